This is an optimization exercise on Yosys and OpenROAD, whose aim is small area, not a production implementation.
Where RTL was checked, it was by simulation tests only, not by an equivalence proof against the original.
Runs are listed by start time; runs that overlapped did not see each other's results, and the first one shown may already differ from the original design.
Not every run is shown, and edits may drop behaviour that the tests do not exercise.
Function not checked in runs 5 and 6: the RTL went through the layout flow alone.
Power figures rest on the tool's default switching activity, not on a simulated workload.

==> design.v <==
module Queue(
  input         clock,
  input         reset,
  output        io_enq_ready,
  input         io_enq_valid,
  input  [63:0] io_enq_bits_addr,
  input  [63:0] io_enq_bits_PTBR,
  input  [1:0]  io_enq_bits_source,
  input         io_deq_ready,
  output        io_deq_valid,
  output [63:0] io_deq_bits_addr,
  output [63:0] io_deq_bits_PTBR,
  output [1:0]  io_deq_bits_source
);
  reg [63:0] ram_addr [0:0];  
  wire  ram_addr_io_deq_bits_MPORT_en;  
  wire  ram_addr_io_deq_bits_MPORT_addr;  
  wire [63:0] ram_addr_io_deq_bits_MPORT_data;  
  wire [63:0] ram_addr_MPORT_data;  
  wire  ram_addr_MPORT_addr;  
  wire  ram_addr_MPORT_mask;  
  wire  ram_addr_MPORT_en;  
  reg [63:0] ram_PTBR [0:0];  
  wire  ram_PTBR_io_deq_bits_MPORT_en;  
  wire  ram_PTBR_io_deq_bits_MPORT_addr;  
  wire [63:0] ram_PTBR_io_deq_bits_MPORT_data;  
  wire [63:0] ram_PTBR_MPORT_data;  
  wire  ram_PTBR_MPORT_addr;  
  wire  ram_PTBR_MPORT_mask;  
  wire  ram_PTBR_MPORT_en;  
  reg [1:0] ram_source [0:0];  
  wire  ram_source_io_deq_bits_MPORT_en;  
  wire  ram_source_io_deq_bits_MPORT_addr;  
  wire [1:0] ram_source_io_deq_bits_MPORT_data;  
  wire [1:0] ram_source_MPORT_data;  
  wire  ram_source_MPORT_addr;  
  wire  ram_source_MPORT_mask;  
  wire  ram_source_MPORT_en;  
  reg  maybe_full;  
  wire  empty = ~maybe_full;  
  wire  do_enq = io_enq_ready & io_enq_valid;  
  wire  do_deq = io_deq_ready & io_deq_valid;  
  assign ram_addr_io_deq_bits_MPORT_en = 1'h1;
  assign ram_addr_io_deq_bits_MPORT_addr = 1'h0;
  assign ram_addr_io_deq_bits_MPORT_data = ram_addr[ram_addr_io_deq_bits_MPORT_addr];  
  assign ram_addr_MPORT_data = io_enq_bits_addr;
  assign ram_addr_MPORT_addr = 1'h0;
  assign ram_addr_MPORT_mask = 1'h1;
  assign ram_addr_MPORT_en = io_enq_ready & io_enq_valid;
  assign ram_PTBR_io_deq_bits_MPORT_en = 1'h1;
  assign ram_PTBR_io_deq_bits_MPORT_addr = 1'h0;
  assign ram_PTBR_io_deq_bits_MPORT_data = ram_PTBR[ram_PTBR_io_deq_bits_MPORT_addr];  
  assign ram_PTBR_MPORT_data = io_enq_bits_PTBR;
  assign ram_PTBR_MPORT_addr = 1'h0;
  assign ram_PTBR_MPORT_mask = 1'h1;
  assign ram_PTBR_MPORT_en = io_enq_ready & io_enq_valid;
  assign ram_source_io_deq_bits_MPORT_en = 1'h1;
  assign ram_source_io_deq_bits_MPORT_addr = 1'h0;
  assign ram_source_io_deq_bits_MPORT_data = ram_source[ram_source_io_deq_bits_MPORT_addr];  
  assign ram_source_MPORT_data = io_enq_bits_source;
  assign ram_source_MPORT_addr = 1'h0;
  assign ram_source_MPORT_mask = 1'h1;
  assign ram_source_MPORT_en = io_enq_ready & io_enq_valid;
  assign io_enq_ready = ~maybe_full;  
  assign io_deq_valid = ~empty;  
  assign io_deq_bits_addr = ram_addr_io_deq_bits_MPORT_data;  
  assign io_deq_bits_PTBR = ram_PTBR_io_deq_bits_MPORT_data;  
  assign io_deq_bits_source = ram_source_io_deq_bits_MPORT_data;  
  always @(posedge clock) begin
    if (ram_addr_MPORT_en & ram_addr_MPORT_mask) begin
      ram_addr[ram_addr_MPORT_addr] <= ram_addr_MPORT_data;  
    end
    if (ram_PTBR_MPORT_en & ram_PTBR_MPORT_mask) begin
      ram_PTBR[ram_PTBR_MPORT_addr] <= ram_PTBR_MPORT_data;  
    end
    if (ram_source_MPORT_en & ram_source_MPORT_mask) begin
      ram_source[ram_source_MPORT_addr] <= ram_source_MPORT_data;  
    end
    if (reset) begin  
      maybe_full <= 1'h0;  
    end else if (do_enq != do_deq) begin  
      maybe_full <= do_enq;  
    end
  end
endmodule
module Queue_1(
  input         clock,
  input         reset,
  output        io_enq_ready,
  input         io_enq_valid,
  input  [63:0] io_enq_bits_addr,
  input  [1:0]  io_enq_bits_source,
  input         io_deq_ready,
  output        io_deq_valid,
  output [63:0] io_deq_bits_addr,
  output [1:0]  io_deq_bits_source
);
  reg [63:0] ram_addr [0:0];  
  wire  ram_addr_io_deq_bits_MPORT_en;  
  wire  ram_addr_io_deq_bits_MPORT_addr;  
  wire [63:0] ram_addr_io_deq_bits_MPORT_data;  
  wire [63:0] ram_addr_MPORT_data;  
  wire  ram_addr_MPORT_addr;  
  wire  ram_addr_MPORT_mask;  
  wire  ram_addr_MPORT_en;  
  reg [1:0] ram_source [0:0];  
  wire  ram_source_io_deq_bits_MPORT_en;  
  wire  ram_source_io_deq_bits_MPORT_addr;  
  wire [1:0] ram_source_io_deq_bits_MPORT_data;  
  wire [1:0] ram_source_MPORT_data;  
  wire  ram_source_MPORT_addr;  
  wire  ram_source_MPORT_mask;  
  wire  ram_source_MPORT_en;  
  reg  maybe_full;  
  wire  empty = ~maybe_full;  
  wire  do_enq = io_enq_ready & io_enq_valid;  
  wire  do_deq = io_deq_ready & io_deq_valid;  
  assign ram_addr_io_deq_bits_MPORT_en = 1'h1;
  assign ram_addr_io_deq_bits_MPORT_addr = 1'h0;
  assign ram_addr_io_deq_bits_MPORT_data = ram_addr[ram_addr_io_deq_bits_MPORT_addr];  
  assign ram_addr_MPORT_data = io_enq_bits_addr;
  assign ram_addr_MPORT_addr = 1'h0;
  assign ram_addr_MPORT_mask = 1'h1;
  assign ram_addr_MPORT_en = io_enq_ready & io_enq_valid;
  assign ram_source_io_deq_bits_MPORT_en = 1'h1;
  assign ram_source_io_deq_bits_MPORT_addr = 1'h0;
  assign ram_source_io_deq_bits_MPORT_data = ram_source[ram_source_io_deq_bits_MPORT_addr];  
  assign ram_source_MPORT_data = io_enq_bits_source;
  assign ram_source_MPORT_addr = 1'h0;
  assign ram_source_MPORT_mask = 1'h1;
  assign ram_source_MPORT_en = io_enq_ready & io_enq_valid;
  assign io_enq_ready = ~maybe_full;  
  assign io_deq_valid = ~empty;  
  assign io_deq_bits_addr = ram_addr_io_deq_bits_MPORT_data;  
  assign io_deq_bits_source = ram_source_io_deq_bits_MPORT_data;  
  always @(posedge clock) begin
    if (ram_addr_MPORT_en & ram_addr_MPORT_mask) begin
      ram_addr[ram_addr_MPORT_addr] <= ram_addr_MPORT_data;  
    end
    if (ram_source_MPORT_en & ram_source_MPORT_mask) begin
      ram_source[ram_source_MPORT_addr] <= ram_source_MPORT_data;  
    end
    if (reset) begin  
      maybe_full <= 1'h0;  
    end else if (do_enq != do_deq) begin  
      maybe_full <= do_enq;  
    end
  end
endmodule
module TLB(
  input         clock,
  input         reset,
  output        io_tlb_req_ready,
  input         io_tlb_req_valid,
  input  [63:0] io_tlb_req_bits_addr,
  input  [63:0] io_tlb_req_bits_PTBR,
  input  [1:0]  io_tlb_req_bits_source,
  input         io_tlb_rsp_ready,
  output        io_tlb_rsp_valid,
  output [63:0] io_tlb_rsp_bits_addr,
  output [1:0]  io_tlb_rsp_bits_source,
  output        io_l2tlb_rsp_ready,
  input         io_l2tlb_rsp_valid,
  input  [63:0] io_l2tlb_rsp_bits_addr,
  input  [1:0]  io_l2tlb_rsp_bits_source,
  input         io_l2tlb_req_ready,
  output        io_l2tlb_req_valid,
  output [63:0] io_l2tlb_req_bits_addr,
  output [63:0] io_l2tlb_req_bits_PTBR,
  output [1:0]  io_l2tlb_req_bits_source
);
  wire  l2tlb_req_fifo_clock;  
  wire  l2tlb_req_fifo_reset;  
  wire  l2tlb_req_fifo_io_enq_ready;  
  wire  l2tlb_req_fifo_io_enq_valid;  
  wire [63:0] l2tlb_req_fifo_io_enq_bits_addr;  
  wire [63:0] l2tlb_req_fifo_io_enq_bits_PTBR;  
  wire [1:0] l2tlb_req_fifo_io_enq_bits_source;  
  wire  l2tlb_req_fifo_io_deq_ready;  
  wire  l2tlb_req_fifo_io_deq_valid;  
  wire [63:0] l2tlb_req_fifo_io_deq_bits_addr;  
  wire [63:0] l2tlb_req_fifo_io_deq_bits_PTBR;  
  wire [1:0] l2tlb_req_fifo_io_deq_bits_source;  
  wire  tlb_rsp_fifo_clock;  
  wire  tlb_rsp_fifo_reset;  
  wire  tlb_rsp_fifo_io_enq_ready;  
  wire  tlb_rsp_fifo_io_enq_valid;  
  wire [63:0] tlb_rsp_fifo_io_enq_bits_addr;  
  wire [1:0] tlb_rsp_fifo_io_enq_bits_source;  
  wire  tlb_rsp_fifo_io_deq_ready;  
  wire  tlb_rsp_fifo_io_deq_valid;  
  wire [63:0] tlb_rsp_fifo_io_deq_bits_addr;  
  wire [1:0] tlb_rsp_fifo_io_deq_bits_source;  
  Queue l2tlb_req_fifo (  
    .clock(l2tlb_req_fifo_clock),
    .reset(l2tlb_req_fifo_reset),
    .io_enq_ready(l2tlb_req_fifo_io_enq_ready),
    .io_enq_valid(l2tlb_req_fifo_io_enq_valid),
    .io_enq_bits_addr(l2tlb_req_fifo_io_enq_bits_addr),
    .io_enq_bits_PTBR(l2tlb_req_fifo_io_enq_bits_PTBR),
    .io_enq_bits_source(l2tlb_req_fifo_io_enq_bits_source),
    .io_deq_ready(l2tlb_req_fifo_io_deq_ready),
    .io_deq_valid(l2tlb_req_fifo_io_deq_valid),
    .io_deq_bits_addr(l2tlb_req_fifo_io_deq_bits_addr),
    .io_deq_bits_PTBR(l2tlb_req_fifo_io_deq_bits_PTBR),
    .io_deq_bits_source(l2tlb_req_fifo_io_deq_bits_source)
  );
  Queue_1 tlb_rsp_fifo (  
    .clock(tlb_rsp_fifo_clock),
    .reset(tlb_rsp_fifo_reset),
    .io_enq_ready(tlb_rsp_fifo_io_enq_ready),
    .io_enq_valid(tlb_rsp_fifo_io_enq_valid),
    .io_enq_bits_addr(tlb_rsp_fifo_io_enq_bits_addr),
    .io_enq_bits_source(tlb_rsp_fifo_io_enq_bits_source),
    .io_deq_ready(tlb_rsp_fifo_io_deq_ready),
    .io_deq_valid(tlb_rsp_fifo_io_deq_valid),
    .io_deq_bits_addr(tlb_rsp_fifo_io_deq_bits_addr),
    .io_deq_bits_source(tlb_rsp_fifo_io_deq_bits_source)
  );
  assign io_tlb_req_ready = l2tlb_req_fifo_io_enq_ready;  
  assign io_tlb_rsp_valid = tlb_rsp_fifo_io_deq_valid;  
  assign io_tlb_rsp_bits_addr = tlb_rsp_fifo_io_deq_bits_addr;  
  assign io_tlb_rsp_bits_source = tlb_rsp_fifo_io_deq_bits_source;  
  assign io_l2tlb_rsp_ready = tlb_rsp_fifo_io_enq_ready;  
  assign io_l2tlb_req_valid = l2tlb_req_fifo_io_deq_valid;  
  assign io_l2tlb_req_bits_addr = l2tlb_req_fifo_io_deq_bits_addr;  
  assign io_l2tlb_req_bits_PTBR = l2tlb_req_fifo_io_deq_bits_PTBR;  
  assign io_l2tlb_req_bits_source = l2tlb_req_fifo_io_deq_bits_source;  
  assign l2tlb_req_fifo_clock = clock;
  assign l2tlb_req_fifo_reset = reset;
  assign l2tlb_req_fifo_io_enq_valid = io_tlb_req_valid;  
  assign l2tlb_req_fifo_io_enq_bits_addr = io_tlb_req_bits_addr;  
  assign l2tlb_req_fifo_io_enq_bits_PTBR = io_tlb_req_bits_PTBR;  
  assign l2tlb_req_fifo_io_enq_bits_source = io_tlb_req_bits_source;  
  assign l2tlb_req_fifo_io_deq_ready = io_l2tlb_req_ready;  
  assign tlb_rsp_fifo_clock = clock;
  assign tlb_rsp_fifo_reset = reset;
  assign tlb_rsp_fifo_io_enq_valid = io_l2tlb_rsp_valid;  
  assign tlb_rsp_fifo_io_enq_bits_addr = io_l2tlb_rsp_bits_addr;  
  assign tlb_rsp_fifo_io_enq_bits_source = io_l2tlb_rsp_bits_source;  
  assign tlb_rsp_fifo_io_deq_ready = io_tlb_rsp_ready;  
endmodule
module L2TLB(
  input         clock,
  input         reset,
  output        io_l2tlb_req_ready,
  input         io_l2tlb_req_valid,
  input  [63:0] io_l2tlb_req_bits_addr,
  input  [63:0] io_l2tlb_req_bits_PTBR,
  input  [1:0]  io_l2tlb_req_bits_source,
  input         io_l2tlb_rsp_ready,
  output        io_l2tlb_rsp_valid,
  output [63:0] io_l2tlb_rsp_bits_addr,
  output [1:0]  io_l2tlb_rsp_bits_source,
  output        io_ptw_rsp_ready,
  input         io_ptw_rsp_valid,
  input  [63:0] io_ptw_rsp_bits_addr,
  input  [1:0]  io_ptw_rsp_bits_source,
  input         io_ptw_req_ready,
  output        io_ptw_req_valid,
  output [63:0] io_ptw_req_bits_addr,
  output [63:0] io_ptw_req_bits_PTBR,
  output [1:0]  io_ptw_req_bits_source
);
  wire  ptw_req_fifo_clock;  
  wire  ptw_req_fifo_reset;  
  wire  ptw_req_fifo_io_enq_ready;  
  wire  ptw_req_fifo_io_enq_valid;  
  wire [63:0] ptw_req_fifo_io_enq_bits_addr;  
  wire [63:0] ptw_req_fifo_io_enq_bits_PTBR;  
  wire [1:0] ptw_req_fifo_io_enq_bits_source;  
  wire  ptw_req_fifo_io_deq_ready;  
  wire  ptw_req_fifo_io_deq_valid;  
  wire [63:0] ptw_req_fifo_io_deq_bits_addr;  
  wire [63:0] ptw_req_fifo_io_deq_bits_PTBR;  
  wire [1:0] ptw_req_fifo_io_deq_bits_source;  
  wire  l2tlb_rsp_fifo_clock;  
  wire  l2tlb_rsp_fifo_reset;  
  wire  l2tlb_rsp_fifo_io_enq_ready;  
  wire  l2tlb_rsp_fifo_io_enq_valid;  
  wire [63:0] l2tlb_rsp_fifo_io_enq_bits_addr;  
  wire [1:0] l2tlb_rsp_fifo_io_enq_bits_source;  
  wire  l2tlb_rsp_fifo_io_deq_ready;  
  wire  l2tlb_rsp_fifo_io_deq_valid;  
  wire [63:0] l2tlb_rsp_fifo_io_deq_bits_addr;  
  wire [1:0] l2tlb_rsp_fifo_io_deq_bits_source;  
  Queue ptw_req_fifo (  
    .clock(ptw_req_fifo_clock),
    .reset(ptw_req_fifo_reset),
    .io_enq_ready(ptw_req_fifo_io_enq_ready),
    .io_enq_valid(ptw_req_fifo_io_enq_valid),
    .io_enq_bits_addr(ptw_req_fifo_io_enq_bits_addr),
    .io_enq_bits_PTBR(ptw_req_fifo_io_enq_bits_PTBR),
    .io_enq_bits_source(ptw_req_fifo_io_enq_bits_source),
    .io_deq_ready(ptw_req_fifo_io_deq_ready),
    .io_deq_valid(ptw_req_fifo_io_deq_valid),
    .io_deq_bits_addr(ptw_req_fifo_io_deq_bits_addr),
    .io_deq_bits_PTBR(ptw_req_fifo_io_deq_bits_PTBR),
    .io_deq_bits_source(ptw_req_fifo_io_deq_bits_source)
  );
  Queue_1 l2tlb_rsp_fifo (  
    .clock(l2tlb_rsp_fifo_clock),
    .reset(l2tlb_rsp_fifo_reset),
    .io_enq_ready(l2tlb_rsp_fifo_io_enq_ready),
    .io_enq_valid(l2tlb_rsp_fifo_io_enq_valid),
    .io_enq_bits_addr(l2tlb_rsp_fifo_io_enq_bits_addr),
    .io_enq_bits_source(l2tlb_rsp_fifo_io_enq_bits_source),
    .io_deq_ready(l2tlb_rsp_fifo_io_deq_ready),
    .io_deq_valid(l2tlb_rsp_fifo_io_deq_valid),
    .io_deq_bits_addr(l2tlb_rsp_fifo_io_deq_bits_addr),
    .io_deq_bits_source(l2tlb_rsp_fifo_io_deq_bits_source)
  );
  assign io_l2tlb_req_ready = ptw_req_fifo_io_enq_ready;  
  assign io_l2tlb_rsp_valid = l2tlb_rsp_fifo_io_deq_valid;  
  assign io_l2tlb_rsp_bits_addr = l2tlb_rsp_fifo_io_deq_bits_addr;  
  assign io_l2tlb_rsp_bits_source = l2tlb_rsp_fifo_io_deq_bits_source;  
  assign io_ptw_rsp_ready = l2tlb_rsp_fifo_io_enq_ready;  
  assign io_ptw_req_valid = ptw_req_fifo_io_deq_valid;  
  assign io_ptw_req_bits_addr = ptw_req_fifo_io_deq_bits_addr;  
  assign io_ptw_req_bits_PTBR = ptw_req_fifo_io_deq_bits_PTBR;  
  assign io_ptw_req_bits_source = ptw_req_fifo_io_deq_bits_source;  
  assign ptw_req_fifo_clock = clock;
  assign ptw_req_fifo_reset = reset;
  assign ptw_req_fifo_io_enq_valid = io_l2tlb_req_valid;  
  assign ptw_req_fifo_io_enq_bits_addr = io_l2tlb_req_bits_addr;  
  assign ptw_req_fifo_io_enq_bits_PTBR = io_l2tlb_req_bits_PTBR;  
  assign ptw_req_fifo_io_enq_bits_source = io_l2tlb_req_bits_source;  
  assign ptw_req_fifo_io_deq_ready = io_ptw_req_ready;  
  assign l2tlb_rsp_fifo_clock = clock;
  assign l2tlb_rsp_fifo_reset = reset;
  assign l2tlb_rsp_fifo_io_enq_valid = io_ptw_rsp_valid;  
  assign l2tlb_rsp_fifo_io_enq_bits_addr = io_ptw_rsp_bits_addr;  
  assign l2tlb_rsp_fifo_io_enq_bits_source = io_ptw_rsp_bits_source;  
  assign l2tlb_rsp_fifo_io_deq_ready = io_l2tlb_rsp_ready;  
endmodule
module RRArbiter(
  input         clock,
  input         reset,
  input         io_in_0_valid,
  input  [43:0] io_in_0_bits_ppn,
  input  [26:0] io_in_0_bits_vpn,
  input  [1:0]  io_in_0_bits_cur_level,
  input  [1:0]  io_in_0_bits_source,
  input         io_in_1_valid,
  input  [43:0] io_in_1_bits_ppn,
  input  [26:0] io_in_1_bits_vpn,
  input  [1:0]  io_in_1_bits_cur_level,
  input  [1:0]  io_in_1_bits_source,
  input         io_in_2_valid,
  input  [43:0] io_in_2_bits_ppn,
  input  [26:0] io_in_2_bits_vpn,
  input  [1:0]  io_in_2_bits_cur_level,
  input  [1:0]  io_in_2_bits_source,
  input         io_in_3_valid,
  input  [43:0] io_in_3_bits_ppn,
  input  [26:0] io_in_3_bits_vpn,
  input  [1:0]  io_in_3_bits_cur_level,
  input  [1:0]  io_in_3_bits_source,
  input         io_out_ready,
  output        io_out_valid,
  output [43:0] io_out_bits_ppn,
  output [26:0] io_out_bits_vpn,
  output [1:0]  io_out_bits_cur_level,
  output [1:0]  io_out_bits_source,
  output [1:0]  io_chosen
);
  wire  _GEN_1 = 2'h1 == io_chosen ? io_in_1_valid : io_in_0_valid;  
  wire  _GEN_2 = 2'h2 == io_chosen ? io_in_2_valid : _GEN_1;  
  wire [43:0] _GEN_5 = 2'h1 == io_chosen ? io_in_1_bits_ppn : io_in_0_bits_ppn;  
  wire [43:0] _GEN_6 = 2'h2 == io_chosen ? io_in_2_bits_ppn : _GEN_5;  
  wire [26:0] _GEN_9 = 2'h1 == io_chosen ? io_in_1_bits_vpn : io_in_0_bits_vpn;  
  wire [26:0] _GEN_10 = 2'h2 == io_chosen ? io_in_2_bits_vpn : _GEN_9;  
  wire [1:0] _GEN_13 = 2'h1 == io_chosen ? io_in_1_bits_cur_level : io_in_0_bits_cur_level;  
  wire [1:0] _GEN_14 = 2'h2 == io_chosen ? io_in_2_bits_cur_level : _GEN_13;  
  wire [1:0] _GEN_17 = 2'h1 == io_chosen ? io_in_1_bits_source : io_in_0_bits_source;  
  wire [1:0] _GEN_18 = 2'h2 == io_chosen ? io_in_2_bits_source : _GEN_17;  
  wire  _ctrl_validMask_grantMask_lastGrant_T = io_out_ready & io_out_valid;  
  reg [1:0] lastGrant;  
  wire  grantMask_1 = 2'h1 > lastGrant;  
  wire  grantMask_2 = 2'h2 > lastGrant;  
  wire  grantMask_3 = 2'h3 > lastGrant;  
  wire  validMask_1 = io_in_1_valid & grantMask_1;  
  wire  validMask_2 = io_in_2_valid & grantMask_2;  
  wire  validMask_3 = io_in_3_valid & grantMask_3;  
  wire [1:0] _GEN_21 = io_in_2_valid ? 2'h2 : 2'h3;  
  wire [1:0] _GEN_22 = io_in_1_valid ? 2'h1 : _GEN_21;  
  wire [1:0] _GEN_23 = io_in_0_valid ? 2'h0 : _GEN_22;  
  wire [1:0] _GEN_24 = validMask_3 ? 2'h3 : _GEN_23;  
  wire [1:0] _GEN_25 = validMask_2 ? 2'h2 : _GEN_24;  
  assign io_out_valid = 2'h3 == io_chosen ? io_in_3_valid : _GEN_2;  
  assign io_out_bits_ppn = 2'h3 == io_chosen ? io_in_3_bits_ppn : _GEN_6;  
  assign io_out_bits_vpn = 2'h3 == io_chosen ? io_in_3_bits_vpn : _GEN_10;  
  assign io_out_bits_cur_level = 2'h3 == io_chosen ? io_in_3_bits_cur_level : _GEN_14;  
  assign io_out_bits_source = 2'h3 == io_chosen ? io_in_3_bits_source : _GEN_18;  
  assign io_chosen = validMask_1 ? 2'h1 : _GEN_25;  
  always @(posedge clock) begin
    if (reset) begin  
      lastGrant <= 2'h0;
    end else if (_ctrl_validMask_grantMask_lastGrant_T) begin  
      lastGrant <= io_chosen;  
    end
  end
endmodule
module FistLevelPTW(
  input         clock,
  input         reset,
  output        io_ptw_req_ready,
  input         io_ptw_req_valid,
  input  [63:0] io_ptw_req_bits_addr,
  input  [63:0] io_ptw_req_bits_PTBR,
  input  [1:0]  io_ptw_req_bits_source,
  input         io_mem_req_ready,
  output        io_mem_req_valid,
  output [63:0] io_mem_req_bits_addr,
  output [1:0]  io_mem_req_bits_source,
  output        io_mem_rsp_ready,
  input         io_mem_rsp_valid,
  input  [63:0] io_mem_rsp_bits_addr,
  input  [1:0]  io_mem_rsp_bits_source,
  input         io_ll_req_ready,
  output        io_ll_req_valid,
  output [63:0] io_ll_req_bits_addr,
  output [1:0]  io_ll_req_bits_source
);
  wire  memreq_arb_clock;  
  wire  memreq_arb_io_in_0_valid;  
  wire [43:0] memreq_arb_io_in_0_bits_ppn;  
  wire [26:0] memreq_arb_io_in_0_bits_vpn;  
  wire [1:0] memreq_arb_io_in_0_bits_cur_level;  
  wire [1:0] memreq_arb_io_in_0_bits_source;  
  wire  memreq_arb_io_in_1_valid;  
  wire [43:0] memreq_arb_io_in_1_bits_ppn;  
  wire [26:0] memreq_arb_io_in_1_bits_vpn;  
  wire [1:0] memreq_arb_io_in_1_bits_cur_level;  
  wire [1:0] memreq_arb_io_in_1_bits_source;  
  wire  memreq_arb_io_in_2_valid;  
  wire [43:0] memreq_arb_io_in_2_bits_ppn;  
  wire [26:0] memreq_arb_io_in_2_bits_vpn;  
  wire [1:0] memreq_arb_io_in_2_bits_cur_level;  
  wire [1:0] memreq_arb_io_in_2_bits_source;  
  wire  memreq_arb_io_in_3_valid;  
  wire [43:0] memreq_arb_io_in_3_bits_ppn;  
  wire [26:0] memreq_arb_io_in_3_bits_vpn;  
  wire [1:0] memreq_arb_io_in_3_bits_cur_level;  
  wire [1:0] memreq_arb_io_in_3_bits_source;  
  wire  memreq_arb_io_out_ready;  
  wire  memreq_arb_io_out_valid;  
  wire [43:0] memreq_arb_io_out_bits_ppn;  
  wire [26:0] memreq_arb_io_out_bits_vpn;  
  wire [1:0] memreq_arb_io_out_bits_cur_level;  
  wire [1:0] memreq_arb_io_out_bits_source;  
  wire [1:0] memreq_arb_io_chosen;  
  wire  llreq_arb_clock;  
  wire  llreq_arb_io_in_0_valid;  
  wire [43:0] llreq_arb_io_in_0_bits_ppn;  
  wire [26:0] llreq_arb_io_in_0_bits_vpn;  
  wire [1:0] llreq_arb_io_in_0_bits_cur_level;  
  wire [1:0] llreq_arb_io_in_0_bits_source;  
  wire  llreq_arb_io_in_1_valid;  
  wire [43:0] llreq_arb_io_in_1_bits_ppn;  
  wire [26:0] llreq_arb_io_in_1_bits_vpn;  
  wire [1:0] llreq_arb_io_in_1_bits_cur_level;  
  wire [1:0] llreq_arb_io_in_1_bits_source;  
  wire  llreq_arb_io_in_2_valid;  
  wire [43:0] llreq_arb_io_in_2_bits_ppn;  
  wire [26:0] llreq_arb_io_in_2_bits_vpn;  
  wire [1:0] llreq_arb_io_in_2_bits_cur_level;  
  wire [1:0] llreq_arb_io_in_2_bits_source;  
  wire  llreq_arb_io_in_3_valid;  
  wire [43:0] llreq_arb_io_in_3_bits_ppn;  
  wire [26:0] llreq_arb_io_in_3_bits_vpn;  
  wire [1:0] llreq_arb_io_in_3_bits_cur_level;  
  wire [1:0] llreq_arb_io_in_3_bits_source;  
  wire  llreq_arb_io_out_ready;  
  wire  llreq_arb_io_out_valid;  
  wire [43:0] llreq_arb_io_out_bits_ppn;  
  wire [26:0] llreq_arb_io_out_bits_vpn;  
  wire [1:0] llreq_arb_io_out_bits_cur_level;  
  wire [1:0] llreq_arb_io_out_bits_source;  
  wire [1:0] llreq_arb_io_chosen;  
  reg [43:0] entries_0_ppn;  
  reg [26:0] entries_0_vpn;  
  reg [1:0] entries_0_cur_level;  
  reg [1:0] entries_0_source;  
  reg [43:0] entries_1_ppn;  
  reg [26:0] entries_1_vpn;  
  reg [1:0] entries_1_cur_level;  
  reg [1:0] entries_1_source;  
  reg [43:0] entries_2_ppn;  
  reg [26:0] entries_2_vpn;  
  reg [1:0] entries_2_cur_level;  
  reg [1:0] entries_2_source;  
  reg [43:0] entries_3_ppn;  
  reg [26:0] entries_3_vpn;  
  reg [1:0] entries_3_cur_level;  
  reg [1:0] entries_3_source;  
  reg [1:0] state_0;  
  reg [1:0] state_1;  
  reg [1:0] state_2;  
  reg [1:0] state_3;  
  wire  is_idle_0 = state_0 == 2'h0;  
  wire  is_idle_1 = state_1 == 2'h0;  
  wire  is_idle_2 = state_2 == 2'h0;  
  wire  is_idle_3 = state_3 == 2'h0;  
  wire [1:0] _enq_ptr_T = is_idle_2 ? 2'h2 : 2'h3;  
  wire [1:0] _enq_ptr_T_1 = is_idle_1 ? 2'h1 : _enq_ptr_T;  
  wire [1:0] enq_ptr = is_idle_0 ? 2'h0 : _enq_ptr_T_1;  
  wire  is_memwait_0 = state_0 == 2'h2;  
  wire  is_memwait_1 = state_1 == 2'h2;  
  wire  is_memwait_2 = state_2 == 2'h2;  
  wire  is_memwait_3 = state_3 == 2'h2;  
  wire  is_llreq_0 = state_0 == 2'h3;  
  wire  is_llreq_1 = state_1 == 2'h3;  
  wire  is_llreq_2 = state_2 == 2'h3;  
  wire  _T = io_ptw_req_ready & io_ptw_req_valid;  
  wire [1:0] _GEN_0 = 2'h0 == enq_ptr ? 2'h1 : state_0;  
  wire [1:0] _GEN_1 = 2'h1 == enq_ptr ? 2'h1 : state_1;  
  wire [1:0] _GEN_2 = 2'h2 == enq_ptr ? 2'h1 : state_2;  
  wire [1:0] _GEN_3 = 2'h3 == enq_ptr ? 2'h1 : state_3;  
  wire [1:0] _entries_cur_level_T_1 = 2'h3 - 2'h1;  
  wire [1:0] _GEN_4 = 2'h0 == enq_ptr ? _entries_cur_level_T_1 : entries_0_cur_level;  
  wire [1:0] _GEN_5 = 2'h1 == enq_ptr ? _entries_cur_level_T_1 : entries_1_cur_level;  
  wire [1:0] _GEN_6 = 2'h2 == enq_ptr ? _entries_cur_level_T_1 : entries_2_cur_level;  
  wire [1:0] _GEN_7 = 2'h3 == enq_ptr ? _entries_cur_level_T_1 : entries_3_cur_level;  
  wire [26:0] _GEN_8 = 2'h0 == enq_ptr ? io_ptw_req_bits_addr[38:12] : entries_0_vpn;  
  wire [26:0] _GEN_9 = 2'h1 == enq_ptr ? io_ptw_req_bits_addr[38:12] : entries_1_vpn;  
  wire [26:0] _GEN_10 = 2'h2 == enq_ptr ? io_ptw_req_bits_addr[38:12] : entries_2_vpn;  
  wire [26:0] _GEN_11 = 2'h3 == enq_ptr ? io_ptw_req_bits_addr[38:12] : entries_3_vpn;  
  wire [43:0] _GEN_12 = 2'h0 == enq_ptr ? io_ptw_req_bits_PTBR[43:0] : entries_0_ppn;  
  wire [43:0] _GEN_13 = 2'h1 == enq_ptr ? io_ptw_req_bits_PTBR[43:0] : entries_1_ppn;  
  wire [43:0] _GEN_14 = 2'h2 == enq_ptr ? io_ptw_req_bits_PTBR[43:0] : entries_2_ppn;  
  wire [43:0] _GEN_15 = 2'h3 == enq_ptr ? io_ptw_req_bits_PTBR[43:0] : entries_3_ppn;  
  wire [1:0] _GEN_16 = 2'h0 == enq_ptr ? io_ptw_req_bits_source : entries_0_source;  
  wire [1:0] _GEN_17 = 2'h1 == enq_ptr ? io_ptw_req_bits_source : entries_1_source;  
  wire [1:0] _GEN_18 = 2'h2 == enq_ptr ? io_ptw_req_bits_source : entries_2_source;  
  wire [1:0] _GEN_19 = 2'h3 == enq_ptr ? io_ptw_req_bits_source : entries_3_source;  
  wire [1:0] _GEN_20 = _T ? _GEN_0 : state_0;  
  wire [1:0] _GEN_21 = _T ? _GEN_1 : state_1;  
  wire [1:0] _GEN_22 = _T ? _GEN_2 : state_2;  
  wire [1:0] _GEN_23 = _T ? _GEN_3 : state_3;  
  wire [1:0] _GEN_24 = _T ? _GEN_4 : entries_0_cur_level;  
  wire [1:0] _GEN_25 = _T ? _GEN_5 : entries_1_cur_level;  
  wire [1:0] _GEN_26 = _T ? _GEN_6 : entries_2_cur_level;  
  wire [1:0] _GEN_27 = _T ? _GEN_7 : entries_3_cur_level;  
  wire [26:0] _GEN_28 = _T ? _GEN_8 : entries_0_vpn;  
  wire [26:0] _GEN_29 = _T ? _GEN_9 : entries_1_vpn;  
  wire [26:0] _GEN_30 = _T ? _GEN_10 : entries_2_vpn;  
  wire [26:0] _GEN_31 = _T ? _GEN_11 : entries_3_vpn;  
  wire [43:0] _GEN_32 = _T ? _GEN_12 : entries_0_ppn;  
  wire [43:0] _GEN_33 = _T ? _GEN_13 : entries_1_ppn;  
  wire [43:0] _GEN_34 = _T ? _GEN_14 : entries_2_ppn;  
  wire [43:0] _GEN_35 = _T ? _GEN_15 : entries_3_ppn;  
  wire [1:0] _GEN_36 = _T ? _GEN_16 : entries_0_source;  
  wire [1:0] _GEN_37 = _T ? _GEN_17 : entries_1_source;  
  wire [1:0] _GEN_38 = _T ? _GEN_18 : entries_2_source;  
  wire [1:0] _GEN_39 = _T ? _GEN_19 : entries_3_source;  
  wire [5:0] _io_mem_req_bits_addr_vpnidx_T = memreq_arb_io_out_bits_cur_level * 4'h9;  
  wire [26:0] _io_mem_req_bits_addr_vpnidx_T_1 = memreq_arb_io_out_bits_vpn >> _io_mem_req_bits_addr_vpnidx_T;  
  wire [8:0] io_mem_req_bits_addr_vpnidx = _io_mem_req_bits_addr_vpnidx_T_1[8:0];  
  wire [55:0] _GEN_112 = {memreq_arb_io_out_bits_ppn, 12'h0};  
  wire [58:0] _io_mem_req_bits_addr_T = {{3'd0}, _GEN_112};  
  wire [11:0] _io_mem_req_bits_addr_T_1 = {io_mem_req_bits_addr_vpnidx, 3'h0};  
  wire [58:0] _GEN_113 = {{47'd0}, _io_mem_req_bits_addr_T_1};  
  wire [58:0] _io_mem_req_bits_addr_T_3 = _io_mem_req_bits_addr_T + _GEN_113;  
  wire [58:0] _io_mem_req_bits_addr_T_4 = _io_mem_req_bits_addr_T_3 & 59'hffffffffffffff;  
  wire  _T_1 = io_mem_req_ready & io_mem_req_valid;  
  wire [1:0] _GEN_40 = 2'h0 == memreq_arb_io_chosen ? 2'h2 : _GEN_20;  
  wire [1:0] _GEN_41 = 2'h1 == memreq_arb_io_chosen ? 2'h2 : _GEN_21;  
  wire [1:0] _GEN_42 = 2'h2 == memreq_arb_io_chosen ? 2'h2 : _GEN_22;  
  wire [1:0] _GEN_43 = 2'h3 == memreq_arb_io_chosen ? 2'h2 : _GEN_23;  
  wire [1:0] _GEN_44 = _T_1 ? _GEN_40 : _GEN_20;  
  wire [1:0] _GEN_45 = _T_1 ? _GEN_41 : _GEN_21;  
  wire [1:0] _GEN_46 = _T_1 ? _GEN_42 : _GEN_22;  
  wire [1:0] _GEN_47 = _T_1 ? _GEN_43 : _GEN_23;  
  wire  _T_2 = io_mem_rsp_ready & io_mem_rsp_valid;  
  wire [1:0] _state_0_T_1 = entries_0_cur_level > 2'h1 ? 2'h1 : 2'h3;  
  wire [1:0] _entries_0_cur_level_T_1 = entries_0_cur_level - 2'h1;  
  wire [1:0] _GEN_48 = is_memwait_0 & entries_0_source == io_mem_rsp_bits_source ? _state_0_T_1 : _GEN_44;  
  wire [1:0] _GEN_49 = is_memwait_0 & entries_0_source == io_mem_rsp_bits_source ? _entries_0_cur_level_T_1 : _GEN_24;  
  wire [43:0] _GEN_50 = is_memwait_0 & entries_0_source == io_mem_rsp_bits_source ? io_mem_rsp_bits_addr[53:10] :
    _GEN_32;  
  wire [1:0] _state_1_T_1 = entries_1_cur_level > 2'h1 ? 2'h1 : 2'h3;  
  wire [1:0] _entries_1_cur_level_T_1 = entries_1_cur_level - 2'h1;  
  wire [1:0] _GEN_51 = is_memwait_1 & entries_1_source == io_mem_rsp_bits_source ? _state_1_T_1 : _GEN_45;  
  wire [1:0] _GEN_52 = is_memwait_1 & entries_1_source == io_mem_rsp_bits_source ? _entries_1_cur_level_T_1 : _GEN_25;  
  wire [43:0] _GEN_53 = is_memwait_1 & entries_1_source == io_mem_rsp_bits_source ? io_mem_rsp_bits_addr[53:10] :
    _GEN_33;  
  wire [1:0] _state_2_T_1 = entries_2_cur_level > 2'h1 ? 2'h1 : 2'h3;  
  wire [1:0] _entries_2_cur_level_T_1 = entries_2_cur_level - 2'h1;  
  wire [1:0] _GEN_54 = is_memwait_2 & entries_2_source == io_mem_rsp_bits_source ? _state_2_T_1 : _GEN_46;  
  wire [1:0] _GEN_55 = is_memwait_2 & entries_2_source == io_mem_rsp_bits_source ? _entries_2_cur_level_T_1 : _GEN_26;  
  wire [43:0] _GEN_56 = is_memwait_2 & entries_2_source == io_mem_rsp_bits_source ? io_mem_rsp_bits_addr[53:10] :
    _GEN_34;  
  wire [1:0] _state_3_T_1 = entries_3_cur_level > 2'h1 ? 2'h1 : 2'h3;  
  wire [1:0] _entries_3_cur_level_T_1 = entries_3_cur_level - 2'h1;  
  wire [1:0] _GEN_57 = is_memwait_3 & entries_3_source == io_mem_rsp_bits_source ? _state_3_T_1 : _GEN_47;  
  wire [1:0] _GEN_58 = is_memwait_3 & entries_3_source == io_mem_rsp_bits_source ? _entries_3_cur_level_T_1 : _GEN_27;  
  wire [43:0] _GEN_59 = is_memwait_3 & entries_3_source == io_mem_rsp_bits_source ? io_mem_rsp_bits_addr[53:10] :
    _GEN_35;  
  wire [1:0] _GEN_60 = _T_2 ? _GEN_48 : _GEN_44;  
  wire [1:0] _GEN_61 = _T_2 ? _GEN_49 : _GEN_24;  
  wire [43:0] _GEN_62 = _T_2 ? _GEN_50 : _GEN_32;  
  wire [1:0] _GEN_63 = _T_2 ? _GEN_51 : _GEN_45;  
  wire [1:0] _GEN_64 = _T_2 ? _GEN_52 : _GEN_25;  
  wire [43:0] _GEN_65 = _T_2 ? _GEN_53 : _GEN_33;  
  wire [1:0] _GEN_66 = _T_2 ? _GEN_54 : _GEN_46;  
  wire [1:0] _GEN_67 = _T_2 ? _GEN_55 : _GEN_26;  
  wire [43:0] _GEN_68 = _T_2 ? _GEN_56 : _GEN_34;  
  wire [1:0] _GEN_69 = _T_2 ? _GEN_57 : _GEN_47;  
  wire [1:0] _GEN_70 = _T_2 ? _GEN_58 : _GEN_27;  
  wire [43:0] _GEN_71 = _T_2 ? _GEN_59 : _GEN_35;  
  wire [1:0] _deq_ptr_T = is_llreq_2 ? 2'h2 : 2'h3;  
  wire [1:0] _deq_ptr_T_1 = is_llreq_1 ? 2'h1 : _deq_ptr_T;  
  wire [1:0] deq_ptr = llreq_arb_io_chosen;  
  wire  _T_11 = io_ll_req_ready & io_ll_req_valid;  
  wire [5:0] _io_ll_req_bits_addr_vpnidx_T = llreq_arb_io_out_bits_cur_level * 4'h9;  
  wire [26:0] _io_ll_req_bits_addr_vpnidx_T_1 = llreq_arb_io_out_bits_vpn >> _io_ll_req_bits_addr_vpnidx_T;  
  wire [8:0] io_ll_req_bits_addr_vpnidx = _io_ll_req_bits_addr_vpnidx_T_1[8:0];  
  wire [55:0] _GEN_114 = {llreq_arb_io_out_bits_ppn, 12'h0};  
  wire [58:0] _io_ll_req_bits_addr_T = {{3'd0}, _GEN_114};  
  wire [11:0] _io_ll_req_bits_addr_T_1 = {io_ll_req_bits_addr_vpnidx, 3'h0};  
  wire [58:0] _GEN_115 = {{47'd0}, _io_ll_req_bits_addr_T_1};  
  wire [58:0] _io_ll_req_bits_addr_T_3 = _io_ll_req_bits_addr_T + _GEN_115;  
  wire [58:0] _io_ll_req_bits_addr_T_4 = _io_ll_req_bits_addr_T_3 & 59'hffffffffffffff;  
  RRArbiter memreq_arb (  
    .clock(memreq_arb_clock),
    .reset(reset),
    .io_in_0_valid(memreq_arb_io_in_0_valid),
    .io_in_0_bits_ppn(memreq_arb_io_in_0_bits_ppn),
    .io_in_0_bits_vpn(memreq_arb_io_in_0_bits_vpn),
    .io_in_0_bits_cur_level(memreq_arb_io_in_0_bits_cur_level),
    .io_in_0_bits_source(memreq_arb_io_in_0_bits_source),
    .io_in_1_valid(memreq_arb_io_in_1_valid),
    .io_in_1_bits_ppn(memreq_arb_io_in_1_bits_ppn),
    .io_in_1_bits_vpn(memreq_arb_io_in_1_bits_vpn),
    .io_in_1_bits_cur_level(memreq_arb_io_in_1_bits_cur_level),
    .io_in_1_bits_source(memreq_arb_io_in_1_bits_source),
    .io_in_2_valid(memreq_arb_io_in_2_valid),
    .io_in_2_bits_ppn(memreq_arb_io_in_2_bits_ppn),
    .io_in_2_bits_vpn(memreq_arb_io_in_2_bits_vpn),
    .io_in_2_bits_cur_level(memreq_arb_io_in_2_bits_cur_level),
    .io_in_2_bits_source(memreq_arb_io_in_2_bits_source),
    .io_in_3_valid(memreq_arb_io_in_3_valid),
    .io_in_3_bits_ppn(memreq_arb_io_in_3_bits_ppn),
    .io_in_3_bits_vpn(memreq_arb_io_in_3_bits_vpn),
    .io_in_3_bits_cur_level(memreq_arb_io_in_3_bits_cur_level),
    .io_in_3_bits_source(memreq_arb_io_in_3_bits_source),
    .io_out_ready(memreq_arb_io_out_ready),
    .io_out_valid(memreq_arb_io_out_valid),
    .io_out_bits_ppn(memreq_arb_io_out_bits_ppn),
    .io_out_bits_vpn(memreq_arb_io_out_bits_vpn),
    .io_out_bits_cur_level(memreq_arb_io_out_bits_cur_level),
    .io_out_bits_source(memreq_arb_io_out_bits_source),
    .io_chosen(memreq_arb_io_chosen)
  );
  RRArbiter llreq_arb (  
    .clock(llreq_arb_clock),
    .reset(reset),
    .io_in_0_valid(llreq_arb_io_in_0_valid),
    .io_in_0_bits_ppn(llreq_arb_io_in_0_bits_ppn),
    .io_in_0_bits_vpn(llreq_arb_io_in_0_bits_vpn),
    .io_in_0_bits_cur_level(llreq_arb_io_in_0_bits_cur_level),
    .io_in_0_bits_source(llreq_arb_io_in_0_bits_source),
    .io_in_1_valid(llreq_arb_io_in_1_valid),
    .io_in_1_bits_ppn(llreq_arb_io_in_1_bits_ppn),
    .io_in_1_bits_vpn(llreq_arb_io_in_1_bits_vpn),
    .io_in_1_bits_cur_level(llreq_arb_io_in_1_bits_cur_level),
    .io_in_1_bits_source(llreq_arb_io_in_1_bits_source),
    .io_in_2_valid(llreq_arb_io_in_2_valid),
    .io_in_2_bits_ppn(llreq_arb_io_in_2_bits_ppn),
    .io_in_2_bits_vpn(llreq_arb_io_in_2_bits_vpn),
    .io_in_2_bits_cur_level(llreq_arb_io_in_2_bits_cur_level),
    .io_in_2_bits_source(llreq_arb_io_in_2_bits_source),
    .io_in_3_valid(llreq_arb_io_in_3_valid),
    .io_in_3_bits_ppn(llreq_arb_io_in_3_bits_ppn),
    .io_in_3_bits_vpn(llreq_arb_io_in_3_bits_vpn),
    .io_in_3_bits_cur_level(llreq_arb_io_in_3_bits_cur_level),
    .io_in_3_bits_source(llreq_arb_io_in_3_bits_source),
    .io_out_ready(llreq_arb_io_out_ready),
    .io_out_valid(llreq_arb_io_out_valid),
    .io_out_bits_ppn(llreq_arb_io_out_bits_ppn),
    .io_out_bits_vpn(llreq_arb_io_out_bits_vpn),
    .io_out_bits_cur_level(llreq_arb_io_out_bits_cur_level),
    .io_out_bits_source(llreq_arb_io_out_bits_source),
    .io_chosen(llreq_arb_io_chosen)
  );
  assign io_ptw_req_ready = is_idle_0 | is_idle_1 | is_idle_2 | is_idle_3;  
  assign io_mem_req_valid = memreq_arb_io_out_valid;  
  assign io_mem_req_bits_addr = {{5'd0}, _io_mem_req_bits_addr_T_4};  
  assign io_mem_req_bits_source = memreq_arb_io_out_bits_source;  
  assign io_mem_rsp_ready = is_memwait_0 | is_memwait_1 | is_memwait_2 | is_memwait_3;  
  assign io_ll_req_valid = llreq_arb_io_out_valid;  
  assign io_ll_req_bits_addr = {{5'd0}, _io_ll_req_bits_addr_T_4};  
  assign io_ll_req_bits_source = llreq_arb_io_out_bits_source;  
  assign memreq_arb_clock = clock;
  assign memreq_arb_io_in_0_valid = state_0 == 2'h1;  
  assign memreq_arb_io_in_0_bits_ppn = entries_0_ppn;  
  assign memreq_arb_io_in_0_bits_vpn = entries_0_vpn;  
  assign memreq_arb_io_in_0_bits_cur_level = entries_0_cur_level;  
  assign memreq_arb_io_in_0_bits_source = entries_0_source;  
  assign memreq_arb_io_in_1_valid = state_1 == 2'h1;  
  assign memreq_arb_io_in_1_bits_ppn = entries_1_ppn;  
  assign memreq_arb_io_in_1_bits_vpn = entries_1_vpn;  
  assign memreq_arb_io_in_1_bits_cur_level = entries_1_cur_level;  
  assign memreq_arb_io_in_1_bits_source = entries_1_source;  
  assign memreq_arb_io_in_2_valid = state_2 == 2'h1;  
  assign memreq_arb_io_in_2_bits_ppn = entries_2_ppn;  
  assign memreq_arb_io_in_2_bits_vpn = entries_2_vpn;  
  assign memreq_arb_io_in_2_bits_cur_level = entries_2_cur_level;  
  assign memreq_arb_io_in_2_bits_source = entries_2_source;  
  assign memreq_arb_io_in_3_valid = state_3 == 2'h1;  
  assign memreq_arb_io_in_3_bits_ppn = entries_3_ppn;  
  assign memreq_arb_io_in_3_bits_vpn = entries_3_vpn;  
  assign memreq_arb_io_in_3_bits_cur_level = entries_3_cur_level;  
  assign memreq_arb_io_in_3_bits_source = entries_3_source;  
  assign memreq_arb_io_out_ready = io_mem_req_ready;  
  assign llreq_arb_clock = clock;
  assign llreq_arb_io_in_0_valid = state_0 == 2'h3;  
  assign llreq_arb_io_in_0_bits_ppn = entries_0_ppn;  
  assign llreq_arb_io_in_0_bits_vpn = entries_0_vpn;  
  assign llreq_arb_io_in_0_bits_cur_level = entries_0_cur_level;  
  assign llreq_arb_io_in_0_bits_source = entries_0_source;  
  assign llreq_arb_io_in_1_valid = state_1 == 2'h3;  
  assign llreq_arb_io_in_1_bits_ppn = entries_1_ppn;  
  assign llreq_arb_io_in_1_bits_vpn = entries_1_vpn;  
  assign llreq_arb_io_in_1_bits_cur_level = entries_1_cur_level;  
  assign llreq_arb_io_in_1_bits_source = entries_1_source;  
  assign llreq_arb_io_in_2_valid = state_2 == 2'h3;  
  assign llreq_arb_io_in_2_bits_ppn = entries_2_ppn;  
  assign llreq_arb_io_in_2_bits_vpn = entries_2_vpn;  
  assign llreq_arb_io_in_2_bits_cur_level = entries_2_cur_level;  
  assign llreq_arb_io_in_2_bits_source = entries_2_source;  
  assign llreq_arb_io_in_3_valid = state_3 == 2'h3;  
  assign llreq_arb_io_in_3_bits_ppn = entries_3_ppn;  
  assign llreq_arb_io_in_3_bits_vpn = entries_3_vpn;  
  assign llreq_arb_io_in_3_bits_cur_level = entries_3_cur_level;  
  assign llreq_arb_io_in_3_bits_source = entries_3_source;  
  assign llreq_arb_io_out_ready = io_ll_req_ready;  
  always @(posedge clock) begin
    if (reset) begin  
      entries_0_ppn <= 44'h0;  
    end else if (_T_11) begin  
      if (2'h0 == deq_ptr) begin  
        entries_0_ppn <= 44'h0;  
      end else begin
        entries_0_ppn <= _GEN_62;
      end
    end else begin
      entries_0_ppn <= _GEN_62;
    end
    if (reset) begin  
      entries_0_vpn <= 27'h0;  
    end else if (_T_11) begin  
      if (2'h0 == deq_ptr) begin  
        entries_0_vpn <= 27'h0;  
      end else begin
        entries_0_vpn <= _GEN_28;
      end
    end else begin
      entries_0_vpn <= _GEN_28;
    end
    if (reset) begin  
      entries_0_cur_level <= 2'h0;  
    end else if (_T_11) begin  
      if (2'h0 == deq_ptr) begin  
        entries_0_cur_level <= 2'h0;  
      end else begin
        entries_0_cur_level <= _GEN_61;
      end
    end else begin
      entries_0_cur_level <= _GEN_61;
    end
    if (reset) begin  
      entries_0_source <= 2'h0;  
    end else if (_T_11) begin  
      if (2'h0 == deq_ptr) begin  
        entries_0_source <= 2'h0;  
      end else begin
        entries_0_source <= _GEN_36;
      end
    end else begin
      entries_0_source <= _GEN_36;
    end
    if (reset) begin  
      entries_1_ppn <= 44'h0;  
    end else if (_T_11) begin  
      if (2'h1 == deq_ptr) begin  
        entries_1_ppn <= 44'h0;  
      end else begin
        entries_1_ppn <= _GEN_65;
      end
    end else begin
      entries_1_ppn <= _GEN_65;
    end
    if (reset) begin  
      entries_1_vpn <= 27'h0;  
    end else if (_T_11) begin  
      if (2'h1 == deq_ptr) begin  
        entries_1_vpn <= 27'h0;  
      end else begin
        entries_1_vpn <= _GEN_29;
      end
    end else begin
      entries_1_vpn <= _GEN_29;
    end
    if (reset) begin  
      entries_1_cur_level <= 2'h0;  
    end else if (_T_11) begin  
      if (2'h1 == deq_ptr) begin  
        entries_1_cur_level <= 2'h0;  
      end else begin
        entries_1_cur_level <= _GEN_64;
      end
    end else begin
      entries_1_cur_level <= _GEN_64;
    end
    if (reset) begin  
      entries_1_source <= 2'h0;  
    end else if (_T_11) begin  
      if (2'h1 == deq_ptr) begin  
        entries_1_source <= 2'h0;  
      end else begin
        entries_1_source <= _GEN_37;
      end
    end else begin
      entries_1_source <= _GEN_37;
    end
    if (reset) begin  
      entries_2_ppn <= 44'h0;  
    end else if (_T_11) begin  
      if (2'h2 == deq_ptr) begin  
        entries_2_ppn <= 44'h0;  
      end else begin
        entries_2_ppn <= _GEN_68;
      end
    end else begin
      entries_2_ppn <= _GEN_68;
    end
    if (reset) begin  
      entries_2_vpn <= 27'h0;  
    end else if (_T_11) begin  
      if (2'h2 == deq_ptr) begin  
        entries_2_vpn <= 27'h0;  
      end else begin
        entries_2_vpn <= _GEN_30;
      end
    end else begin
      entries_2_vpn <= _GEN_30;
    end
    if (reset) begin  
      entries_2_cur_level <= 2'h0;  
    end else if (_T_11) begin  
      if (2'h2 == deq_ptr) begin  
        entries_2_cur_level <= 2'h0;  
      end else begin
        entries_2_cur_level <= _GEN_67;
      end
    end else begin
      entries_2_cur_level <= _GEN_67;
    end
    if (reset) begin  
      entries_2_source <= 2'h0;  
    end else if (_T_11) begin  
      if (2'h2 == deq_ptr) begin  
        entries_2_source <= 2'h0;  
      end else begin
        entries_2_source <= _GEN_38;
      end
    end else begin
      entries_2_source <= _GEN_38;
    end
    if (reset) begin  
      entries_3_ppn <= 44'h0;  
    end else if (_T_11) begin  
      if (2'h3 == deq_ptr) begin  
        entries_3_ppn <= 44'h0;  
      end else begin
        entries_3_ppn <= _GEN_71;
      end
    end else begin
      entries_3_ppn <= _GEN_71;
    end
    if (reset) begin  
      entries_3_vpn <= 27'h0;  
    end else if (_T_11) begin  
      if (2'h3 == deq_ptr) begin  
        entries_3_vpn <= 27'h0;  
      end else begin
        entries_3_vpn <= _GEN_31;
      end
    end else begin
      entries_3_vpn <= _GEN_31;
    end
    if (reset) begin  
      entries_3_cur_level <= 2'h0;  
    end else if (_T_11) begin  
      if (2'h3 == deq_ptr) begin  
        entries_3_cur_level <= 2'h0;  
      end else begin
        entries_3_cur_level <= _GEN_70;
      end
    end else begin
      entries_3_cur_level <= _GEN_70;
    end
    if (reset) begin  
      entries_3_source <= 2'h0;  
    end else if (_T_11) begin  
      if (2'h3 == deq_ptr) begin  
        entries_3_source <= 2'h0;  
      end else begin
        entries_3_source <= _GEN_39;
      end
    end else begin
      entries_3_source <= _GEN_39;
    end
    if (reset) begin  
      state_0 <= 2'h0;  
    end else if (_T_11) begin  
      if (2'h0 == deq_ptr) begin  
        state_0 <= 2'h0;  
      end else begin
        state_0 <= _GEN_60;
      end
    end else begin
      state_0 <= _GEN_60;
    end
    if (reset) begin  
      state_1 <= 2'h0;  
    end else if (_T_11) begin  
      if (2'h1 == deq_ptr) begin  
        state_1 <= 2'h0;  
      end else begin
        state_1 <= _GEN_63;
      end
    end else begin
      state_1 <= _GEN_63;
    end
    if (reset) begin  
      state_2 <= 2'h0;  
    end else if (_T_11) begin  
      if (2'h2 == deq_ptr) begin  
        state_2 <= 2'h0;  
      end else begin
        state_2 <= _GEN_66;
      end
    end else begin
      state_2 <= _GEN_66;
    end
    if (reset) begin  
      state_3 <= 2'h0;  
    end else if (_T_11) begin  
      if (2'h3 == deq_ptr) begin  
        state_3 <= 2'h0;  
      end else begin
        state_3 <= _GEN_69;
      end
    end else begin
      state_3 <= _GEN_69;
    end
  end
endmodule
module RRArbiter_2(
  input         clock,
  input         reset,
  input         io_in_0_valid,
  input  [63:0] io_in_0_bits_addr,
  input  [1:0]  io_in_0_bits_source,
  input         io_in_1_valid,
  input  [63:0] io_in_1_bits_addr,
  input  [1:0]  io_in_1_bits_source,
  input         io_in_2_valid,
  input  [63:0] io_in_2_bits_addr,
  input  [1:0]  io_in_2_bits_source,
  input         io_in_3_valid,
  input  [63:0] io_in_3_bits_addr,
  input  [1:0]  io_in_3_bits_source,
  input         io_out_ready,
  output        io_out_valid,
  output [63:0] io_out_bits_addr,
  output [1:0]  io_out_bits_source,
  output [1:0]  io_chosen
);
  wire  _GEN_1 = 2'h1 == io_chosen ? io_in_1_valid : io_in_0_valid;  
  wire  _GEN_2 = 2'h2 == io_chosen ? io_in_2_valid : _GEN_1;  
  wire [63:0] _GEN_5 = 2'h1 == io_chosen ? io_in_1_bits_addr : io_in_0_bits_addr;  
  wire [63:0] _GEN_6 = 2'h2 == io_chosen ? io_in_2_bits_addr : _GEN_5;  
  wire [1:0] _GEN_9 = 2'h1 == io_chosen ? io_in_1_bits_source : io_in_0_bits_source;  
  wire [1:0] _GEN_10 = 2'h2 == io_chosen ? io_in_2_bits_source : _GEN_9;  
  wire  _ctrl_validMask_grantMask_lastGrant_T = io_out_ready & io_out_valid;  
  reg [1:0] lastGrant;  
  wire  grantMask_1 = 2'h1 > lastGrant;  
  wire  grantMask_2 = 2'h2 > lastGrant;  
  wire  grantMask_3 = 2'h3 > lastGrant;  
  wire  validMask_1 = io_in_1_valid & grantMask_1;  
  wire  validMask_2 = io_in_2_valid & grantMask_2;  
  wire  validMask_3 = io_in_3_valid & grantMask_3;  
  wire [1:0] _GEN_13 = io_in_2_valid ? 2'h2 : 2'h3;  
  wire [1:0] _GEN_14 = io_in_1_valid ? 2'h1 : _GEN_13;  
  wire [1:0] _GEN_15 = io_in_0_valid ? 2'h0 : _GEN_14;  
  wire [1:0] _GEN_16 = validMask_3 ? 2'h3 : _GEN_15;  
  wire [1:0] _GEN_17 = validMask_2 ? 2'h2 : _GEN_16;  
  assign io_out_valid = 2'h3 == io_chosen ? io_in_3_valid : _GEN_2;  
  assign io_out_bits_addr = 2'h3 == io_chosen ? io_in_3_bits_addr : _GEN_6;  
  assign io_out_bits_source = 2'h3 == io_chosen ? io_in_3_bits_source : _GEN_10;  
  assign io_chosen = validMask_1 ? 2'h1 : _GEN_17;  
  always @(posedge clock) begin
    if (reset) begin  
      lastGrant <= 2'h0;
    end else if (_ctrl_validMask_grantMask_lastGrant_T) begin  
      lastGrant <= io_chosen;  
    end
  end
endmodule
module LastLevelPTW(
  input         clock,
  input         reset,
  output        io_ll_req_ready,
  input         io_ll_req_valid,
  input  [63:0] io_ll_req_bits_addr,
  input  [1:0]  io_ll_req_bits_source,
  input         io_mem_req_ready,
  output        io_mem_req_valid,
  output [63:0] io_mem_req_bits_addr,
  output [1:0]  io_mem_req_bits_source,
  output        io_mem_rsp_ready,
  input         io_mem_rsp_valid,
  input  [63:0] io_mem_rsp_bits_addr,
  input  [1:0]  io_mem_rsp_bits_source,
  input         io_ptw_rsp_ready,
  output        io_ptw_rsp_valid,
  output [63:0] io_ptw_rsp_bits_addr,
  output [1:0]  io_ptw_rsp_bits_source
);
  wire  memreq_arb_clock;  
  wire  memreq_arb_io_in_0_valid;  
  wire [63:0] memreq_arb_io_in_0_bits_addr;  
  wire [1:0] memreq_arb_io_in_0_bits_source;  
  wire  memreq_arb_io_in_1_valid;  
  wire [63:0] memreq_arb_io_in_1_bits_addr;  
  wire [1:0] memreq_arb_io_in_1_bits_source;  
  wire  memreq_arb_io_in_2_valid;  
  wire [63:0] memreq_arb_io_in_2_bits_addr;  
  wire [1:0] memreq_arb_io_in_2_bits_source;  
  wire  memreq_arb_io_in_3_valid;  
  wire [63:0] memreq_arb_io_in_3_bits_addr;  
  wire [1:0] memreq_arb_io_in_3_bits_source;  
  wire  memreq_arb_io_out_ready;  
  wire  memreq_arb_io_out_valid;  
  wire [63:0] memreq_arb_io_out_bits_addr;  
  wire [1:0] memreq_arb_io_out_bits_source;  
  wire [1:0] memreq_arb_io_chosen;  
  wire  ptwrsp_arb_clock;  
  wire  ptwrsp_arb_io_in_0_valid;  
  wire [63:0] ptwrsp_arb_io_in_0_bits_addr;  
  wire [1:0] ptwrsp_arb_io_in_0_bits_source;  
  wire  ptwrsp_arb_io_in_1_valid;  
  wire [63:0] ptwrsp_arb_io_in_1_bits_addr;  
  wire [1:0] ptwrsp_arb_io_in_1_bits_source;  
  wire  ptwrsp_arb_io_in_2_valid;  
  wire [63:0] ptwrsp_arb_io_in_2_bits_addr;  
  wire [1:0] ptwrsp_arb_io_in_2_bits_source;  
  wire  ptwrsp_arb_io_in_3_valid;  
  wire [63:0] ptwrsp_arb_io_in_3_bits_addr;  
  wire [1:0] ptwrsp_arb_io_in_3_bits_source;  
  wire  ptwrsp_arb_io_out_ready;  
  wire  ptwrsp_arb_io_out_valid;  
  wire [63:0] ptwrsp_arb_io_out_bits_addr;  
  wire [1:0] ptwrsp_arb_io_out_bits_source;  
  wire [1:0] ptwrsp_arb_io_chosen;  
  reg [63:0] entries_0_addr;  
  reg [1:0] entries_0_source;  
  reg [63:0] entries_1_addr;  
  reg [1:0] entries_1_source;  
  reg [63:0] entries_2_addr;  
  reg [1:0] entries_2_source;  
  reg [63:0] entries_3_addr;  
  reg [1:0] entries_3_source;  
  reg [1:0] state_0;  
  reg [1:0] state_1;  
  reg [1:0] state_2;  
  reg [1:0] state_3;  
  wire  is_idle_0 = state_0 == 2'h0;  
  wire  is_idle_1 = state_1 == 2'h0;  
  wire  is_idle_2 = state_2 == 2'h0;  
  wire  is_idle_3 = state_3 == 2'h0;  
  wire [1:0] _enq_ptr_T = is_idle_2 ? 2'h2 : 2'h3;  
  wire [1:0] _enq_ptr_T_1 = is_idle_1 ? 2'h1 : _enq_ptr_T;  
  wire [1:0] enq_ptr = is_idle_0 ? 2'h0 : _enq_ptr_T_1;  
  wire  is_memwait_0 = state_0 == 2'h2;  
  wire  is_memwait_1 = state_1 == 2'h2;  
  wire  is_memwait_2 = state_2 == 2'h2;  
  wire  is_memwait_3 = state_3 == 2'h2;  
  wire  is_ptwrsp_0 = state_0 == 2'h3;  
  wire  is_ptwrsp_1 = state_1 == 2'h3;  
  wire  is_ptwrsp_2 = state_2 == 2'h3;  
  wire  _T = io_ll_req_ready & io_ll_req_valid;  
  wire [1:0] _GEN_0 = 2'h0 == enq_ptr ? 2'h1 : state_0;  
  wire [1:0] _GEN_1 = 2'h1 == enq_ptr ? 2'h1 : state_1;  
  wire [1:0] _GEN_2 = 2'h2 == enq_ptr ? 2'h1 : state_2;  
  wire [1:0] _GEN_3 = 2'h3 == enq_ptr ? 2'h1 : state_3;  
  wire [63:0] _GEN_4 = 2'h0 == enq_ptr ? io_ll_req_bits_addr : entries_0_addr;  
  wire [63:0] _GEN_5 = 2'h1 == enq_ptr ? io_ll_req_bits_addr : entries_1_addr;  
  wire [63:0] _GEN_6 = 2'h2 == enq_ptr ? io_ll_req_bits_addr : entries_2_addr;  
  wire [63:0] _GEN_7 = 2'h3 == enq_ptr ? io_ll_req_bits_addr : entries_3_addr;  
  wire [1:0] _GEN_8 = 2'h0 == enq_ptr ? io_ll_req_bits_source : entries_0_source;  
  wire [1:0] _GEN_9 = 2'h1 == enq_ptr ? io_ll_req_bits_source : entries_1_source;  
  wire [1:0] _GEN_10 = 2'h2 == enq_ptr ? io_ll_req_bits_source : entries_2_source;  
  wire [1:0] _GEN_11 = 2'h3 == enq_ptr ? io_ll_req_bits_source : entries_3_source;  
  wire [1:0] _GEN_12 = _T ? _GEN_0 : state_0;  
  wire [1:0] _GEN_13 = _T ? _GEN_1 : state_1;  
  wire [1:0] _GEN_14 = _T ? _GEN_2 : state_2;  
  wire [1:0] _GEN_15 = _T ? _GEN_3 : state_3;  
  wire [63:0] _GEN_16 = _T ? _GEN_4 : entries_0_addr;  
  wire [63:0] _GEN_17 = _T ? _GEN_5 : entries_1_addr;  
  wire [63:0] _GEN_18 = _T ? _GEN_6 : entries_2_addr;  
  wire [63:0] _GEN_19 = _T ? _GEN_7 : entries_3_addr;  
  wire [1:0] _GEN_20 = _T ? _GEN_8 : entries_0_source;  
  wire [1:0] _GEN_21 = _T ? _GEN_9 : entries_1_source;  
  wire [1:0] _GEN_22 = _T ? _GEN_10 : entries_2_source;  
  wire [1:0] _GEN_23 = _T ? _GEN_11 : entries_3_source;  
  wire  _T_1 = io_mem_req_ready & io_mem_req_valid;  
  wire [1:0] _GEN_24 = 2'h0 == memreq_arb_io_chosen ? 2'h2 : _GEN_12;  
  wire [1:0] _GEN_25 = 2'h1 == memreq_arb_io_chosen ? 2'h2 : _GEN_13;  
  wire [1:0] _GEN_26 = 2'h2 == memreq_arb_io_chosen ? 2'h2 : _GEN_14;  
  wire [1:0] _GEN_27 = 2'h3 == memreq_arb_io_chosen ? 2'h2 : _GEN_15;  
  wire [1:0] _GEN_28 = _T_1 ? _GEN_24 : _GEN_12;  
  wire [1:0] _GEN_29 = _T_1 ? _GEN_25 : _GEN_13;  
  wire [1:0] _GEN_30 = _T_1 ? _GEN_26 : _GEN_14;  
  wire [1:0] _GEN_31 = _T_1 ? _GEN_27 : _GEN_15;  
  wire  _T_2 = io_mem_rsp_ready & io_mem_rsp_valid;  
  wire [1:0] _GEN_32 = is_memwait_0 & entries_0_source == io_mem_rsp_bits_source ? 2'h3 : _GEN_28;  
  wire [63:0] _GEN_33 = is_memwait_0 & entries_0_source == io_mem_rsp_bits_source ? io_mem_rsp_bits_addr : _GEN_16;  
  wire [1:0] _GEN_34 = is_memwait_1 & entries_1_source == io_mem_rsp_bits_source ? 2'h3 : _GEN_29;  
  wire [63:0] _GEN_35 = is_memwait_1 & entries_1_source == io_mem_rsp_bits_source ? io_mem_rsp_bits_addr : _GEN_17;  
  wire [1:0] _GEN_36 = is_memwait_2 & entries_2_source == io_mem_rsp_bits_source ? 2'h3 : _GEN_30;  
  wire [63:0] _GEN_37 = is_memwait_2 & entries_2_source == io_mem_rsp_bits_source ? io_mem_rsp_bits_addr : _GEN_18;  
  wire [1:0] _GEN_38 = is_memwait_3 & entries_3_source == io_mem_rsp_bits_source ? 2'h3 : _GEN_31;  
  wire [63:0] _GEN_39 = is_memwait_3 & entries_3_source == io_mem_rsp_bits_source ? io_mem_rsp_bits_addr : _GEN_19;  
  wire [1:0] _GEN_40 = _T_2 ? _GEN_32 : _GEN_28;  
  wire [63:0] _GEN_41 = _T_2 ? _GEN_33 : _GEN_16;  
  wire [1:0] _GEN_42 = _T_2 ? _GEN_34 : _GEN_29;  
  wire [63:0] _GEN_43 = _T_2 ? _GEN_35 : _GEN_17;  
  wire [1:0] _GEN_44 = _T_2 ? _GEN_36 : _GEN_30;  
  wire [63:0] _GEN_45 = _T_2 ? _GEN_37 : _GEN_18;  
  wire [1:0] _GEN_46 = _T_2 ? _GEN_38 : _GEN_31;  
  wire [63:0] _GEN_47 = _T_2 ? _GEN_39 : _GEN_19;  
  wire [1:0] _deq_ptr_T = is_ptwrsp_2 ? 2'h2 : 2'h3;  
  wire [1:0] _deq_ptr_T_1 = is_ptwrsp_1 ? 2'h1 : _deq_ptr_T;  
  wire [1:0] deq_ptr = ptwrsp_arb_io_chosen;  
  wire  _T_11 = io_ptw_rsp_ready & io_ptw_rsp_valid;  
  RRArbiter_2 memreq_arb (  
    .clock(memreq_arb_clock),
    .reset(reset),
    .io_in_0_valid(memreq_arb_io_in_0_valid),
    .io_in_0_bits_addr(memreq_arb_io_in_0_bits_addr),
    .io_in_0_bits_source(memreq_arb_io_in_0_bits_source),
    .io_in_1_valid(memreq_arb_io_in_1_valid),
    .io_in_1_bits_addr(memreq_arb_io_in_1_bits_addr),
    .io_in_1_bits_source(memreq_arb_io_in_1_bits_source),
    .io_in_2_valid(memreq_arb_io_in_2_valid),
    .io_in_2_bits_addr(memreq_arb_io_in_2_bits_addr),
    .io_in_2_bits_source(memreq_arb_io_in_2_bits_source),
    .io_in_3_valid(memreq_arb_io_in_3_valid),
    .io_in_3_bits_addr(memreq_arb_io_in_3_bits_addr),
    .io_in_3_bits_source(memreq_arb_io_in_3_bits_source),
    .io_out_ready(memreq_arb_io_out_ready),
    .io_out_valid(memreq_arb_io_out_valid),
    .io_out_bits_addr(memreq_arb_io_out_bits_addr),
    .io_out_bits_source(memreq_arb_io_out_bits_source),
    .io_chosen(memreq_arb_io_chosen)
  );
  RRArbiter_2 ptwrsp_arb (  
    .clock(ptwrsp_arb_clock),
    .reset(reset),
    .io_in_0_valid(ptwrsp_arb_io_in_0_valid),
    .io_in_0_bits_addr(ptwrsp_arb_io_in_0_bits_addr),
    .io_in_0_bits_source(ptwrsp_arb_io_in_0_bits_source),
    .io_in_1_valid(ptwrsp_arb_io_in_1_valid),
    .io_in_1_bits_addr(ptwrsp_arb_io_in_1_bits_addr),
    .io_in_1_bits_source(ptwrsp_arb_io_in_1_bits_source),
    .io_in_2_valid(ptwrsp_arb_io_in_2_valid),
    .io_in_2_bits_addr(ptwrsp_arb_io_in_2_bits_addr),
    .io_in_2_bits_source(ptwrsp_arb_io_in_2_bits_source),
    .io_in_3_valid(ptwrsp_arb_io_in_3_valid),
    .io_in_3_bits_addr(ptwrsp_arb_io_in_3_bits_addr),
    .io_in_3_bits_source(ptwrsp_arb_io_in_3_bits_source),
    .io_out_ready(ptwrsp_arb_io_out_ready),
    .io_out_valid(ptwrsp_arb_io_out_valid),
    .io_out_bits_addr(ptwrsp_arb_io_out_bits_addr),
    .io_out_bits_source(ptwrsp_arb_io_out_bits_source),
    .io_chosen(ptwrsp_arb_io_chosen)
  );
  assign io_ll_req_ready = is_idle_0 | is_idle_1 | is_idle_2 | is_idle_3;  
  assign io_mem_req_valid = memreq_arb_io_out_valid;  
  assign io_mem_req_bits_addr = memreq_arb_io_out_bits_addr;  
  assign io_mem_req_bits_source = memreq_arb_io_out_bits_source;  
  assign io_mem_rsp_ready = is_memwait_0 | is_memwait_1 | is_memwait_2 | is_memwait_3;  
  assign io_ptw_rsp_valid = ptwrsp_arb_io_out_valid;  
  assign io_ptw_rsp_bits_addr = ptwrsp_arb_io_out_bits_addr;  
  assign io_ptw_rsp_bits_source = ptwrsp_arb_io_out_bits_source;  
  assign memreq_arb_clock = clock;
  assign memreq_arb_io_in_0_valid = state_0 == 2'h1;  
  assign memreq_arb_io_in_0_bits_addr = entries_0_addr;  
  assign memreq_arb_io_in_0_bits_source = entries_0_source;  
  assign memreq_arb_io_in_1_valid = state_1 == 2'h1;  
  assign memreq_arb_io_in_1_bits_addr = entries_1_addr;  
  assign memreq_arb_io_in_1_bits_source = entries_1_source;  
  assign memreq_arb_io_in_2_valid = state_2 == 2'h1;  
  assign memreq_arb_io_in_2_bits_addr = entries_2_addr;  
  assign memreq_arb_io_in_2_bits_source = entries_2_source;  
  assign memreq_arb_io_in_3_valid = state_3 == 2'h1;  
  assign memreq_arb_io_in_3_bits_addr = entries_3_addr;  
  assign memreq_arb_io_in_3_bits_source = entries_3_source;  
  assign memreq_arb_io_out_ready = io_mem_req_ready;  
  assign ptwrsp_arb_clock = clock;
  assign ptwrsp_arb_io_in_0_valid = state_0 == 2'h3;  
  assign ptwrsp_arb_io_in_0_bits_addr = entries_0_addr;  
  assign ptwrsp_arb_io_in_0_bits_source = entries_0_source;  
  assign ptwrsp_arb_io_in_1_valid = state_1 == 2'h3;  
  assign ptwrsp_arb_io_in_1_bits_addr = entries_1_addr;  
  assign ptwrsp_arb_io_in_1_bits_source = entries_1_source;  
  assign ptwrsp_arb_io_in_2_valid = state_2 == 2'h3;  
  assign ptwrsp_arb_io_in_2_bits_addr = entries_2_addr;  
  assign ptwrsp_arb_io_in_2_bits_source = entries_2_source;  
  assign ptwrsp_arb_io_in_3_valid = state_3 == 2'h3;  
  assign ptwrsp_arb_io_in_3_bits_addr = entries_3_addr;  
  assign ptwrsp_arb_io_in_3_bits_source = entries_3_source;  
  assign ptwrsp_arb_io_out_ready = io_ptw_rsp_ready;  
  always @(posedge clock) begin
    if (reset) begin  
      entries_0_addr <= 64'h0;  
    end else if (_T_11) begin  
      if (2'h0 == deq_ptr) begin  
        entries_0_addr <= 64'h0;  
      end else begin
        entries_0_addr <= _GEN_41;
      end
    end else begin
      entries_0_addr <= _GEN_41;
    end
    if (reset) begin  
      entries_0_source <= 2'h0;  
    end else if (_T_11) begin  
      if (2'h0 == deq_ptr) begin  
        entries_0_source <= 2'h0;  
      end else begin
        entries_0_source <= _GEN_20;
      end
    end else begin
      entries_0_source <= _GEN_20;
    end
    if (reset) begin  
      entries_1_addr <= 64'h0;  
    end else if (_T_11) begin  
      if (2'h1 == deq_ptr) begin  
        entries_1_addr <= 64'h0;  
      end else begin
        entries_1_addr <= _GEN_43;
      end
    end else begin
      entries_1_addr <= _GEN_43;
    end
    if (reset) begin  
      entries_1_source <= 2'h0;  
    end else if (_T_11) begin  
      if (2'h1 == deq_ptr) begin  
        entries_1_source <= 2'h0;  
      end else begin
        entries_1_source <= _GEN_21;
      end
    end else begin
      entries_1_source <= _GEN_21;
    end
    if (reset) begin  
      entries_2_addr <= 64'h0;  
    end else if (_T_11) begin  
      if (2'h2 == deq_ptr) begin  
        entries_2_addr <= 64'h0;  
      end else begin
        entries_2_addr <= _GEN_45;
      end
    end else begin
      entries_2_addr <= _GEN_45;
    end
    if (reset) begin  
      entries_2_source <= 2'h0;  
    end else if (_T_11) begin  
      if (2'h2 == deq_ptr) begin  
        entries_2_source <= 2'h0;  
      end else begin
        entries_2_source <= _GEN_22;
      end
    end else begin
      entries_2_source <= _GEN_22;
    end
    if (reset) begin  
      entries_3_addr <= 64'h0;  
    end else if (_T_11) begin  
      if (2'h3 == deq_ptr) begin  
        entries_3_addr <= 64'h0;  
      end else begin
        entries_3_addr <= _GEN_47;
      end
    end else begin
      entries_3_addr <= _GEN_47;
    end
    if (reset) begin  
      entries_3_source <= 2'h0;  
    end else if (_T_11) begin  
      if (2'h3 == deq_ptr) begin  
        entries_3_source <= 2'h0;  
      end else begin
        entries_3_source <= _GEN_23;
      end
    end else begin
      entries_3_source <= _GEN_23;
    end
    if (reset) begin  
      state_0 <= 2'h0;  
    end else if (_T_11) begin  
      if (2'h0 == deq_ptr) begin  
        state_0 <= 2'h0;  
      end else begin
        state_0 <= _GEN_40;
      end
    end else begin
      state_0 <= _GEN_40;
    end
    if (reset) begin  
      state_1 <= 2'h0;  
    end else if (_T_11) begin  
      if (2'h1 == deq_ptr) begin  
        state_1 <= 2'h0;  
      end else begin
        state_1 <= _GEN_42;
      end
    end else begin
      state_1 <= _GEN_42;
    end
    if (reset) begin  
      state_2 <= 2'h0;  
    end else if (_T_11) begin  
      if (2'h2 == deq_ptr) begin  
        state_2 <= 2'h0;  
      end else begin
        state_2 <= _GEN_44;
      end
    end else begin
      state_2 <= _GEN_44;
    end
    if (reset) begin  
      state_3 <= 2'h0;  
    end else if (_T_11) begin  
      if (2'h3 == deq_ptr) begin  
        state_3 <= 2'h0;  
      end else begin
        state_3 <= _GEN_46;
      end
    end else begin
      state_3 <= _GEN_46;
    end
  end
endmodule
module PageCache(
  input         clock,
  input         reset,
  output        io_in_req_ready,
  input         io_in_req_valid,
  input  [63:0] io_in_req_bits_addr,
  input  [1:0]  io_in_req_bits_source,
  input         io_in_rsp_ready,
  output        io_in_rsp_valid,
  output [63:0] io_in_rsp_bits_addr,
  output [1:0]  io_in_rsp_bits_source,
  input         io_out_req_ready,
  output        io_out_req_valid,
  output [63:0] io_out_req_bits_addr,
  output [1:0]  io_out_req_bits_source,
  output        io_out_rsp_ready,
  input         io_out_rsp_valid,
  input  [63:0] io_out_rsp_bits_data,
  input  [1:0]  io_out_rsp_bits_source
);
  wire  mem_req_fifo_clock;  
  wire  mem_req_fifo_reset;  
  wire  mem_req_fifo_io_enq_ready;  
  wire  mem_req_fifo_io_enq_valid;  
  wire [63:0] mem_req_fifo_io_enq_bits_addr;  
  wire [1:0] mem_req_fifo_io_enq_bits_source;  
  wire  mem_req_fifo_io_deq_ready;  
  wire  mem_req_fifo_io_deq_valid;  
  wire [63:0] mem_req_fifo_io_deq_bits_addr;  
  wire [1:0] mem_req_fifo_io_deq_bits_source;  
  wire  mem_rsp_fifo_clock;  
  wire  mem_rsp_fifo_reset;  
  wire  mem_rsp_fifo_io_enq_ready;  
  wire  mem_rsp_fifo_io_enq_valid;  
  wire [63:0] mem_rsp_fifo_io_enq_bits_addr;  
  wire [1:0] mem_rsp_fifo_io_enq_bits_source;  
  wire  mem_rsp_fifo_io_deq_ready;  
  wire  mem_rsp_fifo_io_deq_valid;  
  wire [63:0] mem_rsp_fifo_io_deq_bits_addr;  
  wire [1:0] mem_rsp_fifo_io_deq_bits_source;  
  Queue_1 mem_req_fifo (  
    .clock(mem_req_fifo_clock),
    .reset(mem_req_fifo_reset),
    .io_enq_ready(mem_req_fifo_io_enq_ready),
    .io_enq_valid(mem_req_fifo_io_enq_valid),
    .io_enq_bits_addr(mem_req_fifo_io_enq_bits_addr),
    .io_enq_bits_source(mem_req_fifo_io_enq_bits_source),
    .io_deq_ready(mem_req_fifo_io_deq_ready),
    .io_deq_valid(mem_req_fifo_io_deq_valid),
    .io_deq_bits_addr(mem_req_fifo_io_deq_bits_addr),
    .io_deq_bits_source(mem_req_fifo_io_deq_bits_source)
  );
  Queue_1 mem_rsp_fifo (  
    .clock(mem_rsp_fifo_clock),
    .reset(mem_rsp_fifo_reset),
    .io_enq_ready(mem_rsp_fifo_io_enq_ready),
    .io_enq_valid(mem_rsp_fifo_io_enq_valid),
    .io_enq_bits_addr(mem_rsp_fifo_io_enq_bits_addr),
    .io_enq_bits_source(mem_rsp_fifo_io_enq_bits_source),
    .io_deq_ready(mem_rsp_fifo_io_deq_ready),
    .io_deq_valid(mem_rsp_fifo_io_deq_valid),
    .io_deq_bits_addr(mem_rsp_fifo_io_deq_bits_addr),
    .io_deq_bits_source(mem_rsp_fifo_io_deq_bits_source)
  );
  assign io_in_req_ready = mem_req_fifo_io_enq_ready;  
  assign io_in_rsp_valid = mem_rsp_fifo_io_deq_valid;  
  assign io_in_rsp_bits_addr = mem_rsp_fifo_io_deq_bits_addr;  
  assign io_in_rsp_bits_source = mem_rsp_fifo_io_deq_bits_source;  
  assign io_out_req_valid = mem_req_fifo_io_deq_valid;  
  assign io_out_req_bits_addr = mem_req_fifo_io_deq_bits_addr;  
  assign io_out_req_bits_source = mem_req_fifo_io_deq_bits_source;  
  assign io_out_rsp_ready = mem_rsp_fifo_io_enq_ready;  
  assign mem_req_fifo_clock = clock;
  assign mem_req_fifo_reset = reset;
  assign mem_req_fifo_io_enq_valid = io_in_req_valid;  
  assign mem_req_fifo_io_enq_bits_addr = io_in_req_bits_addr;  
  assign mem_req_fifo_io_enq_bits_source = io_in_req_bits_source;  
  assign mem_req_fifo_io_deq_ready = io_out_req_ready;  
  assign mem_rsp_fifo_clock = clock;
  assign mem_rsp_fifo_reset = reset;
  assign mem_rsp_fifo_io_enq_valid = io_out_rsp_valid;  
  assign mem_rsp_fifo_io_enq_bits_addr = io_out_rsp_bits_data;  
  assign mem_rsp_fifo_io_enq_bits_source = io_out_rsp_bits_source;  
  assign mem_rsp_fifo_io_deq_ready = io_in_rsp_ready;  
endmodule
module Arbiter(
  output        io_in_0_ready,
  input         io_in_0_valid,
  input  [63:0] io_in_0_bits_addr,
  input  [2:0]  io_in_0_bits_source,
  output        io_in_1_ready,
  input         io_in_1_valid,
  input  [63:0] io_in_1_bits_addr,
  input  [2:0]  io_in_1_bits_source,
  input         io_out_ready,
  output        io_out_valid,
  output [63:0] io_out_bits_addr,
  output [2:0]  io_out_bits_source
);
  wire  grant_1 = ~io_in_0_valid;  
  assign io_in_0_ready = io_out_ready;  
  assign io_in_1_ready = grant_1 & io_out_ready;  
  assign io_out_valid = ~grant_1 | io_in_1_valid;  
  assign io_out_bits_addr = io_in_0_valid ? io_in_0_bits_addr : io_in_1_bits_addr;  
  assign io_out_bits_source = io_in_0_valid ? io_in_0_bits_source : io_in_1_bits_source;  
endmodule
module MMUMemArbiter(
  output        io_memReqVecIn_0_ready,
  input         io_memReqVecIn_0_valid,
  input  [63:0] io_memReqVecIn_0_bits_addr,
  input  [1:0]  io_memReqVecIn_0_bits_source,
  output        io_memReqVecIn_1_ready,
  input         io_memReqVecIn_1_valid,
  input  [63:0] io_memReqVecIn_1_bits_addr,
  input  [1:0]  io_memReqVecIn_1_bits_source,
  input         io_memReqOut_ready,
  output        io_memReqOut_valid,
  output [63:0] io_memReqOut_bits_addr,
  output [2:0]  io_memReqOut_bits_source,
  output        io_memRspIn_ready,
  input         io_memRspIn_valid,
  input  [63:0] io_memRspIn_bits_data,
  input  [2:0]  io_memRspIn_bits_source,
  input         io_memRspVecOut_0_ready,
  output        io_memRspVecOut_0_valid,
  output [63:0] io_memRspVecOut_0_bits_data,
  output [1:0]  io_memRspVecOut_0_bits_source,
  input         io_memRspVecOut_1_ready,
  output        io_memRspVecOut_1_valid,
  output [63:0] io_memRspVecOut_1_bits_data,
  output [1:0]  io_memRspVecOut_1_bits_source
);
  wire  memReqArb_io_in_0_ready;  
  wire  memReqArb_io_in_0_valid;  
  wire [63:0] memReqArb_io_in_0_bits_addr;  
  wire [2:0] memReqArb_io_in_0_bits_source;  
  wire  memReqArb_io_in_1_ready;  
  wire  memReqArb_io_in_1_valid;  
  wire [63:0] memReqArb_io_in_1_bits_addr;  
  wire [2:0] memReqArb_io_in_1_bits_source;  
  wire  memReqArb_io_out_ready;  
  wire  memReqArb_io_out_valid;  
  wire [63:0] memReqArb_io_out_bits_addr;  
  wire [2:0] memReqArb_io_out_bits_source;  
  wire [1:0] _io_memRspIn_ready_T_1 = 2'h1 << io_memRspIn_bits_source[2];  
  wire [1:0] _io_memRspIn_ready_T_2 = {io_memRspVecOut_0_ready,io_memRspVecOut_1_ready};  
  wire [1:0] _io_memRspIn_ready_T_5 = {_io_memRspIn_ready_T_2[0],_io_memRspIn_ready_T_2[1]};  
  wire [1:0] _io_memRspIn_ready_T_6 = _io_memRspIn_ready_T_1 & _io_memRspIn_ready_T_5;  
  Arbiter memReqArb (  
    .io_in_0_ready(memReqArb_io_in_0_ready),
    .io_in_0_valid(memReqArb_io_in_0_valid),
    .io_in_0_bits_addr(memReqArb_io_in_0_bits_addr),
    .io_in_0_bits_source(memReqArb_io_in_0_bits_source),
    .io_in_1_ready(memReqArb_io_in_1_ready),
    .io_in_1_valid(memReqArb_io_in_1_valid),
    .io_in_1_bits_addr(memReqArb_io_in_1_bits_addr),
    .io_in_1_bits_source(memReqArb_io_in_1_bits_source),
    .io_out_ready(memReqArb_io_out_ready),
    .io_out_valid(memReqArb_io_out_valid),
    .io_out_bits_addr(memReqArb_io_out_bits_addr),
    .io_out_bits_source(memReqArb_io_out_bits_source)
  );
  assign io_memReqVecIn_0_ready = memReqArb_io_in_0_ready;  
  assign io_memReqVecIn_1_ready = memReqArb_io_in_1_ready;  
  assign io_memReqOut_valid = memReqArb_io_out_valid;  
  assign io_memReqOut_bits_addr = memReqArb_io_out_bits_addr;  
  assign io_memReqOut_bits_source = memReqArb_io_out_bits_source;  
  assign io_memRspIn_ready = |_io_memRspIn_ready_T_6;  
  assign io_memRspVecOut_0_valid = ~io_memRspIn_bits_source[2] & io_memRspIn_valid;  
  assign io_memRspVecOut_0_bits_data = io_memRspIn_bits_data;  
  assign io_memRspVecOut_0_bits_source = io_memRspIn_bits_source[1:0];  
  assign io_memRspVecOut_1_valid = io_memRspIn_bits_source[2] & io_memRspIn_valid;  
  assign io_memRspVecOut_1_bits_data = io_memRspIn_bits_data;  
  assign io_memRspVecOut_1_bits_source = io_memRspIn_bits_source[1:0];  
  assign memReqArb_io_in_0_valid = io_memReqVecIn_0_valid;  
  assign memReqArb_io_in_0_bits_addr = io_memReqVecIn_0_bits_addr;  
  assign memReqArb_io_in_0_bits_source = {1'h0,io_memReqVecIn_0_bits_source};  
  assign memReqArb_io_in_1_valid = io_memReqVecIn_1_valid;  
  assign memReqArb_io_in_1_bits_addr = io_memReqVecIn_1_bits_addr;  
  assign memReqArb_io_in_1_bits_source = {1'h1,io_memReqVecIn_1_bits_source};  
  assign memReqArb_io_out_ready = io_memReqOut_ready;  
endmodule
module MMU(
  input         clock,
  input         reset,
  output        io_mmu_req_ready,
  input         io_mmu_req_valid,
  input  [63:0] io_mmu_req_bits_addr,
  input  [63:0] io_mmu_req_bits_PTBR,
  input  [1:0]  io_mmu_req_bits_source,
  input         io_mmu_rsp_ready,
  output        io_mmu_rsp_valid,
  output [63:0] io_mmu_rsp_bits_addr,
  output [1:0]  io_mmu_rsp_bits_source,
  input         io_mem_req_ready,
  output        io_mem_req_valid,
  output [63:0] io_mem_req_bits_addr,
  output [2:0]  io_mem_req_bits_source,
  output        io_mem_rsp_ready,
  input         io_mem_rsp_valid,
  input  [63:0] io_mem_rsp_bits_data,
  input  [2:0]  io_mem_rsp_bits_source
);
  wire  tlb_clock;  
  wire  tlb_reset;  
  wire  tlb_io_tlb_req_ready;  
  wire  tlb_io_tlb_req_valid;  
  wire [63:0] tlb_io_tlb_req_bits_addr;  
  wire [63:0] tlb_io_tlb_req_bits_PTBR;  
  wire [1:0] tlb_io_tlb_req_bits_source;  
  wire  tlb_io_tlb_rsp_ready;  
  wire  tlb_io_tlb_rsp_valid;  
  wire [63:0] tlb_io_tlb_rsp_bits_addr;  
  wire [1:0] tlb_io_tlb_rsp_bits_source;  
  wire  tlb_io_l2tlb_rsp_ready;  
  wire  tlb_io_l2tlb_rsp_valid;  
  wire [63:0] tlb_io_l2tlb_rsp_bits_addr;  
  wire [1:0] tlb_io_l2tlb_rsp_bits_source;  
  wire  tlb_io_l2tlb_req_ready;  
  wire  tlb_io_l2tlb_req_valid;  
  wire [63:0] tlb_io_l2tlb_req_bits_addr;  
  wire [63:0] tlb_io_l2tlb_req_bits_PTBR;  
  wire [1:0] tlb_io_l2tlb_req_bits_source;  
  wire  l2tlb_clock;  
  wire  l2tlb_reset;  
  wire  l2tlb_io_l2tlb_req_ready;  
  wire  l2tlb_io_l2tlb_req_valid;  
  wire [63:0] l2tlb_io_l2tlb_req_bits_addr;  
  wire [63:0] l2tlb_io_l2tlb_req_bits_PTBR;  
  wire [1:0] l2tlb_io_l2tlb_req_bits_source;  
  wire  l2tlb_io_l2tlb_rsp_ready;  
  wire  l2tlb_io_l2tlb_rsp_valid;  
  wire [63:0] l2tlb_io_l2tlb_rsp_bits_addr;  
  wire [1:0] l2tlb_io_l2tlb_rsp_bits_source;  
  wire  l2tlb_io_ptw_rsp_ready;  
  wire  l2tlb_io_ptw_rsp_valid;  
  wire [63:0] l2tlb_io_ptw_rsp_bits_addr;  
  wire [1:0] l2tlb_io_ptw_rsp_bits_source;  
  wire  l2tlb_io_ptw_req_ready;  
  wire  l2tlb_io_ptw_req_valid;  
  wire [63:0] l2tlb_io_ptw_req_bits_addr;  
  wire [63:0] l2tlb_io_ptw_req_bits_PTBR;  
  wire [1:0] l2tlb_io_ptw_req_bits_source;  
  wire  ptw_clock;  
  wire  ptw_reset;  
  wire  ptw_io_ptw_req_ready;  
  wire  ptw_io_ptw_req_valid;  
  wire [63:0] ptw_io_ptw_req_bits_addr;  
  wire [63:0] ptw_io_ptw_req_bits_PTBR;  
  wire [1:0] ptw_io_ptw_req_bits_source;  
  wire  ptw_io_mem_req_ready;  
  wire  ptw_io_mem_req_valid;  
  wire [63:0] ptw_io_mem_req_bits_addr;  
  wire [1:0] ptw_io_mem_req_bits_source;  
  wire  ptw_io_mem_rsp_ready;  
  wire  ptw_io_mem_rsp_valid;  
  wire [63:0] ptw_io_mem_rsp_bits_addr;  
  wire [1:0] ptw_io_mem_rsp_bits_source;  
  wire  ptw_io_ll_req_ready;  
  wire  ptw_io_ll_req_valid;  
  wire [63:0] ptw_io_ll_req_bits_addr;  
  wire [1:0] ptw_io_ll_req_bits_source;  
  wire  llptw_clock;  
  wire  llptw_reset;  
  wire  llptw_io_ll_req_ready;  
  wire  llptw_io_ll_req_valid;  
  wire [63:0] llptw_io_ll_req_bits_addr;  
  wire [1:0] llptw_io_ll_req_bits_source;  
  wire  llptw_io_mem_req_ready;  
  wire  llptw_io_mem_req_valid;  
  wire [63:0] llptw_io_mem_req_bits_addr;  
  wire [1:0] llptw_io_mem_req_bits_source;  
  wire  llptw_io_mem_rsp_ready;  
  wire  llptw_io_mem_rsp_valid;  
  wire [63:0] llptw_io_mem_rsp_bits_addr;  
  wire [1:0] llptw_io_mem_rsp_bits_source;  
  wire  llptw_io_ptw_rsp_ready;  
  wire  llptw_io_ptw_rsp_valid;  
  wire [63:0] llptw_io_ptw_rsp_bits_addr;  
  wire [1:0] llptw_io_ptw_rsp_bits_source;  
  wire  page_cache_clock;  
  wire  page_cache_reset;  
  wire  page_cache_io_in_req_ready;  
  wire  page_cache_io_in_req_valid;  
  wire [63:0] page_cache_io_in_req_bits_addr;  
  wire [1:0] page_cache_io_in_req_bits_source;  
  wire  page_cache_io_in_rsp_ready;  
  wire  page_cache_io_in_rsp_valid;  
  wire [63:0] page_cache_io_in_rsp_bits_addr;  
  wire [1:0] page_cache_io_in_rsp_bits_source;  
  wire  page_cache_io_out_req_ready;  
  wire  page_cache_io_out_req_valid;  
  wire [63:0] page_cache_io_out_req_bits_addr;  
  wire [1:0] page_cache_io_out_req_bits_source;  
  wire  page_cache_io_out_rsp_ready;  
  wire  page_cache_io_out_rsp_valid;  
  wire [63:0] page_cache_io_out_rsp_bits_data;  
  wire [1:0] page_cache_io_out_rsp_bits_source;  
  wire  ll_page_cache_clock;  
  wire  ll_page_cache_reset;  
  wire  ll_page_cache_io_in_req_ready;  
  wire  ll_page_cache_io_in_req_valid;  
  wire [63:0] ll_page_cache_io_in_req_bits_addr;  
  wire [1:0] ll_page_cache_io_in_req_bits_source;  
  wire  ll_page_cache_io_in_rsp_ready;  
  wire  ll_page_cache_io_in_rsp_valid;  
  wire [63:0] ll_page_cache_io_in_rsp_bits_addr;  
  wire [1:0] ll_page_cache_io_in_rsp_bits_source;  
  wire  ll_page_cache_io_out_req_ready;  
  wire  ll_page_cache_io_out_req_valid;  
  wire [63:0] ll_page_cache_io_out_req_bits_addr;  
  wire [1:0] ll_page_cache_io_out_req_bits_source;  
  wire  ll_page_cache_io_out_rsp_ready;  
  wire  ll_page_cache_io_out_rsp_valid;  
  wire [63:0] ll_page_cache_io_out_rsp_bits_data;  
  wire [1:0] ll_page_cache_io_out_rsp_bits_source;  
  wire  mem_arb_io_memReqVecIn_0_ready;  
  wire  mem_arb_io_memReqVecIn_0_valid;  
  wire [63:0] mem_arb_io_memReqVecIn_0_bits_addr;  
  wire [1:0] mem_arb_io_memReqVecIn_0_bits_source;  
  wire  mem_arb_io_memReqVecIn_1_ready;  
  wire  mem_arb_io_memReqVecIn_1_valid;  
  wire [63:0] mem_arb_io_memReqVecIn_1_bits_addr;  
  wire [1:0] mem_arb_io_memReqVecIn_1_bits_source;  
  wire  mem_arb_io_memReqOut_ready;  
  wire  mem_arb_io_memReqOut_valid;  
  wire [63:0] mem_arb_io_memReqOut_bits_addr;  
  wire [2:0] mem_arb_io_memReqOut_bits_source;  
  wire  mem_arb_io_memRspIn_ready;  
  wire  mem_arb_io_memRspIn_valid;  
  wire [63:0] mem_arb_io_memRspIn_bits_data;  
  wire [2:0] mem_arb_io_memRspIn_bits_source;  
  wire  mem_arb_io_memRspVecOut_0_ready;  
  wire  mem_arb_io_memRspVecOut_0_valid;  
  wire [63:0] mem_arb_io_memRspVecOut_0_bits_data;  
  wire [1:0] mem_arb_io_memRspVecOut_0_bits_source;  
  wire  mem_arb_io_memRspVecOut_1_ready;  
  wire  mem_arb_io_memRspVecOut_1_valid;  
  wire [63:0] mem_arb_io_memRspVecOut_1_bits_data;  
  wire [1:0] mem_arb_io_memRspVecOut_1_bits_source;  
  TLB tlb (  
    .clock(tlb_clock),
    .reset(tlb_reset),
    .io_tlb_req_ready(tlb_io_tlb_req_ready),
    .io_tlb_req_valid(tlb_io_tlb_req_valid),
    .io_tlb_req_bits_addr(tlb_io_tlb_req_bits_addr),
    .io_tlb_req_bits_PTBR(tlb_io_tlb_req_bits_PTBR),
    .io_tlb_req_bits_source(tlb_io_tlb_req_bits_source),
    .io_tlb_rsp_ready(tlb_io_tlb_rsp_ready),
    .io_tlb_rsp_valid(tlb_io_tlb_rsp_valid),
    .io_tlb_rsp_bits_addr(tlb_io_tlb_rsp_bits_addr),
    .io_tlb_rsp_bits_source(tlb_io_tlb_rsp_bits_source),
    .io_l2tlb_rsp_ready(tlb_io_l2tlb_rsp_ready),
    .io_l2tlb_rsp_valid(tlb_io_l2tlb_rsp_valid),
    .io_l2tlb_rsp_bits_addr(tlb_io_l2tlb_rsp_bits_addr),
    .io_l2tlb_rsp_bits_source(tlb_io_l2tlb_rsp_bits_source),
    .io_l2tlb_req_ready(tlb_io_l2tlb_req_ready),
    .io_l2tlb_req_valid(tlb_io_l2tlb_req_valid),
    .io_l2tlb_req_bits_addr(tlb_io_l2tlb_req_bits_addr),
    .io_l2tlb_req_bits_PTBR(tlb_io_l2tlb_req_bits_PTBR),
    .io_l2tlb_req_bits_source(tlb_io_l2tlb_req_bits_source)
  );
  L2TLB l2tlb (  
    .clock(l2tlb_clock),
    .reset(l2tlb_reset),
    .io_l2tlb_req_ready(l2tlb_io_l2tlb_req_ready),
    .io_l2tlb_req_valid(l2tlb_io_l2tlb_req_valid),
    .io_l2tlb_req_bits_addr(l2tlb_io_l2tlb_req_bits_addr),
    .io_l2tlb_req_bits_PTBR(l2tlb_io_l2tlb_req_bits_PTBR),
    .io_l2tlb_req_bits_source(l2tlb_io_l2tlb_req_bits_source),
    .io_l2tlb_rsp_ready(l2tlb_io_l2tlb_rsp_ready),
    .io_l2tlb_rsp_valid(l2tlb_io_l2tlb_rsp_valid),
    .io_l2tlb_rsp_bits_addr(l2tlb_io_l2tlb_rsp_bits_addr),
    .io_l2tlb_rsp_bits_source(l2tlb_io_l2tlb_rsp_bits_source),
    .io_ptw_rsp_ready(l2tlb_io_ptw_rsp_ready),
    .io_ptw_rsp_valid(l2tlb_io_ptw_rsp_valid),
    .io_ptw_rsp_bits_addr(l2tlb_io_ptw_rsp_bits_addr),
    .io_ptw_rsp_bits_source(l2tlb_io_ptw_rsp_bits_source),
    .io_ptw_req_ready(l2tlb_io_ptw_req_ready),
    .io_ptw_req_valid(l2tlb_io_ptw_req_valid),
    .io_ptw_req_bits_addr(l2tlb_io_ptw_req_bits_addr),
    .io_ptw_req_bits_PTBR(l2tlb_io_ptw_req_bits_PTBR),
    .io_ptw_req_bits_source(l2tlb_io_ptw_req_bits_source)
  );
  FistLevelPTW ptw (  
    .clock(ptw_clock),
    .reset(ptw_reset),
    .io_ptw_req_ready(ptw_io_ptw_req_ready),
    .io_ptw_req_valid(ptw_io_ptw_req_valid),
    .io_ptw_req_bits_addr(ptw_io_ptw_req_bits_addr),
    .io_ptw_req_bits_PTBR(ptw_io_ptw_req_bits_PTBR),
    .io_ptw_req_bits_source(ptw_io_ptw_req_bits_source),
    .io_mem_req_ready(ptw_io_mem_req_ready),
    .io_mem_req_valid(ptw_io_mem_req_valid),
    .io_mem_req_bits_addr(ptw_io_mem_req_bits_addr),
    .io_mem_req_bits_source(ptw_io_mem_req_bits_source),
    .io_mem_rsp_ready(ptw_io_mem_rsp_ready),
    .io_mem_rsp_valid(ptw_io_mem_rsp_valid),
    .io_mem_rsp_bits_addr(ptw_io_mem_rsp_bits_addr),
    .io_mem_rsp_bits_source(ptw_io_mem_rsp_bits_source),
    .io_ll_req_ready(ptw_io_ll_req_ready),
    .io_ll_req_valid(ptw_io_ll_req_valid),
    .io_ll_req_bits_addr(ptw_io_ll_req_bits_addr),
    .io_ll_req_bits_source(ptw_io_ll_req_bits_source)
  );
  LastLevelPTW llptw (  
    .clock(llptw_clock),
    .reset(llptw_reset),
    .io_ll_req_ready(llptw_io_ll_req_ready),
    .io_ll_req_valid(llptw_io_ll_req_valid),
    .io_ll_req_bits_addr(llptw_io_ll_req_bits_addr),
    .io_ll_req_bits_source(llptw_io_ll_req_bits_source),
    .io_mem_req_ready(llptw_io_mem_req_ready),
    .io_mem_req_valid(llptw_io_mem_req_valid),
    .io_mem_req_bits_addr(llptw_io_mem_req_bits_addr),
    .io_mem_req_bits_source(llptw_io_mem_req_bits_source),
    .io_mem_rsp_ready(llptw_io_mem_rsp_ready),
    .io_mem_rsp_valid(llptw_io_mem_rsp_valid),
    .io_mem_rsp_bits_addr(llptw_io_mem_rsp_bits_addr),
    .io_mem_rsp_bits_source(llptw_io_mem_rsp_bits_source),
    .io_ptw_rsp_ready(llptw_io_ptw_rsp_ready),
    .io_ptw_rsp_valid(llptw_io_ptw_rsp_valid),
    .io_ptw_rsp_bits_addr(llptw_io_ptw_rsp_bits_addr),
    .io_ptw_rsp_bits_source(llptw_io_ptw_rsp_bits_source)
  );
  PageCache page_cache (  
    .clock(page_cache_clock),
    .reset(page_cache_reset),
    .io_in_req_ready(page_cache_io_in_req_ready),
    .io_in_req_valid(page_cache_io_in_req_valid),
    .io_in_req_bits_addr(page_cache_io_in_req_bits_addr),
    .io_in_req_bits_source(page_cache_io_in_req_bits_source),
    .io_in_rsp_ready(page_cache_io_in_rsp_ready),
    .io_in_rsp_valid(page_cache_io_in_rsp_valid),
    .io_in_rsp_bits_addr(page_cache_io_in_rsp_bits_addr),
    .io_in_rsp_bits_source(page_cache_io_in_rsp_bits_source),
    .io_out_req_ready(page_cache_io_out_req_ready),
    .io_out_req_valid(page_cache_io_out_req_valid),
    .io_out_req_bits_addr(page_cache_io_out_req_bits_addr),
    .io_out_req_bits_source(page_cache_io_out_req_bits_source),
    .io_out_rsp_ready(page_cache_io_out_rsp_ready),
    .io_out_rsp_valid(page_cache_io_out_rsp_valid),
    .io_out_rsp_bits_data(page_cache_io_out_rsp_bits_data),
    .io_out_rsp_bits_source(page_cache_io_out_rsp_bits_source)
  );
  PageCache ll_page_cache (  
    .clock(ll_page_cache_clock),
    .reset(ll_page_cache_reset),
    .io_in_req_ready(ll_page_cache_io_in_req_ready),
    .io_in_req_valid(ll_page_cache_io_in_req_valid),
    .io_in_req_bits_addr(ll_page_cache_io_in_req_bits_addr),
    .io_in_req_bits_source(ll_page_cache_io_in_req_bits_source),
    .io_in_rsp_ready(ll_page_cache_io_in_rsp_ready),
    .io_in_rsp_valid(ll_page_cache_io_in_rsp_valid),
    .io_in_rsp_bits_addr(ll_page_cache_io_in_rsp_bits_addr),
    .io_in_rsp_bits_source(ll_page_cache_io_in_rsp_bits_source),
    .io_out_req_ready(ll_page_cache_io_out_req_ready),
    .io_out_req_valid(ll_page_cache_io_out_req_valid),
    .io_out_req_bits_addr(ll_page_cache_io_out_req_bits_addr),
    .io_out_req_bits_source(ll_page_cache_io_out_req_bits_source),
    .io_out_rsp_ready(ll_page_cache_io_out_rsp_ready),
    .io_out_rsp_valid(ll_page_cache_io_out_rsp_valid),
    .io_out_rsp_bits_data(ll_page_cache_io_out_rsp_bits_data),
    .io_out_rsp_bits_source(ll_page_cache_io_out_rsp_bits_source)
  );
  MMUMemArbiter mem_arb (  
    .io_memReqVecIn_0_ready(mem_arb_io_memReqVecIn_0_ready),
    .io_memReqVecIn_0_valid(mem_arb_io_memReqVecIn_0_valid),
    .io_memReqVecIn_0_bits_addr(mem_arb_io_memReqVecIn_0_bits_addr),
    .io_memReqVecIn_0_bits_source(mem_arb_io_memReqVecIn_0_bits_source),
    .io_memReqVecIn_1_ready(mem_arb_io_memReqVecIn_1_ready),
    .io_memReqVecIn_1_valid(mem_arb_io_memReqVecIn_1_valid),
    .io_memReqVecIn_1_bits_addr(mem_arb_io_memReqVecIn_1_bits_addr),
    .io_memReqVecIn_1_bits_source(mem_arb_io_memReqVecIn_1_bits_source),
    .io_memReqOut_ready(mem_arb_io_memReqOut_ready),
    .io_memReqOut_valid(mem_arb_io_memReqOut_valid),
    .io_memReqOut_bits_addr(mem_arb_io_memReqOut_bits_addr),
    .io_memReqOut_bits_source(mem_arb_io_memReqOut_bits_source),
    .io_memRspIn_ready(mem_arb_io_memRspIn_ready),
    .io_memRspIn_valid(mem_arb_io_memRspIn_valid),
    .io_memRspIn_bits_data(mem_arb_io_memRspIn_bits_data),
    .io_memRspIn_bits_source(mem_arb_io_memRspIn_bits_source),
    .io_memRspVecOut_0_ready(mem_arb_io_memRspVecOut_0_ready),
    .io_memRspVecOut_0_valid(mem_arb_io_memRspVecOut_0_valid),
    .io_memRspVecOut_0_bits_data(mem_arb_io_memRspVecOut_0_bits_data),
    .io_memRspVecOut_0_bits_source(mem_arb_io_memRspVecOut_0_bits_source),
    .io_memRspVecOut_1_ready(mem_arb_io_memRspVecOut_1_ready),
    .io_memRspVecOut_1_valid(mem_arb_io_memRspVecOut_1_valid),
    .io_memRspVecOut_1_bits_data(mem_arb_io_memRspVecOut_1_bits_data),
    .io_memRspVecOut_1_bits_source(mem_arb_io_memRspVecOut_1_bits_source)
  );
  assign io_mmu_req_ready = tlb_io_tlb_req_ready;  
  assign io_mmu_rsp_valid = tlb_io_tlb_rsp_valid;  
  assign io_mmu_rsp_bits_addr = tlb_io_tlb_rsp_bits_addr;  
  assign io_mmu_rsp_bits_source = tlb_io_tlb_rsp_bits_source;  
  assign io_mem_req_valid = mem_arb_io_memReqOut_valid;  
  assign io_mem_req_bits_addr = mem_arb_io_memReqOut_bits_addr;  
  assign io_mem_req_bits_source = mem_arb_io_memReqOut_bits_source;  
  assign io_mem_rsp_ready = mem_arb_io_memRspIn_ready;  
  assign tlb_clock = clock;
  assign tlb_reset = reset;
  assign tlb_io_tlb_req_valid = io_mmu_req_valid;  
  assign tlb_io_tlb_req_bits_addr = io_mmu_req_bits_addr;  
  assign tlb_io_tlb_req_bits_PTBR = io_mmu_req_bits_PTBR;  
  assign tlb_io_tlb_req_bits_source = io_mmu_req_bits_source;  
  assign tlb_io_tlb_rsp_ready = io_mmu_rsp_ready;  
  assign tlb_io_l2tlb_rsp_valid = l2tlb_io_l2tlb_rsp_valid;  
  assign tlb_io_l2tlb_rsp_bits_addr = l2tlb_io_l2tlb_rsp_bits_addr;  
  assign tlb_io_l2tlb_rsp_bits_source = l2tlb_io_l2tlb_rsp_bits_source;  
  assign tlb_io_l2tlb_req_ready = l2tlb_io_l2tlb_req_ready;  
  assign l2tlb_clock = clock;
  assign l2tlb_reset = reset;
  assign l2tlb_io_l2tlb_req_valid = tlb_io_l2tlb_req_valid;  
  assign l2tlb_io_l2tlb_req_bits_addr = tlb_io_l2tlb_req_bits_addr;  
  assign l2tlb_io_l2tlb_req_bits_PTBR = tlb_io_l2tlb_req_bits_PTBR;  
  assign l2tlb_io_l2tlb_req_bits_source = tlb_io_l2tlb_req_bits_source;  
  assign l2tlb_io_l2tlb_rsp_ready = tlb_io_l2tlb_rsp_ready;  
  assign l2tlb_io_ptw_rsp_valid = llptw_io_ptw_rsp_valid;  
  assign l2tlb_io_ptw_rsp_bits_addr = llptw_io_ptw_rsp_bits_addr;  
  assign l2tlb_io_ptw_rsp_bits_source = llptw_io_ptw_rsp_bits_source;  
  assign l2tlb_io_ptw_req_ready = ptw_io_ptw_req_ready;  
  assign ptw_clock = clock;
  assign ptw_reset = reset;
  assign ptw_io_ptw_req_valid = l2tlb_io_ptw_req_valid;  
  assign ptw_io_ptw_req_bits_addr = l2tlb_io_ptw_req_bits_addr;  
  assign ptw_io_ptw_req_bits_PTBR = l2tlb_io_ptw_req_bits_PTBR;  
  assign ptw_io_ptw_req_bits_source = l2tlb_io_ptw_req_bits_source;  
  assign ptw_io_mem_req_ready = page_cache_io_in_req_ready;  
  assign ptw_io_mem_rsp_valid = page_cache_io_in_rsp_valid;  
  assign ptw_io_mem_rsp_bits_addr = page_cache_io_in_rsp_bits_addr;  
  assign ptw_io_mem_rsp_bits_source = page_cache_io_in_rsp_bits_source;  
  assign ptw_io_ll_req_ready = llptw_io_ll_req_ready;  
  assign llptw_clock = clock;
  assign llptw_reset = reset;
  assign llptw_io_ll_req_valid = ptw_io_ll_req_valid;  
  assign llptw_io_ll_req_bits_addr = ptw_io_ll_req_bits_addr;  
  assign llptw_io_ll_req_bits_source = ptw_io_ll_req_bits_source;  
  assign llptw_io_mem_req_ready = ll_page_cache_io_in_req_ready;  
  assign llptw_io_mem_rsp_valid = ll_page_cache_io_in_rsp_valid;  
  assign llptw_io_mem_rsp_bits_addr = ll_page_cache_io_in_rsp_bits_addr;  
  assign llptw_io_mem_rsp_bits_source = ll_page_cache_io_in_rsp_bits_source;  
  assign llptw_io_ptw_rsp_ready = l2tlb_io_ptw_rsp_ready;  
  assign page_cache_clock = clock;
  assign page_cache_reset = reset;
  assign page_cache_io_in_req_valid = ptw_io_mem_req_valid;  
  assign page_cache_io_in_req_bits_addr = ptw_io_mem_req_bits_addr;  
  assign page_cache_io_in_req_bits_source = ptw_io_mem_req_bits_source;  
  assign page_cache_io_in_rsp_ready = ptw_io_mem_rsp_ready;  
  assign page_cache_io_out_req_ready = mem_arb_io_memReqVecIn_1_ready;  
  assign page_cache_io_out_rsp_valid = mem_arb_io_memRspVecOut_1_valid;  
  assign page_cache_io_out_rsp_bits_data = mem_arb_io_memRspVecOut_1_bits_data;  
  assign page_cache_io_out_rsp_bits_source = mem_arb_io_memRspVecOut_1_bits_source;  
  assign ll_page_cache_clock = clock;
  assign ll_page_cache_reset = reset;
  assign ll_page_cache_io_in_req_valid = llptw_io_mem_req_valid;  
  assign ll_page_cache_io_in_req_bits_addr = llptw_io_mem_req_bits_addr;  
  assign ll_page_cache_io_in_req_bits_source = llptw_io_mem_req_bits_source;  
  assign ll_page_cache_io_in_rsp_ready = llptw_io_mem_rsp_ready;  
  assign ll_page_cache_io_out_req_ready = mem_arb_io_memReqVecIn_0_ready;  
  assign ll_page_cache_io_out_rsp_valid = mem_arb_io_memRspVecOut_0_valid;  
  assign ll_page_cache_io_out_rsp_bits_data = mem_arb_io_memRspVecOut_0_bits_data;  
  assign ll_page_cache_io_out_rsp_bits_source = mem_arb_io_memRspVecOut_0_bits_source;  
  assign mem_arb_io_memReqVecIn_0_valid = ll_page_cache_io_out_req_valid;  
  assign mem_arb_io_memReqVecIn_0_bits_addr = ll_page_cache_io_out_req_bits_addr;  
  assign mem_arb_io_memReqVecIn_0_bits_source = ll_page_cache_io_out_req_bits_source;  
  assign mem_arb_io_memReqVecIn_1_valid = page_cache_io_out_req_valid;  
  assign mem_arb_io_memReqVecIn_1_bits_addr = page_cache_io_out_req_bits_addr;  
  assign mem_arb_io_memReqVecIn_1_bits_source = page_cache_io_out_req_bits_source;  
  assign mem_arb_io_memReqOut_ready = io_mem_req_ready;  
  assign mem_arb_io_memRspIn_valid = io_mem_rsp_valid;  
  assign mem_arb_io_memRspIn_bits_data = io_mem_rsp_bits_data;  
  assign mem_arb_io_memRspIn_bits_source = io_mem_rsp_bits_source;  
  assign mem_arb_io_memRspVecOut_0_ready = ll_page_cache_io_out_rsp_ready;  
  assign mem_arb_io_memRspVecOut_1_ready = page_cache_io_out_rsp_ready;  
endmodule
==> run.sh <==
#!/bin/bash
# synth_recipe.tcl (not shown) runs the flow's synth.tcl, then flattens the netlist and writes it again
# the make line also repeats each setting of config.mk as NAME=value (left out here)
make -C /OpenROAD-flow-scripts/flow DESIGN_CONFIG=/design/flow/config.mk WORK_HOME=/design/flow/orfs CLKGATE_MAP_FILE= SYNTH_SCRIPT=/design/flow/synth_recipe.tcl finish
==> config.mk <==
export PLATFORM = sky130hd
export DESIGN_NAME = MMU
export DESIGN_NICKNAME = MMU
export VERILOG_FILES = /design/flow/design.v
export SDC_FILE = /design/flow/constraint.sdc
export NUM_CORES = 4
export LEC_CHECK = 0
export CAP_MARGIN = 20
export CORE_MARGIN = 2
export CORE_UTILIZATION = 40
export SLEW_MARGIN = 20
==> constraint.sdc <==
create_clock -name core_clock -period 6.0 [get_ports {clock}]
set_input_delay 1.2000 -clock core_clock [delete_from_list [all_inputs] [get_ports {clock}]]
set_output_delay 1.2000 -clock core_clock [all_outputs]
set_load 0.01 [all_outputs]
==> results of run 1 <==
-- cells by family (layout without fill, tap and decap cells) --
family                   count (synthesis)  in the layout
XOR/XNOR                                16             16
flip-flops                            1107           1107
AND/OR/NAND/NOR                       1855           1855
multiplexers                           218            218
adder cells (fa/ha/maj)                  4              4
AO/OA/AOI/OAI                         1648           1648
other                                    0              1
buffers and inverters                  481            602
-- registers in the layout, indices dropped and copies added (netlist names), 44 cells and up --
name / count
l2tlb.l2tlb_rsp_fifo.ram_addr: 64
ptw.entries_3_ppn: 44
tlb.tlb_rsp_fifo.ram_addr: 64
ll_page_cache.mem_req_fifo.ram_addr: 64
ptw.entries_2_ppn: 44
ptw.entries_0_ppn: 44
page_cache.mem_req_fifo.ram_addr: 53
llptw.entries_1_addr: 64
llptw.entries_0_addr: 64
llptw.entries_3_addr: 64
llptw.entries_2_addr: 64
ptw.entries_1_ppn: 44
page_cache.mem_rsp_fifo.ram_addr: 44
l2tlb.ptw_req_fifo.ram_PTBR: 44
tlb.l2tlb_req_fifo.ram_PTBR: 44
ll_page_cache.mem_rsp_fifo.ram_addr: 64
-- area by class of cell --
cell class	count	area share
tap	1650	0.0354
multi-input combinational	3741	0.365
antenna	1	0.0000428
sequential	1107	0.467
clock buffer	167	0.0591
clock inverter	61	0.0122
timing repair buffer	361	0.0602
inverter	13	0.000857
-- worst max-delay path by stage --
stage | from | end | slack, ns
floorplan | llptw.state_1[0] | l2tlb.l2tlb_rsp_fifo.ram_addr[0][0] | 0.87
global placement | reset | ptw.entries_0_ppn[28] | 2.11
detailed placement | reset | ptw.entries_0_ppn[29] | 2.08
CTS | ll_page_cache.mem_req_fifo.maybe_full | io_mem_req_bits_addr[48] | 1.66
global route | ll_page_cache.mem_req_fifo.maybe_full | io_mem_req_bits_addr[48] | 1.65
finish | ll_page_cache.mem_req_fifo.maybe_full | io_mem_req_bits_addr[48] | 1.68
-- report_power, final --
| group | internal (uW) | switching (uW) |
|---|---|---|
| combinational | 270 | 506 |
| clock | 4650 | 3190 |
| sequential | 8060 | 153 |
-- placed cells by master, fill, tap and decap left out, drive strengths merged, types with 13 or more instances in the layout --
master and instances:
or3 26, clkbuf 167, buf 79, nor2 389
xnor2 16, nand2 1125, and2 149, clkdlybuf4s50 282
a22oi 15, bufinv 15, nor3 45, a311oi 180
nor2b 13, o22ai 17, o21ai 246, a21o 92
a2111oi 24, a211oi 216, and4 13, a21oi 654
edfxtp 511, mux2 59, a31oi 112, mux2i 159
clkinv 39, inv 15, dfxtp 596, nand3 54
-- critical path, cell delays in order (launching register included) --
cell and delay (ns):
dfxtp_4 0.87, buf_4 0.44, mux2_2 0.49, clkdlybuf4s50_1 0.52
-- stage by stage --
step	util	std cells	hold WS (ns)	area, um^2
floorplan	-	5329	0.400	50300
global placement	0.433	6872	0.403	54200
detailed placement	0.433	6872	0.405	54200
CTS	0.466	7100	0.416	58400
global route	0.466	7100	0.419	58400
finish	0.466	7101	0.414	58400
-- layer usage --
metal	vias to the layer above	part of all wire	track usage
met1	20600	0.42	0.394
met2	2616	0.42	0.404
met5	-	0.00031	0
li1	19300	-	-
met3	459	0.12	0.0657
met4	8	0.035	0.104
==> impl_metrics.tcl, run 1 <==
set metrics [dict create \
    yosysTopAreaCell "edfxtp_1" \
    status "timing/DRC/antenna clean" \
    cts.path.max_buffers 3 \
    clk_latency_ns 0.75 \
    crit_arrival_ns 3.12 \
    cellLeakagePower_uw 0.0187 \
    synth_mux_area_frac 0.0448 \
    clock_sinks 1107 \
    powerDensity_nw_per_um2 288 \
    preCtsSetupSlack_ns 2.08 \
    core_area_um2 125000 \
    seq_area_frac_synth 0.542 \
    power.total_uw 16800 \
    globalRoute.totalOverflow 0 \
    grt_usage 0.276 \
    synth_cell_types 86 \
    reg2reg_depth 8 \
    critPathKind "flop to output pin" \
    wl_per_cell_um 25.9 \
    path_clk_slew_ns 0.06 \
    nFillCells 11800 \
    avgSynthCellArea_um2 9.44 \
    area_delta_synth_final_pct 16.1 \
    die_area_um2 129000 \
    reg2reg_from "ptw.state_1[1]" \
    cp_data_required_time_ns 4.80 \
    max_freq_mhz 232 \
    synth_compound_area_frac 0.214 \
    worstReg2RegEnd "page_cache.mem_req_fifo.ram_addr[0][6]" \
    register_area_um2 27300 \
    hold_class "flop to flop" \
    cts_buffers 121 \
    h-tree-depth 3 \
    ff2ff_setup_slack_ns 1.94 \
    final_hold_viol_count 0 \
    synth_area_um2 50300 \
    first_pass_iters 8 \
    syn_inst 5329 \
    drive_above_1_share 0.0828 \
    yosysWarnings 6 \
    synth-simple-area-share 0.155 \
    period_share 0.720 \
    synth_area_leaders "edfxtp_1, dfxtp_1, nand2_1" \
    io_pins 340 \
    synth_adder_area_share 0.000995 \
    layout_setup_ws_ns 1.68 \
    maxSlewHeadroom 0.213 \
    synth_top_family_by_area "compound AO/OA/AOI/OAI gates" \
    hpwl_um 107000 \
    setup_viol_count_final 0 \
    wl_um 184000 \
    hold_path.startpoint "l2tlb.l2tlb_rsp_fifo.ram_addr[0][33]" \
    finalMaxSlewViolations 0 \
    synth_top_cells_by_count "nand2_1, a21oi_1, dfxtp_1" \
    synthArstFlopShare 0 \
    grt_pass1_wl_um 265000 \
    drc 0 \
    avgViaCountPerCell 6.05 \
    initial_utilization 0.402 \
    synth_xor_xnor_area_share 0.00278 \
    holdPathStages 0 \
    dr.first_iter.drc_count 5391 \
    die_h_um 359 \
    max-cap-violations 0 \
    rsz0062_at_grt "false" \
    fp-row-count 130 \
    multi_input_area_um2 21300 \
    ys.flop_type "dfxtp_1" \
    cts_setup_buffers 0 \
    cts-root-buf "clkbuf_16" \
    antenna_found_initial 12 \
    crit_path_end_kind "output pin" \
    crit_path_max_fanout 48 \
    peakVddDrop_uv 253 \
    grt_start_max_net_pins 111 \
    ant_nets 0 \
    cts.repair.resized 0 \
    die_w_um 359 \
    tns_ns 0 \
    worst-slew-pin-transition_ns 1.18 \
    hold_path_end "tlb.tlb_rsp_fifo.ram_addr[0][33]" \
    cts_hold_buf 0 \
    nets 5552 \
    place.gp.congestion 0.878 \
    synth.top_cell.area_share 0.305 \
    synth_edf_count 511 \
    port-buffer-count 282 \
    ys_ff_latch 1107 \
    vias 42900 \
    synth.most_common_cell "nand2_1" \
    grt_pass1_vias 39500 \
    startpoint_type "flop" \
    min_period_ns 4.32 \
    clock_skew_ns 0.0292 \
    cts_tree "yes" \
]
==> run 2: changes to the inputs <==
==> design.v (replaced) <==
module MMU(
  input         clock,
  input         reset,
  output        io_mmu_req_ready,
  input         io_mmu_req_valid,
  input  [63:0] io_mmu_req_bits_addr,
  input  [63:0] io_mmu_req_bits_PTBR,
  input  [1:0]  io_mmu_req_bits_source,
  input         io_mmu_rsp_ready,
  output        io_mmu_rsp_valid,
  output [63:0] io_mmu_rsp_bits_addr,
  output [1:0]  io_mmu_rsp_bits_source,
  input         io_mem_req_ready,
  output        io_mem_req_valid,
  output [63:0] io_mem_req_bits_addr,
  output [2:0]  io_mem_req_bits_source,
  output        io_mem_rsp_ready,
  input         io_mem_rsp_valid,
  input  [63:0] io_mem_rsp_bits_data,
  input  [2:0]  io_mem_rsp_bits_source
);
  function [1:0] rr_pick;
    input [3:0] v;
    input [1:0] lg;
    begin
      if (v[1] && lg < 2'd1)      rr_pick = 2'd1;
      else if (v[2] && lg < 2'd2) rr_pick = 2'd2;
      else if (v[3] && lg < 2'd3) rr_pick = 2'd3;
      else if (v[0])              rr_pick = 2'd0;
      else if (v[1])              rr_pick = 2'd1;
      else if (v[2])              rr_pick = 2'd2;
      else                        rr_pick = 2'd3;
    end
  endfunction
  function [1:0] first_set;
    input [3:0] v;
    begin
      if (v[0])      first_set = 2'd0;
      else if (v[1]) first_set = 2'd1;
      else if (v[2]) first_set = 2'd2;
      else           first_set = 2'd3;
    end
  endfunction
  reg        q1_full, q2_full, q3_full, q4_full;      
  reg [1:0]  q1_src, q2_src, q3_src, q4_src;
  reg        pcq_full, llq_full, pcr_full, llr_full;  
  reg [1:0]  pcq_src, llq_src, pcr_src, llr_src;
  reg        pcq_lvl;                                 
  reg [7:0]  fst;                                     
  reg [3:0]  flv;                                     
  reg [7:0]  fsrc;
  reg [7:0]  lst;                                     
  reg [7:0]  lsrc;
  reg [1:0]  fl_mlg, fl_llg, ll_mlg, ll_rlg;          
  reg [175:0] s_ppn;    
  reg [79:0]  s_vlo;    
  reg [27:0]  s_vhi;    
  wire [3:0] fl_idle, fl_req, fl_wait, fl_ll;
  wire [3:0] ll_idle, ll_req, ll_wait, ll_rsp;
  wire [3:0] fl_hit, ll_hit;
  genvar g;
  generate
    for (g = 0; g < 4; g = g + 1) begin : dec
      assign fl_idle[g] = fst[2*g +: 2] == 2'd0;
      assign fl_req[g]  = fst[2*g +: 2] == 2'd1;
      assign fl_wait[g] = fst[2*g +: 2] == 2'd2;
      assign fl_ll[g]   = fst[2*g +: 2] == 2'd3;
      assign ll_idle[g] = lst[2*g +: 2] == 2'd0;
      assign ll_req[g]  = lst[2*g +: 2] == 2'd1;
      assign ll_wait[g] = lst[2*g +: 2] == 2'd2;
      assign ll_rsp[g]  = lst[2*g +: 2] == 2'd3;
      assign fl_hit[g]  = fl_wait[g] && fsrc[2*g +: 2] == pcr_src;
      assign ll_hit[g]  = ll_wait[g] && lsrc[2*g +: 2] == llr_src;
    end
  endgenerate
  wire req_fire = io_mmu_req_valid & ~q1_full;
  wire q1_deq   = q1_full & ~q2_full;
  wire q2_deq   = q2_full & (|fl_idle);
  wire [1:0] fl_enq = first_set(fl_idle);
  wire [1:0] fl_mch   = rr_pick(fl_req, fl_mlg);
  wire       fl_mfire = (|fl_req) & ~pcq_full;
  wire       pcr_deq  = pcr_full & (|fl_wait);
  wire [1:0] fl_lch   = rr_pick(fl_ll, fl_llg);
  wire       fl_lfire = (|fl_ll) & (|ll_idle);
  wire [1:0] ll_enq   = first_set(ll_idle);
  wire [1:0] ll_mch   = rr_pick(ll_req, ll_mlg);
  wire       ll_mfire = (|ll_req) & ~llq_full;
  wire       llr_deq  = llr_full & (|ll_wait);
  wire [1:0] ll_rch   = rr_pick(ll_rsp, ll_rlg);
  wire       ll_rfire = (|ll_rsp) & ~q3_full;
  wire q3_deq = q3_full & ~q4_full;
  wire q4_deq = q4_full & io_mmu_rsp_ready;
  wire llq_deq  = llq_full & io_mem_req_ready;
  wire pcq_deq  = pcq_full & ~llq_full & io_mem_req_ready;
  wire rsp_hi   = io_mem_rsp_bits_source[2];
  wire pcr_enq  = io_mem_rsp_valid & rsp_hi & ~pcr_full;
  wire llr_enq  = io_mem_rsp_valid & ~rsp_hi & ~llr_full;
  integer i;
  always @(posedge clock) begin
    if (reset) q1_full <= 1'b0; else if (req_fire) q1_full <= 1'b1; else if (q1_deq) q1_full <= 1'b0;
    if (reset) q2_full <= 1'b0; else if (q1_deq) q2_full <= 1'b1; else if (q2_deq) q2_full <= 1'b0;
    if (reset) q3_full <= 1'b0; else if (ll_rfire) q3_full <= 1'b1; else if (q3_deq) q3_full <= 1'b0;
    if (reset) q4_full <= 1'b0; else if (q3_deq) q4_full <= 1'b1; else if (q4_deq) q4_full <= 1'b0;
    if (reset) pcq_full <= 1'b0; else if (fl_mfire) pcq_full <= 1'b1; else if (pcq_deq) pcq_full <= 1'b0;
    if (reset) llq_full <= 1'b0; else if (ll_mfire) llq_full <= 1'b1; else if (llq_deq) llq_full <= 1'b0;
    if (reset) pcr_full <= 1'b0; else if (pcr_enq) pcr_full <= 1'b1; else if (pcr_deq) pcr_full <= 1'b0;
    if (reset) llr_full <= 1'b0; else if (llr_enq) llr_full <= 1'b1; else if (llr_deq) llr_full <= 1'b0;
    if (req_fire) q1_src <= io_mmu_req_bits_source;
    if (q1_deq) q2_src <= q1_src;
    if (ll_rfire) q3_src <= lsrc[2*ll_rch +: 2];
    if (q3_deq) q4_src <= q3_src;
    if (fl_mfire) begin
      pcq_src <= fsrc[2*fl_mch +: 2];
      pcq_lvl <= flv[fl_mch];
    end
    if (ll_mfire) llq_src <= lsrc[2*ll_mch +: 2];
    if (pcr_enq) pcr_src <= io_mem_rsp_bits_source[1:0];
    if (llr_enq) llr_src <= io_mem_rsp_bits_source[1:0];
    if (reset) fl_mlg <= 2'd0; else if (fl_mfire) fl_mlg <= fl_mch;
    if (reset) fl_llg <= 2'd0; else if (fl_lfire) fl_llg <= fl_lch;
    if (reset) ll_mlg <= 2'd0; else if (ll_mfire) ll_mlg <= ll_mch;
    if (reset) ll_rlg <= 2'd0; else if (ll_rfire) ll_rlg <= ll_rch;
    for (i = 0; i < 4; i = i + 1) begin
      if (reset) begin
        fst[2*i +: 2] <= 2'd0;
        lst[2*i +: 2] <= 2'd0;
      end else begin
        if (q2_deq && fl_enq == i) fst[2*i +: 2] <= 2'd1;
        if (fl_mfire && fl_mch == i) fst[2*i +: 2] <= 2'd2;
        if (pcr_deq && fl_hit[i]) fst[2*i +: 2] <= flv[i] ? 2'd1 : 2'd3;
        if (fl_lfire && fl_lch == i) fst[2*i +: 2] <= 2'd0;
        if (fl_lfire && ll_enq == i) lst[2*i +: 2] <= 2'd1;
        if (ll_mfire && ll_mch == i) lst[2*i +: 2] <= 2'd2;
        if (llr_deq && ll_hit[i]) lst[2*i +: 2] <= 2'd3;
        if (ll_rfire && ll_rch == i) lst[2*i +: 2] <= 2'd0;
      end
      if (q2_deq && fl_enq == i) begin
        flv[i] <= 1'b1;
        fsrc[2*i +: 2] <= q2_src;
      end else if (pcr_deq && fl_hit[i]) begin
        flv[i] <= 1'b0;
      end
      if (fl_lfire && ll_enq == i) lsrc[2*i +: 2] <= fsrc[2*fl_lch +: 2];
    end
  end
  wire rsp_fire = io_mem_rsp_valid & (rsp_hi ? ~pcr_full : ~llr_full);
  wire [43:0] req_ppn = io_mmu_req_bits_PTBR[43:0];
  wire [19:0] req_vlo = io_mmu_req_bits_addr[31:12];
  wire [6:0]  req_vhi = io_mmu_req_bits_addr[38:32];
  wire [43:0] rsp_ppn = io_mem_rsp_bits_data[53:10];
  wire [19:0] rsp_vlo = {io_mem_rsp_bits_data[63:54], io_mem_rsp_bits_data[9:0]};
  generate
    for (g = 0; g < 4; g = g + 1) begin : slot
      wire wp = rsp_fire && io_mem_rsp_bits_source[1:0] == g;
      wire wv = wp & ~rsp_hi;
      wire wr = req_fire && io_mmu_req_bits_source == g && !wp;
      wire hp = ~(wr | wp);
      wire hv = ~(wr | wv);
      always @(posedge clock) begin
        s_ppn[44*g +: 44] <= ({44{wr}} & req_ppn) | ({44{wp}} & rsp_ppn) | ({44{hp}} & s_ppn[44*g +: 44]);
        s_vlo[20*g +: 20] <= ({20{wr}} & req_vlo) | ({20{wv}} & rsp_vlo) | ({20{hv}} & s_vlo[20*g +: 20]);
        s_vhi[7*g +: 7]   <= ({7{wr}} & req_vhi) | ({7{~wr}} & s_vhi[7*g +: 7]);
      end
    end
  endgenerate
  wire [1:0]  m_src = llq_full ? llq_src : pcq_src;
  wire [43:0] m_ppn = s_ppn[44*m_src +: 44];
  wire [26:0] m_vpn = {s_vhi[7*m_src +: 7], s_vlo[20*m_src +: 20]};
  wire [8:0]  m_idx = llq_full ? m_vpn[8:0] : (pcq_lvl ? m_vpn[26:18] : m_vpn[17:9]);
  assign io_mmu_req_ready       = ~q1_full;
  assign io_mmu_rsp_valid       = q4_full;
  assign io_mmu_rsp_bits_source = q4_src;
  assign io_mmu_rsp_bits_addr   = {s_vlo[20*q4_src + 10 +: 10], s_ppn[44*q4_src +: 44], s_vlo[20*q4_src +: 10]};
  assign io_mem_req_valid       = llq_full | pcq_full;
  assign io_mem_req_bits_addr   = {8'h0, m_ppn, m_idx, 3'h0};
  assign io_mem_req_bits_source = {~llq_full, m_src};
  assign io_mem_rsp_ready       = rsp_hi ? ~pcr_full : ~llr_full;
endmodule
==> run 2 against run 1 <==
  * Routed wire length is 65% lower
  * Largest cell class is now multi-input gates
  * Critical path depth is 4 higher
  * Combinational power is 120% higher
  * Area after synthesis is 63% lower
  * Utilization is 3.0 points higher
  * Flip-flop and latch count is 754 lower
  * Final area is 61% lower
==> impl_metrics.tcl, run 2 <==
set metrics [dict create \
    die_h_um 220 \
    startpoint_type "flop" \
    hpwl_um 39300 \
    critPathKind "flop to output pin" \
    h-tree-depth 2 \
    die_w_um 220 \
    top_register "s_ppn" \
    crit_end "io_mem_req_bits_addr[23]" \
    synth_top_cells_by_count "nand2_1, dfxtp_1, mux2i_1" \
    drc 0 \
    status "timing/DRC/antenna clean" \
    synth_area_leaders "dfxtp_1, edfxtp_1, mux2i_1" \
    die_area_um2 48200 \
    ys_ff_latch 353 \
    ff2ff_setup_slack_ns 3.23 \
    reg_top3 "s_ppn (176), s_vlo (80)" \
    synth_edf_count 61 \
    largest_reg_flops 176 \
    crit_path_max_fanout 73 \
    fp-row-count 79 \
    peakVddDrop_uv 145 \
    fin_area_um2 23000 \
    reg2reg_depth 7 \
    path_clk_slew_ns 0.06 \
    wl_um 63600 \
    cts-root-buf "clkbuf_16" \
    first_pass_iters 6 \
    cts.repair.resized 0 \
    dr.first_iter.drc_count 1586 \
    setup_viol_count_final 0 \
    nFillCells 4349 \
    nets 2415 \
    grt_pass1_vias 16400 \
    synthArstFlopShare 0 \
    crit_arrival_ns 3.83 \
    reg2reg_from "q1_full" \
    powerDensity_nw_per_um2 321 \
    wl_per_cell_um 22.3 \
    avgSynthCellArea_um2 9.16 \
    antenna_found_initial 5 \
    maxSlewHeadroom 0.238 \
    final_cell_mix "nand2_1, dfxtp_1, clkdlybuf4s50_1" \
    area_delta_synth_final_pct 23.4 \
    cts_tree "yes" \
    drive_above_1_share 0.0878 \
    grt_usage 0.258 \
    syn_inst 2030 \
    max_freq_mhz 199 \
    grt_start_max_net_pins 89 \
    period_share 0.838 \
    initial_utilization 0.402 \
    ant_nets 0 \
    clk_latency_ns 0.57 \
    vias 16900 \
    clock_skew_ns 0.0169 \
    finalMaxSlewViolations 0 \
    ys.flop_type "dfxtp_1" \
    cellLeakagePower_uw 0.00904 \
    yosysTopAreaCell "dfxtp_1" \
    cts_buffers 41 \
    tns_ns 0 \
    cts_hold_buf 0 \
    final_common_cell "nand2_1" \
    synth_area_um2 18600 \
    port-buffer-count 271 \
    cp_data_required_time_ns 4.80 \
    core_area_um2 46300 \
    worstReg2RegEnd "s_ppn[59]" \
    place_area_um2 21600 \
    crit_path_end_kind "output pin" \
    worst-slew-pin-transition_ns 1.14 \
    crit_start "llq_full" \
    place.gp.congestion 0.894 \
    synth.top_cell.area_share 0.314 \
    cts_setup_buffers 0 \
    max-cap-violations 0 \
    clock_sinks 353 \
    avgViaCountPerCell 5.91 \
    yosysWarnings 1 \
    rsz0062_at_grt "false" \
    synth_cell_types 69 \
    grt_pass1_wl_um 95900 \
    io_pins 340 \
    min_period_ns 5.03 \
    seq_area_frac_synth 0.413 \
    hold_class "flop to flop" \
    cts.path.max_buffers 3 \
    synth.most_common_cell "nand2_1" \
    final_hold_viol_count 0 \
    globalRoute.totalOverflow 0 \
]
## run 2: changes by cell type after synthesis, sizes merged, moves of 104 or more
cell / previous run / this run
a311oi: 180 / 1
nand2: 1125 / 368
a21oi: 654 / 114
and2: 149 / 8
o21ai: 246 / 67
and3: 2 / 106
a211oi: 216 / 8
clkbuf: 341 / 86
edfxtp: 511 / 61
nor2: 389 / 171
dfxtp: 596 / 292
## run 2: worst min-delay path by stage
stage / from / end / slack (ns) / cells after the start
after global placement: q3_src[1] / q4_src[1] / 0.41 / 0
after global routing: q3_src[0] / q4_src[0] / 0.44 / 0
final: q1_src[1] / q2_src[1] / 0.42 / 0
after floorplan: q1_src[0] / q2_src[0] / 0.40 / 0
after CTS: q1_src[1] / q2_src[1] / 0.42 / 0
after detailed placement: q1_src[1] / q2_src[1] / 0.40 / 0
## run 2: cells by family (layout without fill, tap and decap cells)
logic type | after synthesis | count (layout) | share of synthesized area
simple gates | 763 | 763 | 0.183
compound gates | 442 | 442 | 0.159
flops | 353 | 353 | 0.413
mux | 253 | 253 | 0.187
buf+inv | 202 | 405 | 0.0504
xor+xnor | 16 | 16 | 0.00753
other cells | 1 | 15 | 0.000202
## run 2: layout make-up
type / count / area [um^2] / share of cell area
Sequential cell: 353 / 7680 / 0.334
Clock inverter: 14 / 100 / 0.00436
Tap cell: 607 / 759 / 0.0331
Antenna cell: 4 / 10.0 / 0.000436
Clock buffer: 60 / 1230 / 0.0536
Inverter: 22 / 85.1 / 0.00371
Timing Repair Buffer: 309 / 3040 / 0.132
Multi-Input combinational cell: 1485 / 10100 / 0.438
## run 2: metrics by stage
step	hold slack [ns]	util	setup WS [ns]	power, uW	std cells
2_1_floorplan	0.400	-	2.96	4100	2040
3_3_place_gp	0.409	0.467	1.62	4840	2776
3_5_place_dp	0.405	0.467	1.59	4900	2776
4_1_cts	0.417	0.496	0.985	7400	2850
5_1_grt	0.439	0.496	0.841	7700	2853
6_report	0.416	0.496	0.974	7360	2854
## run 2: layer usage
metal	share of wire	track usage	vias to the layer above
met5	0.00020	0	-
met4	0.038	0.115	2
met3	0.076	0.0399	163
met2	0.46	0.416	805
met1	0.42	0.341	8121
li1	-	-	7765
## run 2: report_power, final
part / switching (uW) / internal (uW)
clock network: 1030 / 1460
registers: 332 / 2840
logic: 756 / 943
## run 2: worst max-delay path, cell delays in order, from the launching register on
cell and delay (ns):
dfxtp_1 0.39, mux2i_4 0.28, buf_4 0.80, buf_4 0.61
nand2_1 0.09, and3_1 0.17, a31oi_1 0.25, clkdlybuf4s50_1 0.60
==> run 3: changes to the inputs <==
--- a/config.mk
+++ b/config.mk
@@ -9,3 +9,4 @@
 export CORE_MARGIN = 2
 export CORE_UTILIZATION = 40
+export CTS_BUF_LIST = sky130_fd_sc_hd__clkbuf_4
 export SLEW_MARGIN = 20
==> run 3 against run 2 <==
  * Clock-buffer cell count up 85
  * Fmax down 5.5%
  * Flip-flop and latch count unchanged
  * Setup slack worse by 0.29 ns
  * Highest routed layer unchanged
  * Final area about the same
  * Non-clock buffer count unchanged
  * Power down 2.4%
  * Sequential share of layout area about the same
  * Critical endpoint is now io_mem_req_bits_addr[19]
  * Worst hold slack better by 0.0046 ns
  * Routed wire length up 0.83%
==> impl_metrics.tcl, run 3 <==
set metrics [dict create \
    rsz0062_at_grt "false" \
    syn_inst 2030 \
    nFillCells 4409 \
    synthArstFlopShare 0 \
    top_register "s_ppn" \
    min_period_ns 5.32 \
    largest_reg_flops 176 \
    register_area_um2 7680 \
    synth_edf_count 61 \
    hpwl_um 39300 \
    hold_class "flop to flop" \
    finalMaxSlewViolations 0 \
    worst-slew-pin-transition_ns 1.16 \
    synth_area_leaders "dfxtp_1, edfxtp_1, mux2i_1" \
    setup_viol_count_final 0 \
    cts_buffers 100 \
    final_common_cell "nand2_1" \
    avgViaCountPerCell 5.82 \
    die_w_um 220 \
    clock_skew_ns 0.0497 \
    reg2reg_depth 7 \
    reg2reg_from "q1_full" \
    drive_above_1_share 0.124 \
    final_cell_mix "nand2_1, dfxtp_1, clkdlybuf4s50_1" \
    io_pins 340 \
    powerDensity_nw_per_um2 313 \
    cts-root-buf "clkbuf_4" \
    p_sw_uw 2170 \
    hold_path.startpoint "q1_src[1]" \
    first_pass_iters 5 \
    preCtsSetupSlack_ns 1.59 \
    yosysWarnings 1 \
    status "timing/DRC/antenna clean" \
    final_hold_viol_count 0 \
    die_area_um2 48200 \
    drc 0 \
    sequentialPowerShare 0.441 \
    cts_setup_buffers 0 \
    netSwitchingFraction 0.302 \
    p_int_uw 5020 \
    synth_top_cells_by_count "nand2_1, dfxtp_1, mux2i_1" \
    ant_nets 0 \
    globalRoute.totalOverflow 0 \
    hold_path_end "q2_src[1]" \
    period_share 0.886 \
    multi_input_area_um2 10100 \
    clk_latency_ns 0.83 \
    h-tree-depth 3 \
    ys.flop_type "dfxtp_1" \
    cts.repair.resized 0 \
    die_h_um 220 \
    tns_ns 0 \
    wl_per_cell_um 21.6 \
    critPathKind "flop to output pin" \
    synth.most_common_cell "nand2_1" \
    layout_setup_ws_ns 0.684 \
    peakVddDrop_uv 136 \
    startpoint_type "flop" \
    ys_ff_latch 353 \
    clock_sinks 353 \
    cellLeakagePower_uw 0.00916 \
    power.total_uw 7190 \
    worstReg2RegEnd "s_ppn[64]" \
    max-cap-violations 0 \
    grt_usage 0.261 \
    grt_start_max_net_pins 89 \
    crit_path_end_kind "output pin" \
    power.share.clock 0.322 \
    synth_area_um2 18600 \
    area_delta_synth_final_pct 23.3 \
    wl_um 64100 \
    fp-row-count 79 \
    nets 2474 \
    max_freq_mhz 188 \
    cts_hold_buf 0 \
    place.gp.congestion 0.894 \
    reg_top3 "s_ppn (176), s_vlo (80)" \
    cts.path.max_buffers 3 \
    core_area_um2 46300 \
    maxSlewHeadroom 0.227 \
    grt_pass1_wl_um 96900 \
    cp_data_required_time_ns 4.80 \
    ff2ff_setup_slack_ns 3.23 \
    grt_pass1_vias 16800 \
    dr.first_iter.drc_count 1519 \
    avgSynthCellArea_um2 9.16 \
    vias 17200 \
    synth.top_cell.area_share 0.314 \
    port-buffer-count 271 \
    yosysTopAreaCell "dfxtp_1" \
    crit_path_max_fanout 73 \
    path_clk_slew_ns 0.06 \
    pwr-share-comb 0.236 \
    holdPathStages 0 \
    seq_area_frac_synth 0.413 \
    antenna_found_initial 6 \
    synth_cell_types 69 \
    cts_tree "yes" \
    crit_arrival_ns 4.12 \
    initial_utilization 0.402 \
]
-- run 3: cell counts after synthesis --
No cell type changed its count.
-- run 3: kinds of logic (layout without fill, tap and decap cells) --
group | count (synthesis) | after routing | synth area share
multiplexers | 253 | 253 | 0.187
other | 1 | 18 | 0.000202
AND/OR/NAND/NOR | 763 | 763 | 0.183
flip-flops | 353 | 353 | 0.413
XOR/XNOR | 16 | 16 | 0.00753
AO/OA/AOI/OAI | 442 | 442 | 0.159
buffers and inverters | 202 | 510 | 0.0504
-- run 3: power by group through the flow --
| stage | sequential, uW | combinational (uW) | clock (uW) |
|---|---|---|---|
| 2_1_floorplan | 3100 | 1010 | 0 |
| 3_3_place_gp | 3180 | 1660 | 0 |
| 3_5_place_dp | 3200 | 1690 | 0 |
| 4_1_cts | 3160 | 1700 | 2380 |
| 5_1_grt | 3220 | 1840 | 2510 |
| 6_report | 3170 | 1700 | 2320 |
-- run 3: worst max-delay path by stage --
stage	start	end	slack (ns)	cells after the start
floorplan	llq_full	io_mem_req_bits_addr[3]	2.96	7
detailed placement	llq_full	io_mem_req_bits_addr[19]	1.59	7
finish	llq_full	io_mem_req_bits_addr[19]	0.68	7
global placement	llq_full	io_mem_req_bits_addr[19]	1.62	7
CTS	llq_full	io_mem_req_bits_addr[19]	0.64	7
global route	llq_full	io_mem_req_bits_addr[19]	0.52	7
-- run 3: cell type report --
class	count	share of cell area
Timing Repair Buffer	309	0.132
Clock buffer	145	0.0474
Sequential cell	353	0.335
Antenna cell	7	0.000763
Tap cell	607	0.0331
Clock inverter	34	0.00971
Multi-Input combinational cell	1485	0.438
Inverter	22	0.00371
-- run 3: critical path, cell delays in order, from the launching register on --
cell and delay (ns):
dfxtp_1 0.39, mux2i_4 0.28, buf_4 0.80, buf_4 0.62, nand2_1 0.10, and3_1 0.18
a31oi_1 0.24, clkdlybuf4s50_1 0.61
-- run 3: layer usage --
metal | vias up | wire length [um] | track usage
met5 | - | 13 | 0
met4 | 2 | 2170 | 0.124
met3 | 133 | 4980 | 0.0478
met2 | 810 | 29600 | 0.418
met1 | 8346 | 27300 | 0.340
li1 | 7946 | - | -
-- run 3: stage by stage --
stage	area, um^2	instances	utilization	hold slack [ns]
after floorplan	18600	2040	-	0.400
final	22900	2962	0.496	0.421
after global placement	21600	2776	0.467	0.409
after detailed placement	21600	2776	0.467	0.405
after CTS	22900	2955	0.496	0.420
after global routing	22900	2959	0.496	0.430
==> run 4: changes to the inputs <==
==> flow/run.sh (new file) <==
#!/bin/bash
# Standard ORFS layout with two changes: the smallest buffer on every port (instead of
# clkdlybuf4s50_1), and clock tree synthesis without dummy loads and with larger sink clusters.
export BUFFER_PORTS_ARGS="-buffer_cell sky130_fd_sc_hd__buf_1"
export CTS_ARGS="-sink_clustering_enable -repair_clock_nets -dont_use_dummy_load -buf_list sky130_fd_sc_hd__clkbuf_16"
bash standard.sh > standard.log 2>&1
==> standard.sh (new file) <==
#!/bin/bash
# synth_recipe.tcl (not shown) runs the flow's synth.tcl, then flattens the netlist and writes it again
# the make line also repeats each setting of config.mk as NAME=value (left out here)
make -C /OpenROAD-flow-scripts/flow DESIGN_CONFIG=/design/flow/config.mk WORK_HOME=/design/flow/orfs CLKGATE_MAP_FILE= SYNTH_SCRIPT=/design/flow/synth_recipe.tcl "${@:-finish}"
--- a/config.mk
+++ b/config.mk
@@ -9,4 +9,3 @@
 export CORE_MARGIN = 2
 export CORE_UTILIZATION = 40
-export CTS_BUF_LIST = sky130_fd_sc_hd__clkbuf_4
 export SLEW_MARGIN = 20
removed: run.sh
==> run 4 against run 3 <==
  * Power fell by 6.7%
  * Via count fell by 3.0%
  * Worst hold slack got worse by 0.011 ns
  * Synthesized cell count did not move
  * Combinational power fell by 17%
  * Non-clock buffer count fell by 6
  * Clock skew fell by 0.029 ns
  * Final area fell by 8.7%
  * Setup slack improved by 0.70 ns
  * Critical path type unchanged
  * Largest cell class unchanged
==> impl_metrics.tcl, run 4 <==
set metrics [dict create \
    cellLeakagePower_uw 0.00812 \
    die_area_um2 48200 \
    synthArstFlopShare 0 \
    sequentialPowerShare 0.473 \
    final_common_cell "nand2_1" \
    core_area_um2 46300 \
    multi_input_area_um2 10100 \
    hpwl_um 39100 \
    ys.flop_type "dfxtp_1" \
    period_share 0.769 \
    die_w_um 220 \
    power.total_uw 6710 \
    place.gp.congestion 0.885 \
    grt_pass1_vias 16100 \
    synth_area_um2 18600 \
    ys_ff_latch 353 \
    largest_reg_flops 176 \
    clock_sinks 353 \
    cts_tree "yes" \
    min_period_ns 4.62 \
    drc 0 \
    worst-slew-pin-transition_ns 1.11 \
    startpoint_type "flop" \
    final_hold_viol_count 0 \
    clk_latency_ns 0.56 \
    crit_path_frequent_cell "buf_4" \
    synth_top_cells_by_count "nand2_1, dfxtp_1, mux2i_1" \
    crit_path_end_kind "output pin" \
    tns_ns 0 \
    cp_data_required_time_ns 4.80 \
    hold_path.startpoint "q1_src[1]" \
    cts_hold_buf 0 \
    clock_skew_ns 0.0208 \
    path_clk_slew_ns 0.06 \
    peakVddDrop_uv 195 \
    p_sw_uw 2010 \
    cts_setup_buffers 0 \
    initial_utilization 0.402 \
    netSwitchingFraction 0.299 \
    yosysWarnings 1 \
    synth_cell_types 69 \
    crit_start "llq_full" \
    max_stage_delay_ns 0.62 \
    ant_nets 0 \
    vias 16700 \
    maxSlewHeadroom 0.259 \
    cts.repair.resized 0 \
    final_cell_mix "nand2_1, dfxtp_1, buf_1" \
    port-buffer-count 271 \
    cp_slowest_cell "buf_4" \
    crit_chain "buf_4 > mux2i_4 > buf_4 > buf_4 > nand3_1 > nand3_1 > o21ai_0 > buf_1" \
    synth.top_cell.area_share 0.314 \
    p_int_uw 4700 \
    pwr-share-comb 0.211 \
    max_freq_mhz 217 \
    antenna_found_initial 9 \
    register_area_um2 7680 \
    power.share.clock 0.317 \
    seq_area_frac_synth 0.413 \
    reg_top3 "s_ppn (176), s_vlo (80)" \
    synth.most_common_cell "nand2_1" \
    crit_arrival_ns 3.42 \
    max-cap-violations 0 \
    synth_edf_count 61 \
    crit_family "buffers and inverters" \
    first_pass_iters 6 \
    reg2reg_from "pcr_full" \
    io_pins 340 \
    cp.buffers_inverters 4 \
    dr.first_iter.drc_count 1396 \
    crit_path_max_fanout 44 \
    synth_area_leaders "dfxtp_1, edfxtp_1, mux2i_1" \
    nFillCells 4461 \
    top_register "s_ppn" \
    fp-row-count 79 \
    grt_start_max_net_pins 82 \
    setup_viol_count_final 0 \
    area_delta_synth_final_pct 12.6 \
    cts_buffers 41 \
    drive_above_1_share 0.0785 \
    status "timing/DRC/antenna clean" \
    hold_class "flop to flop" \
    wl_per_cell_um 22.2 \
    die_h_um 220 \
    globalRoute.totalOverflow 0 \
    avgSynthCellArea_um2 9.16 \
    cts.path.max_buffers 3 \
    wl_um 62600 \
    grt_pass1_wl_um 93000 \
    grt_usage 0.250 \
    cts-root-buf "clkbuf_16" \
    rsz0062_at_grt "false" \
    nets 2409 \
    critPathKind "flop to output pin" \
    finalMaxSlewViolations 0 \
    powerDensity_nw_per_um2 320 \
    syn_inst 2030 \
    avgViaCountPerCell 5.92 \
    h-tree-depth 2 \
    yosysTopAreaCell "dfxtp_1" \
]
==> run 4: cell counts after synthesis <==
Identical to the previous run, type by type.
==> run 4: path summary, 6_finish.rpt <==
path | end | slack (ns) | cells after the start
worst max-delay path | io_mem_req_bits_addr[3] | 1.38 | 8
worst min-delay path | q2_src[1] | 0.41 | 0
worst max register to register | s_vlo[15] | 2.97 | 7
worst min register to register | q2_src[1] | 0.41 | 0
==> run 4: per-layer routing <==
metal	track usage	wire [um]
met2	0.394	28800
met4	0.113	2290
met1	0.332	26600
met5	0	18
met3	0.0515	4910
==> run 4: power groups by stage <==
stage | Combinational [uW] | Sequential, uW | Clock [uW]
floorplan | 1010 | 3100 | 0
global placement | 1370 | 3180 | 0
detailed placement | 1410 | 3200 | 0
CTS | 1410 | 3160 | 2180
global route | 1550 | 3220 | 2260
finish | 1410 | 3170 | 2120
==> run 4: cell type report <==
class,instances,share of cell area
antenna,11,0.00131
tap,607,0.0363
timing repair buffer,303,0.0613
sequential,353,0.367
multi-input combinational,1485,0.481
inverter,22,0.00406
clock buffer,41,0.0490
==> run 4: stage by stage <==
stage	hold slack, ns	instances	setup WS [ns]	instance area [um^2]	utilization
global placement	0.403	2770	1.77	19900	0.430
floorplan	0.400	2040	2.96	18600	-
global route	0.408	2818	1.25	20900	0.452
finish	0.410	2822	1.38	20900	0.453
detailed placement	0.406	2770	1.69	19900	0.430
CTS	0.408	2811	1.36	20900	0.452
==> run 4: kinds of logic (layout without fill, tap and decap cells) <==
kind of cell,after synthesis,in the layout,share of synthesized area
buf+inv,202,366,0.0504
compound gates,442,442,0.159
other cells,1,22,0.000202
flops,353,353,0.413
simple gates,763,763,0.183
mux,253,253,0.187
xor+xnor,16,16,0.00753
==> run 4: worst register-to-register path, delay by kind of cell (launching register included) <==
family / cells / cell delay [ns]
flip-flops: 1 / 0.40
multiplexers: 1 / 0.32
AO/OA/AOI/OAI: 1 / 0.15
buffers and inverters: 2 / 0.66
AND/OR/NAND/NOR: 3 / 1.45
==> run 5: changes to the inputs <==
--- a/design.v
+++ b/design.v
@@ -164,12 +164,31 @@
     end
   endgenerate
+  integer k;
   wire [1:0]  m_src = llq_full ? llq_src : pcq_src;
-  wire [43:0] m_ppn = s_ppn[44*m_src +: 44];
-  wire [26:0] m_vpn = {s_vhi[7*m_src +: 7], s_vlo[20*m_src +: 20]};
-  wire [8:0]  m_idx = llq_full ? m_vpn[8:0] : (pcq_lvl ? m_vpn[26:18] : m_vpn[17:9]);
+  wire        lv0 = llq_full;
+  wire        lv1 = ~llq_full & ~pcq_lvl;
+  wire        lv2 = ~llq_full & pcq_lvl;
+  reg  [43:0] m_ppn;
+  reg  [8:0]  m_idx;
+  reg  [26:0] vk;
+  always @(*) begin
+    m_ppn = 44'h0;
+    m_idx = 9'h0;
+    for (k = 0; k < 4; k = k + 1) begin
+      vk = {s_vhi[7*k +: 7], s_vlo[20*k +: 20]};
+      m_ppn = m_ppn | ({44{m_src == k}} & s_ppn[44*k +: 44]);
+      m_idx = m_idx | ({9{m_src == k}} & (({9{lv0}} & vk[8:0]) | ({9{lv1}} & vk[17:9]) | ({9{lv2}} & vk[26:18])));
+    end
+  end
   assign io_mmu_req_ready       = ~q1_full;
   assign io_mmu_rsp_valid       = q4_full;
   assign io_mmu_rsp_bits_source = q4_src;
-  assign io_mmu_rsp_bits_addr   = {s_vlo[20*q4_src + 10 +: 10], s_ppn[44*q4_src +: 44], s_vlo[20*q4_src +: 10]};
+  reg [63:0] rsp_word;
+  always @(*) begin
+    rsp_word = 64'h0;
+    for (k = 0; k < 4; k = k + 1)
+      rsp_word = rsp_word | ({64{q4_src == k}} & {s_vlo[20*k + 10 +: 10], s_ppn[44*k +: 44], s_vlo[20*k +: 10]});
+  end
+  assign io_mmu_rsp_bits_addr   = rsp_word;
   assign io_mem_req_valid       = llq_full | pcq_full;
   assign io_mem_req_bits_addr   = {8'h0, m_ppn, m_idx, 3'h0};
==> flow/run.sh (replaced) <==
#!/bin/bash
# The standard layout (standard.sh) with three changes:
#  - synthesis: synth_recipe.tcl unchanged, except that abc maps with flow/nf.script (&nf);
#  - port buffers: the smallest buffer (buf_1) on every input and output port;
#  - clock tree: no dummy loads, clkbuf_16 buffers, larger sink clusters.
set -euo pipefail
W=$PWD
cat flow/abc_override.tcl synth_recipe.tcl > my_synth.tcl
sed "s#SYNTH_SCRIPT=[^ ]*#SYNTH_SCRIPT=$W/my_synth.tcl#" standard.sh > my_standard.sh
grep -q "SYNTH_SCRIPT=$W/my_synth.tcl" my_standard.sh
export FLOW_ABC_SCRIPT=$W/flow/nf.script
export BUFFER_PORTS_ARGS="-buffer_cell sky130_fd_sc_hd__buf_1"
export CTS_ARGS="-sink_clustering_enable -repair_clock_nets -dont_use_dummy_load -buf_list sky130_fd_sc_hd__clkbuf_16 -sink_clustering_size 30 -sink_clustering_max_diameter 100"
bash my_standard.sh > standard.log 2>&1
==> flow/abc_override.tcl (new file) <==
# Map the logic with ABC's &nf area-oriented mapper (flow/nf.script) in place of the script
# ORFS passes to abc; everything else in the synthesis is the standard synthesis.
proc abc {args} {
  set i [lsearch -exact $args -script]
  if { $i >= 0 } { set args [lreplace $args $i [expr {$i + 1}] -script $::env(FLOW_ABC_SCRIPT)] }
  yosys abc {*}$args
}
==> flow/nf.script (new file) <==
strash
&get -n
&st
&dch
&nf -R 1000
&put
==> run 5 against run 4 <==
  * Utilization is 2.1 points higher
  * Area after synthesis is 16% lower
  * Die area is 15% lower
  * Clock skew is 0.011 ns higher
  * Register-to-register slack worse by 0.18 ns
  * Sequential share of layout area is 5.2 points higher
  * Critical path type unchanged
  * Critical endpoint is now io_mem_req_bits_addr[4]
==> impl_metrics.tcl, run 5 <==
set metrics [dict create \
    nets 2320 \
    crit_path_end_kind "output pin" \
    crit_start "llq_full" \
    max-cap-violations 0 \
    vias 16500 \
    seq_area_frac_synth 0.489 \
    crit_path_max_fanout 43 \
    synth.most_common_cell "nand2_1" \
    cts_hold_buf 0 \
    h-tree-depth 1 \
    avgViaCountPerCell 6.26 \
    synthArstFlopShare 0 \
    core_area_um2 38700 \
    hold_path.startpoint "q3_src[1]" \
    yosysTopAreaCell "dfxtp_1" \
    ant_nets 0 \
    path_clk_slew_ns 0.11 \
    ys_ff_latch 353 \
    io_pins 340 \
    met2_usage 0.461 \
    grt-busiest-layer "met2" \
    fp-row-count 72 \
    register_area_um2 7680 \
    max_stage_delay_ns 0.70 \
    max_freq_mhz 199 \
    synth_cell_types 40 \
    wl_um 61700 \
    synth_area_um2 15700 \
    grt_start_max_net_pins 51 \
    port-buffer-count 271 \
    drive_above_1_share 0.0421 \
    initial_utilization 0.405 \
    fin_util 0.473 \
    reg_top3 "s_ppn (176), s_vlo (80)" \
    cts_tree "yes" \
    cts.path.max_buffers 3 \
    synth_edf_count 61 \
    cellLeakagePower_uw 0.00732 \
    avgSynthCellArea_um2 8.81 \
    status "timing/DRC/antenna clean" \
    ff2ff_setup_slack_ns 2.79 \
    setup_viol_count_final 0 \
    cp_slowest_cell "mux2i_1" \
    grt_usage 0.287 \
    cts_setup_buffers 0 \
    reg2reg_depth 10 \
    cts-root-buf "clkbuf_16" \
    cts_buffers 16 \
    period_share 0.837 \
    synth.top_cell.area_share 0.372 \
    worstReg2RegEnd "s_vlo[40]" \
    maxSlewHeadroom 0.261 \
    hpwl_um 37800 \
    cp_data_required_time_ns 4.80 \
    dr.first_iter.drc_count 2830 \
    die_area_um2 40900 \
    drc 0 \
    largest_reg_flops 176 \
    holdPathStages 0 \
    antenna_found_initial 10 \
    startpoint_type "flop" \
    crit_chain "buf_4 > mux2i_1 > clkinv_1 > nand2_1 > a21oi_1 > nor3_1 > o21ai_0 > buf_1" \
    finalMaxSlewViolations 0 \
    clock_skew_ns 0.0317 \
    critPathKind "flop to output pin" \
    grt.met1_usage 0.383 \
    peakVddDrop_uv 222 \
    multi_input_area_um2 7860 \
    place.gp.congestion 0.892 \
    synth_top_cells_by_count "nand2_1, dfxtp_1, a22oi_1" \
    globalRoute.totalOverflow 0 \
    final_common_cell "nand2_1" \
    grt_pass1_wl_um 92100 \
    hold_path_end "q4_src[1]" \
    reg2reg_from "pcr_full" \
    synth_area_leaders "dfxtp_1, nand2_1, a222oi_1" \
    gr-usage-met3 0.0624 \
    final_cell_mix "nand2_1, dfxtp_1, buf_1" \
    yosysWarnings 1 \
    first_pass_iters 12 \
    rsz0062_at_grt "false" \
    die_h_um 202 \
    syn_inst 1783 \
    cts.repair.resized 0 \
    ys.flop_type "dfxtp_1" \
    fin_area_um2 18300 \
    nFillCells 3804 \
    grt_pass1_vias 15700 \
    min_period_ns 5.02 \
    worst-slew-pin-transition_ns 1.11 \
    wl_per_cell_um 23.4 \
    clk_latency_ns 0.55 \
    final_hold_viol_count 0 \
    die_w_um 202 \
    powerDensity_nw_per_um2 316 \
    place_area_um2 17900 \
    crit_arrival_ns 3.82 \
    hold_class "flop to flop" \
    area_delta_synth_final_pct 16.7 \
    clock_sinks 353 \
    top_register "s_ppn" \
]
-- run 5: changes by cell type in the layout (fill, tap and decap cells not counted), moves of 60 or more --
| cell | change |
|---|---|
| clkinv_1 | +91 |
| a21oi_1 | -73 |
| nand2_1 | +265 |
| a221o_1 | -60 |
| mux2i_1 | -169 |
| and3_1 | -105 |
| nor2_1 | -98 |
| mux4_2 | -73 |
| a22oi_1 | +198 |
| a222oi_1 | +199 |
| a31oi_1 | -89 |
-- run 5: worst max-delay path: cells and delay by family, from the launching register on --
family | cells | cell delay [ns]
multiplexers | 1 | 0.70
AND/OR/NAND/NOR | 2 | 0.86
buffers and inverters | 3 | 1.10
flip-flops | 1 | 0.39
AO/OA/AOI/OAI | 2 | 0.24
-- run 5: cell families (layout without fill, tap and decap cells) --
logic type / after synthesis / count (layout) / share of synthesized area
AND/OR/NAND/NOR: 796 / 796 / 0.203
AO/OA/AOI/OAI: 507 / 507 / 0.267
multiplexers: 8 / 8 / 0.00510
buffers and inverters: 102 / 424 / 0.0270
XOR/XNOR: 16 / 16 / 0.00892
flip-flops: 353 / 353 / 0.489
other: 1 / 17 / 0.000239
-- run 5: how the worst max path moves through the flow --
| stage | end | slack (ns) | cells after the start |
|---|---|---|---|
| final | io_mem_req_bits_addr[4] | 0.98 | 8 |
| after global routing | io_mem_req_bits_addr[8] | 0.87 | 8 |
| after CTS | io_mem_req_bits_addr[8] | 1.08 | 8 |
| after detailed placement | s_vlo[40] | 1.58 | 11 |
| after global placement | s_vlo[40] | 1.62 | 11 |
| after floorplan | s_vlo[60] | -0.05 | 7 |
-- run 5: per-layer routing --
layer | up-vias | part of all wire
li1 | 7443 | -
met1 | 7872 | 0.40
met2 | 1052 | 0.45
met3 | 130 | 0.12
met4 | 14 | 0.027
met5 | - | 0.0014
-- run 5: power by group --
part | internal [uW] | total, uW | switching (uW)
logic | 539 | 1370 | 833
clock network | 485 | 1260 | 773
registers | 2830 | 3170 | 336
total | 3850 | 5800 | 1940
-- run 5: stage by stage --
step | power, uW | setup slack [ns] | TNS [ns] | hold slack [ns] | instances
after floorplan | 3990 | -0.0459 | -0.413 | 0.400 | 1793
after global placement | 4510 | 1.62 | 0 | 0.405 | 2617
after detailed placement | 4560 | 1.58 | 0 | 0.406 | 2617
after CTS | 5800 | 1.08 | 0 | 0.420 | 2633
after global routing | 6080 | 0.868 | 0 | 0.422 | 2635
final | 5800 | 0.978 | 0 | 0.420 | 2639
-- run 5: area by class of cell --
class,count,share of cell area
Sequential cell,353,0.419
Timing Repair Buffer,317,0.0757
Inverter,91,0.0186
Multi-Input combinational cell,1338,0.429
Antenna cell,6,0.000819
Clock buffer,16,0.0218
Tap cell,518,0.0354
==> run 6: changes to the inputs <==
--- a/config.mk
+++ b/config.mk
@@ -7,5 +7,7 @@
 export LEC_CHECK = 0
 export CAP_MARGIN = 20
+export CELL_PAD_IN_SITES_DETAIL_PLACEMENT = 1
 export CORE_MARGIN = 2
 export CORE_UTILIZATION = 40
+export PLACE_DENSITY = 0.45
 export SLEW_MARGIN = 20
==> run 6 against run 5 <==
  * Critical path depth decreased by 1
  * Sequential power about the same
  * Final area decreased by 0.19%
  * Routed wire length increased by 4.9%
  * Worst hold slack improved by 0.012 ns
  * Clock power about the same
  * Setup slack improved by 0.37 ns
  * Sequential share of layout area increased by 0.087 points
  * Global-route usage increased by 1.9 points
  * Largest cell class unchanged
  * Largest power group unchanged
  * Highest routed layer unchanged
==> impl_metrics.tcl, run 6 <==
set metrics [dict create \
    holdPathStages 0 \
    powerDensity_nw_per_um2 317 \
    maxSlewHeadroom 0.275 \
    cts.repair.resized 0 \
    reg_top3 "s_ppn (176), s_vlo (80)" \
    die_area_um2 40900 \
    critPathKind "flop to output pin" \
    max_freq_mhz 215 \
    cp_data_required_time_ns 4.80 \
    final_common_cell "nand2_1" \
    synth_cell_types 40 \
    vias 16500 \
    cellLeakagePower_uw 0.00729 \
    nets 2315 \
    first_pass_iters 13 \
    hold_path.startpoint "q1_src[1]" \
    drive_above_1_share 0.0398 \
    worst-slew-pin-transition_ns 1.08 \
    ys_ff_latch 353 \
    hpwl_um 39600 \
    wl_um 64700 \
    cp_slowest_cell "mux2i_1" \
    setup_viol_count_final 0 \
    tns_ns 0 \
    yosysTopAreaCell "dfxtp_1" \
    crit_arrival_ns 3.45 \
    reg2reg_depth 10 \
    cts-root-buf "clkbuf_16" \
    synth_area_leaders "dfxtp_1, nand2_1, a222oi_1" \
    fp-row-count 72 \
    io_pins 340 \
    grt_pass1_wl_um 98400 \
    startpoint_type "flop" \
    period_share 0.775 \
    min_period_ns 4.65 \
    h-tree-depth 1 \
    cts.path.max_buffers 3 \
    grt_pass1_vias 16700 \
    synth_edf_count 61 \
    ff2ff_setup_slack_ns 2.74 \
    largest_reg_flops 176 \
    rsz0062_at_grt "false" \
    place_area_um2 17900 \
    crit_path_end_kind "output pin" \
    synth_area_um2 15700 \
    synth_top_cells_by_count "nand2_1, dfxtp_1, a22oi_1" \
    die_w_um 202 \
    die_h_um 202 \
    max_stage_delay_ns 0.65 \
    wl_per_cell_um 24.5 \
    worstReg2RegEnd "s_vlo[43]" \
    cts_setup_buffers 0 \
    cts_buffers 16 \
    power.total_uw 5810 \
    nFillCells 4734 \
    avgViaCountPerCell 6.24 \
    globalRoute.totalOverflow 0 \
    fin_area_um2 18300 \
    core_area_um2 38700 \
    cts_tree "yes" \
    crit_path_max_fanout 44 \
    clock_sinks 353 \
    max-cap-violations 0 \
    synth.most_common_cell "nand2_1" \
    final_cell_mix "nand2_1, dfxtp_1, buf_1" \
    top_register "s_ppn" \
    synth.top_cell.area_share 0.372 \
    peakVddDrop_uv 161 \
    hold_path_end "q2_src[1]" \
    place.gp.congestion 0.835 \
    initial_utilization 0.405 \
    crit_chain "mux2i_1 > clkinv_1 > nor2_4 > buf_4 > a222oi_1 > nand2_1 > buf_1" \
    dr.first_iter.drc_count 2261 \
    path_clk_slew_ns 0.11 \
    clock_skew_ns 0.0461 \
    ant_nets 0 \
    final_hold_viol_count 0 \
    hold_class "flop to flop" \
    clk_latency_ns 0.54 \
    avgSynthCellArea_um2 8.81 \
    synthArstFlopShare 0 \
    antenna_found_initial 13 \
    grt_start_max_net_pins 54 \
    area_delta_synth_final_pct 16.5 \
    finalMaxSlewViolations 0 \
    cts_hold_buf 0 \
    seq_area_frac_synth 0.489 \
    drc 0 \
    reg2reg_from "llr_full" \
    yosysWarnings 1 \
    port-buffer-count 271 \
    grt_usage 0.307 \
    status "timing/DRC/antenna clean" \
    syn_inst 1783 \
    ys.flop_type "dfxtp_1" \
]
-- run 6: cell types whose count changed in the layout (fill, tap and decap cells not counted) --
cell,delta
buf_4,-5
diode_2,+3
a31oi_1,+1
a31oi_2,-1
dfxtp_1,-1
dfxtp_2,+1
-- run 6: layout make-up --
| type | instances | area [um^2] | area share |
|---|---|---|---|
| multi-input combinational | 1338 | 7850 | 0.429 |
| sequential | 353 | 7680 | 0.420 |
| timing repair buffer | 312 | 1350 | 0.0738 |
| tap | 518 | 648 | 0.0354 |
| clock buffer | 16 | 400 | 0.0219 |
| inverter | 91 | 342 | 0.0187 |
| antenna | 9 | 22.5 | 0.00123 |
-- run 6: per-stage QoR --
stage | cells | utilization | setup WS [ns] | hold WS [ns]
CTS | 2628 | 0.472 | 1.35 | 0.433
finish | 2637 | 0.472 | 1.35 | 0.432
global placement | 2612 | 0.461 | 1.44 | 0.407
floorplan | 1793 | - | -0.0459 | 0.400
detailed placement | 2612 | 0.461 | 1.40 | 0.406
global route | 2631 | 0.472 | 1.15 | 0.446
-- run 6: logic make-up (layout without fill, tap and decap cells) --
group | after synthesis | count (layout) | synth area share
xor+xnor | 16 | 16 | 0.00892
other cells | 1 | 20 | 0.000239
simple gates | 796 | 796 | 0.203
buf+inv | 102 | 419 | 0.0270
mux | 8 | 8 | 0.00510
flops | 353 | 353 | 0.489
compound gates | 507 | 507 | 0.267
-- run 6: critical path, delay by kind of cell, from the launching register on --
kind | cells | cell delay, ns
AOI/OAI and AO/OA | 1 | 0.23
buffers and inverters | 3 | 1.26
DFF | 1 | 0.44
muxes | 1 | 0.65
and+or+nand+nor | 2 | 0.31
-- run 6: worst max path at each step --
| stage | start | endpoint | depth (start not counted) |
|---|---|---|---|
| final | llq_full | io_mem_req_bits_addr[32] | 7 |
| after global routing | llq_full | io_mem_req_bits_addr[32] | 7 |
| after detailed placement | io_mem_rsp_bits_source[2] | s_vlo[43] | 11 |
| after global placement | io_mem_rsp_bits_source[2] | s_vlo[43] | 11 |
| after floorplan | io_mem_rsp_bits_source[2] | s_vlo[60] | 7 |
| after CTS | llq_full | io_mem_req_bits_addr[38] | 7 |
-- run 6: report_power, final --
group / leakage, uW / switching (uW) / internal, uW
clock: 0.000197 / 766 / 486
sequential: 0.00300 / 348 / 2830
combinational: 0.00410 / 842 / 535
-- run 6: metal layers --
metal / GRT usage / wire [um] / vias up
li1: - / - / 7438
met1: 0.395 / 26600 / 8147
met4: 0.0972 / 1280 / 12
met5: 0 / 77 / -
met3: 0.0611 / 5770 / 93
met2: 0.517 / 31000 / 761
==> run 7: changes to the inputs <==
--- a/design.v
+++ b/design.v
@@ -43,7 +43,8 @@
   endfunction
   reg        q1_full, q2_full, q3_full, q4_full;      
-  reg [1:0]  q1_src, q2_src, q3_src, q4_src;
+  reg [1:0]  q1_src, q3_src, q4_src;                 
   reg        pcq_full, llq_full, pcr_full, llr_full;  
-  reg [1:0]  pcq_src, llq_src, pcr_src, llr_src;
+  reg [1:0]  pcq_src, llq_src;
+  reg [1:0]  r_src;                                   
   reg        pcq_lvl;                                 
   reg [7:0]  fst;                                     
@@ -70,21 +71,21 @@
       assign ll_wait[g] = lst[2*g +: 2] == 2'd2;
       assign ll_rsp[g]  = lst[2*g +: 2] == 2'd3;
-      assign fl_hit[g]  = fl_wait[g] && fsrc[2*g +: 2] == pcr_src;
-      assign ll_hit[g]  = ll_wait[g] && lsrc[2*g +: 2] == llr_src;
+      assign fl_hit[g]  = fl_wait[g] && fsrc[2*g +: 2] == r_src;
+      assign ll_hit[g]  = ll_wait[g] && lsrc[2*g +: 2] == r_src;
     end
   endgenerate
   wire req_fire = io_mmu_req_valid & ~q1_full;
   wire q1_deq   = q1_full & ~q2_full;
-  wire q2_deq   = q2_full & (|fl_idle);
+  wire q2_deq   = q2_full;              
   wire [1:0] fl_enq = first_set(fl_idle);
   wire [1:0] fl_mch   = rr_pick(fl_req, fl_mlg);
   wire       fl_mfire = (|fl_req) & ~pcq_full;
-  wire       pcr_deq  = pcr_full & (|fl_wait);
+  wire       pcr_deq  = pcr_full;       
   wire [1:0] fl_lch   = rr_pick(fl_ll, fl_llg);
-  wire       fl_lfire = (|fl_ll) & (|ll_idle);
+  wire       fl_lfire = |fl_ll;         
   wire [1:0] ll_enq   = first_set(ll_idle);
   wire [1:0] ll_mch   = rr_pick(ll_req, ll_mlg);
   wire       ll_mfire = (|ll_req) & ~llq_full;
-  wire       llr_deq  = llr_full & (|ll_wait);
+  wire       llr_deq  = llr_full;
   wire [1:0] ll_rch   = rr_pick(ll_rsp, ll_rlg);
   wire       ll_rfire = (|ll_rsp) & ~q3_full;
@@ -107,5 +108,4 @@
     if (reset) llr_full <= 1'b0; else if (llr_enq) llr_full <= 1'b1; else if (llr_deq) llr_full <= 1'b0;
     if (req_fire) q1_src <= io_mmu_req_bits_source;
-    if (q1_deq) q2_src <= q1_src;
     if (ll_rfire) q3_src <= lsrc[2*ll_rch +: 2];
     if (q3_deq) q4_src <= q3_src;
@@ -115,6 +115,5 @@
     end
     if (ll_mfire) llq_src <= lsrc[2*ll_mch +: 2];
-    if (pcr_enq) pcr_src <= io_mem_rsp_bits_source[1:0];
-    if (llr_enq) llr_src <= io_mem_rsp_bits_source[1:0];
+    if (pcr_enq | llr_enq) r_src <= io_mem_rsp_bits_source[1:0];
     if (reset) fl_mlg <= 2'd0; else if (fl_mfire) fl_mlg <= fl_mch;
     if (reset) fl_llg <= 2'd0; else if (fl_lfire) fl_llg <= fl_lch;
@@ -137,5 +136,5 @@
       if (q2_deq && fl_enq == i) begin
         flv[i] <= 1'b1;
-        fsrc[2*i +: 2] <= q2_src;
+        fsrc[2*i +: 2] <= q1_src;
       end else if (pcr_deq && fl_hit[i]) begin
         flv[i] <= 1'b0;
@@ -160,5 +159,5 @@
         s_ppn[44*g +: 44] <= ({44{wr}} & req_ppn) | ({44{wp}} & rsp_ppn) | ({44{hp}} & s_ppn[44*g +: 44]);
         s_vlo[20*g +: 20] <= ({20{wr}} & req_vlo) | ({20{wv}} & rsp_vlo) | ({20{hv}} & s_vlo[20*g +: 20]);
-        s_vhi[7*g +: 7]   <= ({7{wr}} & req_vhi) | ({7{~wr}} & s_vhi[7*g +: 7]);
+        if (wr) s_vhi[7*g +: 7] <= req_vhi;
       end
     end
==> flow/nf.script (replaced) <==
strash
&get -n
&st
&dch -f
&nf -R 2000 -C 32 -F 8
&put
==> run 7 against run 6 <==
  * Worst hold slack improved by 0.00060 ns
  * Global-route usage decreased by 0.29 points
  * Power decreased by 6.1%
  * Critical path depth unchanged
  * First-iteration DRC count increased by 21%
  * Final area decreased by 2.7%
  * Synthesized cell count decreased by 9.3%
  * Register-to-register slack got worse by 0.06 ns
  * Clock-buffer cell count unchanged
  * Critical path type unchanged
  * Critical endpoint unchanged
  * Largest power group unchanged
==> impl_metrics.tcl, run 7 <==
set metrics [dict create \
    synth_cell_types 40 \
    top_register "s_ppn" \
    synth.most_common_cell "nand2_1" \
    synth.top_cell.area_share 0.383 \
    synth_mux_area_frac 0.0149 \
    seq_area_frac_synth 0.495 \
    period_share 0.764 \
    preCtsSetupSlack_ns 1.39 \
    final_common_cell "nand2_1" \
    crit_chain "mux2i_1 > clkinv_1 > nor2_4 > buf_4 > a222oi_1 > nand2_1 > buf_1" \
    syn_inst 1617 \
    synth-simple-area-share 0.146 \
    crit_path_max_fanout 22 \
    cp_slowest_cell "mux2i_1" \
    max-cap-violations 0 \
    first_pass_iters 13 \
    cts.repair.resized 0 \
    synth_area_leaders "dfxtp_1, a222oi_1, edfxtp_1" \
    min_period_ns 4.58 \
    grt_usage 0.304 \
    port-buffer-count 271 \
    powerDensity_nw_per_um2 306 \
    nets 2150 \
    status "timing/DRC/antenna clean" \
    globalRoute.totalOverflow 0 \
    synth_edf_count 57 \
    ant_nets 0 \
    clk_latency_ns 0.52 \
    maxSlewHeadroom 0.249 \
    max_stage_delay_ns 0.65 \
    tns_ns 0 \
    yosysWarnings 1 \
    largest_reg_flops 176 \
    clock_skew_ns 0.0424 \
    core_area_um2 37700 \
    synth_top_cells_by_count "nand2_1, a222oi_1, dfxtp_1" \
    dr.first_iter.drc_count 2734 \
    reg_top3 "s_ppn (176), s_vlo (80), s_vhi (28)" \
    crit_start "llq_full" \
    synth_compound_area_frac 0.283 \
    grt_pass1_wl_um 92900 \
    vias 15900 \
    cts_setup_buffers 0 \
    wl_um 62400 \
    hold_class "flop to flop" \
    synth_top_family_by_area "compound AO/OA/AOI/OAI gates" \
    drc 0 \
    cts_tree "yes" \
    hold_path.startpoint "q3_src[0]" \
    clock_sinks 349 \
    worst-slew-pin-transition_ns 1.12 \
    cellLeakagePower_uw 0.00669 \
    rsz0062_at_grt "false" \
    finalMaxSlewViolations 0 \
    fp-row-count 71 \
    netSwitchingFraction 0.318 \
    h-tree-depth 1 \
    synth_adder_area_share 0 \
    power.share.clock 0.226 \
    ys_ff_latch 349 \
    sequentialPowerShare 0.564 \
    critPathKind "flop to output pin" \
    wl_per_cell_um 25.4 \
    initial_utilization 0.406 \
    place.gp.congestion 0.791 \
    avgViaCountPerCell 6.44 \
    cts_buffers 16 \
    avgSynthCellArea_um2 9.45 \
    cts-root-buf "clkbuf_16" \
    setup_viol_count_final 0 \
    crit_arrival_ns 3.38 \
    cp.buffers_inverters 3 \
    hpwl_um 38100 \
    layout_setup_ws_ns 1.42 \
    grt_start_max_net_pins 65 \
    reg2reg_from "pcr_full" \
    io_pins 340 \
    crit_family "buffers and inverters" \
    startpoint_type "flop" \
    antenna_found_initial 7 \
    area_delta_synth_final_pct 16.5 \
    die_h_um 199 \
    synth_area_um2 15300 \
    final_hold_viol_count 0 \
    die_w_um 199 \
    cts.path.max_buffers 3 \
    synth_xor_xnor_area_share 0.00917 \
    peakVddDrop_uv 229 \
    p_sw_uw 1730 \
    grt_pass1_vias 15600 \
    fin_util 0.473 \
    max_freq_mhz 218 \
    path_clk_slew_ns 0.10 \
    p_int_uw 3720 \
    crit_path_end_kind "output pin" \
    nFillCells 4482 \
    cp_data_required_time_ns 4.80 \
    die_area_um2 39800 \
    synthArstFlopShare 0 \
    ys.flop_type "dfxtp_1" \
    yosysTopAreaCell "dfxtp_1" \
    final_cell_mix "nand2_1, a222oi_1, dfxtp_1" \
    drive_above_1_share 0.0473 \
    cts_hold_buf 0 \
    pwr-share-comb 0.210 \
]
run 7: changes by cell type in the layout (fill, tap and decap cells not counted), sizes merged, moves of 6 or more:
cell    delta
a21oi     -27
a222oi   +119
a22o       -6
a22oi    -123
clkinv   +101
mux4       +7
nand2    -224
nor2b     -10
xnor2     -14
xor2      +14
run 7: kinds of logic (layout without fill, tap and decap cells):
family                 count (synthesis)  after routing
multiplexers                          14             14
other                                  1             17
AND/OR/NAND/NOR                      556            556
AO/OA/AOI/OAI                        478            478
flip-flops                           349            349
buffers and inverters                203            521
XOR/XNOR                              16             16
run 7: power by group through the flow:
stage	sequential (uW)	clock (uW)	combinational, uW
2_1_floorplan	3020	0	749
3_3_place_gp	3090	0	1100
3_5_place_dp	3110	0	1140
4_1_cts	3060	1290	1150
5_1_grt	3120	1360	1270
6_report	3080	1230	1150
run 7: final cells by class:
class	count	area (um^2)	share of cell area
diodes	6	15.0	0.000843
repair buffers	313	1330	0.0749
well taps	511	639	0.0359
clock buffers	16	400	0.0225
inverters	192	721	0.0405
flip-flops and latches	349	7560	0.425
multi-input cells	1075	7140	0.401
run 7: worst reg2reg max path, stage by stage (launching register included):
cell and delay [ns]:
dfxtp_1 0.41, mux2i_1 0.21, and2_0 0.40, and3_2 0.89, nor2b_2 0.29, buf_4 0.34
nor2_1 0.09, buf_4 0.26, a22oi_1 0.22, nand2_1 0.08
run 7: path summary, 6_finish.rpt:
kind | end | slack (ns) | depth (start not counted)
max | io_mem_req_bits_addr[32] | 1.42 | 7
min | q4_src[0] | 0.43 | 0
max reg2reg | s_vlo[74] | 2.68 | 9
min reg2reg | q4_src[0] | 0.43 | 0
run 7: stage by stage:
stage | hold slack (ns) | cells | total power (uW) | instance area, um^2
finish | 0.432 | 2462 | 5450 | 17800
global route | 0.455 | 2460 | 5750 | 17800
CTS | 0.437 | 2456 | 5490 | 17800
detailed placement | 0.411 | 2440 | 4250 | 17400
global placement | 0.404 | 2440 | 4200 | 17400
floorplan | 0.400 | 1627 | 3770 | 15300
run 7: routing by layer:
layer / up-vias / part of all wire / global-route usage
met4: 4 / 0.028 / 0.101
met1: 7925 / 0.42 / 0.407
met3: 94 / 0.095 / 0.0547
li1: 7061 / - / -
met2: 779 / 0.46 / 0.495
met5: - / 0.00042 / 0
==> run 8: changes to the inputs <==
--- a/design.v
+++ b/design.v
@@ -53,5 +53,5 @@
   reg [7:0]  lst;                                     
   reg [7:0]  lsrc;
-  reg [1:0]  fl_mlg, fl_llg, ll_mlg, ll_rlg;          
+  reg [1:0]  fl_mlg, ll_mlg, ll_rlg;                  
   reg [175:0] s_ppn;    
   reg [79:0]  s_vlo;    
@@ -76,5 +76,5 @@
   endgenerate
   wire req_fire = io_mmu_req_valid & ~q1_full;
-  wire q1_deq   = q1_full & ~q2_full;
+  wire q1_deq   = q1_full;              
   wire q2_deq   = q2_full;              
   wire [1:0] fl_enq = first_set(fl_idle);
@@ -82,5 +82,5 @@
   wire       fl_mfire = (|fl_req) & ~pcq_full;
   wire       pcr_deq  = pcr_full;       
-  wire [1:0] fl_lch   = rr_pick(fl_ll, fl_llg);
+  wire [1:0] fl_lch   = first_set(fl_ll);
   wire       fl_lfire = |fl_ll;         
   wire [1:0] ll_enq   = first_set(ll_idle);
@@ -117,5 +117,4 @@
     if (pcr_enq | llr_enq) r_src <= io_mem_rsp_bits_source[1:0];
     if (reset) fl_mlg <= 2'd0; else if (fl_mfire) fl_mlg <= fl_mch;
-    if (reset) fl_llg <= 2'd0; else if (fl_lfire) fl_llg <= fl_lch;
     if (reset) ll_mlg <= 2'd0; else if (ll_mfire) ll_mlg <= ll_mch;
     if (reset) ll_rlg <= 2'd0; else if (ll_rfire) ll_rlg <= ll_rch;
--- a/config.mk
+++ b/config.mk
@@ -6,8 +6,8 @@
 export NUM_CORES = 4
 export LEC_CHECK = 0
-export CAP_MARGIN = 20
+export CAP_MARGIN = 5
 export CELL_PAD_IN_SITES_DETAIL_PLACEMENT = 1
 export CORE_MARGIN = 2
 export CORE_UTILIZATION = 40
 export PLACE_DENSITY = 0.45
-export SLEW_MARGIN = 20
+export SLEW_MARGIN = 5
==> run 8 against run 7 <==
  * Still clean on timing, DRC and antenna
  * Worst hold slack better by 0.0014 ns
  * Utilization fell by 0.066 points
  * Via count is 0.23% higher
  * Power shrank 0.19%
  * Global-route usage rose by 0.51 points
  * Routed wire length grew 1.3%
  * Critical path type unchanged
  * Largest power group unchanged
  * Highest routed layer unchanged
==> impl_metrics.tcl, run 8 <==
set metrics [dict create \
    status "timing/DRC/antenna clean" \
    synthArstFlopShare 0 \
    drive_above_1_share 0.0448 \
    drc 0 \
    powerDensity_nw_per_um2 308 \
    synth_area_leaders "dfxtp_1, a222oi_1, edfxtp_1" \
    synth_top_cells_by_count "nand2_1, a222oi_1, dfxtp_1" \
    cts_tree "yes" \
    final_hold_viol_count 0 \
    h-tree-depth 1 \
    grt_start_max_net_pins 64 \
    synth_cell_types 40 \
    grt_usage 0.309 \
    ys_ff_latch 347 \
    wl_per_cell_um 25.7 \
    vias 15900 \
    hpwl_um 38400 \
    max_freq_mhz 211 \
    yosysWarnings 1 \
    fp-row-count 71 \
    cts_setup_buffers 0 \
    cts_buffers 16 \
    max_stage_delay_ns 0.70 \
    setup_viol_count_final 0 \
    final_cells 2459 \
    largest_reg_flops 176 \
    core_area_um2 37500 \
    ys.flop_type "dfxtp_1" \
    avgViaCountPerCell 6.47 \
    reg_top3 "s_ppn (176), s_vlo (80), s_vhi (28)" \
    initial_utilization 0.405 \
    cts-root-buf "clkbuf_16" \
    register_area_um2 7520 \
    layout_setup_ws_ns 1.25 \
    synth.most_common_cell "nand2_1" \
    yosysTopAreaCell "dfxtp_1" \
    peakVddDrop_uv 215 \
    rsz0062_at_grt "false" \
    final_common_cell "nand2_1" \
    crit_arrival_ns 3.55 \
    critPathKind "flop to output pin" \
    wl_met2_um 30300 \
    synth.top_cell.area_share 0.382 \
    place_inst 2435 \
    area_delta_synth_final_pct 16.5 \
    fin_util 0.472 \
    avgSynthCellArea_um2 9.41 \
    seq_area_frac_synth 0.495 \
    cts.repair.resized 0 \
    reg2reg_depth 7 \
    cellLeakagePower_uw 0.00666 \
    crit_path_end_kind "output pin" \
    grt_pass1_vias 15900 \
    cts.path.max_buffers 3 \
    clk_latency_ns 0.53 \
    first_pass_iters 17 \
    die_w_um 199 \
    tns_ns 0 \
    synth_area_um2 15200 \
    final_cell_mix "nand2_1, a222oi_1, dfxtp_1" \
    synth_edf_count 57 \
    routed.top_layer "met5" \
    nets 2145 \
    grt_pass1_wl_um 94300 \
    period_share 0.791 \
    max-cap-violations 0 \
    startpoint_type "flop" \
    cp_data_required_time_ns 4.80 \
    die_area_um2 39500 \
    cp_slowest_cell "mux2i_1" \
    globalRoute.totalOverflow 0 \
    place.gp.congestion 0.821 \
    antenna_found_initial 12 \
    holdPathStages 0 \
    drt-met1-wl_um 24900 \
    dr.first_iter.drc_count 2714 \
    wl_met3_um 6140 \
    die_h_um 199 \
    wl_um 63300 \
    path_clk_slew_ns 0.11 \
    port-buffer-count 271 \
    maxSlewHeadroom 0.245 \
    worst-slew-pin-transition_ns 1.13 \
    crit_path_max_fanout 44 \
    nFillCells 4425 \
    top_register "s_ppn" \
    hold_class "flop to flop" \
    clock_skew_ns 0.0713 \
    ant_nets 0 \
    crit_chain "mux2i_1 > clkinv_1 > nor2_4 > buf_4 > a222oi_1 > nand2_1 > buf_1" \
    clock_sinks 347 \
    finalMaxSlewViolations 0 \
    cts_hold_buf 0 \
    syn_inst 1613 \
    preCtsSetupSlack_ns 1.65 \
    io_pins 340 \
    multi_input_area_um2 7080 \
    min_period_ns 4.75 \
]
run 8: changes by cell type after synthesis, sizes merged, moves of 3 or more:
cell / change
o21bai: -4
a222oi: +3
nor2: +6
o21ai: -3
a21boi: -4
nor3: -3
nor2b: +4
mux4: -4
nand2: +3
a21oi: -3
clkinv: -4
run 8: kinds of logic (layout without fill, tap and decap cells):
family	Yosys count	count (layout)	synth area share
buffers and inverters	199	516	0.0519
AO/OA/AOI/OAI	471	471	0.283
AND/OR/NAND/NOR	568	568	0.151
multiplexers	11	11	0.00972
other	1	19	0.000247
XOR/XNOR	16	16	0.00923
flip-flops	347	347	0.495
run 8: worst max-delay path: cells and delay by family (launching register included):
kind	cells	cell delay (ns)
flops	1	0.45
buf+inv	3	1.26
compound gates	1	0.26
simple gates	2	0.34
mux	1	0.70
run 8: worst paths after layout:
path,startpoint,end,slack (ns)
hold reg to reg,q3_src[1],q4_src[1],0.43
hold / removal,q3_src[1],q4_src[1],0.43
setup reg to reg,llr_full,s_ppn[144],2.85
setup / recovery,llq_full,io_mem_req_bits_addr[42],1.25
run 8: power breakdown:
part           total, uW  internal [uW]  switching (uW)
Sequential          3050           2740             310
Combinational       1140            467             670
Clock               1260            485             770
Total               5440           3690            1750
run 8: area by class of cell:
cell class                      count  share of cell area
Sequential cell                   347               0.425
Multi-Input combinational cell   1077               0.400
Timing Repair Buffer              312              0.0749
Inverter                          188              0.0399
Tap cell                          511              0.0361
Clock buffer                       16              0.0226
Antenna cell                        8             0.00113
run 8: through the flow:
stage          cell area (um^2)  total power [uW]  hold slack [ns]
2_1_floorplan             15200              3740            0.400
3_3_place_gp              17300              4160            0.401
3_5_place_dp              17300              4220            0.406
4_1_cts                   17700              5450            0.433
5_1_grt                   17700              5710            0.446
6_report                  17700              5440            0.434
run 8: layer usage:
layer	GRT usage	vias up
met5	0	-
met4	0.114	10
met2	0.522	782
met3	0.0660	113
li1	-	7042
met1	0.386	7952
==> run 9: changes to the inputs <==
==> flow/run.sh (replaced) <==
#!/bin/bash
# The standard layout (standard.sh) with three changes:
#  - synthesis: synth_recipe.tcl unchanged, except that abc maps with flow/nf.script (&nf);
#  - port buffers: the smallest buffer (buf_1) on every input and output port;
#  - clock tree: no dummy loads, clkbuf_8 buffers, larger sink clusters.
set -euo pipefail
W=$PWD
cat flow/abc_override.tcl synth_recipe.tcl > my_synth.tcl
sed "s#SYNTH_SCRIPT=[^ ]*#SYNTH_SCRIPT=$W/my_synth.tcl#" standard.sh > my_standard.sh
grep -q "SYNTH_SCRIPT=$W/my_synth.tcl" my_standard.sh
export FLOW_ABC_SCRIPT=$W/flow/nf.script
export BUFFER_PORTS_ARGS="-buffer_cell sky130_fd_sc_hd__buf_1"
export CTS_ARGS="-sink_clustering_enable -repair_clock_nets -dont_use_dummy_load -buf_list sky130_fd_sc_hd__clkbuf_8 -sink_clustering_size 20 -sink_clustering_max_diameter 60"
bash my_standard.sh > standard.log 2>&1
==> run 9 against run 8 <==
  * Clock-buffer cell count rose by 21
  * Sequential power barely moved
  * Non-clock buffer count did not move
  * Synthesized cell count is the same
  * Fmax shrank 1.7%
  * Largest cell class unchanged
==> impl_metrics.tcl, run 9 <==
set metrics [dict create \
    ys.flop_type "dfxtp_1" \
    avgViaCountPerCell 6.47 \
    startpoint_type "flop" \
    max_stage_delay_ns 0.70 \
    cp_slowest_cell "mux2i_1" \
    synth.top_cell.area_share 0.382 \
    core_area_um2 37500 \
    reg2reg_depth 7 \
    clock_skew_ns 0.0552 \
    drc 0 \
    sequentialPowerShare 0.548 \
    globalRoute.totalOverflow 0 \
    grt_pass1_vias 16100 \
    cp_data_required_time_ns 4.80 \
    worstReg2RegEnd "s_ppn[167]" \
    status "timing/DRC/antenna clean" \
    h-tree-depth 2 \
    vias 16000 \
    critPathKind "flop to output pin" \
    final_cell_mix "nand2_1, a222oi_1, dfxtp_1" \
    initial_utilization 0.405 \
    p_sw_uw 1810 \
    final_hold_viol_count 0 \
    hold_class "flop to flop" \
    dr.first_iter.drc_count 2695 \
    hold_path.startpoint "q3_src[1]" \
    cts-root-buf "clkbuf_8" \
    grt_pass1_wl_um 95100 \
    synth.most_common_cell "nand2_1" \
    syn_inst 1613 \
    yosysWarnings 1 \
    tns_ns 0 \
    place.gp.congestion 0.821 \
    pwr-share-comb 0.204 \
    cts_setup_buffers 0 \
    crit_end "io_mem_req_bits_addr[37]" \
    register_area_um2 7520 \
    synth_area_um2 15200 \
    wl_um 63800 \
    crit_path_end_kind "output pin" \
    multi_input_area_um2 7080 \
    place_area_um2 17300 \
    max-cap-violations 0 \
    p_int_uw 3760 \
    cts_hold_buf 0 \
    ant_nets 0 \
    path_clk_slew_ns 0.07 \
    grt_start_max_net_pins 64 \
    period_share 0.805 \
    crit_start "llq_full" \
    layout_setup_ws_ns 1.17 \
    hpwl_um 38400 \
    die_w_um 199 \
    reg2reg_from "llr_full" \
    grt_usage 0.314 \
    maxSlewHeadroom 0.234 \
    fin_util 0.475 \
    cts.path.max_buffers 3 \
    nFillCells 4434 \
    reg_top3 "s_ppn (176), s_vlo (80), s_vhi (28)" \
    port-buffer-count 271 \
    synth_area_leaders "dfxtp_1, a222oi_1, edfxtp_1" \
    top_register "s_ppn" \
    crit_path_max_fanout 44 \
    largest_reg_flops 176 \
    fin_area_um2 17800 \
    cts_tree "yes" \
    area_delta_synth_final_pct 17.2 \
    io_pins 340 \
    min_period_ns 4.83 \
    nets 2166 \
    preCtsSetupSlack_ns 1.65 \
    seq_area_frac_synth 0.495 \
    cts_buffers 37 \
    cellLeakagePower_uw 0.00672 \
    worst-slew-pin-transition_ns 1.15 \
    avgSynthCellArea_um2 9.41 \
    netSwitchingFraction 0.325 \
    crit_chain "mux2i_1 > clkinv_1 > nor2_4 > buf_4 > a222oi_1 > nand2_1 > buf_1" \
    ff2ff_setup_slack_ns 2.88 \
    max_freq_mhz 207 \
    clock_sinks 347 \
    rsz0062_at_grt "false" \
    synth_cell_types 40 \
    power.share.clock 0.248 \
    final_common_cell "nand2_1" \
    fp-row-count 71 \
    antenna_found_initial 10 \
    crit_arrival_ns 3.63 \
    powerDensity_nw_per_um2 313 \
    synthArstFlopShare 0 \
    clk_latency_ns 0.62 \
    wl_per_cell_um 25.7 \
    ys_ff_latch 347 \
    die_area_um2 39500 \
    synth_edf_count 57 \
    whs_ns 0.422 \
    setup_viol_count_final 0 \
    die_h_um 199 \
    peakVddDrop_uv 185 \
    synth_top_cells_by_count "nand2_1, a222oi_1, dfxtp_1" \
    cts.repair.resized 0 \
    first_pass_iters 12 \
    yosysTopAreaCell "dfxtp_1" \
    drive_above_1_share 0.0551 \
    finalMaxSlewViolations 0 \
]
==> run 9: stage by stage <==
step,power [uW],instances
5_1_grt,5860,2476
3_3_place_gp,4160,2435
4_1_cts,5600,2472
6_report,5570,2479
2_1_floorplan,3740,1623
3_5_place_dp,4220,2435
==> run 9: worst max-delay path: cells and delay by family (launching register included) <==
family,cells,cell delay (ns)
buf+inv,3,1.32
mux,1,0.70
flops,1,0.44
simple gates,2,0.31
compound gates,1,0.23
==> run 9: power by group through the flow <==
stage / combinational [uW] / sequential, uW / clock [uW]
floorplan: 740 / 3000 / 0
global route: 1260 / 3090 / 1500
global placement: 1090 / 3070 / 0
finish: 1140 / 3050 / 1380
CTS: 1140 / 3040 / 1420
detailed placement: 1130 / 3090 / 0
==> run 9: how the worst min path moves through the flow <==
stage | endpoint | slack (ns) | cells after the start
2_1_floorplan | q4_src[0] | 0.40 | 0
3_3_place_gp | q4_src[0] | 0.40 | 0
3_5_place_dp | q4_src[1] | 0.41 | 0
4_1_cts | q4_src[1] | 0.42 | 0
5_1_grt | q4_src[1] | 0.43 | 0
6_report | q4_src[1] | 0.42 | 0
==> run 9: routing by layer <==
layer	vias up	track usage	share of wire	routed length, um
li1	7083	-	-	-
met1	7924	0.386	0.39	24600
met2	857	0.528	0.48	30300
met3	157	0.0697	0.10	6610
met4	12	0.135	0.034	2140
met5	-	0	0.0014	90
==> run 9: layout make-up <==
cell class | count | area share
multi-input combinational | 1077 | 0.398
sequential | 347 | 0.422
tap | 511 | 0.0359
inverter | 188 | 0.0396
timing repair buffer | 312 | 0.0744
clock buffer | 37 | 0.0286
antenna | 7 | 0.000984
==> run 9: cell families after synthesis <==
family | share of synthesized area
xor gates and xnor gates | 0.00923
muxes | 0.00972
and+or+nand+nor | 0.151
other | 0.000247
DFF | 0.495
AOI/OAI and AO/OA | 0.283
buffers and inverters | 0.0519
==> run 10: changes to the inputs <==
==> flow/run.sh (replaced) <==
#!/bin/bash
# The standard layout (standard.sh) with three changes:
#  - synthesis: synth_recipe.tcl unchanged, except that abc maps with flow/nf.script (&nf);
#  - port buffers: the smallest buffer (buf_1) on every input and output port;
#  - clock tree: no dummy loads, clkbuf_16 buffers, larger sink clusters.
set -euo pipefail
W=$PWD
cat flow/abc_override.tcl synth_recipe.tcl > my_synth.tcl
sed "s#SYNTH_SCRIPT=[^ ]*#SYNTH_SCRIPT=$W/my_synth.tcl#" standard.sh > my_standard.sh
grep -q "SYNTH_SCRIPT=$W/my_synth.tcl" my_standard.sh
export FLOW_ABC_SCRIPT=$W/flow/nf.script
export BUFFER_PORTS_ARGS="-buffer_cell sky130_fd_sc_hd__buf_1"
export CTS_ARGS="-sink_clustering_enable -repair_clock_nets -dont_use_dummy_load -buf_list sky130_fd_sc_hd__clkbuf_16 -sink_clustering_size 30 -sink_clustering_max_diameter 70"
bash my_standard.sh > standard.log 2>&1
==> run 10 against run 9 <==
  * Still clean on timing, DRC and antenna
  * Flip-flop and latch count stayed put
  * Clock power is 28% higher
  * Sequential share of layout area is 0.62 points lower
  * Non-clock buffer count stayed put
  * Highest routed layer unchanged
  * Sequential power hardly changed
  * Die area stayed put
==> impl_metrics.tcl, run 10 <==
set metrics [dict create \
    status "timing/DRC/antenna clean" \
    nFillCells 4397 \
    h-tree-depth 1 \
    wl_per_cell_um 25.8 \
    yosysTopAreaCell "dfxtp_1" \
    multi_input_area_um2 7080 \
    cp_data_required_time_ns 4.80 \
    startpoint_type "flop" \
    synth_cell_types 40 \
    cts_buffers 31 \
    critPathKind "flop to output pin" \
    drive_above_1_share 0.0522 \
    port-buffer-count 271 \
    ys_ff_latch 347 \
    wl_met2_um 30500 \
    hpwl_um 38400 \
    cts.path.max_buffers 3 \
    max-cap-violations 0 \
    finalMaxSlewViolations 0 \
    ff2ff_setup_slack_ns 2.90 \
    globalRoute.totalOverflow 0 \
    cellLeakagePower_uw 0.00684 \
    crit_chain "mux2i_1 > clkinv_1 > nor2_4 > buf_4 > a222oi_1 > nand2_1 > buf_1" \
    layout_setup_ws_ns 1.18 \
    max_stage_delay_ns 0.70 \
    core_area_um2 37500 \
    area_delta_synth_final_pct 19.0 \
    min_period_ns 4.82 \
    hold_class "flop to flop" \
    synthArstFlopShare 0 \
    final_common_cell "nand2_1" \
    reg_top3 "s_ppn (176), s_vlo (80), s_vhi (28)" \
    cp_slowest_cell "mux2i_1" \
    antenna_found_initial 11 \
    vias 16000 \
    cts_setup_buffers 0 \
    peakVddDrop_uv 212 \
    setup_viol_count_final 0 \
    drc 0 \
    avgViaCountPerCell 6.47 \
    synth_top_cells_by_count "nand2_1, a222oi_1, dfxtp_1" \
    powerDensity_nw_per_um2 330 \
    synth_area_leaders "dfxtp_1, a222oi_1, edfxtp_1" \
    tns_ns 0 \
    initial_utilization 0.405 \
    maxSlewHeadroom 0.258 \
    clock_skew_ns 0.0396 \
    largest_reg_flops 176 \
    syn_inst 1613 \
    first_pass_iters 11 \
    cts-root-buf "clkbuf_16" \
    wl_met3_um 6340 \
    top_register "s_ppn" \
    synth.most_common_cell "nand2_1" \
    rsz0062_at_grt "false" \
    nets 2160 \
    final_cell_mix "nand2_1, a222oi_1, dfxtp_1" \
    fp-row-count 71 \
    place.gp.congestion 0.821 \
    grt_usage 0.311 \
    crit_path_max_fanout 44 \
    die_area_um2 39500 \
    worst-slew-pin-transition_ns 1.11 \
    crit_path_end_kind "output pin" \
    synth.top_cell.area_share 0.382 \
    die_w_um 199 \
    yosysWarnings 1 \
    ant_nets 0 \
    path_clk_slew_ns 0.09 \
    routed.top_layer "met5" \
    synth_edf_count 57 \
    clock_sinks 347 \
    max_freq_mhz 208 \
    synth_area_um2 15200 \
    clk_latency_ns 0.59 \
    dr.first_iter.drc_count 2607 \
    final_hold_viol_count 0 \
    seq_area_frac_synth 0.495 \
    register_area_um2 7520 \
    cts.repair.resized 0 \
    crit_family "buffers and inverters" \
    preCtsSetupSlack_ns 1.65 \
    grt_pass1_vias 16100 \
    avgSynthCellArea_um2 9.41 \
    period_share 0.803 \
    die_h_um 199 \
    wl_um 63700 \
    grt_pass1_wl_um 95000 \
    cp.buffers_inverters 3 \
    cts_hold_buf 0 \
    cts_tree "yes" \
    crit_arrival_ns 3.62 \
    ys.flop_type "dfxtp_1" \
    drt-met1-wl_um 24900 \
    grt_start_max_net_pins 64 \
    io_pins 340 \
]
## run 10: kinds of logic after synthesis
group           Yosys count  share of synthesized area
mux                      11                    0.00972
buf+inv                 199                     0.0519
simple gates            568                      0.151
xor+xnor                 16                    0.00923
other cells               1                   0.000247
compound gates          471                      0.283
flops                   347                      0.495
## run 10: stage by stage
stage | area, um^2 | hold WS (ns) | utilization | total power [uW] | instances
final | 18100 | 0.418 | 0.482 | 5950 | 2473
after global routing | 18100 | 0.429 | 0.482 | 6230 | 2472
after CTS | 18000 | 0.418 | 0.481 | 5970 | 2466
after detailed placement | 17300 | 0.406 | 0.461 | 4220 | 2435
after global placement | 17300 | 0.401 | 0.461 | 4160 | 2435
after floorplan | 15200 | 0.400 | - | 3740 | 1623
## run 10: path summary, 6_finish.rpt
check                           depth (start not counted)                       end  startpoint
worst max-delay path                                    7  io_mem_req_bits_addr[42]    llq_full
worst min-delay path                                    0                 q4_src[1]   q3_src[1]
worst max register to register                          7                s_ppn[162]    pcr_full
worst min register to register                          0                 q4_src[1]   q3_src[1]
## run 10: final cells by class
class | count | area share
clock buffer | 31 | 0.0429
tap | 511 | 0.0354
timing repair buffer | 312 | 0.0733
inverter | 188 | 0.0391
sequential | 347 | 0.416
multi-input combinational | 1077 | 0.392
antenna | 7 | 0.000970
## run 10: layer usage
layer,vias up,global-route usage
met5,-,0
li1,7084,-
met3,130,0.0666
met4,10,0.123
met1,7957,0.385
met2,809,0.527
## run 10: power by group
group          total, uW  switching [uW]  internal, uW  leakage, uW
clock               1760             857           902     0.000382
sequential          3060             311          2740      0.00295
combinational       1140             673           467      0.00351
==> run 11: changes to the inputs <==
--- a/flow/run.sh
+++ b/flow/run.sh
@@ -11,4 +11,4 @@
 export FLOW_ABC_SCRIPT=$W/flow/nf.script
 export BUFFER_PORTS_ARGS="-buffer_cell sky130_fd_sc_hd__buf_1"
-export CTS_ARGS="-sink_clustering_enable -repair_clock_nets -dont_use_dummy_load -buf_list sky130_fd_sc_hd__clkbuf_16 -sink_clustering_size 30 -sink_clustering_max_diameter 70"
+export CTS_ARGS="-sink_clustering_enable -repair_clock_nets -dont_use_dummy_load -buf_list sky130_fd_sc_hd__clkbuf_16 -sink_clustering_size 30 -sink_clustering_max_diameter 100"
 bash my_standard.sh > standard.log 2>&1
--- a/config.mk
+++ b/config.mk
@@ -9,5 +9,5 @@
 export CELL_PAD_IN_SITES_DETAIL_PLACEMENT = 1
 export CORE_MARGIN = 2
-export CORE_UTILIZATION = 40
-export PLACE_DENSITY = 0.45
+export CORE_UTILIZATION = 55
+export PLACE_DENSITY = 0.6
 export SLEW_MARGIN = 5
==> run 11 against run 10 <==
  * Still clean
  * First-iteration DRC count grew 69%
  * Largest power group unchanged
  * Register-to-register slack lost 0.10 ns
  * Utilization is 16 points higher
  * Clock-buffer cell count down 16
  * Synthesized cell count is the same
  * Combinational power about the same
  * Sequential share of layout area grew 1.4 points
==> impl_metrics.tcl, run 11 <==
set metrics [dict create \
    status "timing/DRC/antenna clean" \
    tns_ns 0 \
    cp.buffers_inverters 4 \
    die_h_um 170 \
    synthArstFlopShare 0 \
    min_period_ns 5.43 \
    area_delta_synth_final_pct 15.0 \
    largest_reg_flops 176 \
    final_cell_mix "nand2_1, a222oi_1, dfxtp_1" \
    worst-slew-pin-transition_ns 1.15 \
    critPathKind "flop to output pin" \
    synth_edf_count 57 \
    max_stage_delay_ns 0.74 \
    fp-row-count 60 \
    cp_data_required_time_ns 4.80 \
    pwr-share-comb 0.214 \
    avgViaCountPerCell 7.37 \
    ant_nets 0 \
    wl_met3_um 7590 \
    wl_per_cell_um 27.2 \
    period_share 0.905 \
    cts_tree "yes" \
    ys.flop_type "dfxtp_1" \
    clock_sinks 347 \
    first_pass_iters 16 \
    p_sw_uw 1770 \
    power.share.clock 0.219 \
    avgSynthCellArea_um2 9.41 \
    drt-met1-wl_um 21600 \
    reg_top3 "s_ppn (176), s_vlo (80), s_vhi (28)" \
    grt_usage 0.411 \
    layout_setup_ws_ns 0.569 \
    powerDensity_nw_per_um2 311 \
    synth_area_um2 15200 \
    h-tree-depth 1 \
    sequentialPowerShare 0.566 \
    final_common_cell "nand2_1" \
    drc 0 \
    grt_pass1_wl_um 94100 \
    wl_um 62200 \
    yosysTopAreaCell "dfxtp_1" \
    grt_pass1_vias 17600 \
    cts-root-buf "clkbuf_16" \
    power.total_uw 5440 \
    crit_path_end_kind "output pin" \
    dr.first_iter.drc_count 4413 \
    hold_class "flop to flop" \
    cp.depth 8 \
    peakVddDrop_uv 266 \
    routed.top_layer "met4" \
    final_hold_viol_count 0 \
    globalRoute.totalOverflow 0 \
    cts_buffers 15 \
    maxSlewHeadroom 0.229 \
    crit_family "buffers and inverters" \
    nets 2145 \
    seq_area_frac_synth 0.495 \
    cp_slowest_cell "mux2i_1" \
    clock_skew_ns 0.0218 \
    path_clk_slew_ns 0.10 \
    grt_start_max_net_pins 65 \
    finalMaxSlewViolations 0 \
    syn_inst 1613 \
    drive_above_1_share 0.0443 \
    initial_utilization 0.562 \
    cts.repair.resized 0 \
    netSwitchingFraction 0.326 \
    clk_latency_ns 0.53 \
    cts_hold_buf 0 \
    core_area_um2 27000 \
    synth_cell_types 40 \
    place.gp.congestion 0.858 \
    top_register "s_ppn" \
    startpoint_type "flop" \
    cts.path.max_buffers 3 \
    rsz0062_at_grt "false" \
    hpwl_um 38400 \
    synth_top_cells_by_count "nand2_1, a222oi_1, dfxtp_1" \
    crit_path_frequent_cell "buf_4" \
    max_freq_mhz 184 \
    die_area_um2 29000 \
    die_w_um 170 \
    holdPathStages 0 \
    cellLeakagePower_uw 0.00665 \
    preCtsSetupSlack_ns 1.22 \
    ys_ff_latch 347 \
    synth.most_common_cell "nand2_1" \
    crit_chain "buf_4 > mux2i_1 > clkinv_1 > nor2_4 > buf_4 > a222oi_1 > nand2_1 > buf_1" \
    synth.top_cell.area_share 0.382 \
    vias 16900 \
    synth_area_leaders "dfxtp_1, a222oi_1, edfxtp_1" \
    io_pins 340 \
    p_int_uw 3670 \
    setup_viol_count_final 0 \
    crit_arrival_ns 4.23 \
    antenna_found_initial 8 \
    yosysWarnings 1 \
    reg2reg_depth 8 \
    wl_met2_um 29600 \
    cts_setup_buffers 0 \
    max-cap-violations 0 \
    crit_path_max_fanout 40 \
    port-buffer-count 271 \
]
## run 11: cell counts after synthesis
Identical to the previous run, type by type.
## run 11: worst paths after layout
check / start / end / slack (ns)
worst max-delay path: llq_full / io_mem_req_bits_addr[34] / 0.57
worst min-delay path: q3_src[0] / q4_src[0] / 0.44
worst max register to register: llr_full / s_ppn[0] / 2.80
worst min register to register: q3_src[0] / q4_src[0] / 0.44
## run 11: layout make-up
cell class / count / area (um^2)
Clock buffer: 15 / 375
Inverter: 188 / 706
Multi-Input combinational cell: 1077 / 7080
Tap cell: 341 / 427
Antenna cell: 8 / 20.0
Fill cell: 3231 / 9560
Sequential cell: 347 / 7520
Timing Repair Buffer: 313 / 1330
## run 11: per-stage QoR
step / instances / cell area, um^2 / util / hold WS, ns
after floorplan: 1623 / 15200 / - / 0.400
after global placement: 2266 / 17100 / 0.631 / 0.404
after detailed placement: 2266 / 17100 / 0.631 / 0.413
after CTS: 2281 / 17400 / 0.645 / 0.438
after global routing: 2287 / 17500 / 0.646 / 0.465
final: 2289 / 17500 / 0.646 / 0.435
## run 11: metal layers
| layer | track usage | vias up |
|---|---|---|
| met5 | 0 | - |
| met4 | 0.253 | 0 |
| met2 | 0.705 | 1384 |
| li1 | - | 7051 |
| met3 | 0.0900 | 273 |
| met1 | 0.468 | 8152 |
## run 11: cell families after synthesis
family                 Yosys count  synth area share
buffers and inverters          199            0.0519
AO/OA/AOI/OAI                  471             0.283
AND/OR/NAND/NOR                568             0.151
multiplexers                    11           0.00972
XOR/XNOR                        16           0.00923
flip-flops                     347             0.495
other                            1          0.000247
## run 11: power groups by stage
| stage | sequential, uW | clock, uW | combinational (uW) |
|---|---|---|---|
| finish | 3080 | 1190 | 1160 |
| global route | 3110 | 1260 | 1270 |
| CTS | 3050 | 1190 | 1150 |
| detailed placement | 3100 | 0 | 1140 |
| global placement | 3060 | 0 | 1060 |
| floorplan | 3000 | 0 | 740 |
==> run 12: changes to the inputs <==
--- a/flow/run.sh
+++ b/flow/run.sh
@@ -11,4 +11,4 @@
 export FLOW_ABC_SCRIPT=$W/flow/nf.script
 export BUFFER_PORTS_ARGS="-buffer_cell sky130_fd_sc_hd__buf_1"
-export CTS_ARGS="-sink_clustering_enable -repair_clock_nets -dont_use_dummy_load -buf_list sky130_fd_sc_hd__clkbuf_16 -sink_clustering_size 30 -sink_clustering_max_diameter 100"
+export CTS_ARGS="-sink_clustering_enable -repair_clock_nets -dont_use_dummy_load -buf_list sky130_fd_sc_hd__clkbuf_16 -sink_clustering_size 26 -sink_clustering_max_diameter 100"
 bash my_standard.sh > standard.log 2>&1
--- a/config.mk
+++ b/config.mk
@@ -9,5 +9,5 @@
 export CELL_PAD_IN_SITES_DETAIL_PLACEMENT = 1
 export CORE_MARGIN = 2
-export CORE_UTILIZATION = 55
-export PLACE_DENSITY = 0.6
+export CORE_UTILIZATION = 40
+export PLACE_DENSITY = 0.45
 export SLEW_MARGIN = 5
==> run 12 against run 11 <==
  * Sequential power hardly changed
  * Routed wire length is 2.3% higher
  * Critical path depth fell by 1
  * Power increased by 0.67%
  * Fmax grew 14%
  * Setup slack gained 0.67 ns
  * Die area grew 37%
  * Critical path type unchanged
==> impl_metrics.tcl, run 12 <==
set metrics [dict create \
    status "timing/DRC/antenna clean" \
    setup_viol_count_final 0 \
    maxSlewHeadroom 0.241 \
    cts-root-buf "clkbuf_16" \
    final_cell_mix "nand2_1, a222oi_1, dfxtp_1" \
    power.share.clock 0.234 \
    powerDensity_nw_per_um2 309 \
    h-tree-depth 1 \
    wl_per_cell_um 25.9 \
    place.gp.congestion 0.821 \
    rsz0062_at_grt "false" \
    p_int_uw 3720 \
    hpwl_um 38400 \
    synth_top_cells_by_count "nand2_1, a222oi_1, dfxtp_1" \
    critPathKind "flop to output pin" \
    die_w_um 199 \
    ys_ff_latch 347 \
    cp_data_required_time_ns 4.80 \
    synth.top_cell.area_share 0.382 \
    first_pass_iters 13 \
    cts_hold_buf 0 \
    yosysTopAreaCell "dfxtp_1" \
    clock_skew_ns 0.0413 \
    wl_um 63600 \
    fp-row-count 71 \
    final_hold_viol_count 0 \
    clock_sinks 347 \
    startpoint_type "flop" \
    grt_start_max_net_pins 64 \
    reg_top3 "s_ppn (176), s_vlo (80), s_vhi (28)" \
    drc 0 \
    fin_area_um2 17700 \
    p_sw_uw 1750 \
    crit_path_end_kind "output pin" \
    finalMaxSlewViolations 0 \
    cts_buffers 17 \
    synth.most_common_cell "nand2_1" \
    cellLeakagePower_uw 0.00667 \
    path_clk_slew_ns 0.09 \
    ys.flop_type "dfxtp_1" \
    cts_tree "yes" \
    core_area_um2 37500 \
    register_area_um2 7520 \
    synthArstFlopShare 0 \
    synth_edf_count 57 \
    top_register "s_ppn" \
    antenna_found_initial 10 \
    avgSynthCellArea_um2 9.41 \
    synth_area_leaders "dfxtp_1, a222oi_1, edfxtp_1" \
    cts.path.max_buffers 3 \
    port-buffer-count 271 \
    max_freq_mhz 210 \
    seq_area_frac_synth 0.495 \
    crit_arrival_ns 3.56 \
    sequentialPowerShare 0.558 \
    period_share 0.793 \
    syn_inst 1613 \
    nets 2146 \
    cts.repair.resized 0 \
    power.total_uw 5470 \
    avgViaCountPerCell 6.51 \
    clk_latency_ns 0.54 \
    yosysWarnings 1 \
    area_delta_synth_final_pct 16.7 \
    max-cap-violations 0 \
    die_h_um 199 \
    min_period_ns 4.76 \
    pwr-share-comb 0.208 \
    tns_ns 0 \
    dr.first_iter.drc_count 2423 \
    netSwitchingFraction 0.320 \
    final_common_cell "nand2_1" \
    peakVddDrop_uv 165 \
    cts_setup_buffers 0 \
    worst-slew-pin-transition_ns 1.14 \
    drive_above_1_share 0.0453 \
    die_area_um2 39500 \
    grt_pass1_wl_um 94400 \
    io_pins 340 \
    multi_input_area_um2 7080 \
    crit_path_max_fanout 44 \
    grt_usage 0.309 \
    grt_pass1_vias 15900 \
    globalRoute.totalOverflow 0 \
    synth_area_um2 15200 \
    ant_nets 0 \
    nFillCells 4424 \
    hold_class "flop to flop" \
    synth_cell_types 40 \
    initial_utilization 0.405 \
    largest_reg_flops 176 \
    vias 16000 \
    place_area_um2 17300 \
]
## run 12: cell counts after synthesis
No cell type changed its count.
## run 12: worst paths after layout
kind                                 from                  endpoint  slack (ns)  cells past startpoint
worst max register to register   pcr_full                 s_vlo[68]        2.90                      9
worst min-delay path            q3_src[1]                 q4_src[1]        0.43                      0
worst max-delay path             llq_full  io_mem_req_bits_addr[42]        1.24                      7
worst min register to register  q3_src[1]                 q4_src[1]        0.43                      0
## run 12: area by class of cell
| cell class | count | share of cell area |
|---|---|---|
| diodes | 7 | 0.000989 |
| inverters | 188 | 0.0398 |
| clock buffers | 17 | 0.0240 |
| well taps | 511 | 0.0361 |
| multi-input cells | 1077 | 0.400 |
| flip-flops and latches | 347 | 0.424 |
| repair buffers | 312 | 0.0748 |
## run 12: through the flow
| stage | instances | utilization | hold slack [ns] | setup slack, ns |
|---|---|---|---|---|
| 2_1_floorplan | 1623 | - | 0.400 | 0.0761 |
| 5_1_grt | 2457 | 0.472 | 0.442 | 0.988 |
| 3_5_place_dp | 2435 | 0.461 | 0.406 | 1.65 |
| 6_report | 2459 | 0.473 | 0.429 | 1.24 |
| 4_1_cts | 2452 | 0.472 | 0.430 | 1.25 |
| 3_3_place_gp | 2435 | 0.461 | 0.401 | 1.76 |
## run 12: logic make-up after synthesis
logic type	share of synthesized area
xor+xnor	0.00923
simple gates	0.151
other cells	0.000247
compound gates	0.283
mux	0.00972
flops	0.495
buf+inv	0.0519
## run 12: critical path, stage by stage (launching register included)
cell	delay (ns)
dfxtp_2	0.45
mux2i_1	0.70
clkinv_1	0.44
nor2_4	0.19
buf_4	0.58
a222oi_1	0.26
nand2_1	0.14
buf_1	0.25
## run 12: power by group through the flow
stage / Combinational (uW) / Clock (uW) / Sequential, uW
detailed placement: 1130 / 0 / 3090
CTS: 1140 / 1320 / 3040
finish: 1140 / 1280 / 3050
floorplan: 740 / 0 / 3000
global route: 1260 / 1390 / 3090
global placement: 1090 / 0 / 3070
## run 12: metal layers
layer / share of wire / vias to the layer above / track usage
li1: - / 7045 / -
met5: 0.0011 / - / 0
met4: 0.027 / 10 / 0.117
met1: 0.39 / 8034 / 0.383
met2: 0.49 / 803 / 0.527
met3: 0.095 / 114 / 0.0644
==> run 13: changes to the inputs <==
==> run.sh (new file) <==
#!/bin/bash
# synth_recipe.tcl (not shown) runs the flow's synth.tcl, then flattens the netlist and writes it again
# the make line also repeats each setting of config.mk as NAME=value (left out here)
make -C /OpenROAD-flow-scripts/flow DESIGN_CONFIG=/design/flow/config.mk WORK_HOME=/design/flow/orfs CLKGATE_MAP_FILE= SYNTH_SCRIPT=/design/flow/synth_recipe.tcl finish
--- a/config.mk
+++ b/config.mk
@@ -6,8 +6,11 @@
 export NUM_CORES = 4
 export LEC_CHECK = 0
+export ABC_AREA = 1
 export CAP_MARGIN = 5
-export CELL_PAD_IN_SITES_DETAIL_PLACEMENT = 1
 export CORE_MARGIN = 2
 export CORE_UTILIZATION = 40
+export CTS_BUF_LIST = sky130_fd_sc_hd__clkbuf_16
+export CTS_CLUSTER_DIAMETER = 100
+export CTS_CLUSTER_SIZE = 26
 export PLACE_DENSITY = 0.45
 export SLEW_MARGIN = 5
removed: flow/run.sh
removed: flow/abc_override.tcl
removed: flow/nf.script
removed: standard.sh
==> run 13 against run 12 <==
  * Sequential power shrank 1%
  * Via count rose by 14%
  * Final area grew 18%
  * Clock skew down 0.011 ns
  * Critical path type unchanged
  * Still clean
==> impl_metrics.tcl, run 13 <==
set metrics [dict create \
    status "timing/DRC/antenna clean" \
    hold_path_end "q4_src[0]" \
    hold_path.startpoint "q3_src[0]" \
    seq_area_frac_synth 0.433 \
    yosysWarnings 1 \
    area_delta_synth_final_pct 20.6 \
    worstReg2RegEnd "s_vhi[19]" \
    die_w_um 212 \
    clock_skew_ns 0.0306 \
    cts_hold_buf 0 \
    ff2ff_setup_slack_ns 3.35 \
    avgViaCountPerCell 5.48 \
    ys_ff_latch 347 \
    cp.buffers_inverters 7 \
    crit_chain "inv_2 > buf_4 > or2_1 > o21ai_2 > inv_2 > nand2_1 > buf_4 > inv_2 > buf_4 > nand2_1 > o2111ai_1 > clkdlybuf4s50_1" \
    first_pass_iters 6 \
    finalMaxSlewViolations 0 \
    max_stage_delay_ns 0.62 \
    synth_adder_area_share 0 \
    final_cell_mix "nand2_1, dfxtp_1, nand3_1" \
    cellLeakagePower_uw 0.00861 \
    vias 18300 \
    cts-root-buf "clkbuf_16" \
    grt_start_max_net_pins 58 \
    die_area_um2 45100 \
    ant_nets 0 \
    crit_path_max_fanout 37 \
    peakVddDrop_uv 191 \
    final_common_cell "nand2_1" \
    die_h_um 212 \
    fp-row-count 76 \
    final_hold_viol_count 0 \
    crit_start "llq_full" \
    synth.top_cell.area_share 0.334 \
    critPathKind "flop to output pin" \
    cp_slowest_cell "inv_2" \
    crit_family "buffers and inverters" \
    nets 2936 \
    dr.first_iter.drc_count 1894 \
    largest_reg_flops 176 \
    synth_area_leaders "dfxtp_1, nand2_1, edfxtp_1" \
    worst-slew-pin-transition_ns 1.12 \
    core_area_um2 43000 \
    clk_latency_ns 0.56 \
    clock_sinks 347 \
    tns_ns 0 \
    ys.flop_type "dfxtp_1" \
    cts.repair.resized 0 \
    synth_area_um2 17400 \
    reg2reg_depth 6 \
    period_share 0.843 \
    crit_arrival_ns 3.86 \
    globalRoute.totalOverflow 0 \
    port-buffer-count 271 \
    crit_path_end_kind "output pin" \
    power.total_uw 5770 \
    synth-simple-area-share 0.379 \
    drc 0 \
    initial_utilization 0.404 \
    yosysTopAreaCell "dfxtp_1" \
    synth_xor_xnor_area_share 0.00806 \
    cts.path.max_buffers 3 \
    synthArstFlopShare 0 \
    synth_edf_count 57 \
    hpwl_um 42800 \
    startpoint_type "flop" \
    setup_viol_count_final 0 \
    wl_per_cell_um 20.9 \
    synth_compound_area_frac 0.100 \
    grt_usage 0.303 \
    path_clk_slew_ns 0.11 \
    holdPathStages 0 \
    min_period_ns 5.06 \
    cp_data_required_time_ns 4.80 \
    reg_top3 "s_ppn (176), s_vlo (80), s_vhi (28)" \
    synth_top_cells_by_count "nand2_1, dfxtp_1, nand3_1" \
    powerDensity_nw_per_um2 275 \
    synth.most_common_cell "nand2_1" \
    drive_above_1_share 0.0332 \
    cts_setup_buffers 0 \
    reg2reg_from "q1_full" \
    cts_buffers 17 \
    avgSynthCellArea_um2 6.83 \
    synth_cell_types 41 \
    hold_class "flop to flop" \
    top_register "s_ppn" \
    antenna_found_initial 12 \
    wl_um 69800 \
    grt_pass1_wl_um 104000 \
    h-tree-depth 1 \
    maxSlewHeadroom 0.250 \
    cts_tree "yes" \
    io_pins 340 \
    max-cap-violations 0 \
    synth_top_family_by_area "simple AND/OR/NAND/NOR gates" \
    syn_inst 2544 \
    synth_mux_area_frac 0 \
    nFillCells 4318 \
    max_freq_mhz 198 \
    rsz0062_at_grt "false" \
    grt_pass1_vias 17000 \
    place.gp.congestion 0.860 \
]
## run 13: cell types whose count changed in the layout (fill, tap and decap cells not counted), sizes merged, moves of 184 or more
cell / change
buf: -279
nand3: +266
clkdlybuf4s50: +271
clkinv: -184
inv: +185
a222oi: -323
nand2: +760
## run 13: worst max-delay path by stage
stage	depth (start not counted)	endpoint	slack, ns
3_3_place_gp	12	io_mem_req_bits_addr[12]	1.60
5_1_grt	12	io_mem_req_bits_addr[12]	0.82
3_5_place_dp	12	io_mem_req_bits_addr[12]	1.57
4_1_cts	12	io_mem_req_bits_addr[12]	0.96
2_1_floorplan	9	io_mem_req_bits_addr[3]	3.31
6_report	12	io_mem_req_bits_addr[12]	0.94
## run 13: final cells by class
| type | count | area (um^2) | share of cell area |
|---|---|---|---|
| sequential | 347 | 7520 | 0.359 |
| timing repair buffer | 304 | 3000 | 0.143 |
| clock buffer | 17 | 425 | 0.0203 |
| multi-input combinational | 1887 | 8550 | 0.408 |
| antenna | 7 | 17.5 | 0.000836 |
| inverter | 176 | 661 | 0.0315 |
| clock inverter | 13 | 62.6 | 0.00298 |
| tap | 585 | 732 | 0.0349 |
## run 13: kinds of logic after synthesis
logic type      count (synthesis)
simple gates                 1606
flops                         347
buf+inv                       320
compound gates                254
xor+xnor                       16
other cells                     1
## run 13: stage by stage
| stage | hold slack, ns | cell area [um^2] | util | setup WS, ns | instances |
|---|---|---|---|---|---|
| 2_1_floorplan | 0.400 | 17400 | - | 3.31 | 2554 |
| 3_3_place_gp | 0.408 | 20500 | 0.476 | 1.60 | 3299 |
| 3_5_place_dp | 0.408 | 20500 | 0.476 | 1.57 | 3299 |
| 4_1_cts | 0.434 | 20900 | 0.487 | 0.961 | 3329 |
| 5_1_grt | 0.437 | 21000 | 0.488 | 0.819 | 3335 |
| 6_report | 0.434 | 21000 | 0.488 | 0.944 | 3336 |
## run 13: power breakdown
part,internal (uW),total [uW],switching [uW]
logic,637,1390,750
clock network,532,1370,836
registers,2750,3010,260
## run 13: per-layer routing
layer  GRT usage  vias to the layer above  share of wire
met5           0                        -        0.00083
met4       0.105                       10          0.032
met3      0.0418                      129          0.085
met2       0.483                      899           0.45
met1       0.421                     8577           0.43
li1            -                     8681              -

==> static timing again, ports no longer ideal <==
In the flow no input, the clock included, has a driving cell. The finished layouts below were timed again as built, in two steps.
Step 1: set_driving_cell puts a clkbuf_16 on clock and a buf_2 on each other input, an assumption about the parent block.
Step 2 adds t to the input delays and takes it off the output delays; t is the mean of the earliest and latest rising clock arrival at the registers after step 1. Input paths then give back, and output paths get back, about the clock's delay inside the block.
a / b / c = ideal / step 1 / step 2; a / b = the first two.
| run | t (ns) | slack for setup (ns) | worst data-port slew with drivers (ns) |
|---|---|---|---|
| run 1 | 0.806 | 1.682 / 1.605 / 1.937 | 0.05 |
| run 2 | 0.616 | 0.974 / 0.915 / 1.531 | 0.11 |
| run 3 | 0.859 | 0.684 / 0.630 / 1.489 | 0.11 |
| run 4 | 0.601 | 1.385 / 1.326 / 1.589 | 0.13 |
| run 5 | 0.584 | 0.978 / 0.921 / 1.505 | 0.10 |
| run 6 | 0.575 | 1.350 / 1.291 / 1.403 | 0.11 |
| run 7 | 0.564 | 1.419 / 1.361 / 1.418 | 0.10 |
| run 8 | 0.559 | 1.251 / 1.198 / 1.658 | 0.11 |
| run 9 | 0.653 | 1.170 / 1.117 / 1.683 | 0.12 |
| run 10 | 0.633 | 1.183 / 1.125 / 1.669 | 0.10 |
| run 11 | 0.566 | 0.569 / 0.517 / 1.083 | 0.10 |
| run 12 | 0.579 | 1.243 / 1.185 / 1.660 | 0.11 |
| run 13 | 0.607 | 0.944 / 0.886 / 1.493 | 0.11 |
After both steps setup and hold are still met in every run listed. The setup slack of run 7, which loses most, moves by -0.058 ns with the drivers and by -0.001 ns with both steps.
